Background: an optimization exercise with open tools, aiming at small area. Do not read the settings as production practice.
Only simulation tests tie the RTL to the original design; equivalence was not proved.
The runs stand in the order in which they began. Some may have run side by side, so a run need not build on the results above it, and the first need not be the original design.
Not every run is shown, and edits may drop behaviour that the tests do not exercise.
Power is estimated from default activity; no workload was simulated.

[config.mk]
export PLATFORM = sky130hd
export DESIGN_NAME = fury
export DESIGN_NICKNAME = fury
export VERILOG_FILES = /design/flow/design.v
export SDC_FILE = /design/flow/constraint.sdc
export NUM_CORES = 4
export LEC_CHECK = 0
export CAP_MARGIN = 20
export CORE_MARGIN = 2
export CORE_UTILIZATION = 30
export PLACE_DENSITY = 0.5
export SLEW_MARGIN = 20
[monster_left_1.hex]
fc
fc
fc
fc
fc
fc
fc
fc
fc
fc
fc
fc
fc
fc
00
00
fc
fc
fc
fc
fc
fc
fc
fc
fc
00
00
00
00
00
00
00
fc
00
ff
ff
00
fc
fc
fc
fc
fc
fc
00
00
ff
ff
ff
ff
ff
ff
ff
00
00
ff
ff
00
fc
fc
fc
fc
fc
00
db
ff
ff
ff
ff
ff
ff
ff
ff
ff
ff
ff
92
00
fc
fc
fc
fc
00
db
db
db
ff
ff
ff
ff
ff
ff
ff
ff
ff
ff
00
00
00
fc
fc
00
00
db
db
db
ff
ff
ff
ff
ff
ff
ff
ff
ff
00
ff
00
ff
00
fc
24
00
00
db
ff
ff
ff
ff
ff
ff
ff
ff
ff
ff
ff
ff
ff
b6
00
fc
49
00
00
db
ff
ff
ff
ff
ff
ff
ff
ff
ff
ff
ff
ff
ff
ff
b6
00
00
00
00
00
49
49
49
49
ff
ff
ff
ff
ff
ff
ff
ff
ff
ff
b6
00
00
00
00
00
17
17
49
ff
ff
ff
ff
ff
ff
ff
ff
ff
ff
ff
b6
00
fc
00
00
b6
1f
ff
ff
ff
ff
ff
ff
ff
ff
ff
ff
ff
ff
ff
b6
00
fc
fc
00
b6
b6
ff
ff
ff
ff
ff
ff
ff
ff
ff
ff
ff
ff
ff
b6
00
fc
fc
fc
ff
80
b6
b6
ff
ff
ff
ff
ff
ff
ff
ff
ff
ff
ff
b6
00
fc
fc
fc
fc
fc
80
b6
b6
ff
ff
ff
ff
ff
ff
ff
ff
ff
b6
00
fc
fc
fc
fc
fc
e0
e0
e0
b6
b6
db
00
00
00
00
00
00
00
b6
00
fc
fc
fc
fc
00
b6
b6
b6
b6
92
b6
fa
db
db
ff
ff
ff
00
00
fc
fc
fc
fc
fc
fc
fc
00
00
ff
ff
ff
fa
00
00
00
00
00
fc
fc
fc
fc
fc
fc
fc
fc
fc
fc
00
ff
ff
00
ff
ff
ff
ff
ff
fc
fc
fc
fc
fc
fc
fc
fc
fc
fc
fc
00
b6
b6
00
ff
ff
ff
ff
00
fc
fc
fc
fc
fc
fc
fc
fc
fc
fc
fc
00
00
00
00
b6
b6
b6
b6
00
fc
fc
fc
fc
fc
fc
fc
fc
fc
fc
fc
fc
fc
fc
00
00
00
00
00
00
fc
fc
fc
fc
fc
00
00
00
00
00
00
00
00
00
00
00
00
00
00
00
00
00
00
00
00
00
00
00
00
00
00
00
00
00
00
00
00
00
00
00
00
00
00
00
00
00
00
00
00
00
00
00
00
00
00
00
00
00
00
00
00
00
00
00
00
00
00
00
00
00
00
00
00
00
00
00
00
00
00
00
00
00
00
00
00
00
00
00
00
00
00
00
00
00
00
00
00
[monster_right_1.hex]
fc
fc
fc
fc
00
00
fc
fc
fc
fc
fc
fc
fc
fc
fc
fc
fc
fc
fc
fc
fc
fc
fc
00
ff
ff
00
fc
00
00
00
00
00
00
00
fc
fc
fc
fc
fc
fc
fc
fc
00
ff
ff
00
00
ff
ff
ff
ff
ff
ff
ff
00
00
fc
fc
fc
fc
fc
fc
00
92
ff
ff
ff
ff
ff
ff
ff
ff
ff
ff
ff
db
00
fc
fc
fc
fc
00
00
00
ff
ff
ff
ff
ff
ff
ff
ff
ff
ff
db
db
db
00
fc
fc
00
ff
00
ff
00
ff
ff
ff
ff
ff
ff
ff
ff
ff
db
db
db
00
00
fc
00
96
ff
ff
ff
ff
ff
ff
ff
ff
ff
ff
ff
ff
ff
db
00
00
24
00
b6
ff
ff
ff
ff
ff
ff
ff
ff
ff
ff
ff
ff
ff
ff
db
00
00
49
00
b6
ff
ff
ff
ff
ff
ff
ff
ff
ff
ff
49
49
49
49
00
00
00
00
00
b6
ff
ff
ff
ff
ff
ff
ff
ff
ff
ff
ff
49
17
17
00
00
00
00
00
b6
ff
ff
ff
ff
ff
ff
ff
ff
ff
ff
ff
ff
ff
1f
b6
00
00
fc
00
b6
ff
ff
ff
ff
ff
ff
ff
ff
ff
ff
ff
ff
ff
b6
b6
00
fc
fc
00
b6
ff
ff
ff
ff
ff
ff
ff
ff
ff
ff
ff
b6
b6
80
ff
fc
fc
fc
fc
00
b6
ff
ff
ff
ff
ff
ff
ff
ff
ff
b6
b6
80
fc
fc
fc
fc
fc
fc
00
96
b6
db
db
db
db
db
db
db
b6
b6
e0
e0
e0
fc
fc
fc
fc
fc
fc
00
00
00
00
00
00
00
00
00
92
b6
b6
b6
b6
00
fc
fc
fc
fc
fc
fc
fc
00
ff
ff
ff
db
db
00
ff
ff
00
db
00
fc
fc
fc
fc
fc
fc
fc
fc
fc
00
00
00
00
00
fa
ff
ff
00
00
fa
fc
fc
fc
fc
fc
fc
fc
fc
fc
00
ff
ff
ff
ff
00
b6
b6
00
fc
fc
fc
fc
fc
fc
fc
fc
fc
fc
fc
00
b6
b6
b6
b6
00
00
00
00
fc
fc
fc
fc
fc
fc
fc
fc
fc
fc
fc
00
00
00
00
00
00
fc
fc
fc
fc
fc
fc
fc
fc
fc
00
00
00
00
00
00
00
00
00
00
00
00
00
00
00
00
00
00
00
00
00
00
00
00
00
00
00
00
00
00
00
00
00
00
00
00
00
00
00
00
00
00
00
00
00
00
00
00
00
00
00
00
00
00
00
00
00
00
00
00
00
00
00
00
00
00
00
00
00
00
00
00
00
00
00
00
00
00
00
00
00
00
00
00
00
00
00
00
00
00
00
00
[monster_left_0.hex]
fc
fc
fc
fc
fc
fc
fc
fc
fc
fc
fc
fc
fc
fc
00
00
fc
fc
fc
fc
fc
fc
fc
fc
fc
00
00
00
00
00
00
00
fc
00
ff
ff
00
fc
fc
fc
fc
fc
fc
00
00
ff
ff
ff
ff
ff
ff
ff
00
00
ff
ff
00
fc
fc
fc
fc
fc
00
db
ff
ff
ff
ff
ff
ff
ff
ff
ff
ff
ff
92
00
fc
fc
fc
fc
00
db
db
db
ff
ff
ff
ff
ff
ff
ff
ff
ff
ff
00
00
00
fc
fc
fc
00
db
db
db
ff
ff
ff
ff
ff
ff
ff
ff
ff
ff
ff
ff
ff
00
fc
24
00
00
db
ff
ff
ff
ff
ff
ff
ff
ff
ff
ff
ff
ff
ff
b6
00
fc
49
00
00
db
ff
ff
ff
ff
ff
ff
ff
ff
ff
ff
ff
ff
ff
ff
b6
00
00
00
00
00
49
49
49
49
ff
ff
ff
ff
ff
ff
ff
ff
ff
ff
b6
00
00
00
00
00
17
17
49
ff
ff
ff
ff
ff
ff
ff
ff
ff
ff
ff
b6
00
fc
00
00
b6
1f
ff
ff
ff
ff
ff
ff
ff
ff
ff
ff
ff
ff
ff
b6
00
fc
fc
00
b6
b6
ff
ff
ff
ff
ff
ff
ff
ff
ff
ff
ff
ff
ff
b6
00
fc
fc
fc
ff
80
b6
b6
ff
ff
ff
ff
ff
ff
ff
ff
ff
ff
ff
b6
00
fc
fc
fc
fc
fc
80
b6
b6
ff
ff
ff
ff
ff
ff
ff
ff
ff
b6
00
fc
fc
fc
fc
fc
e0
e0
e0
b6
b6
db
db
db
db
db
db
db
b6
b6
00
fc
fc
fc
fc
00
b6
b6
b6
b6
92
00
00
00
00
00
00
00
00
00
fc
fc
fc
fc
fc
00
00
00
00
00
00
fa
db
db
ff
ff
ff
00
00
fc
fc
fc
fc
fc
fc
fc
00
db
00
ff
ff
00
db
db
ff
ff
ff
00
fc
fc
fc
fc
fc
fc
fc
fc
fc
fc
00
b6
b6
00
ff
ff
ff
ff
00
fc
fc
fc
fc
fc
fc
fc
fc
fc
fc
fc
00
00
00
00
b6
b6
b6
b6
00
fc
fc
fc
fc
fc
fc
fc
fc
fc
fc
fc
fc
fc
fc
00
00
00
00
00
00
fc
fc
fc
fc
fc
00
00
00
00
00
00
00
00
00
00
00
00
00
00
00
00
00
00
00
00
00
00
00
00
00
00
00
00
00
00
00
00
00
00
00
00
00
00
00
00
00
00
00
00
00
00
00
00
00
00
00
00
00
00
00
00
00
00
00
00
00
00
00
00
00
00
00
00
00
00
00
00
00
00
00
00
00
00
00
00
00
00
00
00
00
00
00
00
00
00
00
00
[hero_main_0.hex]
fc
fc
fc
00
fc
fc
00
00
00
00
00
00
00
00
00
fc
fc
fc
fc
fc
fc
fc
00
b6
91
69
00
b2
d6
d6
b6
b6
d6
d6
da
b6
8c
00
fc
fc
fc
fc
fc
00
91
00
6d
00
92
00
00
00
00
00
00
00
00
69
00
fc
fc
fc
fc
fc
fc
00
fc
91
6d
00
b6
d6
d6
d6
d6
d6
d6
d6
89
00
fc
fc
fc
fc
fc
fc
00
fc
00
8c
b6
d6
92
8e
91
92
8d
91
91
00
91
00
fc
fc
fc
fc
fc
fc
fc
00
6d
b6
8d
91
91
b1
91
91
91
49
00
91
00
fc
fc
fc
fc
fc
fc
fc
00
00
00
00
00
00
00
00
00
00
00
00
00
91
91
8d
fc
fc
fc
fc
fc
fc
00
f6
88
88
a5
a6
89
88
88
88
ff
00
fc
00
00
00
fc
00
00
fc
00
00
f5
f6
f2
f6
00
69
f5
f5
f6
ff
00
fc
fc
fc
00
00
8d
8c
00
00
6d
00
ff
ff
ff
00
00
ff
ff
ff
00
6d
fc
fc
fc
fc
00
64
8c
8d
00
6d
00
00
ff
ff
ff
ff
ff
ff
00
45
8d
fc
fc
fc
fc
fc
fc
00
44
8d
00
00
6d
6d
49
44
45
6e
8d
44
f6
d6
fc
fc
fc
fc
fc
fc
fc
fc
00
6c
00
6c
6c
4c
6c
4c
4c
6c
6c
fc
fc
fc
fc
fc
fc
fc
fc
fc
fc
fc
00
00
6c
24
48
00
28
28
6d
6c
fc
fc
fc
fc
fc
fc
fc
fc
fc
fc
fc
fc
00
00
fc
fc
fc
fc
fc
00
20
fc
fc
fc
fc
fc
fc
00
00
00
00
00
00
00
00
00
00
00
00
00
00
00
00
00
00
00
00
00
00
00
00
00
00
00
00
00
00
00
00
00
00
00
00
00
00
00
00
00
00
00
00
00
00
00
00
00
00
00
00
00
00
00
00
00
00
00
00
00
00
00
00
00
00
00
00
00
00
00
00
00
00
00
00
00
00
00
00
00
00
00
00
00
00
00
00
00
00
00
00
00
00
00
00
00
00
00
00
00
00
00
00
00
00
00
00
00
00
00
00
00
00
00
00
00
00
00
00
00
00
00
00
00
00
00
00
00
00
00
00
00
00
00
00
00
00
00
00
00
00
00
00
00
00
00
00
00
00
00
00
00
00
00
00
00
00
00
00
00
00
00
00
00
00
00
00
00
00
00
00
00
00
00
00
00
00
00
00
00
00
00
00
00
00
00
00
00
00
00
00
00
00
00
00
00
[monster_up_0.hex]
fc
fc
fc
fc
fc
00
00
00
00
00
00
00
00
00
00
fc
fc
fc
fc
fc
fc
fc
fc
00
00
db
db
db
db
db
db
db
db
db
db
00
00
fc
fc
fc
fc
00
db
ff
ff
ff
ff
ff
db
db
db
db
ff
ff
ff
ff
ff
b6
00
fc
fc
00
ff
ff
ff
ff
ff
ff
ff
db
ff
ff
ff
ff
ff
ff
ff
b6
00
fc
fc
00
ff
ff
ff
ff
ff
ff
ff
db
ff
ff
ff
ff
ff
ff
ff
b6
00
fc
fc
00
ff
ff
ff
ff
ff
ff
ff
db
ff
ff
ff
ff
ff
ff
ff
b2
00
fc
fc
00
00
ff
ff
ff
ff
ff
ff
db
ff
ff
ff
ff
ff
ff
ff
00
00
fc
00
ff
ff
00
b6
ff
ff
ff
ff
db
ff
ff
ff
ff
ff
b6
00
ff
ff
00
00
b6
ff
ff
ff
ff
ff
ff
ff
db
ff
ff
ff
ff
ff
ff
ff
b6
b6
00
fc
00
ff
ff
ff
ff
ff
ff
ff
ff
ff
ff
ff
ff
ff
ff
ff
b6
00
fc
fc
00
ff
ff
ff
ff
ff
ff
ff
ff
ff
ff
ff
ff
ff
ff
ff
b6
00
fc
fc
00
ff
ff
ff
ff
ff
ff
ff
ff
ff
ff
ff
ff
ff
ff
ff
b6
00
fc
fc
00
ff
ff
ff
ff
ff
ff
ff
ff
ff
ff
ff
ff
ff
ff
ff
96
00
fc
fc
fc
b2
b6
ff
ff
ff
ff
ff
ff
ff
ff
ff
ff
ff
ff
b6
00
fc
fc
fc
fc
00
00
b6
ff
ff
ff
ff
ff
ff
ff
ff
ff
ff
b6
00
00
fc
fc
fc
fc
ff
ff
00
00
00
00
00
00
00
00
00
00
00
00
ff
00
fc
fc
fc
fc
db
db
00
db
db
db
db
92
b6
db
db
db
db
00
db
00
fc
fc
fc
fc
00
00
00
b6
ff
ff
ff
b6
db
ff
ff
ff
b6
00
00
fc
fc
fc
fc
fc
00
00
00
b6
ff
ff
ff
b2
db
ff
ff
ff
b6
00
00
fc
fc
fc
fc
fc
fc
fc
00
db
db
00
00
00
00
00
00
db
db
00
fc
fc
fc
fc
fc
fc
fc
fc
00
00
00
fc
fc
fc
fc
fc
fc
00
00
00
fc
fc
fc
fc
00
00
00
00
00
00
00
00
00
00
00
00
00
00
00
00
00
00
00
00
00
00
00
00
00
00
00
00
00
00
00
00
00
00
00
00
00
00
00
00
00
00
00
00
00
00
00
00
00
00
00
00
00
00
00
00
00
00
00
00
00
00
00
00
00
00
00
00
00
00
00
00
00
00
00
00
00
00
00
00
00
00
00
00
00
00
00
00
00
00
00
00
[monster_up_1.hex]
fc
fc
fc
fc
fc
00
00
00
00
00
00
00
00
00
00
fc
fc
fc
fc
fc
fc
fc
fc
24
24
b6
b6
b6
b6
b6
b6
b6
b6
b6
b6
24
24
fc
fc
fc
fc
48
fe
92
92
ff
ff
ff
ff
ff
ff
ff
ff
ff
ff
92
92
d9
48
fc
fc
00
ff
ff
ff
ff
ff
ff
ff
db
ff
ff
ff
ff
ff
ff
ff
92
00
fc
fc
00
ff
ff
ff
ff
ff
ff
ff
db
ff
ff
ff
ff
ff
ff
ff
b6
00
fc
fc
00
b6
ff
ff
ff
ff
ff
ff
db
ff
ff
ff
ff
ff
ff
ff
6d
00
fc
fc
24
24
db
ff
ff
ff
ff
ff
db
ff
ff
ff
ff
ff
ff
db
24
00
fc
00
ff
db
24
b6
ff
ff
ff
ff
db
ff
ff
ff
ff
ff
b6
24
db
db
00
00
db
ff
b6
ff
ff
ff
ff
ff
db
ff
ff
ff
ff
ff
ff
b6
db
db
00
b4
24
ff
ff
ff
ff
ff
ff
ff
ff
ff
ff
ff
ff
ff
ff
ff
92
24
b4
fc
00
ff
ff
ff
ff
ff
ff
ff
ff
ff
ff
ff
ff
ff
ff
ff
b6
00
fc
fc
00
ff
ff
ff
ff
ff
ff
ff
ff
ff
ff
ff
ff
ff
ff
ff
b6
00
fc
fc
24
ff
ff
ff
ff
ff
ff
ff
ff
ff
ff
ff
ff
ff
ff
ff
6d
24
fc
fc
fc
92
92
ff
ff
ff
ff
ff
ff
ff
ff
ff
ff
ff
ff
92
00
fc
fc
fc
fc
00
00
b6
ff
ff
ff
ff
ff
ff
ff
ff
ff
ff
b6
00
00
fc
fc
fc
fc
92
92
24
24
24
24
24
24
24
24
24
24
24
24
92
00
fc
fc
fc
fc
49
49
00
6d
6d
6d
6d
49
6d
6d
6d
6d
6d
00
49
b4
fc
fc
fc
fc
6c
6c
00
db
ff
ff
ff
b6
ff
ff
ff
ff
db
00
6c
fc
fc
fc
fc
fc
fc
fc
00
b6
ff
92
92
49
6e
92
92
ff
b7
00
fc
fc
fc
fc
fc
fc
fc
fc
00
b6
92
24
24
24
24
24
24
96
b2
00
fc
fc
fc
fc
fc
fc
fc
fc
00
00
00
fc
fc
fc
fc
fc
fc
00
00
00
fc
fc
fc
fc
00
00
00
00
00
00
00
00
00
00
00
00
00
00
00
00
00
00
00
00
00
00
00
00
00
00
00
00
00
00
00
00
00
00
00
00
00
00
00
00
00
00
00
00
00
00
00
00
00
00
00
00
00
00
00
00
00
00
00
00
00
00
00
00
00
00
00
00
00
00
00
00
00
00
00
00
00
00
00
00
00
00
00
00
00
00
00
00
00
00
00
00
[monster_down_1.hex]
fc
00
00
fc
fc
fc
fc
fc
fc
fc
fc
fc
fc
fc
fc
fc
fc
00
00
fc
24
db
db
24
fc
24
24
24
24
24
24
24
24
24
24
fc
24
db
db
24
00
db
db
b6
fe
b7
b7
b7
b6
92
b6
b7
b7
b7
b7
fe
b6
ff
db
00
b4
24
db
ff
ff
ff
ff
ff
ff
ff
ff
ff
ff
ff
ff
ff
ff
b6
24
b4
fc
00
ff
ff
ff
ff
ff
ff
ff
db
ff
ff
ff
ff
ff
ff
ff
92
00
fc
fc
00
ff
ff
ff
ff
ff
ff
ff
db
ff
ff
ff
ff
ff
ff
ff
b2
00
fc
fc
00
ff
ff
ff
ff
ff
ff
ff
db
ff
ff
ff
ff
ff
ff
ff
b6
00
fc
fc
00
ff
b6
ff
ff
ff
ff
ff
db
ff
ff
ff
ff
ff
ff
b6
b6
00
fc
fc
00
ff
6d
db
db
fb
db
db
db
ff
db
db
db
db
db
6d
b6
00
fc
fc
00
ff
ff
69
29
44
db
db
db
db
db
29
44
29
49
ff
b6
00
fc
fc
00
ff
ff
db
17
00
49
24
44
24
24
13
00
17
db
ff
b6
00
fc
fc
00
ff
ff
ff
df
1b
24
00
00
00
00
1b
1b
df
ff
ff
b6
00
fc
fc
00
ff
ff
ff
ff
bf
92
00
00
00
00
9b
bf
ff
ff
ff
b6
00
fc
fc
b4
ba
d6
ff
db
db
ff
60
60
60
60
a4
db
db
ff
d6
24
b4
fc
fc
fc
24
24
db
d6
a5
e9
e0
e0
e0
e0
d2
a5
da
db
24
00
fc
fc
fc
fc
49
00
49
49
ad
e9
ed
ed
ed
ed
ff
ad
49
49
00
00
fc
fc
fc
fc
ff
49
00
49
4d
4d
4d
4d
4d
4d
49
4d
49
00
49
00
fc
fc
fc
fc
6e
fb
00
ff
49
49
49
49
49
49
49
49
ff
00
fb
48
fc
fc
fc
fc
24
f9
00
ff
ff
b6
b6
92
92
b6
b6
ff
ff
00
f9
fd
fc
fc
fc
fc
fc
fc
00
b6
b6
24
24
24
24
24
24
b6
b6
00
fc
fc
fc
fc
fc
fc
fc
fc
00
00
00
fc
fc
fc
fc
fc
fc
00
00
00
fc
fc
fc
fc
00
00
00
00
00
00
00
00
00
00
00
00
00
00
00
00
00
00
00
00
00
00
00
00
00
00
00
00
00
00
00
00
00
00
00
00
00
00
00
00
00
00
00
00
00
00
00
00
00
00
00
00
00
00
00
00
00
00
00
00
00
00
00
00
00
00
00
00
00
00
00
00
00
00
00
00
00
00
00
00
00
00
00
00
00
00
00
00
00
00
00
00
[monster_right_0.hex]
fc
fc
fc
fc
00
00
fc
fc
fc
fc
fc
fc
fc
fc
fc
fc
fc
fc
fc
fc
fc
fc
fc
00
ff
ff
00
fc
00
00
00
00
00
00
00
fc
fc
fc
fc
fc
fc
fc
fc
00
ff
ff
00
00
ff
ff
ff
ff
ff
ff
ff
00
00
fc
fc
fc
fc
fc
fc
00
92
ff
ff
ff
ff
ff
ff
ff
ff
ff
ff
ff
db
00
fc
fc
fc
fc
00
00
00
ff
ff
ff
ff
ff
ff
ff
ff
ff
ff
db
db
db
00
fc
fc
00
ff
00
ff
00
ff
ff
ff
ff
ff
ff
ff
ff
ff
db
db
db
00
00
fc
00
96
ff
ff
ff
ff
ff
ff
ff
ff
ff
ff
ff
ff
ff
db
00
00
24
00
b6
ff
ff
ff
ff
ff
ff
ff
ff
ff
ff
ff
ff
ff
ff
db
00
00
49
00
b2
ff
ff
ff
ff
ff
ff
ff
ff
ff
ff
49
49
49
49
00
00
00
00
00
b6
ff
ff
ff
ff
ff
ff
ff
ff
ff
ff
ff
49
17
17
00
00
00
00
00
b6
ff
ff
ff
ff
ff
ff
ff
ff
ff
ff
ff
ff
ff
1f
b6
00
00
fc
00
b6
ff
ff
ff
ff
ff
ff
ff
ff
ff
ff
ff
ff
ff
b6
b6
00
fc
fc
00
b6
ff
ff
ff
ff
ff
ff
ff
ff
ff
ff
ff
b6
b6
80
ff
fc
fc
fc
fc
00
b6
ff
ff
ff
ff
ff
ff
ff
ff
ff
b6
b6
80
fc
fc
fc
fc
fc
fc
00
b6
00
00
00
00
00
00
00
db
b6
b6
e0
e0
e0
fc
fc
fc
fc
fc
fc
00
00
ff
ff
ff
db
db
fa
b6
92
b6
b6
b6
b6
00
fc
fc
fc
fc
fc
fc
fc
00
00
00
00
00
fa
ff
ff
ff
00
00
fc
fc
fc
fc
fc
fc
fc
fc
fc
fc
ff
ff
ff
ff
ff
00
ff
ff
00
fc
fc
fc
fc
fc
fc
fc
fc
fc
fc
fc
00
ff
ff
ff
ff
00
b6
b6
00
fc
fc
fc
fc
fc
fc
fc
fc
fc
fc
fc
00
b6
b6
b6
b6
00
00
00
00
fc
fc
fc
fc
fc
fc
fc
fc
fc
fc
fc
00
00
00
00
00
00
fc
fc
fc
fc
fc
fc
fc
fc
fc
00
00
00
00
00
00
00
00
00
00
00
00
00
00
00
00
00
00
00
00
00
00
00
00
00
00
00
00
00
00
00
00
00
00
00
00
00
00
00
00
00
00
00
00
00
00
00
00
00
00
00
00
00
00
00
00
00
00
00
00
00
00
00
00
00
00
00
00
00
00
00
00
00
00
00
00
00
00
00
00
00
00
00
00
00
00
00
00
00
00
00
00
[hero_left.hex]
fc
fc
fc
fc
fc
fc
fc
fc
fc
00
00
00
00
00
00
00
00
00
00
fc
fc
fc
fc
fc
fc
fc
fc
fc
fc
00
d6
d6
d6
d6
d6
d6
d6
d6
d6
d6
fc
fc
fc
fc
fc
fc
fc
fc
fc
00
00
91
91
91
91
91
91
91
91
00
00
00
fc
fc
fc
fc
fc
fc
fc
00
d6
d6
91
91
91
91
91
91
91
6d
00
91
6d
00
fc
fc
fc
fc
fc
00
d6
d6
6d
d6
91
91
91
91
91
91
6d
00
91
6d
00
fc
fc
fc
fc
fc
00
d6
91
6d
d6
91
91
91
91
91
91
6d
00
91
6d
00
fc
fc
fc
fc
fc
00
91
6d
6d
91
91
d6
d6
d6
d6
d6
6d
00
6d
48
00
fc
00
00
fc
fc
00
00
00
00
00
91
91
d6
d6
d6
91
00
00
00
00
00
00
8c
ad
00
fc
fc
fc
00
88
ff
00
91
91
91
91
6d
00
00
db
00
fc
00
44
8c
8c
8c
fc
00
00
00
88
f5
f5
00
00
00
00
f5
00
ff
00
fc
fc
00
64
64
8c
00
00
00
ff
ff
ff
fb
f5
ff
ff
00
00
ff
ff
fc
fc
fc
fc
00
00
44
00
f6
00
00
ff
ff
ff
ff
00
00
00
ff
ff
ff
fc
fc
fc
fc
fc
fc
00
00
88
00
ff
ff
ff
ff
00
6d
49
00
00
00
00
fc
fc
fc
fc
fc
fc
fc
fc
fc
00
00
00
6d
49
00
f6
f6
6d
6d
00
fc
fc
fc
fc
fc
fc
fc
fc
fc
fc
fc
fc
00
6d
49
00
f6
88
49
49
00
fc
fc
fc
fc
fc
fc
fc
fc
fc
fc
fc
fc
00
00
00
00
00
00
00
00
00
fc
fc
fc
fc
fc
fc
fc
fc
fc
fc
fc
fc
fc
00
48
6c
6c
6c
6c
fc
fc
fc
fc
fc
fc
fc
fc
fc
fc
fc
fc
fc
fc
6c
48
00
00
00
00
00
48
00
fc
fc
fc
fc
fc
fc
fc
fc
fc
fc
fc
fc
00
00
fc
fc
fc
fc
fc
00
00
fc
fc
fc
00
00
00
00
00
00
00
00
00
00
00
00
00
00
00
00
00
00
00
00
00
00
00
00
00
00
00
00
00
00
00
00
00
00
00
00
00
00
00
00
00
00
00
00
00
00
00
00
00
00
00
00
00
00
00
00
00
00
00
00
00
00
00
00
00
00
00
00
00
00
00
00
00
00
00
00
00
00
00
00
00
00
00
00
00
00
00
00
00
00
00
00
00
00
00
00
00
00
00
00
00
00
00
00
00
00
00
00
00
00
00
00
00
[hero_main_1.hex]
fc
fc
fc
00
fc
fc
00
00
00
00
00
00
00
00
00
fc
fc
fc
fc
fc
fc
fc
00
b5
91
69
00
d6
b6
b6
d6
b6
b6
d6
b6
d6
6c
00
fc
fc
fc
fc
fc
00
b6
91
6c
00
92
91
b1
8d
8d
91
8d
b1
91
69
00
fc
fc
fc
fc
fc
fc
00
fc
92
6d
00
d6
d6
d6
d6
d6
d6
d6
b6
6d
00
fc
fc
fc
fc
fc
fc
00
fc
00
8c
b6
d6
d6
b6
d6
d6
d6
b6
92
00
91
fc
fc
fc
fc
fc
fc
fc
fc
00
69
b6
91
91
91
92
b1
91
91
69
00
92
00
fc
fc
fc
fc
fc
fc
fc
00
6d
b2
69
6c
6d
69
69
69
6d
69
00
91
91
00
00
fc
fc
fc
fc
fc
fc
00
68
88
ff
00
6c
88
00
ff
8c
db
00
00
6d
6d
fc
fc
00
00
fc
00
00
f5
f2
f5
f6
00
8c
f1
f5
f5
ff
00
fc
fc
fc
00
00
88
b1
fc
00
00
ff
f5
fb
ff
ff
ff
ff
fa
d5
ff
00
fc
fc
fc
00
00
64
8c
6d
20
6d
00
00
ff
ff
ff
ff
ff
ff
00
48
6d
fc
fc
fc
fc
fc
00
44
6d
00
f5
00
6e
00
00
00
00
00
00
44
88
f6
fc
fc
fc
fc
fc
fc
fc
00
44
00
00
6c
8c
6d
6c
4d
4c
6c
4c
00
00
fc
fc
fc
fc
fc
fc
fc
fc
00
88
00
6d
28
29
00
24
48
4c
6c
fc
fc
fc
fc
fc
fc
fc
fc
fc
fc
fc
fc
00
00
fc
fc
fc
fc
dc
00
00
fc
fc
fc
fc
fc
fc
00
00
00
00
00
00
00
00
00
00
00
00
00
00
00
00
00
00
00
00
00
00
00
00
00
00
00
00
00
00
00
00
00
00
00
00
00
00
00
00
00
00
00
00
00
00
00
00
00
00
00
00
00
00
00
00
00
00
00
00
00
00
00
00
00
00
00
00
00
00
00
00
00
00
00
00
00
00
00
00
00
00
00
00
00
00
00
00
00
00
00
00
00
00
00
00
00
00
00
00
00
00
00
00
00
00
00
00
00
00
00
00
00
00
00
00
00
00
00
00
00
00
00
00
00
00
00
00
00
00
00
00
00
00
00
00
00
00
00
00
00
00
00
00
00
00
00
00
00
00
00
00
00
00
00
00
00
00
00
00
00
00
00
00
00
00
00
00
00
00
00
00
00
00
00
00
00
00
00
00
00
00
00
00
00
00
00
00
00
00
00
00
00
00
00
00
00
[hero_down.hex]
fc
00
00
fc
fc
00
00
00
00
00
00
00
00
00
00
fc
fc
fc
fc
fc
fc
00
d6
91
6d
00
d6
d6
d6
d6
d6
d6
d6
d6
d6
91
6d
fc
fc
fc
fc
fc
00
91
91
6d
00
91
91
91
91
91
91
91
91
91
91
6d
fc
fc
fc
fc
fc
fc
fc
fc
91
6d
00
d6
d6
d6
d6
d6
d6
d6
d6
00
6d
00
fc
fc
fc
fc
fc
fc
fc
00
6d
d6
d6
d6
d6
d6
d6
d6
d6
d6
6d
00
00
fc
fc
fc
fc
fc
fc
fc
00
6d
d6
91
91
91
91
91
91
91
91
6d
00
6d
00
fc
fc
fc
fc
fc
fc
00
6d
91
6d
6d
6d
6d
6d
6d
6d
6d
48
00
91
91
00
00
fc
fc
fc
fc
fc
00
88
88
ff
00
88
88
88
00
ff
88
db
fc
00
6d
6d
fc
fc
fc
fc
fc
00
f5
88
88
00
e2
e2
88
00
88
f5
ff
fc
fc
00
00
00
fc
fc
fc
00
00
ff
f5
fb
ff
ff
ff
ff
fb
fb
ff
ff
00
fc
fc
fc
00
fc
00
00
00
6d
00
ff
ff
ff
00
00
00
ff
ff
00
00
00
fc
fc
fc
fc
fc
ad
ad
8c
00
00
6d
00
ff
ff
ff
ff
00
00
00
88
00
fc
fc
fc
fc
fc
8c
ad
8c
00
00
6d
6d
00
00
00
00
49
6d
00
f6
00
fc
fc
fc
fc
fc
00
00
64
8c
f5
00
6c
6c
6c
00
6c
6c
6c
00
fc
fc
fc
fc
fc
fc
fc
fc
fc
00
00
f6
00
48
48
00
48
48
48
6c
00
fc
fc
fc
fc
fc
fc
fc
fc
fc
00
00
00
00
fc
fc
fc
fc
fc
fc
00
00
fc
fc
fc
fc
fc
fc
00
00
00
00
00
00
00
00
00
00
00
00
00
00
00
00
00
00
00
00
00
00
00
00
00
00
00
00
00
00
00
00
00
00
00
00
00
00
00
00
00
00
00
00
00
00
00
00
00
00
00
00
00
00
00
00
00
00
00
00
00
00
00
00
00
00
00
00
00
00
00
00
00
00
00
00
00
00
00
00
00
00
00
00
00
00
00
00
00
00
00
00
00
00
00
00
00
00
00
00
00
00
00
00
00
00
00
00
00
00
00
00
00
00
00
00
00
00
00
00
00
00
00
00
00
00
00
00
00
00
00
00
00
00
00
00
00
00
00
00
00
00
00
00
00
00
00
00
00
00
00
00
00
00
00
00
00
00
00
00
00
00
00
00
00
00
00
00
00
00
00
00
00
00
00
00
[run.sh]
#!/bin/bash
# synth_recipe.tcl (not shown) runs the flow's synth.tcl, then flattens the netlist and writes it again
# the make line also repeats each setting of config.mk as NAME=value (left out here)
make -C /OpenROAD-flow-scripts/flow DESIGN_CONFIG=/design/flow/config.mk WORK_HOME=/design/flow/orfs CLKGATE_MAP_FILE= SYNTH_SCRIPT=/design/flow/synth_recipe.tcl finish
[design.v]
module Monster_state_calculator(m0, m1, m2, m3, m4, m5, m6, m7, m8, m9, m10, m11, x_bg, y_bg, addr_monster, monster_up_on, monster_down_on, monster_left_on, monster_right_on);
    input wire [18: 0] m0, m1, m2, m3, m4, m5, m6, m7, m8, m9, m10, m11;
    input wire [7: 0] x_bg, y_bg;
    output wire [8: 0] addr_monster;
    output wire monster_up_on, monster_down_on, monster_left_on, monster_right_on;
    parameter
        MONS_W = 20,
        MONS_H = 21,
        MONSTERS = 12;
    wire [11: 0] monster;
    wire [7: 0] x_monster, y_monster;
    wire [11: 0] addr;
    assign monster[0] = m0[0] && (x_bg >= m0[10: 3]) && (x_bg < m0[10: 3] + MONS_W) && (y_bg >= m0[18: 11]) && (y_bg < m0[18: 11] + MONS_H);
    assign monster[1] = m1[0] && (x_bg >= m1[10: 3]) && (x_bg < m1[10: 3] + MONS_W) && (y_bg >= m1[18: 11]) && (y_bg < m1[18: 11] + MONS_H);
    assign monster[2] = m2[0] && (x_bg >= m2[10: 3]) && (x_bg < m2[10: 3] + MONS_W) && (y_bg >= m2[18: 11]) && (y_bg < m2[18: 11] + MONS_H);
    assign monster[3] = m3[0] && (x_bg >= m3[10: 3]) && (x_bg < m3[10: 3] + MONS_W) && (y_bg >= m3[18: 11]) && (y_bg < m3[18: 11] + MONS_H);
    assign monster[4] = m4[0] && (x_bg >= m4[10: 3]) && (x_bg < m4[10: 3] + MONS_W) && (y_bg >= m4[18: 11]) && (y_bg < m4[18: 11] + MONS_H);
    assign monster[5] = m5[0] && (x_bg >= m5[10: 3]) && (x_bg < m5[10: 3] + MONS_W) && (y_bg >= m5[18: 11]) && (y_bg < m5[18: 11] + MONS_H);
    assign monster[6] = m6[0] && (x_bg >= m6[10: 3]) && (x_bg < m6[10: 3] + MONS_W) && (y_bg >= m6[18: 11]) && (y_bg < m6[18: 11] + MONS_H);
    assign monster[7] = m7[0] && (x_bg >= m7[10: 3]) && (x_bg < m7[10: 3] + MONS_W) && (y_bg >= m7[18: 11]) && (y_bg < m7[18: 11] + MONS_H);
    assign monster[8] = m8[0] && (x_bg >= m8[10: 3]) && (x_bg < m8[10: 3] + MONS_W) && (y_bg >= m8[18: 11]) && (y_bg < m8[18: 11] + MONS_H);
    assign monster[9] = m9[0] && (x_bg >= m9[10: 3]) && (x_bg < m9[10: 3] + MONS_W) && (y_bg >= m9[18: 11]) && (y_bg < m9[18: 11] + MONS_H);
    assign monster[10] = m10[0] && (x_bg >= m10[10: 3]) && (x_bg < m10[10: 3] + MONS_W) && (y_bg >= m10[18: 11]) && (y_bg < m10[18: 11] + MONS_H);
    assign monster[11] = m11[0] && (x_bg >= m11[10: 3]) && (x_bg < m11[10: 3] + MONS_W) && (y_bg >= m11[18: 11]) && (y_bg < m11[18: 11] + MONS_H);
    assign monster_up_on = (m0[2: 1] == 2'b00 && monster[0]) || (m1[2: 1] == 2'b00 && monster[1]) || (m2[2: 1] == 2'b00 && monster[2]) || (m3[2: 1] == 2'b00 && monster[3]) || (m4[2: 1] == 2'b00 && monster[4]) || (m5[2: 1] == 2'b00 && monster[5]) || (m6[2: 1] == 2'b00 && monster[6]) || (m7[2: 1] == 2'b00 && monster[7]) || (m8[2: 1] == 2'b00 && monster[8]) || (m9[2: 1] == 2'b00 && monster[9]) || (m10[2: 1] == 2'b00 && monster[10]) || (m11[2: 1] == 2'b00 && monster[11]);
    assign monster_down_on = (m0[2: 1] == 2'b01 && monster[0]) || (m1[2: 1] == 2'b01 && monster[1]) || (m2[2: 1] == 2'b01 && monster[2]) || (m3[2: 1] == 2'b01 && monster[3]) || (m4[2: 1] == 2'b01 && monster[4]) || (m5[2: 1] == 2'b01 && monster[5]) || (m6[2: 1] == 2'b01 && monster[6]) || (m7[2: 1] == 2'b01 && monster[7]) || (m8[2: 1] == 2'b01 && monster[8]) || (m9[2: 1] == 2'b01 && monster[9]) || (m10[2: 1] == 2'b01 && monster[10]) || (m11[2: 1] == 2'b01 && monster[11]);
    assign monster_left_on = (m0[2: 1] == 2'b10 && monster[0]) || (m1[2: 1] == 2'b10 && monster[1]) || (m2[2: 1] == 2'b10 && monster[2]) || (m3[2: 1] == 2'b10 && monster[3]) || (m4[2: 1] == 2'b10 && monster[4]) || (m5[2: 1] == 2'b10 && monster[5]) || (m6[2: 1] == 2'b10 && monster[6]) || (m7[2: 1] == 2'b10 && monster[7]) || (m8[2: 1] == 2'b10 && monster[8]) || (m9[2: 1] == 2'b10 && monster[9]) || (m10[2: 1] == 2'b10 && monster[10]) || (m11[2: 1] == 2'b10 && monster[11]);
    assign monster_right_on = (m0[2: 1] == 2'b11 && monster[0]) || (m1[2: 1] == 2'b11 && monster[1]) || (m2[2: 1] == 2'b11 && monster[2]) || (m3[2: 1] == 2'b11 && monster[3]) || (m4[2: 1] == 2'b11 && monster[4]) || (m5[2: 1] == 2'b11 && monster[5]) || (m6[2: 1] == 2'b11 && monster[6]) || (m7[2: 1] == 2'b11 && monster[7]) || (m8[2: 1] == 2'b11 && monster[8]) || (m9[2: 1] == 2'b11 && monster[9]) || (m10[2: 1] == 2'b11 && monster[10]) || (m11[2: 1] == 2'b11 && monster[11]);
    assign x_monster = ({8{monster[0]}} & (x_bg - m0[10: 3])) |
        ({8{monster[1]}} & (x_bg - m1[10: 3])) |
        ({8{monster[2]}} & (x_bg - m2[10: 3])) |
        ({8{monster[3]}} & (x_bg - m3[10: 3])) |
        ({8{monster[4]}} & (x_bg - m4[10: 3])) |
        ({8{monster[5]}} & (x_bg - m5[10: 3])) |
        ({8{monster[6]}} & (x_bg - m6[10: 3])) |
        ({8{monster[7]}} & (x_bg - m7[10: 3])) |
        ({8{monster[8]}} & (x_bg - m8[10: 3])) |
        ({8{monster[9]}} & (x_bg - m9[10: 3])) |
        ({8{monster[10]}} & (x_bg - m10[10: 3])) |
        ({8{monster[11]}} & (x_bg - m11[10: 3]));
    assign y_monster = ({8{monster[0]}} & (y_bg - m0[18: 11])) |
        ({8{monster[1]}} & (y_bg - m1[18: 11])) |
        ({8{monster[2]}} & (y_bg - m2[18: 11])) |
        ({8{monster[3]}} & (y_bg - m3[18: 11])) |
        ({8{monster[4]}} & (y_bg - m4[18: 11])) |
        ({8{monster[5]}} & (y_bg - m5[18: 11])) |
        ({8{monster[6]}} & (y_bg - m6[18: 11])) |
        ({8{monster[7]}} & (y_bg - m7[18: 11])) |
        ({8{monster[8]}} & (y_bg - m8[18: 11])) |
        ({8{monster[9]}} & (y_bg - m9[18: 11])) |
        ({8{monster[10]}} & (y_bg - m10[18: 11])) |
        ({8{monster[11]}} & (y_bg - m11[18: 11]));
    assign addr = {y_monster, 4'b0000} + {2'b00, y_monster, 2'b00} + {4'b0000, x_monster};
    assign addr_monster = addr[8: 0];
endmodule
module VGA_selector(rst, alive, clk_vga, clk_hero, clk_pace, data_bg, data_hero_main_0, data_hero_main_1, data_hero_up, data_hero_down, data_hero_left, data_hero_right, data_monster_up_0, data_monster_up_1, data_monster_down_0, data_monster_down_1, data_monster_left_0, data_monster_left_1, data_monster_right_0, data_monster_right_1, addr_bg, addr_hero, addr_monster, state_monsters, state_hero, x_ptr, y_ptr, pressing, RGB);
    input wire rst, clk_vga, clk_hero, clk_pace, alive;
    input wire pressing;
    input wire [7: 0] data_bg, data_hero_main_0, data_hero_main_1, data_hero_up, data_hero_down, data_hero_left, data_hero_right, data_monster_up_0, data_monster_up_1, data_monster_down_0, data_monster_down_1, data_monster_left_0, data_monster_left_1, data_monster_right_0, data_monster_right_1;
    input wire [227: 0] state_monsters;
    input wire [1: 0] state_hero;
    input wire [9: 0] x_ptr, y_ptr;
    output wire [15: 0] addr_bg;
    output wire [8: 0] addr_hero, addr_monster;
    output reg [7: 0] RGB;
    wire [7: 0] x_bg, y_bg;
    wire [4: 0] x_hero, y_hero;
    wire bg_on, hero_main_on, hero_up_on, hero_down_on, hero_left_on, hero_right_on;
    wire monster_up_on, monster_down_on, monster_left_on, monster_right_on, monster_on;
    parameter
        TRANSPARENT = 8'b11111100,
        LEFT = 155,
        BG_W = 330,
        BG_H = 480,
        HERO_LEFT = 72,
        HERO_UP = 112,
        HERO_W = 21,
        HERO_MAIN_H = 15,
        HERO_HORI_H = 19,
        HERO_VERT_H = 16,
        MONS_W = 20,
        MONS_H = 21,
        MONSTERS = 12;
    assign x_bg = (x_ptr - LEFT) / 2;
    assign y_bg = y_ptr / 2;
    assign x_hero = x_bg - HERO_LEFT;
    assign y_hero = y_bg - HERO_UP;
    assign addr_bg = {1'b0, y_bg, 7'b0000000} + {3'b000, y_bg, 5'b00000} + {6'b000000, y_bg, 2'b00} + {8'b00000000, y_bg} + {8'b00000000, x_bg};
    assign addr_hero = {y_hero, 4'b0000} + {2'b00, y_hero, 2'b00} + {4'b0000, y_hero} + {4'b0000, x_hero};
    assign bg_on = (x_ptr >= LEFT) && (x_ptr < LEFT + BG_W) && (y_ptr >= 0) && (y_ptr < BG_H);
    assign hero_main_on = (x_bg >= HERO_LEFT) && (x_bg < HERO_LEFT + HERO_W) && (y_bg >= HERO_UP) && (y_bg < HERO_UP + HERO_MAIN_H);
    assign hero_up_on = (x_bg >= HERO_LEFT) && (x_bg < HERO_LEFT + HERO_W) && (y_bg >= HERO_UP) && (y_bg < HERO_UP + HERO_VERT_H);
    assign hero_down_on = (x_bg >= HERO_LEFT) && (x_bg < HERO_LEFT + HERO_W) && (y_bg >= HERO_UP) && (y_bg < HERO_UP + HERO_VERT_H);
    assign hero_left_on = (x_bg >= HERO_LEFT) && (x_bg < HERO_LEFT + HERO_W) && (y_bg >= HERO_UP) && (y_bg < HERO_UP + HERO_HORI_H);
    assign hero_right_on = (x_bg >= HERO_LEFT) && (x_bg < HERO_LEFT + HERO_W) && (y_bg >= HERO_UP) && (y_bg < HERO_UP + HERO_HORI_H);
    assign monster_on = monster_up_on | monster_down_on | monster_left_on | monster_right_on;
    Monster_state_calculator monster_state_calculator(state_monsters[18: 0], state_monsters[37: 19], state_monsters[56: 38], state_monsters[75: 57], state_monsters[94: 76], state_monsters[113: 95], state_monsters[132: 114], state_monsters[151: 133], state_monsters[170: 152], state_monsters[189: 171], state_monsters[208: 190], state_monsters[227: 209], x_bg, y_bg, addr_monster, monster_up_on, monster_down_on, monster_left_on, monster_right_on);
    always @(posedge clk_vga) begin
        if (rst)
            RGB <= 8'b0;
        else if (bg_on) begin
            if (alive && monster_on) begin
                if (monster_up_on && clk_hero && data_monster_up_0 != TRANSPARENT) begin
                    RGB <= data_monster_up_0;
                end
                else if (monster_up_on && !clk_hero && data_monster_up_1 != TRANSPARENT) begin
                    RGB <= data_monster_up_1;
                end
                else if (monster_down_on && clk_hero && data_monster_down_0 != TRANSPARENT) begin
                    RGB <= data_monster_down_0;
                end
                else if (monster_down_on && !clk_hero && data_monster_down_1 != TRANSPARENT) begin
                    RGB <= data_monster_down_1;
                end
                else if (monster_left_on && clk_hero && data_monster_left_0 != TRANSPARENT) begin
                    RGB <= data_monster_left_0;
                end
                else if (monster_left_on && !clk_hero && data_monster_left_1 != TRANSPARENT) begin
                    RGB <= data_monster_left_1;
                end
                else if (monster_right_on && clk_hero && data_monster_right_0 != TRANSPARENT) begin
                    RGB <= data_monster_right_0;
                end
                else if (monster_right_on && !clk_hero && data_monster_right_1 != TRANSPARENT) begin
                    RGB <= data_monster_right_1;
                end
                else
                    RGB <= data_bg;
            end
            else if (pressing) begin
                case (state_hero)
                    2'b00: begin
                        if (hero_up_on && data_hero_up != TRANSPARENT)
                            RGB <= data_hero_up;
                        else
                            RGB <= data_bg;
                    end
                    2'b01: begin
                        if (hero_down_on && data_hero_down != TRANSPARENT)
                            RGB <= data_hero_down;
                        else
                            RGB <= data_bg;
                    end
                    2'b10: begin
                        if (hero_left_on && data_hero_left != TRANSPARENT)
                            RGB <= data_hero_left;
                        else
                            RGB <= data_bg;
                    end
                    2'b11: begin
                        if (hero_right_on && data_hero_right != TRANSPARENT)
                            RGB <= data_hero_right;
                        else
                            RGB <= data_bg;
                    end
                endcase
            end
            else if (hero_main_on && clk_hero && data_hero_main_0 != TRANSPARENT)
                RGB <= data_hero_main_0;
            else if (hero_main_on && !clk_hero && data_hero_main_1 != TRANSPARENT)
                RGB <= data_hero_main_1;
            else
                RGB <= data_bg;
        end
        else
            RGB <= 8'b0;
    end
endmodule
module VGA_generator(clk, rst, hsync, vsync, x_ptr, y_ptr, valid);
    input wire clk, rst;
    output wire vsync, hsync, valid;
    output wire [9: 0] x_ptr, y_ptr;
    reg [9: 0] x_cnt, y_cnt;
    parameter
        HPIXELS = 10'd800,
        VLINES = 10'd521,
        HBP = 10'd144,
        HFP = 10'd784,
        VBP = 10'd31,
        VFP = 10'd511;
    always @(posedge clk) begin
        if (rst)
            x_cnt <= 0;
        else if (x_cnt == HPIXELS - 1)
            x_cnt <= 0;
        else
            x_cnt <= x_cnt + 1;
    end
    always @(posedge clk) begin
        if (rst)
            y_cnt <= 0;
        else if (y_cnt == VLINES - 1)
            y_cnt <= 0;
        else if (x_cnt == HPIXELS - 1)
            y_cnt <= y_cnt + 1;
    end
    assign valid = (x_cnt > HBP) && (x_cnt < HFP) && (y_cnt > VBP) && (y_cnt < VFP);
    assign hsync = (x_cnt >= 10'd96) ? 1'b1 : 1'b0;
    assign vsync = (y_cnt >= 10'd2) ? 1'b1 : 1'b0;
    assign x_ptr = x_cnt - HBP;
    assign y_ptr = y_cnt - VBP;
endmodule
module VGA_render(valid, RGB, vga_R, vga_G, vga_B);
    input wire valid;
    input wire [7: 0] RGB;
    output wire [2: 0] vga_R, vga_G;
    output wire [1: 0] vga_B;
    assign vga_R = valid ? RGB[7: 5] : 3'b000;
    assign vga_G = valid ? RGB[4: 2] : 3'b000;
    assign vga_B = valid ? RGB[1: 0] : 2'b00;
endmodule
module Seven_seg(scanning, score, segment, an);
    input wire [1: 0] scanning;
    input wire [15: 0] score;
    output wire [7: 0] segment;
    output wire [3: 0] an;
    reg [3: 0] digit, anode;
    reg [7: 0] digit_seg;
    assign segment[7: 0] = digit_seg;
    assign an = anode;
    always @* begin
        anode <= 4'b1111;
        case (scanning)
            0: anode <= 4'b1110;
            1: anode <= 4'b1101;
            2: anode <= 4'b1011;
            3: anode <= 4'b0111;
        endcase
    end
    always @* begin
        case (scanning)
            0: digit <= score[3: 0];
            1: digit <= score[7: 4];
            2: digit <= score[11: 8];
            3: digit <= score[15: 12];
        endcase
    end
   always @* begin
        case (digit)
            4'b0000: digit_seg <= 8'b11000000;
            4'b0001: digit_seg <= 8'b11111001;
            4'b0010: digit_seg <= 8'b10100100;
            4'b0011: digit_seg <= 8'b10110000;
            4'b0100: digit_seg <= 8'b10011001;
            4'b0101: digit_seg <= 8'b10010010;
            4'b0110: digit_seg <= 8'b10000010;
            4'b0111: digit_seg <= 8'b11111000;
            4'b1000: digit_seg <= 8'b10000000;
            4'b1001: digit_seg <= 8'b10010000;
            default: digit_seg <= 8'b11111111;
        endcase
    end
endmodule
module Score_counter(clk, rst, alive, score_pulse, score);
    input wire clk, rst;
    input wire alive;
    input wire [11: 0] score_pulse;
    output reg [15: 0] score;
    wire pulse;
    reg pulse_d;
    assign pulse = |score_pulse;
    always @(posedge clk) begin
        if (rst)
            pulse_d <= 1'b0;
        else
            pulse_d <= pulse;
    end
    always @(posedge clk) begin
        if (rst || !alive) begin
            score <= 0;
        end else if (pulse && !pulse_d) begin
            if (score[3: 0] == 9) begin
                score[3: 0] <= 0;
                if (score[7: 4] == 9) begin
                    score[7: 4] <= 0;
                    if (score[11: 8] == 9) begin
                        score[11: 8] <= 0;
                        if (score[15: 12] == 9)
                            score[15: 12] <= 0;
                        else
                            score[15: 12] <= score[15: 12] + 1;
                    end else
                        score[11: 8] <= score[11: 8] + 1;
                end else
                    score[7: 4] <= score[7: 4] + 1;
            end else
                score[3: 0] <= score[3: 0] + 1;
        end
    end
endmodule
module Hero_state(clk, rst, en, btn, old_state, state);
    input wire clk, rst, en;
    input wire [3: 0] btn;
    output reg [1: 0] old_state, state;
    always @(posedge clk) begin
      if (rst) begin
        old_state <= 2'b00;
        state <= 2'b00;
      end else if (en) begin
        old_state <= state;
        case (btn)
            4'b0001: begin
                state <= 2'b00;
            end
            4'b0010: begin
                state <= 2'b01;
            end
            4'b0100: begin
                state <= 2'b10;
            end
            4'b1000: begin
                state <= 2'b11;
            end
        endcase
      end
    end
endmodule
module State_machine(clk, rst, game_tick, clk_move, state_hero, power, pressing, alive, state_monsters, toggle, score_pulse);
    input wire clk, rst, game_tick, clk_move, power, pressing;
    input wire [1: 0] state_hero;
    output reg alive, toggle;
    output reg [227: 0] state_monsters;
    output reg [MONSTERS - 1: 0] score_pulse;
    reg monsters_alive [MONSTERS - 1: 0];
    reg [1: 0] monsters_direct [MONSTERS - 1: 0];
    reg [7: 0] monsters_x [MONSTERS - 1: 0], monsters_y [MONSTERS -1: 0];
    parameter
        MONSTERS = 12,
        Y_DOWN_0 = 47,
        Y_DOWN_1 = 67,
        Y_DOWN_2 = 87,
        Y_UP_0 = 167,
        Y_UP_1 = 147,
        Y_UP_2 = 127,
        Y_HORI = 105,
        X_VERT = 73,
        X_LEFT_0 = 131,
        X_LEFT_1 = 111,
        X_LEFT_2 = 91,
        X_RIGHT_0 = 14,
        X_RIGHT_1 = 34,
        X_RIGHT_2 = 54;
    wire [1: 0] random;
    wire [11: 0] resurrect;
    reg [31: 0] cnt;
    reg [31: 0] cnt_attack;
    reg [2: 0] attack;
    reg [11: 0] die;
    reg pressed;
    reg toggled;
    reg moved;
    reg attacking;
    reg power_d;
    always @(posedge clk) begin
        if (rst) begin
            power_d <= 1'b0;
            toggle <= 1'b0;
        end else begin
            power_d <= power;
            if (power && !power_d)
                toggle <= ~toggle;
        end
    end
    always @(posedge clk) begin
      if (rst) begin
        cnt <= 0;
        attack <= 3'b100;
        alive <= 0;
        toggled <= 0;
        pressed <= 0;
        attacking <= 0;
        cnt_attack <= 0;
        moved <= 0;
      end else if (game_tick) begin
        moved <= clk_move;
        if (pressing)
            cnt <= cnt + 233;
        else
            cnt <= cnt + 1;
        toggled <= toggle;
        if (toggled != toggle) begin
            alive <= ~alive;
        end
        else
            alive <= ~(|die) & alive;
        pressed <= pressing;
        if (alive) begin
            if (pressing && !pressed) begin
                attack <= state_hero;
                attacking <= 1;
                cnt_attack <= 0;
            end else begin
                if (attacking) begin
                    if (cnt_attack == 500)
                        attacking <= 0;
                    else
                        cnt_attack <= cnt_attack + 1;
                end
            end
        end
      end
    end
    assign random = {cnt[10], cnt[9]};
    assign resurrect = {cnt[20], cnt[23], cnt[10], cnt[2], cnt[9], cnt[15], cnt[3], cnt[12], cnt[5], cnt[31], cnt[29], cnt[0]};
    genvar i;
    generate
        for (i = 0; i < MONSTERS; i = i + 1) begin
            always @(posedge clk) begin
              if (rst) begin
                state_monsters[i * 19 + 18: i * 19] <= 0;
                die[i] <= 0;
                score_pulse[i] <= 0;
              end else if (game_tick) begin
                if (!alive) begin
                    state_monsters[i * 19 + 18: i * 19] <= 0;
                    die[i] <= 0;
                end
                if (state_monsters[i * 19] == 1) begin
                    case (state_monsters[i * 19 + 2: i * 19 + 1])
                        2'b00: begin
                            if (state_monsters[i * 19 + 18: i * 19 + 11] == Y_UP_2) begin
                                if (attacking == 1'b1 && attack == 2'b01) begin
                                    state_monsters[i * 19] <= 0;
                                    score_pulse[i] <= 1;
                                end
                            end
                        end
                        2'b01: begin
                            if (state_monsters[i * 19 + 18: i * 19 + 11] == Y_DOWN_2) begin
                                if (attacking == 1'b1 && attack == 2'b00) begin
                                    state_monsters[i * 19] <= 0;
                                    score_pulse[i] <= 1;
                                end
                            end
                        end
                        2'b10: begin
                            if (state_monsters[i * 19 + 10: i * 19 + 3] == X_LEFT_2) begin
                                if (attacking == 1'b1 && attack == 2'b11) begin
                                    state_monsters[i * 19] <= 0;
                                    score_pulse[i] <= 1;
                                end
                            end
                        end
                        2'b11: begin
                            if (state_monsters[i * 19 + 10: i * 19 + 3] == X_RIGHT_2) begin
                                if (attacking == 1'b1 && attack == 2'b10) begin
                                    state_monsters[i * 19] <= 0;
                                    score_pulse[i] <= 1;
                                end
                            end
                        end
                    endcase
                end else begin
                    score_pulse[i] <= 0;
                end
                if (clk_move && !moved) begin
                    if (!state_monsters[i * 19] && resurrect[i]) begin
                        state_monsters[i * 19] <= 1'b1;
                        state_monsters[i * 19 + 2: i * 19 + 1] <= random;
                        case (random)
                            2'b00: begin
                                state_monsters[i * 19 + 10: i * 19 + 3] <= X_VERT;
                                state_monsters[i * 19 + 18: i * 19 + 11] <= Y_UP_0;
                            end
                            2'b01: begin
                                state_monsters[i * 19 + 10: i * 19 + 3] <= X_VERT;
                                state_monsters[i * 19 + 18: i * 19 + 11] <= Y_DOWN_0;
                            end
                            2'b10: begin
                                state_monsters[i * 19 + 10: i * 19 + 3] <= X_LEFT_0;
                                state_monsters[i * 19 + 18: i * 19 + 11] <= Y_HORI;
                            end
                            2'b11: begin
                                state_monsters[i * 19 + 10: i * 19 + 3] <= X_RIGHT_0;
                                state_monsters[i * 19 + 18: i * 19 + 11] <= Y_HORI;
                            end
                        endcase
                    end
                    if (state_monsters[i * 19] == 1) begin
                        case (state_monsters[i * 19 + 2: i * 19 + 1])
                            2'b00: begin
                                case (state_monsters[i * 19 + 18: i * 19 + 11])
                                    Y_UP_0: begin
                                        state_monsters[i * 19 + 18: i * 19 + 11] <= Y_UP_1;
                                    end
                                    Y_UP_1: begin
                                        state_monsters[i * 19 + 18: i * 19 + 11] <= Y_UP_2;
                                    end
                                    Y_UP_2: begin
                                        die[i] <= 1;
                                    end
                                endcase
                            end
                            2'b01: begin
                                case (state_monsters[i * 19 + 18: i * 19 + 11])
                                    Y_DOWN_0: begin
                                        state_monsters[i * 19 + 18: i * 19 + 11] <= Y_DOWN_1;
                                    end
                                    Y_DOWN_1: begin
                                        state_monsters[i * 19 + 18: i * 19 + 11] <= Y_DOWN_2;
                                    end
                                    Y_DOWN_2: begin
                                        die[i] <= 1;
                                    end
                                endcase
                            end
                            2'b10: begin
                                case (state_monsters[i * 19 + 10: i * 19 + 3])
                                    X_LEFT_0: begin
                                        state_monsters[i * 19 + 10: i * 19 + 3] <= X_LEFT_1;
                                    end
                                    X_LEFT_1: begin
                                        state_monsters[i * 19 + 10: i * 19 + 3] <= X_LEFT_2;
                                    end
                                    X_LEFT_2: begin
                                        die[i] <= 1;
                                    end
                                endcase
                            end
                            2'b11: begin
                                case (state_monsters[i * 19 + 10: i * 19 + 3])
                                    X_RIGHT_0: begin
                                        state_monsters[i * 19 + 10: i * 19 + 3] <= X_RIGHT_1;
                                    end
                                    X_RIGHT_1: begin
                                        state_monsters[i * 19 + 10: i * 19 + 3] <= X_RIGHT_2;
                                    end
                                    X_RIGHT_2: begin
                                        die[i] <= 1;
                                    end
                                endcase
                            end
                        endcase
                    end
                end
              end
            end
        end
    endgenerate
endmodule
module Sprite_roms(clk, addr_hero, addr_monster, data_hero_main_0, data_hero_main_1, data_hero_up, data_hero_down, data_hero_left, data_hero_right, data_monster_up_0, data_monster_up_1, data_monster_down_0, data_monster_down_1, data_monster_left_0, data_monster_left_1, data_monster_right_0, data_monster_right_1);
    input wire clk;
    input wire [8: 0] addr_hero, addr_monster;
    output reg [7: 0] data_hero_main_0, data_hero_main_1, data_hero_up, data_hero_down, data_hero_left, data_hero_right, data_monster_up_0, data_monster_up_1, data_monster_down_0, data_monster_down_1, data_monster_left_0, data_monster_left_1, data_monster_right_0, data_monster_right_1;
    reg [7: 0] rom_hero_main_0 [0: 511];
    reg [7: 0] rom_hero_main_1 [0: 511];
    reg [7: 0] rom_hero_up [0: 511];
    reg [7: 0] rom_hero_down [0: 511];
    reg [7: 0] rom_hero_left [0: 511];
    reg [7: 0] rom_hero_right [0: 511];
    reg [7: 0] rom_monster_up_0 [0: 511];
    reg [7: 0] rom_monster_up_1 [0: 511];
    reg [7: 0] rom_monster_down_0 [0: 511];
    reg [7: 0] rom_monster_down_1 [0: 511];
    reg [7: 0] rom_monster_left_0 [0: 511];
    reg [7: 0] rom_monster_left_1 [0: 511];
    reg [7: 0] rom_monster_right_0 [0: 511];
    reg [7: 0] rom_monster_right_1 [0: 511];
    initial begin
        $readmemh("hero_main_0.hex", rom_hero_main_0);
        $readmemh("hero_main_1.hex", rom_hero_main_1);
        $readmemh("hero_up.hex", rom_hero_up);
        $readmemh("hero_down.hex", rom_hero_down);
        $readmemh("hero_left.hex", rom_hero_left);
        $readmemh("hero_right.hex", rom_hero_right);
        $readmemh("monster_up_0.hex", rom_monster_up_0);
        $readmemh("monster_up_1.hex", rom_monster_up_1);
        $readmemh("monster_down_0.hex", rom_monster_down_0);
        $readmemh("monster_down_1.hex", rom_monster_down_1);
        $readmemh("monster_left_0.hex", rom_monster_left_0);
        $readmemh("monster_left_1.hex", rom_monster_left_1);
        $readmemh("monster_right_0.hex", rom_monster_right_0);
        $readmemh("monster_right_1.hex", rom_monster_right_1);
    end
    always @(posedge clk) begin
        data_hero_main_0 <= rom_hero_main_0[addr_hero];
        data_hero_main_1 <= rom_hero_main_1[addr_hero];
        data_hero_up <= rom_hero_up[addr_hero];
        data_hero_down <= rom_hero_down[addr_hero];
        data_hero_left <= rom_hero_left[addr_hero];
        data_hero_right <= rom_hero_right[addr_hero];
        data_monster_up_0 <= rom_monster_up_0[addr_monster];
        data_monster_up_1 <= rom_monster_up_1[addr_monster];
        data_monster_down_0 <= rom_monster_down_0[addr_monster];
        data_monster_down_1 <= rom_monster_down_1[addr_monster];
        data_monster_left_0 <= rom_monster_left_0[addr_monster];
        data_monster_left_1 <= rom_monster_left_1[addr_monster];
        data_monster_right_0 <= rom_monster_right_0[addr_monster];
        data_monster_right_1 <= rom_monster_right_1[addr_monster];
    end
endmodule
module fury(clk, rst, power, btn, game_tick, move, pace, scan, bg_data,
            segment, an, vsync, hsync, vga_R, vga_G, vga_B, Led, bg_addr);
    input wire clk, rst, power, game_tick, move, pace;
    input wire [3: 0] btn;
    input wire [1: 0] scan;
    input wire [7: 0] bg_data;
    output wire [7: 0] segment;
    output wire [3: 0] an;
    output wire vsync, hsync;
    output wire [2: 0] vga_R, vga_G;
    output wire [1: 0] vga_B;
    output wire [7: 0] Led;
    output wire [15: 0] bg_addr;
    parameter
        MONSTERS = 12;
    wire valid, pressing, alive, toggle;
    wire [MONSTERS - 1: 0] score_pulse;
    wire [15: 0] score;
    wire [9: 0] x_ptr, y_ptr;
    wire [7: 0] RGB, data_hero_main_0, data_hero_main_1, data_hero_up, data_hero_down, data_hero_left, data_hero_right, data_monster_up_0, data_monster_up_1, data_monster_down_0, data_monster_down_1, data_monster_left_0, data_monster_left_1, data_monster_right_0, data_monster_right_1;
    wire [8: 0] addr_hero, addr_monster;
    wire [1: 0] state_hero, state_hero_old;
    wire [227: 0] state_monsters;
    assign pressing = ^btn;
    assign Led = {7'b0000000, alive};
    Score_counter score_counter(
        .clk(clk),
        .rst(rst),
        .alive(alive),
        .score_pulse(score_pulse),
        .score(score)
    );
    Seven_seg seven_seg(
        .scanning(scan),
        .score(score),
        .segment(segment),
        .an(an)
    );
    State_machine state_machine(
        .clk(clk),
        .rst(rst),
        .game_tick(game_tick),
        .clk_move(move),
        .state_hero(state_hero),
        .power(power),
        .pressing(pressing),
        .alive(alive),
        .toggle(toggle),
        .state_monsters(state_monsters),
        .score_pulse(score_pulse)
    );
    Hero_state hero_state(
        .clk(clk),
        .rst(rst),
        .en(game_tick),
        .btn(btn),
        .old_state(state_hero_old),
        .state(state_hero)
    );
    VGA_generator generator(
        .clk(clk),
        .rst(rst),
        .hsync(hsync),
        .vsync(vsync),
        .x_ptr(x_ptr),
        .y_ptr(y_ptr),
        .valid(valid)
    );
    VGA_selector selector(
        rst,
        alive,
        clk,
        pace,
        game_tick,
        bg_data,
        data_hero_main_0,
        data_hero_main_1,
        data_hero_up,
        data_hero_down,
        data_hero_left,
        data_hero_right,
        data_monster_up_0,
        data_monster_up_1,
        data_monster_down_0,
        data_monster_down_1,
        data_monster_left_0,
        data_monster_left_1,
        data_monster_right_0,
        data_monster_right_1,
        bg_addr,
        addr_hero,
        addr_monster,
        state_monsters,
        state_hero,
        x_ptr,
        y_ptr,
        pressing,
        RGB
    );
    VGA_render render(valid, RGB, vga_R, vga_G, vga_B);
    Sprite_roms sprite_roms(
        .clk(clk),
        .addr_hero(addr_hero),
        .addr_monster(addr_monster),
        .data_hero_main_0(data_hero_main_0),
        .data_hero_main_1(data_hero_main_1),
        .data_hero_up(data_hero_up),
        .data_hero_down(data_hero_down),
        .data_hero_left(data_hero_left),
        .data_hero_right(data_hero_right),
        .data_monster_up_0(data_monster_up_0),
        .data_monster_up_1(data_monster_up_1),
        .data_monster_down_0(data_monster_down_0),
        .data_monster_down_1(data_monster_down_1),
        .data_monster_left_0(data_monster_left_0),
        .data_monster_left_1(data_monster_left_1),
        .data_monster_right_0(data_monster_right_0),
        .data_monster_right_1(data_monster_right_1)
    );
endmodule
[hero_up.hex]
fc
fc
fc
fc
fc
fc
00
00
00
00
00
00
00
00
00
fc
fc
00
00
fc
fc
fc
fc
fc
fc
fc
d6
d6
d6
d6
d6
d6
d6
d6
d6
91
6d
d6
91
91
91
fc
fc
fc
fc
fc
fc
d6
91
91
91
91
91
91
91
91
91
6d
d6
91
6d
6d
fc
fc
fc
fc
fc
00
00
d6
d6
d6
d6
d6
d6
d6
d6
91
00
91
00
fc
00
fc
fc
fc
fc
fc
00
00
d6
d6
d6
d6
d6
d6
d6
d6
6d
00
00
fc
fc
00
fc
fc
fc
fc
00
d6
00
d6
91
91
91
91
91
91
91
6d
00
00
fc
fc
fc
fc
fc
00
00
91
91
00
91
6d
6d
6d
6d
6d
6d
6d
6d
00
00
fc
fc
fc
fc
fc
91
6d
00
fc
00
db
db
db
db
db
db
db
db
db
00
fc
fc
ad
8c
00
00
00
00
fc
fc
00
ff
ff
ff
ff
ff
ff
ff
ff
db
00
fc
00
8c
8c
00
00
fc
fc
fc
00
49
00
00
00
00
00
00
00
00
00
49
00
8c
64
00
fc
fc
fc
fc
fc
00
49
00
24
49
49
49
24
24
49
00
49
00
44
00
fc
fc
fc
fc
fc
fc
00
88
00
49
6d
6d
6d
49
49
6d
00
00
00
fc
fc
fc
fc
fc
fc
fc
fc
00
f6
00
49
6d
6d
6d
49
49
6d
00
fc
fc
fc
fc
fc
fc
fc
fc
fc
fc
fc
fc
00
6c
6c
6c
48
6c
6c
6c
00
fc
fc
fc
fc
fc
fc
fc
fc
fc
fc
fc
fc
00
6c
48
48
48
48
48
6c
00
fc
fc
fc
fc
fc
fc
fc
fc
fc
fc
fc
fc
00
00
fc
fc
fc
fc
fc
00
00
fc
fc
fc
fc
fc
fc
00
00
00
00
00
00
00
00
00
00
00
00
00
00
00
00
00
00
00
00
00
00
00
00
00
00
00
00
00
00
00
00
00
00
00
00
00
00
00
00
00
00
00
00
00
00
00
00
00
00
00
00
00
00
00
00
00
00
00
00
00
00
00
00
00
00
00
00
00
00
00
00
00
00
00
00
00
00
00
00
00
00
00
00
00
00
00
00
00
00
00
00
00
00
00
00
00
00
00
00
00
00
00
00
00
00
00
00
00
00
00
00
00
00
00
00
00
00
00
00
00
00
00
00
00
00
00
00
00
00
00
00
00
00
00
00
00
00
00
00
00
00
00
00
00
00
00
00
00
00
00
00
00
00
00
00
00
00
00
00
00
00
00
00
00
00
00
00
00
00
00
00
00
00
00
00
[monster_down_0.hex]
fc
00
00
fc
fc
fc
fc
fc
fc
fc
fc
fc
fc
fc
fc
fc
fc
00
00
fc
00
ff
db
24
fc
24
24
24
24
24
24
24
24
24
24
fc
24
ff
ff
00
00
b6
b6
b7
da
db
db
db
db
b6
b7
db
db
db
db
ff
b7
ff
b6
00
d8
00
db
ff
ff
ff
ff
ff
ff
ff
ff
ff
ff
ff
ff
ff
ff
b6
00
d8
fc
00
ff
ff
ff
ff
ff
ff
ff
db
ff
ff
ff
ff
ff
ff
ff
92
00
fc
fc
00
ff
ff
ff
ff
ff
ff
ff
db
ff
ff
ff
ff
ff
ff
ff
b6
00
fc
fc
00
ff
ff
ff
ff
ff
ff
ff
db
ff
ff
ff
ff
ff
ff
ff
b6
00
fc
fc
00
ff
71
ff
ff
ff
ff
ff
db
db
ff
ff
ff
ff
ff
6d
b6
00
fc
fc
00
ff
92
92
92
92
db
ff
ff
ff
ff
92
92
92
92
92
b6
00
fc
fc
00
ff
ff
92
0e
00
92
92
92
92
92
0e
00
0e
92
ff
b6
00
fc
fc
00
ff
ff
ff
7b
0d
24
00
00
00
00
1b
0d
7b
ff
ff
b6
00
fc
fc
00
ff
ff
ff
ff
7f
6d
00
00
00
00
5f
7f
ff
ff
ff
b6
00
fc
fc
6c
db
db
ff
db
ff
df
20
20
20
20
a9
ff
db
ff
db
69
6c
fc
fc
fc
49
6d
db
db
ad
f2
c0
c0
c0
c0
c9
ad
db
db
6d
00
fc
fc
fc
fc
49
00
6d
6d
a9
e4
e9
e9
e9
e9
ff
a9
6d
6d
00
00
fc
fc
fc
fc
ff
24
00
24
6d
6e
72
6d
71
6e
6d
6d
24
00
24
00
fc
fc
fc
fc
db
db
00
ff
24
24
24
24
24
24
24
24
ff
00
db
00
fc
fc
fc
fc
da
da
00
ff
db
ff
db
db
db
db
ff
db
ff
00
da
24
fc
fc
fc
fc
fc
fc
00
ff
b6
72
72
92
72
72
8e
b6
ff
00
fc
fc
fc
fc
fc
fc
fc
fc
00
b6
b6
24
24
24
20
20
24
b6
b6
00
fc
fc
fc
fc
fc
fc
fc
fc
00
00
00
fc
fc
fc
fc
fc
fc
00
00
00
fc
fc
fc
fc
00
00
00
00
00
00
00
00
00
00
00
00
00
00
00
00
00
00
00
00
00
00
00
00
00
00
00
00
00
00
00
00
00
00
00
00
00
00
00
00
00
00
00
00
00
00
00
00
00
00
00
00
00
00
00
00
00
00
00
00
00
00
00
00
00
00
00
00
00
00
00
00
00
00
00
00
00
00
00
00
00
00
00
00
00
00
00
00
00
00
00
00
[hero_right.hex]
fc
fc
00
00
00
00
00
00
00
00
00
00
fc
fc
fc
fc
fc
fc
fc
fc
fc
fc
fc
d6
d6
00
d6
d6
d6
d6
d6
91
00
00
fc
fc
fc
fc
fc
fc
fc
fc
fc
00
00
00
d6
d6
d6
d6
d6
91
00
49
00
00
fc
fc
fc
fc
fc
fc
fc
00
d6
d6
00
d6
00
91
91
91
00
49
6d
d6
d6
00
fc
fc
fc
fc
fc
fc
00
d6
91
00
d6
6d
00
00
00
49
6d
6d
d6
91
6d
00
fc
fc
fc
fc
fc
00
d6
91
00
d6
91
6d
00
6d
91
91
6d
d6
91
6d
00
fc
fc
fc
fc
fc
00
91
6d
00
91
91
91
91
91
91
91
6d
91
6d
6d
00
fc
fc
fc
fc
fc
00
00
00
00
00
00
00
00
00
00
00
00
00
00
00
00
fc
fc
fc
fc
fc
fc
00
db
00
88
00
db
88
88
ff
00
00
88
00
fc
fc
fc
fc
fc
fc
fc
fc
00
ff
00
f5
00
ff
88
f5
f5
f5
88
00
00
00
fc
fc
fc
00
00
fc
fc
fc
ff
ff
00
00
ff
ff
f5
fb
ff
ff
ff
00
fc
fc
fc
00
ad
8c
00
fc
fc
ff
ff
ff
00
00
00
ff
ff
ff
ff
00
00
fc
fc
00
ad
8c
44
00
fc
fc
00
00
00
00
49
6d
00
ff
ff
ff
ff
00
fc
fc
8c
8c
8c
44
00
fc
fc
fc
00
88
6d
49
6d
49
00
6d
6d
f6
f5
00
8c
64
00
00
fc
fc
fc
fc
fc
00
88
6d
49
6d
49
00
49
49
88
f6
00
44
00
fc
fc
fc
fc
fc
fc
fc
fc
00
00
00
00
00
00
00
00
00
00
00
00
fc
fc
fc
fc
fc
fc
fc
fc
fc
fc
6c
6c
6c
6c
48
00
fc
00
00
fc
fc
fc
fc
fc
fc
fc
fc
fc
fc
00
48
00
00
00
00
00
48
6c
fc
fc
fc
fc
fc
fc
fc
fc
fc
fc
fc
fc
00
00
fc
fc
fc
fc
fc
00
00
fc
fc
fc
fc
fc
fc
fc
fc
fc
00
00
00
00
00
00
00
00
00
00
00
00
00
00
00
00
00
00
00
00
00
00
00
00
00
00
00
00
00
00
00
00
00
00
00
00
00
00
00
00
00
00
00
00
00
00
00
00
00
00
00
00
00
00
00
00
00
00
00
00
00
00
00
00
00
00
00
00
00
00
00
00
00
00
00
00
00
00
00
00
00
00
00
00
00
00
00
00
00
00
00
00
00
00
00
00
00
00
00
00
00
00
00
00
00
00
00
00
00
00
00
00
00
[constraint.sdc]
create_clock -name core_clock -period 20.0 [get_ports {clk}]
set_input_delay 4.0000 -clock core_clock [delete_from_list [all_inputs] [get_ports {clk}]]
set_output_delay 4.0000 -clock core_clock [all_outputs]
set_load 0.01 [all_outputs]
==> run notes, run 1 <==
- Sw Share: 0.392
- Worst Reg2Reg Path Length in Cells: 28
- Final slew viol count: 0
- Full die area: 0.224 mm²
- Synth warn: 7
- Finished Layout Cells: approximately 13,000
- Final RePlAce weighted congestion: 1.06
- R2R setup slack: roughly 9 ns
- CTS H-tree lvls: 3
- Max Cap Violations: 0
- RR Endpoint: sprite_roms.data_monster_down_1[4]$_DFF_P_
- DP Cell Count: ~12,000
- Clock Sinks: between 400 and 500
- WL/cell: 35.8 µm
- Place WS: slightly above 9 ns
- Die Span Y: approximately 470 µm
- Filler cell count: 24,000
- Yosys cell types: 115
- Initial antenna violation count: 28
- Area added between synthesis and finish: 10.1%
- Flop pwr share: 0.302
- Startpoint types: register
- Largest net degree at the start of global routing: about 150
- Post-synth top area share: 0.146
- Avg Cell Area, Syn: 6.64 µm²
- CP Data Required Time: around 16 ns
- Clk slew on worst S/H paths: about 0.05 ns
- Die X: around 470 µm
- Hold Path Sink: generator.x_cnt[0]$_SDFF_PP0_
- PortBufs: 57
- Actual slew at the worst max-slew pin: 1.29 ns
- Hold path cells: 1
- Synth cell count leaders: nor2_1 (1,164), a21oi_1 (1,108), nand2_1 (983)
- Hold Path Class: reg -> reg
- Clock Tree Root: clkbuf_16
- CTS Hold Buffers Added: 0
- Main area contributors after synthesis: dfxtp_1 (15%), ha_1 (12%), a21oi_1 (8.4%)
- Sequential area share after synthesis: 0.146
- Final setup margin: between 8 and 9 ns
- Max-Slew Margin vs Limit: 0.134
- Final net count: roughly 10,000
- Setup_tns: 0 ns
- #FFs+latches synth: about 480
- Worst skew pair latency: approximately 0.73 ns
- DRC: 0
- FMAX: between 80 and 90 MHz
- Final hold vios: 0
- Crit path time final: ~11 ns
- Routed Antenna Nets: 0
- Synth area leader: dfxtp_1
- Part of the power in the clock network: 0.408
- Sw Pwr: ~1.3 mW
- Critical path type: reg -> out
- Min-delay src: generator.x_cnt[0]$_SDFF_PP0_
- EDFF count, synth: 0
- Pre-antenna DRT Iters: 7
- RSZ-0062 raised after global routing: false
- Slowest stage delay, CP: 0.60 ns
- Crit path max fanout: 25
- CTS tree: done
- All-Layer GR Usage: 0.383
- Io pins: 66
- Num rows: 172
- CTS buffer count: 71
- Total Wirelength: roughly 450 mm
- Post-CTS Setup Repair Bufs: 0
- Pwr dens: roughly 47 mW/mm²
- Max VDD drop: about 0.051 mV
- CP Capture Type: output pin
- DP HPWL: roughly 330 mm
- Layout cells sized above 1: 0.0618
- Gate Count Post-Synth: a little under 10,000
- Vias per cell: 6.67
- Comb pwr share: 0.291
- Leak pwr: roughly 26 nW
- Most used cell, CP: inv_1
- RR Startpoint: generator.y_cnt[1]$_SDFFE_PP0P_
- Worst Path Arrival: 7.39 ns
- # setup viols final: 0
- Initial Util: 0.301
- Longest Clk Path Bufs: 3
- Critical path's slowest cell: ha_1
- Core Region: between 0.2 and 0.25 mm²
- Post-cts sizing count: 0
- Library cell with the highest instance count after synthesis: nor2_1
- Global-route wire length before repair: between 600 and 700 mm
- Fraction of registers with async set/reset: 0
- Max Clock Skew: just over 0.05 ns
- Drt initial violations: approximately 13,000
- Internal power: approximately 2.1 mW
- Synth Cell Area: between 0.06 and 0.07 mm²
- GRT overflow: 0
- Crit share post-route: 0.570
- Vias in the first global route: between 70,000 and 80,000
- Run status: complete, no violations
- Ys flop type: dfxtp_1
- Vias: about 84,000
registers in the layout (all words and copies together), names as in the netlist, 10 cells and up:
signal,cells
generator.x_cnt,10
generator.y_cnt,10
score_counter.score,16
state_machine.cnt,32
state_machine.cnt_attack,32
state_machine.die,12
state_machine.score_pulse,12
state_machine.state_monsters,228
critical path: cells and delay by family, from the launching register on:
family	cells	cell delay, ns
and+or+nand+nor	2	0.23
AOI/OAI and AO/OA	8	1.41
xor gates and xnor gates	2	0.27
DFF	1	0.51
buffers and inverters	8	1.73
adders and majority gates	5	2.51
stage by stage:
step | utilization | total power, mW | instance area, µm² | hold slack (ns)
detailed placement | 0.320 | 1.99 | 70100 | 0.485
CTS | 0.331 | 3.39 | 72500 | 0.498
floorplan | - | 1.54 | 66000 | 0.432
global placement | 0.320 | 2.00 | 70000 | 0.466
finish | 0.331 | 3.41 | 72600 | 0.494
global route | 0.331 | 3.51 | 72600 | 0.512
logic make-up (layout without fill, tap and decap cells):
family	Yosys count	after routing	synth area share
AOI/OAI and AO/OA	3692	3692	0.352
xor gates and xnor gates	344	344	0.0461
adders and majority gates	654	654	0.129
buffers and inverters	1223	941	0.0711
DFF	481	481	0.146
muxes	89	89	0.0156
other	2	27	0.000114
and+or+nand+nor	3450	3450	0.240
worst max path at each step:
stage                                                       endpoint                             from  cells past startpoint  slack, ns
final                                                    bg_addr[15]    generator.x_cnt[4]$_SDFF_PP0_                     25       8.61
after global routing                                     bg_addr[15]    generator.x_cnt[4]$_SDFF_PP0_                     25       8.13
after CTS                                                bg_addr[15]    generator.x_cnt[4]$_SDFF_PP0_                     25       8.49
after detailed placement  sprite_roms.data_monster_down_1[4]$_DFF_P_  generator.y_cnt[1]$_SDFFE_PP0P_                     28       9.09
after global placement                                   bg_addr[15]    generator.x_cnt[4]$_SDFF_PP0_                     25       9.09
after floorplan                                          bg_addr[15]  generator.y_cnt[1]$_SDFFE_PP0P_                     20       9.57
metal layers:
metal	GRT usage	part of all wire	wire (µm)
met1	0.487	0.40	180000
met4	0.271	0.084	37800
met2	0.564	0.41	186000
met3	0.0934	0.10	44800
met5	0	0.00034	152
power by group through the flow:
stage          clock network [mW]  registers [mW]  logic, mW
5_1_grt                      1.46            1.03       1.02
2_1_floorplan                   0            1.02      0.518
4_1_cts                      1.42            1.03      0.945
3_3_place_gp                    0            1.05      0.947
3_5_place_dp                    0            1.05      0.940
6_report                     1.39            1.03      0.994
area by class of cell:
cell class                 count  area [µm²]  share of cell area
timing repair buffer         338        2860              0.0393
sequential                   481        9640               0.133
multi-input combinational   8237       52200               0.719
clock inverter                39         601             0.00827
tap                         2871        3590              0.0495
antenna                       19        47.5            0.000655
inverter                     479        1800              0.0248
clock buffer                  85        1880              0.0259
cells in the final DEF (no fill, tap or decap), types with 67 or more instances in the layout:
cell       netlist  routed
a21oi_1       1108    1107
o211ai_1       162     162
nand4_1        147     147
xor2_1         122     113
ha_1           607     600
nand2b_1        88      87
a31oi_1        172     171
dfxtp_1        481     478
a211oi_1       137     135
xnor2_1        220     205
inv_1          462     453
nor2_1        1164    1143
nor2b_1         89      88
mux2i_1         67      67
a221oi_1        69      69
buf_4           13     267
nor3_1         290     286
o22ai_1         98      98
a22oi_1        115     115
nand2_1        983     978
nor4_1          83      81
o21ai_0        960     957
nand3_1        277     277
clkbuf_16        0      72
a21o_1          86      86
--- run 2: outline of the changes from run 1 ---
design.v: 711 -> 3078 lines; modules unchanged: 1
  Monster_state_calculator: edited, 55 -> 77 lines
  VGA_selector: edited, 113 -> 57 lines
  VGA_generator: edited, 34 -> 23 lines
  VGA_render: edited, 9 -> 8 lines
  Score_counter: edited, 37 -> 35 lines
  Hero_state: edited, 27 -> 17 lines
  State_machine: edited, 223 -> 110 lines
  Sprite_roms: edited, 51 -> 2572 lines, shown in part
  fury: edited, 120 -> 137 lines
==> module Monster_state_calculator as of run 2 <==
module Monster_state_calculator(x_bg, y_bg, oc0, oc1, oc2, dir0, dir1, offset, monster_up_on, monster_down_on, monster_left_on, monster_right_on);
    input wire [7: 0] x_bg, y_bg;
    input wire oc0, oc1;
    input wire [3: 0] oc2;
    input wire [1: 0] dir0, dir1;
    output wire [9: 0] offset;
    output wire monster_up_on, monster_down_on, monster_left_on, monster_right_on;
    parameter
        Y_DOWN_0 = 47,
        Y_DOWN_1 = 67,
        Y_DOWN_2 = 87,
        Y_UP_0 = 167,
        Y_UP_1 = 147,
        Y_UP_2 = 127,
        Y_HORI = 105,
        X_VERT = 73,
        X_LEFT_0 = 131,
        X_LEFT_1 = 111,
        X_LEFT_2 = 91,
        X_RIGHT_0 = 14,
        X_RIGHT_1 = 34,
        X_RIGHT_2 = 54,
        MONS_W = 20,
        MONS_H = 21;
    wire [3: 0] d0, d1;
    assign d0 = {dir0 == 2'd3, dir0 == 2'd2, dir0 == 2'd1, dir0 == 2'd0};
    assign d1 = {dir1 == 2'd3, dir1 == 2'd2, dir1 == 2'd1, dir1 == 2'd0};
    wire in_v = (x_bg >= X_VERT) && (x_bg < X_VERT + MONS_W);
    wire in_h = (y_bg >= Y_HORI) && (y_bg < Y_HORI + MONS_H);
    wire up0 = oc0 && d0[0] && in_v && (y_bg >= Y_UP_0) && (y_bg < Y_UP_0 + MONS_H);
    wire up1 = oc1 && d1[0] && in_v && (y_bg >= Y_UP_1) && (y_bg < Y_UP_1 + MONS_H);
    wire up2 = oc2[0] && in_v && (y_bg >= Y_UP_2) && (y_bg < Y_UP_2 + MONS_H);
    wire dn0 = oc0 && d0[1] && in_v && (y_bg >= Y_DOWN_0) && (y_bg < Y_DOWN_0 + MONS_H);
    wire dn1 = oc1 && d1[1] && in_v && (y_bg >= Y_DOWN_1) && (y_bg < Y_DOWN_1 + MONS_H);
    wire dn2 = oc2[1] && in_v && (y_bg >= Y_DOWN_2) && (y_bg < Y_DOWN_2 + MONS_H);
    wire lf0 = oc0 && d0[2] && in_h && (x_bg >= X_LEFT_0) && (x_bg < X_LEFT_0 + MONS_W);
    wire lf1 = oc1 && d1[2] && in_h && (x_bg >= X_LEFT_1) && (x_bg < X_LEFT_1 + MONS_W);
    wire lf2 = oc2[2] && in_h && (x_bg >= X_LEFT_2) && (x_bg < X_LEFT_2 + MONS_W);
    wire rt0 = oc0 && d0[3] && in_h && (x_bg >= X_RIGHT_0) && (x_bg < X_RIGHT_0 + MONS_W);
    wire rt1 = oc1 && d1[3] && in_h && (x_bg >= X_RIGHT_1) && (x_bg < X_RIGHT_1 + MONS_W);
    wire rt2 = oc2[3] && in_h && (x_bg >= X_RIGHT_2) && (x_bg < X_RIGHT_2 + MONS_W);
    assign monster_up_on = up0 | up1 | up2;
    assign monster_down_on = dn0 | dn1 | dn2;
    assign monster_left_on = lf0 | lf1 | lf2;
    assign monster_right_on = rt0 | rt1 | rt2;
    wire vert = monster_up_on | monster_down_on;
    wire hori = monster_left_on | monster_right_on;
    wire [7: 0] xo_x_vert = x_bg - X_VERT;
    wire [7: 0] xo_x_left_0 = x_bg - X_LEFT_0;
    wire [7: 0] xo_x_left_1 = x_bg - X_LEFT_1;
    wire [7: 0] xo_x_left_2 = x_bg - X_LEFT_2;
    wire [7: 0] xo_x_right_0 = x_bg - X_RIGHT_0;
    wire [7: 0] xo_x_right_1 = x_bg - X_RIGHT_1;
    wire [7: 0] xo_x_right_2 = x_bg - X_RIGHT_2;
    wire [7: 0] yo_y_hori = y_bg - Y_HORI;
    wire [7: 0] yo_y_up_0 = y_bg - Y_UP_0;
    wire [7: 0] yo_y_up_1 = y_bg - Y_UP_1;
    wire [7: 0] yo_y_up_2 = y_bg - Y_UP_2;
    wire [7: 0] yo_y_down_0 = y_bg - Y_DOWN_0;
    wire [7: 0] yo_y_down_1 = y_bg - Y_DOWN_1;
    wire [7: 0] yo_y_down_2 = y_bg - Y_DOWN_2;
    wire [4: 0] x_monster = ({5{vert}} & xo_x_vert[4: 0]) |
        ({5{lf0}} & xo_x_left_0[4: 0]) |
        ({5{lf1}} & xo_x_left_1[4: 0]) |
        ({5{lf2}} & xo_x_left_2[4: 0]) |
        ({5{rt0}} & xo_x_right_0[4: 0]) |
        ({5{rt1}} & xo_x_right_1[4: 0]) |
        ({5{rt2}} & xo_x_right_2[4: 0]);
    wire [4: 0] y_monster = ({5{hori}} & yo_y_hori[4: 0]) |
        ({5{up0}} & yo_y_up_0[4: 0]) |
        ({5{up1}} & yo_y_up_1[4: 0]) |
        ({5{up2}} & yo_y_up_2[4: 0]) |
        ({5{dn0}} & yo_y_down_0[4: 0]) |
        ({5{dn1}} & yo_y_down_1[4: 0]) |
        ({5{dn2}} & yo_y_down_2[4: 0]);
    assign offset = {y_monster, x_monster};
endmodule
==> module VGA_selector as of run 2 <==
module VGA_selector(clk, rst, alive, pace, pressing, state_hero, x_cnt, y_cnt, data_bg, addr_bg, x_bg, y_bg, offset, mon_addr, monster_up_on, monster_down_on, monster_left_on, monster_right_on, m_up, m_down, m_left, m_right, t_up, t_down, t_left, t_right, hero_img, hero_y, hero_x, hero_pix, t_hero, RGB);
    input wire clk, rst, alive, pace, pressing;
    input wire [1: 0] state_hero;
    input wire [9: 0] x_cnt, y_cnt;
    input wire [7: 0] data_bg;
    output wire [15: 0] addr_bg;
    output wire [7: 0] x_bg, y_bg;
    input wire [9: 0] offset;
    output reg [9: 0] mon_addr;
    input wire monster_up_on, monster_down_on, monster_left_on, monster_right_on;
    input wire [7: 0] m_up, m_down, m_left, m_right, hero_pix;
    input wire t_up, t_down, t_left, t_right, t_hero;
    output wire [2: 0] hero_img;
    output wire [4: 0] hero_y, hero_x;
    output reg [7: 0] RGB;
    wire [9: 0] xb = x_cnt - 10'd299;
    wire [9: 0] yb = y_cnt - 10'd31;
    assign x_bg = xb[8: 1];
    assign y_bg = yb[8: 1];
    assign addr_bg = {1'b0, y_bg, 7'b0000000} + {3'b000, y_bg, 5'b00000} + {6'b000000, y_bg, 2'b00} + {8'b00000000, y_bg} + {8'b00000000, x_bg};
    wire bg_x = (x_cnt >= 10'd299) && (x_cnt < 10'd629);
    wire draw = bg_x && (y_cnt >= 10'd32) && (y_cnt < 10'd511);
    wire hero_in = (x_cnt >= 10'd443) && (x_cnt < 10'd485) && (y_cnt >= 10'd255) && (y_cnt < 10'd293);
    wire [9: 0] hxp = x_cnt - 10'd444;
    wire [9: 0] hyp = y_cnt - 10'd255;
    assign hero_x = hxp[5: 1];
    assign hero_y = hyp[5: 1];
    assign hero_img = pressing ? {1'b1, state_hero} : {2'b00, ~pace};
    wire monster_on = monster_up_on | monster_down_on | monster_left_on | monster_right_on;
    reg [7: 0] pix;
    always @* begin
        if (alive && monster_on) begin
            if (monster_up_on && !t_up)
                pix = m_up;
            else if (monster_down_on && !t_down)
                pix = m_down;
            else if (monster_left_on && !t_left)
                pix = m_left;
            else if (monster_right_on && !t_right)
                pix = m_right;
            else
                pix = data_bg;
        end
        else if (hero_in && !t_hero)
            pix = hero_pix;
        else
            pix = data_bg;
    end
    always @(posedge clk) begin
        if (rst || !draw)
            RGB <= 8'b0;
        else
            RGB <= pix;
    end
    always @(posedge clk)
        mon_addr <= offset;
endmodule
==> module VGA_generator as of run 2 <==
module VGA_generator(clk, rst, hsync, vsync, x_cnt, y_cnt);
    input wire clk, rst;
    output wire vsync, hsync;
    output reg [9: 0] x_cnt, y_cnt;
    always @(posedge clk) begin
        if (rst)
            x_cnt <= 0;
        else if (x_cnt == 10'd799)
            x_cnt <= 0;
        else
            x_cnt <= x_cnt + 1;
    end
    always @(posedge clk) begin
        if (rst)
            y_cnt <= 0;
        else if (y_cnt == 10'd520)
            y_cnt <= 0;
        else if (x_cnt == 10'd799)
            y_cnt <= y_cnt + 1;
    end
    assign hsync = (x_cnt >= 10'd96);
    assign vsync = (y_cnt >= 10'd2);
endmodule
==> module VGA_render as of run 2 <==
module VGA_render(RGB, vga_R, vga_G, vga_B);
    input wire [7: 0] RGB;
    output wire [2: 0] vga_R, vga_G;
    output wire [1: 0] vga_B;
    assign vga_R = RGB[7: 5];
    assign vga_G = RGB[4: 2];
    assign vga_B = RGB[1: 0];
endmodule
==> module Score_counter, changes in run 2 <==
@@ -1,11 +1,9 @@
-module Score_counter(clk, rst, alive, score_pulse, score);
+module Score_counter(clk, rst, alive, pulse, score);
     input wire clk, rst;
     input wire alive;
-    input wire [11: 0] score_pulse;
+    input wire pulse;
     output reg [15: 0] score;
-    wire pulse;
     reg pulse_d;
-    assign pulse = |score_pulse;
     always @(posedge clk) begin
         if (rst)
             pulse_d <= 1'b0;
==> module Hero_state as of run 2 <==
module Hero_state(clk, rst, en, btn, state);
    input wire clk, rst, en;
    input wire [3: 0] btn;
    output reg [1: 0] state;
    always @(posedge clk) begin
      if (rst)
        state <= 2'b00;
      else if (en) begin
        case (btn)
            4'b0001: state <= 2'b00;
            4'b0010: state <= 2'b01;
            4'b0100: state <= 2'b10;
            4'b1000: state <= 2'b11;
        endcase
      end
    end
endmodule
==> module State_machine as of run 2 <==
module State_machine(clk, rst, game_tick, clk_move, state_hero, power, pressing, alive, oc0, oc1, oc2, dir0, dir1, kill_pulse);
    input wire clk, rst, game_tick, clk_move, power, pressing;
    input wire [1: 0] state_hero;
    output reg alive;
    output wire oc0, oc1;           
    output wire [3: 0] oc2;         
    output reg [1: 0] dir0, dir1;
    output reg kill_pulse;          
    parameter
        MONSTERS = 12;
    reg [2: 0] mc [MONSTERS - 1: 0];
    reg [31: 0] cnt;
    reg [8: 0] cnt_attack;
    reg [1: 0] attack;
    reg toggle, toggled, pressed, moved, attacking, power_d, die;
    wire [1: 0] random = {cnt[10], cnt[9]};
    wire [11: 0] resurrect = {cnt[20], cnt[23], cnt[10], cnt[2], cnt[9], cnt[15], cnt[3], cnt[12], cnt[5], cnt[31], cnt[29], cnt[0]};
    wire mv = clk_move && !moved;
    wire [1: 0] kdir = attack ^ 2'b01;
    wire [MONSTERS - 1: 0] is0, is1;
    wire [MONSTERS - 1: 0] is2 [3: 0];
    genvar i;
    generate
        for (i = 0; i < MONSTERS; i = i + 1) begin : g
            assign is0[i] = (mc[i] == 3'b001);
            assign is1[i] = (mc[i] == 3'b010);
            assign is2[0][i] = (mc[i] == 3'b100);
            assign is2[1][i] = (mc[i] == 3'b101);
            assign is2[2][i] = (mc[i] == 3'b110);
            assign is2[3][i] = (mc[i] == 3'b111);
            wire st = |mc[i];
            wire kill = attacking && mc[i][2] && (mc[i][1: 0] == kdir);
            always @(posedge clk) begin
                if (rst)
                    mc[i] <= 3'b000;
                else if (game_tick) begin
                    if (mv && !st && resurrect[i])
                        mc[i] <= 3'b001;
                    else if (st && (!alive || kill))
                        mc[i] <= 3'b000;
                    else if (mv) begin
                        if (mc[i] == 3'b001)
                            mc[i] <= 3'b010;
                        else if (mc[i] == 3'b010)
                            mc[i] <= {1'b1, dir1};
                    end
                end
            end
        end
    endgenerate
    assign oc0 = |is0;
    assign oc1 = |is1;
    assign oc2 = {|is2[3], |is2[2], |is2[1], |is2[0]};
    always @(posedge clk) begin
        if (rst) begin
            power_d <= 1'b0;
            toggle <= 1'b0;
        end else begin
            power_d <= power;
            if (power && !power_d)
                toggle <= ~toggle;
        end
    end
    always @(posedge clk) begin
      if (rst) begin
        cnt <= 0;
        attack <= 2'b00;
        alive <= 0;
        toggled <= 0;
        pressed <= 0;
        attacking <= 0;
        cnt_attack <= 0;
        moved <= 0;
        die <= 0;
        kill_pulse <= 0;
        dir0 <= 0;
        dir1 <= 0;
      end else if (game_tick) begin
        moved <= clk_move;
        if (pressing)
            cnt <= cnt + 233;
        else
            cnt <= cnt + 1;
        toggled <= toggle;
        if (toggled != toggle)
            alive <= ~alive;
        else
            alive <= ~die & alive;
        die <= (alive & die) | (mv & (|oc2));
        kill_pulse <= attacking & oc2[kdir];
        if (mv) begin
            dir0 <= random;
            dir1 <= dir0;
        end
        pressed <= pressing;
        if (alive) begin
            if (pressing && !pressed) begin
                attack <= state_hero;
                attacking <= 1;
                cnt_attack <= 0;
            end else if (attacking) begin
                if (cnt_attack == 500)
                    attacking <= 0;
                else
                    cnt_attack <= cnt_attack + 1;
            end
        end
      end
    end
endmodule
==> module Sprite_roms as of run 2, first 39 of 2572 lines <==
module Sprite_roms(mon_addr, pace, hero_img, hero_y, hero_x, m_up, m_down, m_left, m_right, t_up, t_down, t_left, t_right, hero_pix, t_hero);
    input wire [9: 0] mon_addr;
    input wire pace;
    input wire [2: 0] hero_img;
    input wire [4: 0] hero_y, hero_x;
    output wire [7: 0] m_up, m_down, m_left, m_right, hero_pix;
    output wire t_up, t_down, t_left, t_right, t_hero;
    wire up_0 = mon_addr[1] ? 1'b0 : 1'b1;
    wire up_1 = mon_addr[2] ? up_0 : 1'b1;
    wire up_2 = mon_addr[2] ? 1'b0 : 1'b1;
    wire up_3 = mon_addr[0] ? up_2 : up_1;
    wire up_4 = mon_addr[1] ? 1'b1 : 1'b0;
    wire up_5 = mon_addr[2] ? up_4 : 1'b0;
    wire up_6 = mon_addr[0] ? up_5 : 1'b0;
    wire up_7 = mon_addr[3] ? up_6 : up_3;
    wire up_8 = mon_addr[8] ? 1'b0 : up_7;
    wire up_9 = mon_addr[2] ? 1'b0 : up_0;
    wire up_10 = mon_addr[0] ? up_9 : up_2;
    wire up_11 = mon_addr[3] ? 1'b0 : up_10;
    wire up_12 = mon_addr[0] ? 1'b1 : up_4;
    wire up_13 = mon_addr[4] ? up_12 : up_11;
    wire up_14 = mon_addr[0] ? 1'b0 : up_9;
    wire up_15 = mon_addr[3] ? 1'b0 : up_14;
    wire up_16 = mon_addr[0] ? up_4 : 1'b0;
    wire up_17 = mon_addr[4] ? up_16 : up_15;
    wire up_18 = pace ? up_17 : 1'b0;
    wire up_19 = mon_addr[8] ? up_18 : up_13;
    wire up_20 = mon_addr[5] ? up_19 : up_8;
    wire up_21 = mon_addr[6] ? up_17 : up_20;
    wire up_22 = mon_addr[3] ? 1'b0 : up_9;
    wire up_23 = mon_addr[4] ? up_4 : up_22;
    wire up_24 = mon_addr[4] ? up_12 : up_22;
    wire up_25 = mon_addr[5] ? up_24 : up_23;
    wire up_26 = mon_addr[3] ? 1'b0 : up_2;
    wire up_27 = pace ? up_24 : up_26;
    wire up_28 = mon_addr[5] ? up_26 : up_27;
    wire up_29 = mon_addr[6] ? up_28 : up_25;
    wire up_30 = mon_addr[9] ? up_29 : up_21;
    wire up_31 = mon_addr[8] ? up_23 : up_17;
==> module fury as of run 2 <==
module fury(clk, rst, power, btn, game_tick, move, pace, scan, bg_data,
            segment, an, vsync, hsync, vga_R, vga_G, vga_B, Led, bg_addr);
    input wire clk, rst, power, game_tick, move, pace;
    input wire [3: 0] btn;
    input wire [1: 0] scan;
    input wire [7: 0] bg_data;
    output wire [7: 0] segment;
    output wire [3: 0] an;
    output wire vsync, hsync;
    output wire [2: 0] vga_R, vga_G;
    output wire [1: 0] vga_B;
    output wire [7: 0] Led;
    output wire [15: 0] bg_addr;
    wire pressing, alive, kill_pulse;
    wire oc0, oc1;
    wire [3: 0] oc2;
    wire [1: 0] dir0, dir1, state_hero;
    wire [15: 0] score;
    wire [9: 0] x_cnt, y_cnt, offset, mon_addr;
    wire [7: 0] x_bg, y_bg, RGB, m_up, m_down, m_left, m_right, hero_pix;
    wire [2: 0] hero_img;
    wire [4: 0] hero_y, hero_x;
    wire t_up, t_down, t_left, t_right, t_hero;
    wire monster_up_on, monster_down_on, monster_left_on, monster_right_on;
    assign pressing = ^btn;
    assign Led = {7'b0000000, alive};
    Score_counter score_counter(
        .clk(clk),
        .rst(rst),
        .alive(alive),
        .pulse(kill_pulse),
        .score(score)
    );
    Seven_seg seven_seg(
        .scanning(scan),
        .score(score),
        .segment(segment),
        .an(an)
    );
    State_machine state_machine(
        .clk(clk),
        .rst(rst),
        .game_tick(game_tick),
        .clk_move(move),
        .state_hero(state_hero),
        .power(power),
        .pressing(pressing),
        .alive(alive),
        .oc0(oc0),
        .oc1(oc1),
        .oc2(oc2),
        .dir0(dir0),
        .dir1(dir1),
        .kill_pulse(kill_pulse)
    );
    Hero_state hero_state(
        .clk(clk),
        .rst(rst),
        .en(game_tick),
        .btn(btn),
        .state(state_hero)
    );
    VGA_generator generator(
        .clk(clk),
        .rst(rst),
        .hsync(hsync),
        .vsync(vsync),
        .x_cnt(x_cnt),
        .y_cnt(y_cnt)
    );
    Monster_state_calculator monster_state_calculator(
        .x_bg(x_bg),
        .y_bg(y_bg),
        .oc0(oc0),
        .oc1(oc1),
        .oc2(oc2),
        .dir0(dir0),
        .dir1(dir1),
        .offset(offset),
        .monster_up_on(monster_up_on),
        .monster_down_on(monster_down_on),
        .monster_left_on(monster_left_on),
        .monster_right_on(monster_right_on)
    );
    VGA_selector selector(
        .clk(clk),
        .rst(rst),
        .alive(alive),
        .pace(pace),
        .pressing(pressing),
        .state_hero(state_hero),
        .x_cnt(x_cnt),
        .y_cnt(y_cnt),
        .data_bg(bg_data),
        .addr_bg(bg_addr),
        .x_bg(x_bg),
        .y_bg(y_bg),
        .offset(offset),
        .mon_addr(mon_addr),
        .monster_up_on(monster_up_on),
        .monster_down_on(monster_down_on),
        .monster_left_on(monster_left_on),
        .monster_right_on(monster_right_on),
        .m_up(m_up),
        .m_down(m_down),
        .m_left(m_left),
        .m_right(m_right),
        .hero_img(hero_img),
        .hero_y(hero_y),
        .hero_x(hero_x),
        .t_up(t_up),
        .t_down(t_down),
        .t_left(t_left),
        .t_right(t_right),
        .t_hero(t_hero),
        .hero_pix(hero_pix),
        .RGB(RGB)
    );
    VGA_render render(RGB, vga_R, vga_G, vga_B);
    Sprite_roms sprite_roms(
        .mon_addr(mon_addr),
        .pace(pace),
        .hero_img(hero_img),
        .hero_y(hero_y),
        .hero_x(hero_x),
        .m_up(m_up),
        .m_down(m_down),
        .m_left(m_left),
        .m_right(m_right),
        .t_up(t_up),
        .t_down(t_down),
        .t_left(t_left),
        .t_right(t_right),
        .t_hero(t_hero),
        .hero_pix(hero_pix)
    );
endmodule
removed: hero_down.hex
removed: hero_left.hex
removed: hero_main_0.hex
removed: hero_main_1.hex
removed: hero_right.hex
removed: hero_up.hex
removed: monster_down_0.hex
removed: monster_down_1.hex
removed: monster_left_0.hex
removed: monster_left_1.hex
removed: monster_right_0.hex
removed: monster_right_1.hex
removed: monster_up_0.hex
removed: monster_up_1.hex
removed: run.sh
==> flow/run.sh (new file) <==
#!/bin/bash
# The standard layout (standard.sh), except that synthesis maps the logic with
# an area-oriented ABC script (flow/area.abc) in place of ORFS's speed script.
# Everything else, including the registers, is the standard synthesis.
set -euo pipefail
W=$(pwd)
export FLOW_SYNTH_TCL=$W/synth_recipe.tcl
export AREA_ABC_SCRIPT=$W/flow/area.abc
bash standard.sh SYNTH_SCRIPT=$W/flow/area_synth.tcl finish > standard.log 2>&1
==> flow/area.abc (new file) <==
strash
&get -n
&deepsyn -T 180
&put
dch -f
map -a
topo
stime -c
==> flow/area_synth.tcl (new file) <==
# The standard flow's synthesis script (synth_recipe.tcl), with yosys's abc pass given
# the ABC script flow/area.abc instead of ORFS's mapping script.
proc abc {args} {
  set i [lsearch $args -script]
  if {$i >= 0} {
    set args [lreplace $args $i [expr {$i + 1}] -script $::env(AREA_ABC_SCRIPT)]
  }
  yosys abc {*}$args
}
source $::env(FLOW_SYNTH_TCL)
==> standard.sh (new file) <==
#!/bin/bash
# synth_recipe.tcl (not shown) runs the flow's synth.tcl, then flattens the netlist and writes it again
# the make line also repeats each setting of config.mk as NAME=value (left out here)
make -C /OpenROAD-flow-scripts/flow DESIGN_CONFIG=/design/flow/config.mk WORK_HOME=/design/flow/orfs CLKGATE_MAP_FILE= SYNTH_SCRIPT=/design/flow/synth_recipe.tcl "${@:-finish}"
==> run notes, run 2 <==
- Run status: complete, no violations
- DRC: 0 (unchanged)
- FMAX: 84.7 MHz (-3.5%)
- Final RePlAce weighted congestion: 1.18 (+11%)
- Total Wirelength: 204 mm (-54%)
- Layout cells sized above 1: 0.0632 (+0.00140)
- Startpoint types: register
- Gate Count Post-Synth: 3,978 (-60%)
- Largest net degree at the start of global routing: 46 (-68%)
- Crit share post-route: 0.590 (+0.0205)
- Final net count: 4,363 (-58%)
- Area of the multi-input gates: 0.0177 mm² (-66%)
- Synth warn: 7 (unchanged)
- Initial Util: 0.304 (+0.00335)
- CTS H-tree lvls: 4 (+1)
- RSZ-0062 raised after global routing: false
- Setup_tns: 0 ns (unchanged)
- CTS tree: done
- Global-route wire length before repair: 281 mm (-55%)
- # setup viols final: 0 (unchanged)
- CP Capture Type: output pin
- Clock Tree Root: clkbuf_16
- WL/cell: 39.1 µm (+9.4%)
- Max Clock Skew: 0.0160 ns (-0.0353 ns)
- Synth Cell Area: 0.0227 mm² (-66%)
- Die Span Y: 279 µm (-41%)
- Commonest non-fill, non-tap cell in the layout: nor2_1
- Vias in the first global route: 33,800 (-56%)
- CP Data Required Time: 16.00 ns (about the same)
- Worst skew pair latency: 0.49 ns (-0.24 ns)
- Crit path max fanout: 21 (-16%)
- Largest registers: state_machine.mc x36, state_machine.cnt x32, score_counter.score x16
- Largest Register: state_machine.mc
- Actual slew at the worst max-slew pin: 1.34 ns (+0.0520 ns)
- Vias per cell: 7.04 (+5.5%)
- Max FFs per register: 36 (-84%)
- Full die area: 0.0780 mm² (-65%)
- Num rows: 100 (-42%)
- Die X: 279 µm (-41%)
- Io pins: 66 (unchanged)
- RR Startpoint: generator.x_cnt[2]$_SDFF_PP0_
- Initial antenna violation count: 29 (+3.6%)
- Final Core Density: 0.354 (+0.0230)
- Critical path type: reg -> out
- Max Cap Violations: 0 (unchanged)
- Final instance area: 0.0265 mm² (-64%)
- Post-CTS Setup Repair Bufs: 0 (unchanged)
- Most used cell, CP: nor2_1
- All-Layer GR Usage: 0.516 (+0.133)
- Synth cell count leaders: nor2_1 (828), clkinv_1 (581), nand2_1 (474)
- Routed met1 length: 71.1 mm (-61%)
- Core Region: 0.0747 mm² (-66%)
- Area added between synthesis and finish: 16.4%
- Clock Sinks: 149 (-69%)
- Post-cts sizing count: 0 (unchanged)
- #FFs+latches synth: 149 (-69%)
- DP Area: 0.0257 mm² (-63%)
- Fraction of registers with async set/reset: 0 (unchanged)
- Max-Slew Margin vs Limit: 0.105 (-0.0289)
- CTS Hold Buffers Added: 0 (unchanged)
- Main area contributors after synthesis: nor2_1 (14%), dfxtp_1 (13%), clkinv_1 (9.6%)
- Critical path's slowest cell: dfxtp_1
- Filler cell count: 8,586 (-64%)
- Vias: 36,700 (-56%)
- Final hold vios: 0 (unchanged)
- Crit path time final: 11.80 ns (+0.409 ns)
- PortBufs: 57 (unchanged)
- Clk slew on worst S/H paths: 0.07 ns (+0.02 ns)
- Place WS: 8.93 ns (-0.155 ns)
- Pwr dens: 54.8 mW/mm² (+17%)
- Max Used Layer: met5
- Post-synth top area share: 0.137 (-0.00931)
- Ys flop type: dfxtp_1
- CTS buffer count: 17 (-76%)
- Final slew viol count: 0 (unchanged)
- Worst Path Arrival: 7.80 ns (+0.41 ns)
- Max VDD drop: 0.0686 mV (+35%)
- Routed Antenna Nets: 0 (unchanged)
- Avg Cell Area, Syn: 5.72 µm² (-14%)
- Slowest stage delay, CP: 0.89 ns (+0.29 ns)
- Pre-antenna DRT Iters: 8 (+1)
- GRT overflow: 0 (unchanged)
- Sequential cell area: 0.00298 mm² (-69%)
- DP HPWL: 151 mm (-54%)
- Min-delay src: state_machine.moved$_SDFFE_PP0P_
- Drt initial violations: 7,008 (-44%)
- WL met2: 78.8 mm (-58%)
- Longest Clk Path Bufs: 2 (-1)
- Final setup margin: 8.20 ns (-0.409 ns)
- Most frequent cells in the layout: nor2_1 (799), clkinv_1 (580), nand2_1 (474)
- Critical Path Start: generator.x_cnt[2]$_SDFF_PP0_
- Synth area leader: nor2_1
- EDFF count, synth: 0 (unchanged)
- Hold Path Class: reg -> reg
- WL met3: 30.5 mm (-32%)
- Sequential area share after synthesis: 0.131 (-0.0148)
- Library cell with the highest instance count after synthesis: nor2_1
- Leak pwr: 9.16 nW (-65%)
- Yosys cell types: 52 (-55%)
run 2: cell types whose count changed in the layout (fill, tap and decap cells not counted), moves of 453 or more:
cell and delta:
a21oi_1 -739, o21ai_0 -578, clkinv_1 +567, nand2_1 -504, ha_1 -483, inv_1 -453
run 2: stage by stage:
stage               power, mW  hold WS (ns)  cells
floorplan               0.688         0.424   3984
global placement         1.05         0.443   5155
detailed placement       1.03         0.452   5156
CTS                      1.36         0.467   5188
global route             1.46         0.500   5196
finish                   1.45         0.463   5218
run 2: final timing paths:
path | to | slack, ns | cells past startpoint
max | bg_addr[15] | 8.20 | 33
min reg2reg | state_machine.moved$_SDFFE_PP0P_ | 0.46 | 2
min | state_machine.moved$_SDFFE_PP0P_ | 0.46 | 2
max reg2reg | selector.RGB[5]$_SDFF_PP0_ | 11.86 | 17
run 2: where the power goes:
group          switching [mW]  internal, mW
Combinational           0.634         0.166
Clock                   0.160         0.177
Sequential             0.0111         0.303
Total                   0.805         0.647
run 2: metal layers:
layer | vias up | GRT usage
li1 | 14800 | -
met3 | 1348 | 0.266
met2 | 3673 | 0.712
met5 | - | 0.00500
met4 | 30 | 0.451
met1 | 16900 | 0.578
run 2: layout make-up:
type	instances	share of cell area
Clock buffer	18	0.0162
Clock inverter	14	0.00624
Antenna cell	25	0.00236
Multi-Input combinational cell	3245	0.667
Timing Repair Buffer	217	0.0672
Inverter	581	0.0824
Tap cell	969	0.0458
Sequential cell	149	0.113
run 2: cells by family (layout without fill, tap and decap cells):
| kind of cell | after synthesis | in the layout | share of synthesized area |
|---|---|---|---|
| buffers and inverters | 590 | 830 | 0.0989 |
| adders and majority gates | 132 | 132 | 0.0772 |
| AOI/OAI and AO/OA | 1350 | 1350 | 0.368 |
| other | 2 | 33 | 0.000330 |
| and+or+nand+nor | 1731 | 1731 | 0.315 |
| muxes | 1 | 1 | 0.000440 |
| xor gates and xnor gates | 23 | 23 | 0.00886 |
| DFF | 149 | 149 | 0.131 |
run 2: worst max-delay path, delay by kind of cell (launching register included):
kind	cells	cell delay [ns]
simple gates	13	1.29
buf+inv	8	1.88
xor+xnor	1	0.13
flops	1	0.89
fa+ha+maj	5	2.05
compound gates	6	1.06
==> inputs of run 3 (changes only) <==
--- a/design.v
+++ b/design.v
@@ -1,5 +1,5 @@
-module Monster_state_calculator(x_bg, y_bg, oc0, oc1, oc2, dir0, dir1, offset, monster_up_on, monster_down_on, monster_left_on, monster_right_on);
-    input wire [7: 0] x_bg, y_bg;
+module Monster_state_calculator(x_cnt, y_cnt, oc0, oc1, oc2, dir0, dir1, offset, monster_up_on, monster_down_on, monster_left_on, monster_right_on);
+    input wire [9: 0] x_cnt, y_cnt;
     input wire oc0, oc1;
     input wire [3: 0] oc2;
     input wire [1: 0] dir0, dir1;
@@ -22,79 +22,92 @@
         X_RIGHT_2 = 54,
         MONS_W = 20,
         MONS_H = 21;
+    function in_x(input [9: 0] xc, input integer x);
+        in_x = (xc >= 299 + 2 * x) && (xc < 299 + 2 * (x + MONS_W));
+    endfunction
+    function in_y(input [9: 0] yc, input integer y);
+        in_y = (yc >= 31 + 2 * y) && (yc < 31 + 2 * (y + MONS_H));
+    endfunction
     wire [3: 0] d0, d1;
     assign d0 = {dir0 == 2'd3, dir0 == 2'd2, dir0 == 2'd1, dir0 == 2'd0};
     assign d1 = {dir1 == 2'd3, dir1 == 2'd2, dir1 == 2'd1, dir1 == 2'd0};
-    wire in_v = (x_bg >= X_VERT) && (x_bg < X_VERT + MONS_W);
-    wire in_h = (y_bg >= Y_HORI) && (y_bg < Y_HORI + MONS_H);
-    wire up0 = oc0 && d0[0] && in_v && (y_bg >= Y_UP_0) && (y_bg < Y_UP_0 + MONS_H);
-    wire up1 = oc1 && d1[0] && in_v && (y_bg >= Y_UP_1) && (y_bg < Y_UP_1 + MONS_H);
-    wire up2 = oc2[0] && in_v && (y_bg >= Y_UP_2) && (y_bg < Y_UP_2 + MONS_H);
-    wire dn0 = oc0 && d0[1] && in_v && (y_bg >= Y_DOWN_0) && (y_bg < Y_DOWN_0 + MONS_H);
-    wire dn1 = oc1 && d1[1] && in_v && (y_bg >= Y_DOWN_1) && (y_bg < Y_DOWN_1 + MONS_H);
-    wire dn2 = oc2[1] && in_v && (y_bg >= Y_DOWN_2) && (y_bg < Y_DOWN_2 + MONS_H);
-    wire lf0 = oc0 && d0[2] && in_h && (x_bg >= X_LEFT_0) && (x_bg < X_LEFT_0 + MONS_W);
-    wire lf1 = oc1 && d1[2] && in_h && (x_bg >= X_LEFT_1) && (x_bg < X_LEFT_1 + MONS_W);
-    wire lf2 = oc2[2] && in_h && (x_bg >= X_LEFT_2) && (x_bg < X_LEFT_2 + MONS_W);
-    wire rt0 = oc0 && d0[3] && in_h && (x_bg >= X_RIGHT_0) && (x_bg < X_RIGHT_0 + MONS_W);
-    wire rt1 = oc1 && d1[3] && in_h && (x_bg >= X_RIGHT_1) && (x_bg < X_RIGHT_1 + MONS_W);
-    wire rt2 = oc2[3] && in_h && (x_bg >= X_RIGHT_2) && (x_bg < X_RIGHT_2 + MONS_W);
+    wire in_v = in_x(x_cnt, X_VERT);
+    wire in_h = in_y(y_cnt, Y_HORI);
+    wire up0 = oc0 && d0[0] && in_v && in_y(y_cnt, Y_UP_0);
+    wire up1 = oc1 && d1[0] && in_v && in_y(y_cnt, Y_UP_1);
+    wire up2 = oc2[0] && in_v && in_y(y_cnt, Y_UP_2);
+    wire dn0 = oc0 && d0[1] && in_v && in_y(y_cnt, Y_DOWN_0);
+    wire dn1 = oc1 && d1[1] && in_v && in_y(y_cnt, Y_DOWN_1);
+    wire dn2 = oc2[1] && in_v && in_y(y_cnt, Y_DOWN_2);
+    wire lf0 = oc0 && d0[2] && in_h && in_x(x_cnt, X_LEFT_0);
+    wire lf1 = oc1 && d1[2] && in_h && in_x(x_cnt, X_LEFT_1);
+    wire lf2 = oc2[2] && in_h && in_x(x_cnt, X_LEFT_2);
+    wire rt0 = oc0 && d0[3] && in_h && in_x(x_cnt, X_RIGHT_0);
+    wire rt1 = oc1 && d1[3] && in_h && in_x(x_cnt, X_RIGHT_1);
+    wire rt2 = oc2[3] && in_h && in_x(x_cnt, X_RIGHT_2);
     assign monster_up_on = up0 | up1 | up2;
     assign monster_down_on = dn0 | dn1 | dn2;
     assign monster_left_on = lf0 | lf1 | lf2;
     assign monster_right_on = rt0 | rt1 | rt2;
     wire vert = monster_up_on | monster_down_on;
     wire hori = monster_left_on | monster_right_on;
-    wire [7: 0] xo_x_vert = x_bg - X_VERT;
-    wire [7: 0] xo_x_left_0 = x_bg - X_LEFT_0;
-    wire [7: 0] xo_x_left_1 = x_bg - X_LEFT_1;
-    wire [7: 0] xo_x_left_2 = x_bg - X_LEFT_2;
-    wire [7: 0] xo_x_right_0 = x_bg - X_RIGHT_0;
-    wire [7: 0] xo_x_right_1 = x_bg - X_RIGHT_1;
-    wire [7: 0] xo_x_right_2 = x_bg - X_RIGHT_2;
-    wire [7: 0] yo_y_hori = y_bg - Y_HORI;
-    wire [7: 0] yo_y_up_0 = y_bg - Y_UP_0;
-    wire [7: 0] yo_y_up_1 = y_bg - Y_UP_1;
-    wire [7: 0] yo_y_up_2 = y_bg - Y_UP_2;
-    wire [7: 0] yo_y_down_0 = y_bg - Y_DOWN_0;
-    wire [7: 0] yo_y_down_1 = y_bg - Y_DOWN_1;
-    wire [7: 0] yo_y_down_2 = y_bg - Y_DOWN_2;
-    wire [4: 0] x_monster = ({5{vert}} & xo_x_vert[4: 0]) |
-        ({5{lf0}} & xo_x_left_0[4: 0]) |
-        ({5{lf1}} & xo_x_left_1[4: 0]) |
-        ({5{lf2}} & xo_x_left_2[4: 0]) |
-        ({5{rt0}} & xo_x_right_0[4: 0]) |
-        ({5{rt1}} & xo_x_right_1[4: 0]) |
-        ({5{rt2}} & xo_x_right_2[4: 0]);
-    wire [4: 0] y_monster = ({5{hori}} & yo_y_hori[4: 0]) |
-        ({5{up0}} & yo_y_up_0[4: 0]) |
-        ({5{up1}} & yo_y_up_1[4: 0]) |
-        ({5{up2}} & yo_y_up_2[4: 0]) |
-        ({5{dn0}} & yo_y_down_0[4: 0]) |
-        ({5{dn1}} & yo_y_down_1[4: 0]) |
-        ({5{dn2}} & yo_y_down_2[4: 0]);
+    function [4: 0] off_x(input [9: 0] xc, input integer x);
+        reg [9: 0] t;
+        begin
+            t = xc - (299 + 2 * x);
+            off_x = t[5: 1];
+        end
+    endfunction
+    function [4: 0] off_y(input [9: 0] yc, input integer y);
+        reg [9: 0] t;
+        begin
+            t = yc - (31 + 2 * y);
+            off_y = t[5: 1];
+        end
+    endfunction
+    wire [4: 0] x_monster = ({5{vert}} & off_x(x_cnt, X_VERT)) |
+        ({5{lf0}} & off_x(x_cnt, X_LEFT_0)) |
+        ({5{lf1}} & off_x(x_cnt, X_LEFT_1)) |
+        ({5{lf2}} & off_x(x_cnt, X_LEFT_2)) |
+        ({5{rt0}} & off_x(x_cnt, X_RIGHT_0)) |
+        ({5{rt1}} & off_x(x_cnt, X_RIGHT_1)) |
+        ({5{rt2}} & off_x(x_cnt, X_RIGHT_2));
+    wire [4: 0] y_monster = ({5{hori}} & off_y(y_cnt, Y_HORI)) |
+        ({5{up0}} & off_y(y_cnt, Y_UP_0)) |
+        ({5{up1}} & off_y(y_cnt, Y_UP_1)) |
+        ({5{up2}} & off_y(y_cnt, Y_UP_2)) |
+        ({5{dn0}} & off_y(y_cnt, Y_DOWN_0)) |
+        ({5{dn1}} & off_y(y_cnt, Y_DOWN_1)) |
+        ({5{dn2}} & off_y(y_cnt, Y_DOWN_2));
     assign offset = {y_monster, x_monster};
 endmodule
-module VGA_selector(clk, rst, alive, pace, pressing, state_hero, x_cnt, y_cnt, data_bg, addr_bg, x_bg, y_bg, offset, mon_addr, monster_up_on, monster_down_on, monster_left_on, monster_right_on, m_up, m_down, m_left, m_right, t_up, t_down, t_left, t_right, hero_img, hero_y, hero_x, hero_pix, t_hero, RGB);
+module VGA_selector(clk, rst, alive, pace, pressing, state_hero, x_cnt, y_cnt, data_bg, addr_bg, offset, mon_addr, monster_up_on, monster_down_on, monster_left_on, monster_right_on, m_up, m_down, m_hor, t_up, t_down, t_hor, hero_img, hero_y, hero_x, hero_pix, t_hero, RGB);
     input wire clk, rst, alive, pace, pressing;
     input wire [1: 0] state_hero;
     input wire [9: 0] x_cnt, y_cnt;
     input wire [7: 0] data_bg;
     output wire [15: 0] addr_bg;
-    output wire [7: 0] x_bg, y_bg;
     input wire [9: 0] offset;
     output reg [9: 0] mon_addr;
     input wire monster_up_on, monster_down_on, monster_left_on, monster_right_on;
-    input wire [7: 0] m_up, m_down, m_left, m_right, hero_pix;
-    input wire t_up, t_down, t_left, t_right, t_hero;
+    input wire [7: 0] m_up, m_down, m_hor, hero_pix;
+    input wire t_up, t_down, t_hor, t_hero;
     output wire [2: 0] hero_img;
     output wire [4: 0] hero_y, hero_x;
     output reg [7: 0] RGB;
-    wire [9: 0] xb = x_cnt - 10'd299;
-    wire [9: 0] yb = y_cnt - 10'd31;
-    assign x_bg = xb[8: 1];
-    assign y_bg = yb[8: 1];
-    assign addr_bg = {1'b0, y_bg, 7'b0000000} + {3'b000, y_bg, 5'b00000} + {6'b000000, y_bg, 2'b00} + {8'b00000000, y_bg} + {8'b00000000, x_bg};
+    reg [15: 0] addr_r;
+    wire x297 = (x_cnt == 10'd297);
+    wire x298 = (x_cnt == 10'd298);
+    wire step = !x_cnt[0] && (x_cnt >= 10'd300) && (x_cnt <= 10'd626);
+    wire [15: 0] addr_inc = x297 ? (y_cnt[0] ? 16'd256 : 16'd91) :
+                            x298 ? 16'hff01 : {15'b0, step};
+    always @(posedge clk) begin
+        if (x298 && y_cnt == 10'd31)
+            addr_r <= 16'd0;
+        else
+            addr_r <= addr_r + addr_inc;
+    end
+    assign addr_bg = addr_r;
     wire bg_x = (x_cnt >= 10'd299) && (x_cnt < 10'd629);
     wire draw = bg_x && (y_cnt >= 10'd32) && (y_cnt < 10'd511);
     wire hero_in = (x_cnt >= 10'd443) && (x_cnt < 10'd485) && (y_cnt >= 10'd255) && (y_cnt < 10'd293);
@@ -111,10 +124,8 @@
                 pix = m_up;
             else if (monster_down_on && !t_down)
                 pix = m_down;
-            else if (monster_left_on && !t_left)
-                pix = m_left;
-            else if (monster_right_on && !t_right)
-                pix = m_right;
+            else if ((monster_left_on || monster_right_on) && !t_hor)
+                pix = m_hor;     
             else
                 pix = data_bg;
         end
@@ -211,12 +222,8 @@
     input wire pulse;
     output reg [15: 0] score;
     reg pulse_d;
-    always @(posedge clk) begin
-        if (rst)
-            pulse_d <= 1'b0;
-        else
-            pulse_d <= pulse;
-    end
+    always @(posedge clk)
+        pulse_d <= pulse;
     always @(posedge clk) begin
         if (rst || !alive) begin
             score <= 0;
@@ -320,20 +327,14 @@
                 toggle <= ~toggle;
         end
     end
+    wire start_attack = alive && pressing && !pressed;
     always @(posedge clk) begin
       if (rst) begin
         cnt <= 0;
-        attack <= 2'b00;
         alive <= 0;
         toggled <= 0;
-        pressed <= 0;
         attacking <= 0;
-        cnt_attack <= 0;
         moved <= 0;
-        die <= 0;
-        kill_pulse <= 0;
-        dir0 <= 0;
-        dir1 <= 0;
       end else if (game_tick) begin
         moved <= clk_move;
         if (pressing)
@@ -345,6 +346,14 @@
             alive <= ~alive;
         else
             alive <= ~die & alive;
+        if (start_attack)
+            attacking <= 1;
+        else if (alive && attacking && cnt_attack == 500)
+            attacking <= 0;
+      end
+    end
+    always @(posedge clk) begin
+      if (game_tick) begin
         die <= (alive & die) | (mv & (|oc2));
         kill_pulse <= attacking & oc2[kdir];
         if (mv) begin
@@ -352,28 +361,22 @@
             dir1 <= dir0;
         end
         pressed <= pressing;
-        if (alive) begin
-            if (pressing && !pressed) begin
-                attack <= state_hero;
-                attacking <= 1;
-                cnt_attack <= 0;
-            end else if (attacking) begin
-                if (cnt_attack == 500)
-                    attacking <= 0;
-                else
-                    cnt_attack <= cnt_attack + 1;
-            end
-        end
+        if (start_attack) begin
+            attack <= state_hero;
+            cnt_attack <= 0;
+        end else if (alive && attacking && cnt_attack != 500)
+            cnt_attack <= cnt_attack + 1;
       end
     end
 endmodule
-module Sprite_roms(mon_addr, pace, hero_img, hero_y, hero_x, m_up, m_down, m_left, m_right, t_up, t_down, t_left, t_right, hero_pix, t_hero);
+module Sprite_roms(mon_addr, pace, mirror, hero_img, hero_y, hero_x, m_up, m_down, m_hor, t_up, t_down, t_hor, hero_pix, t_hero);
     input wire [9: 0] mon_addr;
-    input wire pace;
+    input wire pace, mirror;
     input wire [2: 0] hero_img;
     input wire [4: 0] hero_y, hero_x;
-    output wire [7: 0] m_up, m_down, m_left, m_right, hero_pix;
-    output wire t_up, t_down, t_left, t_right, t_hero;
+    output wire [7: 0] m_up, m_down, m_hor, hero_pix;
+    output wire t_up, t_down, t_hor, t_hero;
+    wire [4: 0] hor_x = mirror ? 5'd19 - mon_addr[4: 0] : mon_addr[4: 0];
     wire up_0 = mon_addr[1] ? 1'b0 : 1'b1;
     wire up_1 = mon_addr[2] ? up_0 : 1'b1;
     wire up_2 = mon_addr[2] ? 1'b0 : 1'b1;
@@ -1076,503 +1079,292 @@
     assign m_down[5] = down_394;
     assign m_down[6] = down_426;
     assign m_down[7] = down_446;
-    wire left_0 = mon_addr[1] ? 1'b0 : 1'b1;
-    wire left_1 = mon_addr[2] ? left_0 : 1'b1;
-    wire left_2 = mon_addr[2] ? 1'b0 : 1'b1;
-    wire left_3 = mon_addr[0] ? left_2 : left_1;
-    wire left_4 = mon_addr[5] ? left_3 : 1'b1;
-    wire left_5 = mon_addr[1] ? 1'b1 : 1'b0;
-    wire left_6 = mon_addr[0] ? 1'b1 : left_5;
-    wire left_7 = mon_addr[5] ? left_6 : 1'b1;
-    wire left_8 = mon_addr[4] ? left_7 : left_4;
-    wire left_9 = mon_addr[2] ? 1'b0 : left_0;
-    wire left_10 = mon_addr[0] ? 1'b0 : left_9;
-    wire left_11 = pace ? left_10 : 1'b0;
-    wire left_12 = mon_addr[5] ? left_11 : left_10;
-    wire left_13 = mon_addr[0] ? left_5 : 1'b0;
-    wire left_14 = mon_addr[5] ? left_13 : left_5;
-    wire left_15 = mon_addr[4] ? left_14 : left_12;
-    wire left_16 = mon_addr[7] ? left_15 : left_8;
-    wire left_17 = mon_addr[2] ? left_0 : 1'b0;
-    wire left_18 = mon_addr[0] ? 1'b0 : left_17;
-    wire left_19 = mon_addr[5] ? left_18 : left_1;
-    wire left_20 = mon_addr[7] ? 1'b0 : left_19;
-    wire left_21 = mon_addr[3] ? left_20 : left_16;
-    wire left_22 = mon_addr[0] ? left_9 : left_2;
-    wire left_23 = pace ? left_22 : left_3;
-    wire left_24 = pace ? left_2 : left_1;
-    wire left_25 = mon_addr[5] ? left_24 : left_23;
-    wire left_26 = pace ? left_6 : 1'b1;
-    wire left_27 = mon_addr[5] ? 1'b1 : left_26;
-    wire left_28 = mon_addr[4] ? left_27 : left_25;
-    wire left_29 = mon_addr[5] ? 1'b0 : 1'b1;
-    wire left_30 = mon_addr[7] ? left_29 : left_28;
-    wire left_31 = mon_addr[2] ? left_5 : 1'b0;
-    wire left_32 = mon_addr[0] ? left_31 : 1'b0;
-    wire left_33 = pace ? 1'b0 : left_32;
-    wire left_34 = mon_addr[5] ? left_33 : 1'b0;
-    wire left_35 = mon_addr[0] ? left_31 : left_9;
-    wire left_36 = mon_addr[5] ? 1'b0 : left_35;
-    wire left_37 = mon_addr[7] ? left_36 : left_34;
-    wire left_38 = mon_addr[3] ? left_37 : left_30;
-    wire left_39 = mon_addr[9] ? left_38 : left_21;
-    wire left_40 = mon_addr[5] ? left_9 : left_22;
-    wire left_41 = mon_addr[4] ? left_6 : left_40;
-    wire left_42 = mon_addr[5] ? 1'b0 : left_13;
-    wire left_43 = mon_addr[4] ? left_42 : 1'b0;
-    wire left_44 = mon_addr[7] ? left_43 : left_41;
-    wire left_45 = mon_addr[3] ? 1'b0 : left_44;
-    wire left_46 = mon_addr[7] ? 1'b0 : left_1;
-    wire left_47 = mon_addr[7] ? 1'b0 : left_32;
-    wire left_48 = mon_addr[3] ? left_47 : left_46;
-    wire left_49 = mon_addr[9] ? left_48 : left_45;
-    wire left_50 = mon_addr[6] ? left_49 : left_39;
-    wire left_51 = mon_addr[5] ? left_3 : left_22;
-    wire left_52 = mon_addr[5] ? left_13 : 1'b0;
-    wire left_53 = mon_addr[4] ? left_52 : left_51;
-    wire left_54 = mon_addr[7] ? left_53 : 1'b0;
-    wire left_55 = mon_addr[3] ? 1'b0 : left_54;
-    wire left_56 = mon_addr[5] ? left_9 : left_10;
-    wire left_57 = mon_addr[4] ? 1'b0 : left_56;
-    wire left_58 = mon_addr[5] ? left_22 : left_2;
-    wire left_59 = mon_addr[5] ? left_5 : left_13;
-    wire left_60 = mon_addr[4] ? left_59 : left_58;
-    wire left_61 = mon_addr[7] ? left_60 : left_57;
-    wire left_62 = mon_addr[3] ? 1'b0 : left_61;
-    wire left_63 = mon_addr[6] ? left_62 : left_55;
-    wire left_64 = mon_addr[8] ? left_63 : left_50;
-    wire left_65 = mon_addr[2] ? 1'b1 : left_5;
-    wire left_66 = mon_addr[0] ? 1'b1 : 1'b0;
-    wire left_67 = pace ? left_0 : left_66;
-    wire left_68 = mon_addr[5] ? left_67 : 1'b0;
-    wire left_69 = mon_addr[4] ? left_68 : left_65;
-    wire left_70 = mon_addr[7] ? left_69 : 1'b0;
-    wire left_71 = mon_addr[5] ? left_31 : 1'b0;
-    wire left_72 = mon_addr[0] ? left_1 : 1'b1;
-    wire left_73 = mon_addr[0] ? 1'b1 : left_1;
-    wire left_74 = pace ? 1'b1 : left_73;
-    wire left_75 = mon_addr[5] ? left_74 : left_72;
-    wire left_76 = mon_addr[7] ? left_75 : left_71;
-    wire left_77 = mon_addr[3] ? left_76 : left_70;
-    wire left_78 = mon_addr[5] ? left_66 : left_33;
-    wire left_79 = mon_addr[7] ? 1'b0 : left_78;
-    wire left_80 = mon_addr[2] ? left_0 : left_5;
-    wire left_81 = mon_addr[0] ? left_80 : left_65;
-    wire left_82 = pace ? left_81 : left_9;
-    wire left_83 = mon_addr[0] ? left_80 : 1'b1;
-    wire left_84 = mon_addr[5] ? left_83 : left_82;
-    wire left_85 = mon_addr[7] ? 1'b0 : left_84;
-    wire left_86 = mon_addr[3] ? left_85 : left_79;
-    wire left_87 = mon_addr[9] ? left_86 : left_77;
-    wire left_88 = mon_addr[2] ? 1'b1 : 1'b0;
-    wire left_89 = mon_addr[0] ? left_88 : left_5;
-    wire left_90 = mon_addr[0] ? 1'b1 : left_88;
-    wire left_91 = mon_addr[5] ? left_90 : left_89;
-    wire left_92 = mon_addr[0] ? left_65 : left_88;
-    wire left_93 = mon_addr[2] ? 1'b1 : left_0;
-    wire left_94 = mon_addr[0] ? left_65 : left_93;
-    wire left_95 = mon_addr[5] ? left_94 : left_92;
-    wire left_96 = mon_addr[4] ? left_56 : left_95;
-    wire left_97 = mon_addr[7] ? left_96 : left_91;
-    wire left_98 = mon_addr[2] ? left_5 : 1'b1;
-    wire left_99 = mon_addr[5] ? left_72 : left_98;
-    wire left_100 = mon_addr[7] ? 1'b1 : left_99;
-    wire left_101 = mon_addr[3] ? left_100 : left_97;
-    wire left_102 = mon_addr[5] ? 1'b0 : left_80;
-    wire left_103 = mon_addr[7] ? 1'b0 : left_102;
-    wire left_104 = mon_addr[9] ? left_103 : left_101;
-    wire left_105 = mon_addr[6] ? left_104 : left_87;
-    wire left_106 = mon_addr[4] ? left_0 : left_88;
-    wire left_107 = mon_addr[5] ? left_10 : left_0;
-    wire left_108 = mon_addr[4] ? left_107 : left_42;
-    wire left_109 = mon_addr[7] ? left_108 : left_106;
-    wire left_110 = mon_addr[3] ? 1'b1 : left_109;
-    wire left_111 = mon_addr[0] ? left_88 : left_31;
-    wire left_112 = mon_addr[5] ? left_111 : left_88;
-    wire left_113 = mon_addr[4] ? left_0 : left_112;
-    wire left_114 = mon_addr[7] ? 1'b0 : left_113;
-    wire left_115 = mon_addr[0] ? left_9 : 1'b0;
-    wire left_116 = mon_addr[0] ? 1'b1 : left_65;
-    wire left_117 = pace ? left_116 : left_115;
-    wire left_118 = pace ? 1'b0 : left_92;
-    wire left_119 = mon_addr[5] ? left_118 : left_117;
-    wire left_120 = mon_addr[7] ? left_119 : 1'b1;
-    wire left_121 = mon_addr[3] ? left_120 : left_114;
-    wire left_122 = mon_addr[6] ? left_121 : left_110;
-    wire left_123 = mon_addr[8] ? left_122 : left_105;
-    wire left_124 = mon_addr[0] ? left_1 : left_65;
-    wire left_125 = pace ? left_124 : left_22;
-    wire left_126 = mon_addr[5] ? left_83 : left_125;
-    wire left_127 = mon_addr[7] ? 1'b0 : left_126;
-    wire left_128 = mon_addr[3] ? left_127 : left_79;
-    wire left_129 = mon_addr[9] ? left_128 : left_77;
-    wire left_130 = mon_addr[5] ? left_22 : left_0;
-    wire left_131 = mon_addr[4] ? left_130 : left_92;
-    wire left_132 = mon_addr[7] ? left_131 : left_91;
-    wire left_133 = mon_addr[5] ? 1'b1 : left_98;
-    wire left_134 = mon_addr[7] ? 1'b1 : left_133;
-    wire left_135 = mon_addr[3] ? left_134 : left_132;
-    wire left_136 = mon_addr[0] ? left_65 : left_1;
-    wire left_137 = mon_addr[5] ? left_80 : left_136;
-    wire left_138 = mon_addr[7] ? 1'b0 : left_137;
-    wire left_139 = mon_addr[9] ? left_138 : left_135;
-    wire left_140 = mon_addr[6] ? left_139 : left_129;
-    wire left_141 = mon_addr[0] ? left_88 : left_17;
-    wire left_142 = mon_addr[5] ? left_141 : 1'b0;
-    wire left_143 = mon_addr[4] ? left_22 : left_142;
-    wire left_144 = mon_addr[5] ? left_5 : left_6;
-    wire left_145 = mon_addr[4] ? left_40 : left_144;
-    wire left_146 = mon_addr[7] ? left_145 : left_143;
-    wire left_147 = mon_addr[3] ? 1'b1 : left_146;
-    wire left_148 = mon_addr[4] ? left_22 : left_92;
-    wire left_149 = mon_addr[0] ? left_98 : 1'b0;
-    wire left_150 = mon_addr[0] ? left_98 : left_9;
-    wire left_151 = pace ? left_150 : left_149;
-    wire left_152 = mon_addr[5] ? left_88 : left_151;
-    wire left_153 = mon_addr[7] ? left_152 : left_148;
-    wire left_154 = pace ? 1'b1 : left_9;
-    wire left_155 = pace ? left_10 : 1'b1;
-    wire left_156 = mon_addr[5] ? left_155 : left_154;
-    wire left_157 = mon_addr[7] ? left_156 : 1'b1;
-    wire left_158 = mon_addr[3] ? left_157 : left_153;
-    wire left_159 = mon_addr[6] ? left_158 : left_147;
-    wire left_160 = mon_addr[8] ? left_159 : left_140;
-    wire left_161 = mon_addr[4] ? left_68 : left_111;
-    wire left_162 = mon_addr[7] ? left_161 : 1'b0;
-    wire left_163 = mon_addr[3] ? left_76 : left_162;
-    wire left_164 = mon_addr[5] ? left_13 : left_33;
-    wire left_165 = mon_addr[7] ? 1'b0 : left_164;
-    wire left_166 = mon_addr[0] ? left_17 : left_88;
-    wire left_167 = pace ? left_166 : left_9;
-    wire left_168 = mon_addr[0] ? left_17 : left_93;
-    wire left_169 = pace ? left_168 : left_83;
-    wire left_170 = mon_addr[5] ? left_169 : left_167;
-    wire left_171 = mon_addr[7] ? 1'b0 : left_170;
-    wire left_172 = mon_addr[3] ? left_171 : left_165;
-    wire left_173 = mon_addr[9] ? left_172 : left_163;
-    wire left_174 = mon_addr[5] ? left_88 : left_89;
-    wire left_175 = mon_addr[0] ? left_88 : left_93;
-    wire left_176 = mon_addr[5] ? left_88 : left_175;
-    wire left_177 = mon_addr[4] ? left_130 : left_176;
-    wire left_178 = mon_addr[7] ? left_177 : left_174;
-    wire left_179 = mon_addr[3] ? left_100 : left_178;
-    wire left_180 = mon_addr[9] ? left_138 : left_179;
-    wire left_181 = mon_addr[6] ? left_180 : left_173;
-    wire left_182 = mon_addr[0] ? left_93 : left_31;
-    wire left_183 = pace ? 1'b0 : left_182;
-    wire left_184 = mon_addr[5] ? left_183 : left_10;
-    wire left_185 = mon_addr[7] ? left_184 : 1'b1;
-    wire left_186 = mon_addr[3] ? left_185 : left_153;
-    wire left_187 = mon_addr[6] ? left_186 : left_147;
-    wire left_188 = mon_addr[8] ? left_187 : left_181;
-    wire left_189 = mon_addr[6] ? left_104 : left_129;
-    wire left_190 = mon_addr[5] ? left_31 : left_88;
-    wire left_191 = mon_addr[4] ? left_0 : left_190;
-    wire left_192 = mon_addr[7] ? left_108 : left_191;
-    wire left_193 = mon_addr[3] ? 1'b1 : left_192;
-    wire left_194 = pace ? 1'b0 : left_65;
-    wire left_195 = mon_addr[5] ? left_194 : left_117;
-    wire left_196 = mon_addr[7] ? left_195 : 1'b1;
-    wire left_197 = mon_addr[3] ? left_196 : left_114;
-    wire left_198 = mon_addr[6] ? left_197 : left_193;
-    wire left_199 = mon_addr[8] ? left_198 : left_189;
-    wire left_200 = mon_addr[0] ? left_0 : left_88;
-    wire left_201 = pace ? left_200 : left_22;
-    wire left_202 = mon_addr[5] ? left_169 : left_201;
-    wire left_203 = mon_addr[7] ? 1'b0 : left_202;
-    wire left_204 = mon_addr[3] ? left_203 : left_165;
-    wire left_205 = mon_addr[9] ? left_204 : left_163;
-    wire left_206 = mon_addr[6] ? left_180 : left_205;
-    wire left_207 = mon_addr[5] ? left_32 : 1'b0;
-    wire left_208 = mon_addr[4] ? left_22 : left_207;
-    wire left_209 = mon_addr[7] ? left_145 : left_208;
-    wire left_210 = mon_addr[3] ? 1'b1 : left_209;
-    wire left_211 = mon_addr[0] ? left_65 : left_31;
-    wire left_212 = mon_addr[5] ? left_90 : left_211;
-    wire left_213 = mon_addr[4] ? left_22 : left_212;
-    wire left_214 = pace ? left_93 : left_90;
-    wire left_215 = mon_addr[5] ? left_88 : left_214;
-    wire left_216 = mon_addr[7] ? left_215 : left_213;
-    wire left_217 = mon_addr[0] ? left_93 : left_5;
-    wire left_218 = pace ? 1'b0 : left_217;
-    wire left_219 = mon_addr[5] ? left_218 : left_10;
-    wire left_220 = mon_addr[7] ? left_219 : 1'b1;
-    wire left_221 = mon_addr[3] ? left_220 : left_216;
-    wire left_222 = mon_addr[6] ? left_221 : left_210;
-    wire left_223 = mon_addr[8] ? left_222 : left_206;
-    wire left_224 = mon_addr[4] ? left_0 : left_111;
-    wire left_225 = mon_addr[5] ? 1'b0 : left_166;
-    wire left_226 = mon_addr[7] ? left_225 : left_224;
-    wire left_227 = mon_addr[3] ? left_196 : left_226;
-    wire left_228 = mon_addr[6] ? left_227 : left_193;
-    wire left_229 = mon_addr[8] ? left_228 : left_189;
-    wire left_230 = mon_addr[4] ? left_40 : 1'b1;
-    wire left_231 = mon_addr[7] ? left_230 : left_208;
-    wire left_232 = mon_addr[3] ? 1'b1 : left_231;
-    wire left_233 = mon_addr[3] ? left_157 : left_216;
-    wire left_234 = mon_addr[6] ? left_233 : left_232;
-    wire left_235 = mon_addr[8] ? left_234 : left_140;
-    assign t_left = left_64;
-    assign m_left[0] = left_123;
-    assign m_left[1] = left_160;
-    assign m_left[2] = left_188;
-    assign m_left[3] = left_199;
-    assign m_left[4] = left_160;
-    assign m_left[5] = left_223;
-    assign m_left[6] = left_229;
-    assign m_left[7] = left_235;
-    wire right_0 = mon_addr[1] ? 1'b1 : 1'b0;
-    wire right_1 = mon_addr[2] ? right_0 : 1'b1;
-    wire right_2 = mon_addr[2] ? 1'b0 : 1'b1;
-    wire right_3 = mon_addr[1] ? 1'b0 : 1'b1;
-    wire right_4 = mon_addr[2] ? right_0 : right_3;
-    wire right_5 = mon_addr[0] ? right_4 : right_2;
-    wire right_6 = mon_addr[5] ? right_5 : right_1;
-    wire right_7 = mon_addr[2] ? 1'b0 : right_3;
-    wire right_8 = mon_addr[0] ? right_7 : right_2;
-    wire right_9 = mon_addr[6] ? right_8 : right_6;
-    wire right_10 = mon_addr[0] ? 1'b0 : right_7;
-    wire right_11 = mon_addr[5] ? right_10 : right_7;
-    wire right_12 = mon_addr[5] ? 1'b0 : right_10;
-    wire right_13 = mon_addr[6] ? right_12 : right_11;
-    wire right_14 = mon_addr[7] ? right_13 : right_9;
-    wire right_15 = mon_addr[0] ? 1'b1 : right_0;
-    wire right_16 = mon_addr[5] ? right_0 : right_15;
-    wire right_17 = mon_addr[6] ? right_16 : 1'b1;
-    wire right_18 = mon_addr[0] ? right_0 : 1'b0;
-    wire right_19 = mon_addr[5] ? 1'b0 : right_18;
-    wire right_20 = mon_addr[6] ? 1'b0 : right_19;
-    wire right_21 = mon_addr[7] ? right_20 : right_17;
-    wire right_22 = mon_addr[4] ? right_21 : right_14;
-    wire right_23 = mon_addr[2] ? right_3 : 1'b1;
-    wire right_24 = mon_addr[0] ? right_2 : right_23;
-    wire right_25 = mon_addr[5] ? right_24 : right_2;
-    wire right_26 = mon_addr[6] ? right_24 : right_25;
-    wire right_27 = mon_addr[5] ? 1'b0 : right_24;
-    wire right_28 = mon_addr[6] ? 1'b0 : right_27;
-    wire right_29 = mon_addr[7] ? right_28 : right_26;
-    wire right_30 = mon_addr[9] ? right_29 : right_22;
-    wire right_31 = mon_addr[5] ? right_10 : 1'b0;
-    wire right_32 = mon_addr[5] ? right_7 : right_10;
-    wire right_33 = mon_addr[6] ? right_32 : right_31;
-    wire right_34 = mon_addr[7] ? right_33 : 1'b0;
-    wire right_35 = mon_addr[5] ? right_0 : right_18;
-    wire right_36 = mon_addr[6] ? right_35 : 1'b0;
-    wire right_37 = mon_addr[5] ? 1'b1 : right_15;
-    wire right_38 = mon_addr[5] ? right_15 : 1'b1;
-    wire right_39 = mon_addr[6] ? right_38 : right_37;
-    wire right_40 = mon_addr[7] ? right_39 : right_36;
-    wire right_41 = mon_addr[4] ? right_40 : right_34;
-    wire right_42 = mon_addr[8] ? right_41 : right_30;
-    wire right_43 = mon_addr[2] ? right_0 : 1'b0;
-    wire right_44 = mon_addr[0] ? right_43 : 1'b0;
-    wire right_45 = mon_addr[5] ? right_44 : 1'b1;
-    wire right_46 = mon_addr[6] ? 1'b0 : right_45;
-    wire right_47 = mon_addr[7] ? 1'b0 : right_46;
-    wire right_48 = pace ? right_44 : 1'b0;
-    wire right_49 = pace ? right_43 : 1'b0;
-    wire right_50 = mon_addr[5] ? right_49 : right_48;
-    wire right_51 = mon_addr[6] ? right_43 : right_50;
-    wire right_52 = mon_addr[2] ? 1'b1 : 1'b0;
-    wire right_53 = mon_addr[2] ? 1'b1 : right_0;
-    wire right_54 = mon_addr[0] ? right_53 : right_52;
-    wire right_55 = mon_addr[5] ? 1'b0 : right_54;
-    wire right_56 = mon_addr[6] ? 1'b0 : right_55;
-    wire right_57 = mon_addr[7] ? right_56 : right_51;
-    wire right_58 = mon_addr[9] ? right_57 : right_47;
-    wire right_59 = mon_addr[5] ? right_44 : 1'b0;
-    wire right_60 = mon_addr[6] ? 1'b0 : right_59;
-    wire right_61 = mon_addr[7] ? right_60 : 1'b0;
-    wire right_62 = mon_addr[8] ? right_61 : right_58;
-    wire right_63 = mon_addr[3] ? right_62 : right_42;
-    wire right_64 = mon_addr[5] ? right_3 : 1'b0;
-    wire right_65 = mon_addr[0] ? right_52 : right_0;
-    wire right_66 = mon_addr[5] ? right_65 : right_3;
-    wire right_67 = mon_addr[6] ? right_66 : right_64;
-    wire right_68 = mon_addr[0] ? right_52 : right_4;
-    wire right_69 = mon_addr[0] ? right_43 : 1'b1;
-    wire right_70 = mon_addr[5] ? right_69 : right_68;
-    wire right_71 = mon_addr[5] ? right_53 : right_54;
-    wire right_72 = mon_addr[6] ? right_71 : right_70;
-    wire right_73 = mon_addr[7] ? right_72 : right_67;
-    wire right_74 = mon_addr[0] ? right_0 : right_3;
-    wire right_75 = mon_addr[5] ? right_74 : right_10;
-    wire right_76 = mon_addr[6] ? right_75 : right_3;
-    wire right_77 = mon_addr[7] ? right_76 : right_31;
-    wire right_78 = mon_addr[4] ? right_77 : right_73;
-    wire right_79 = pace ? 1'b0 : right_15;
-    wire right_80 = pace ? 1'b1 : 1'b0;
-    wire right_81 = mon_addr[5] ? right_80 : right_79;
-    wire right_82 = mon_addr[5] ? 1'b0 : right_0;
-    wire right_83 = mon_addr[6] ? right_82 : right_81;
-    wire right_84 = mon_addr[7] ? 1'b0 : right_83;
-    wire right_85 = mon_addr[9] ? right_84 : right_78;
-    wire right_86 = mon_addr[5] ? right_54 : right_53;
-    wire right_87 = pace ? 1'b0 : right_52;
-    wire right_88 = pace ? right_52 : 1'b0;
-    wire right_89 = mon_addr[5] ? right_88 : right_87;
-    wire right_90 = mon_addr[6] ? right_89 : right_86;
-    wire right_91 = mon_addr[7] ? right_90 : right_53;
-    wire right_92 = mon_addr[7] ? right_12 : 1'b0;
-    wire right_93 = mon_addr[4] ? right_92 : right_91;
-    wire right_94 = mon_addr[8] ? right_93 : right_85;
-    wire right_95 = mon_addr[0] ? right_23 : 1'b1;
-    wire right_96 = mon_addr[5] ? 1'b1 : right_95;
-    wire right_97 = mon_addr[6] ? right_96 : 1'b0;
-    wire right_98 = mon_addr[7] ? 1'b1 : right_97;
-    wire right_99 = mon_addr[2] ? 1'b1 : right_3;
-    wire right_100 = mon_addr[0] ? right_2 : right_99;
-    wire right_101 = mon_addr[2] ? right_3 : right_0;
-    wire right_102 = mon_addr[0] ? right_0 : right_101;
-    wire right_103 = pace ? right_102 : right_100;
-    wire right_104 = mon_addr[2] ? right_3 : 1'b0;
-    wire right_105 = mon_addr[2] ? 1'b0 : right_0;
-    wire right_106 = mon_addr[0] ? right_105 : right_104;
-    wire right_107 = pace ? right_100 : right_106;
-    wire right_108 = mon_addr[5] ? right_107 : right_103;
-    wire right_109 = mon_addr[5] ? 1'b0 : right_4;
-    wire right_110 = mon_addr[6] ? right_109 : right_108;
-    wire right_111 = mon_addr[7] ? 1'b0 : right_110;
-    wire right_112 = mon_addr[9] ? right_111 : right_98;
-    wire right_113 = mon_addr[5] ? right_95 : 1'b1;
-    wire right_114 = mon_addr[6] ? right_113 : 1'b1;
-    wire right_115 = mon_addr[5] ? right_2 : right_24;
-    wire right_116 = mon_addr[0] ? 1'b0 : right_105;
-    wire right_117 = pace ? right_116 : right_8;
-    wire right_118 = pace ? right_10 : 1'b0;
-    wire right_119 = mon_addr[5] ? right_118 : right_117;
-    wire right_120 = mon_addr[6] ? right_119 : right_115;
-    wire right_121 = mon_addr[7] ? right_120 : right_114;
-    wire right_122 = mon_addr[8] ? right_121 : right_112;
-    wire right_123 = mon_addr[3] ? right_122 : right_94;
-    wire right_124 = mon_addr[5] ? right_52 : right_3;
-    wire right_125 = mon_addr[6] ? right_124 : right_64;
-    wire right_126 = mon_addr[0] ? 1'b1 : right_53;
-    wire right_127 = mon_addr[5] ? right_126 : right_53;
-    wire right_128 = mon_addr[6] ? right_127 : right_70;
-    wire right_129 = mon_addr[7] ? right_128 : right_125;
-    wire right_130 = mon_addr[6] ? right_10 : right_3;
-    wire right_131 = mon_addr[7] ? right_130 : right_31;
-    wire right_132 = mon_addr[4] ? right_131 : right_129;
-    wire right_133 = mon_addr[6] ? right_0 : right_81;
-    wire right_134 = mon_addr[7] ? 1'b0 : right_133;
-    wire right_135 = mon_addr[9] ? right_134 : right_132;
-    wire right_136 = mon_addr[5] ? right_53 : right_126;
-    wire right_137 = pace ? right_116 : right_53;
-    wire right_138 = mon_addr[5] ? right_88 : right_137;
-    wire right_139 = mon_addr[6] ? right_138 : right_136;
-    wire right_140 = mon_addr[7] ? right_139 : right_126;
-    wire right_141 = mon_addr[6] ? right_10 : 1'b0;
-    wire right_142 = mon_addr[7] ? right_12 : right_141;
-    wire right_143 = mon_addr[4] ? right_142 : right_140;
-    wire right_144 = mon_addr[8] ? right_143 : right_135;
-    wire right_145 = mon_addr[0] ? right_1 : right_101;
-    wire right_146 = pace ? right_145 : right_100;
-    wire right_147 = pace ? right_100 : right_102;
-    wire right_148 = mon_addr[5] ? right_147 : right_146;
-    wire right_149 = mon_addr[5] ? right_4 : right_100;
-    wire right_150 = mon_addr[6] ? right_149 : right_148;
-    wire right_151 = mon_addr[7] ? 1'b0 : right_150;
-    wire right_152 = mon_addr[9] ? right_151 : right_98;
-    wire right_153 = mon_addr[0] ? right_1 : 1'b1;
-    wire right_154 = mon_addr[5] ? right_153 : right_2;
-    wire right_155 = mon_addr[6] ? 1'b1 : right_154;
-    wire right_156 = mon_addr[5] ? right_23 : right_95;
-    wire right_157 = mon_addr[0] ? right_105 : right_101;
-    wire right_158 = pace ? right_157 : right_24;
-    wire right_159 = pace ? 1'b1 : right_54;
-    wire right_160 = mon_addr[5] ? right_159 : right_158;
-    wire right_161 = mon_addr[6] ? right_160 : right_156;
-    wire right_162 = mon_addr[7] ? right_161 : right_155;
-    wire right_163 = mon_addr[8] ? right_162 : right_152;
-    wire right_164 = mon_addr[3] ? right_163 : right_144;
-    wire right_165 = mon_addr[7] ? right_128 : right_67;
-    wire right_166 = mon_addr[4] ? right_19 : right_165;
-    wire right_167 = mon_addr[9] ? right_134 : right_166;
-    wire right_168 = pace ? right_53 : right_126;
-    wire right_169 = mon_addr[5] ? right_126 : right_168;
-    wire right_170 = mon_addr[6] ? right_126 : right_169;
-    wire right_171 = pace ? right_116 : right_105;
-    wire right_172 = mon_addr[0] ? right_3 : right_52;
-    wire right_173 = pace ? right_172 : 1'b0;
-    wire right_174 = mon_addr[5] ? right_173 : right_171;
-    wire right_175 = mon_addr[6] ? right_174 : right_136;
-    wire right_176 = mon_addr[7] ? right_175 : right_170;
-    wire right_177 = mon_addr[4] ? right_142 : right_176;
-    wire right_178 = mon_addr[8] ? right_177 : right_167;
-    wire right_179 = mon_addr[6] ? 1'b1 : right_95;
-    wire right_180 = mon_addr[7] ? right_179 : right_97;
-    wire right_181 = pace ? right_102 : right_106;
-    wire right_182 = mon_addr[5] ? right_107 : right_181;
-    wire right_183 = mon_addr[6] ? right_149 : right_182;
-    wire right_184 = mon_addr[7] ? 1'b0 : right_183;
-    wire right_185 = mon_addr[9] ? right_184 : right_180;
-    wire right_186 = mon_addr[0] ? right_52 : right_53;
-    wire right_187 = pace ? right_186 : right_52;
-    wire right_188 = mon_addr[5] ? right_187 : right_106;
-    wire right_189 = mon_addr[6] ? right_188 : right_156;
-    wire right_190 = mon_addr[7] ? right_189 : right_155;
-    wire right_191 = mon_addr[8] ? right_190 : right_185;
-    wire right_192 = mon_addr[3] ? right_191 : right_178;
-    wire right_193 = mon_addr[6] ? right_109 : right_148;
-    wire right_194 = mon_addr[7] ? 1'b0 : right_193;
-    wire right_195 = mon_addr[9] ? right_194 : right_98;
-    wire right_196 = mon_addr[5] ? right_23 : 1'b1;
-    wire right_197 = mon_addr[6] ? right_113 : right_196;
-    wire right_198 = pace ? right_7 : 1'b0;
-    wire right_199 = mon_addr[5] ? right_198 : right_117;
-    wire right_200 = mon_addr[6] ? right_199 : right_115;
-    wire right_201 = mon_addr[7] ? right_200 : right_197;
-    wire right_202 = mon_addr[8] ? right_201 : right_195;
-    wire right_203 = mon_addr[3] ? right_202 : right_94;
-    wire right_204 = mon_addr[5] ? right_126 : right_54;
-    wire right_205 = mon_addr[6] ? right_204 : right_70;
-    wire right_206 = mon_addr[7] ? right_205 : right_67;
-    wire right_207 = mon_addr[4] ? right_19 : right_206;
-    wire right_208 = mon_addr[9] ? right_134 : right_207;
-    wire right_209 = mon_addr[0] ? right_105 : 1'b0;
-    wire right_210 = pace ? right_116 : right_209;
-    wire right_211 = mon_addr[5] ? right_173 : right_210;
-    wire right_212 = mon_addr[6] ? right_211 : right_136;
-    wire right_213 = mon_addr[7] ? right_212 : right_126;
-    wire right_214 = mon_addr[4] ? right_142 : right_213;
-    wire right_215 = mon_addr[8] ? right_214 : right_208;
-    wire right_216 = pace ? right_145 : right_106;
-    wire right_217 = mon_addr[5] ? right_147 : right_216;
-    wire right_218 = mon_addr[6] ? right_149 : right_217;
-    wire right_219 = mon_addr[7] ? 1'b0 : right_218;
-    wire right_220 = mon_addr[9] ? right_219 : right_180;
-    wire right_221 = mon_addr[6] ? right_96 : right_25;
-    wire right_222 = mon_addr[0] ? right_99 : right_53;
-    wire right_223 = pace ? right_222 : right_52;
-    wire right_224 = mon_addr[5] ? right_223 : right_54;
-    wire right_225 = mon_addr[6] ? right_224 : right_156;
-    wire right_226 = mon_addr[7] ? right_225 : right_221;
-    wire right_227 = mon_addr[8] ? right_226 : right_220;
-    wire right_228 = mon_addr[3] ? right_227 : right_215;
-    wire right_229 = mon_addr[6] ? right_95 : right_196;
-    wire right_230 = mon_addr[0] ? right_99 : right_1;
-    wire right_231 = pace ? right_65 : right_230;
-    wire right_232 = mon_addr[5] ? right_198 : right_231;
-    wire right_233 = mon_addr[6] ? right_232 : right_115;
-    wire right_234 = mon_addr[7] ? right_233 : right_229;
-    wire right_235 = mon_addr[8] ? right_234 : right_195;
-    wire right_236 = mon_addr[3] ? right_235 : right_94;
-    wire right_237 = pace ? right_53 : 1'b1;
-    wire right_238 = mon_addr[5] ? right_159 : right_237;
-    wire right_239 = mon_addr[6] ? right_238 : 1'b1;
-    wire right_240 = mon_addr[7] ? right_239 : right_221;
-    wire right_241 = mon_addr[8] ? right_240 : right_152;
-    wire right_242 = mon_addr[3] ? right_241 : right_144;
-    assign t_right = right_63;
-    assign m_right[0] = right_123;
-    assign m_right[1] = right_164;
-    assign m_right[2] = right_192;
-    assign m_right[3] = right_203;
-    assign m_right[4] = right_164;
-    assign m_right[5] = right_228;
-    assign m_right[6] = right_236;
-    assign m_right[7] = right_242;
+    wire hor_0 = mon_addr[7] ? 1'b0 : 1'b1;
+    wire hor_1 = mon_addr[6] ? hor_0 : 1'b1;
+    wire hor_2 = mirror ? hor_0 : hor_1;
+    wire hor_3 = pace ? hor_2 : hor_0;
+    wire hor_4 = mon_addr[5] ? hor_3 : hor_1;
+    wire hor_5 = hor_x[0] ? hor_0 : hor_4;
+    wire hor_6 = mon_addr[6] ? 1'b0 : hor_0;
+    wire hor_7 = mon_addr[5] ? hor_6 : hor_0;
+    wire hor_8 = hor_x[0] ? hor_6 : hor_7;
+    wire hor_9 = hor_x[1] ? hor_8 : hor_5;
+    wire hor_10 = mon_addr[5] ? 1'b0 : hor_6;
+    wire hor_11 = hor_x[0] ? hor_10 : hor_6;
+    wire hor_12 = hor_x[1] ? hor_10 : hor_11;
+    wire hor_13 = hor_x[2] ? hor_12 : hor_9;
+    wire hor_14 = hor_x[1] ? 1'b0 : hor_11;
+    wire hor_15 = hor_x[2] ? hor_14 : hor_10;
+    wire hor_16 = hor_x[3] ? hor_15 : hor_13;
+    wire hor_17 = hor_x[0] ? hor_0 : hor_10;
+    wire hor_18 = mon_addr[5] ? hor_0 : hor_1;
+    wire hor_19 = mon_addr[5] ? hor_1 : 1'b1;
+    wire hor_20 = hor_x[0] ? hor_19 : hor_18;
+    wire hor_21 = hor_x[1] ? hor_20 : hor_17;
+    wire hor_22 = hor_x[4] ? hor_21 : hor_16;
+    wire hor_23 = mon_addr[7] ? 1'b1 : 1'b0;
+    wire hor_24 = mon_addr[6] ? hor_0 : hor_23;
+    wire hor_25 = mirror ? hor_1 : hor_24;
+    wire hor_26 = pace ? hor_25 : hor_1;
+    wire hor_27 = mon_addr[5] ? hor_0 : hor_26;
+    wire hor_28 = hor_x[0] ? hor_27 : hor_18;
+    wire hor_29 = hor_x[1] ? hor_28 : hor_18;
+    wire hor_30 = mirror ? hor_24 : hor_1;
+    wire hor_31 = pace ? hor_25 : hor_30;
+    wire hor_32 = mon_addr[6] ? 1'b1 : 1'b0;
+    wire hor_33 = mirror ? hor_32 : hor_0;
+    wire hor_34 = mirror ? hor_0 : hor_32;
+    wire hor_35 = pace ? hor_34 : hor_33;
+    wire hor_36 = mon_addr[5] ? hor_35 : hor_31;
+    wire hor_37 = mon_addr[5] ? hor_35 : hor_24;
+    wire hor_38 = hor_x[0] ? hor_37 : hor_36;
+    wire hor_39 = mon_addr[6] ? 1'b0 : hor_23;
+    wire hor_40 = mon_addr[5] ? 1'b0 : hor_39;
+    wire hor_41 = hor_x[1] ? hor_40 : hor_38;
+    wire hor_42 = hor_x[2] ? hor_41 : hor_29;
+    wire hor_43 = hor_x[0] ? 1'b0 : hor_40;
+    wire hor_44 = hor_x[1] ? 1'b0 : hor_43;
+    wire hor_45 = pace ? hor_34 : hor_0;
+    wire hor_46 = mon_addr[5] ? hor_45 : hor_24;
+    wire hor_47 = hor_x[0] ? hor_46 : 1'b0;
+    wire hor_48 = hor_x[1] ? hor_47 : 1'b0;
+    wire hor_49 = hor_x[2] ? hor_48 : hor_44;
+    wire hor_50 = hor_x[3] ? hor_49 : hor_42;
+    wire hor_51 = hor_x[0] ? hor_18 : hor_27;
+    wire hor_52 = hor_x[1] ? hor_18 : hor_51;
+    wire hor_53 = hor_x[4] ? hor_52 : hor_50;
+    wire hor_54 = mon_addr[9] ? hor_53 : hor_22;
+    wire hor_55 = mon_addr[6] ? 1'b1 : hor_23;
+    wire hor_56 = mon_addr[5] ? hor_55 : hor_23;
+    wire hor_57 = hor_x[0] ? hor_56 : hor_55;
+    wire hor_58 = mon_addr[6] ? hor_23 : 1'b0;
+    wire hor_59 = mon_addr[5] ? hor_39 : hor_58;
+    wire hor_60 = hor_x[0] ? hor_59 : hor_23;
+    wire hor_61 = hor_x[1] ? hor_60 : hor_57;
+    wire hor_62 = mon_addr[5] ? hor_39 : 1'b0;
+    wire hor_63 = hor_x[0] ? 1'b0 : hor_62;
+    wire hor_64 = hor_x[1] ? 1'b0 : hor_63;
+    wire hor_65 = hor_x[2] ? hor_64 : hor_61;
+    wire hor_66 = hor_x[3] ? 1'b0 : hor_65;
+    wire hor_67 = mon_addr[5] ? hor_58 : 1'b0;
+    wire hor_68 = mon_addr[5] ? hor_23 : hor_58;
+    wire hor_69 = hor_x[0] ? hor_68 : hor_67;
+    wire hor_70 = hor_x[1] ? hor_69 : 1'b0;
+    wire hor_71 = hor_x[4] ? hor_70 : hor_66;
+    wire hor_72 = mon_addr[8] ? hor_71 : hor_54;
+    wire hor_73 = hor_x[0] ? 1'b0 : hor_67;
+    wire hor_74 = hor_x[0] ? hor_56 : hor_39;
+    wire hor_75 = hor_x[1] ? hor_74 : hor_73;
+    wire hor_76 = hor_x[0] ? hor_55 : hor_56;
+    wire hor_77 = hor_x[1] ? hor_55 : hor_76;
+    wire hor_78 = hor_x[2] ? hor_77 : hor_75;
+    wire hor_79 = mon_addr[6] ? 1'b1 : hor_0;
+    wire hor_80 = mirror ? hor_79 : 1'b1;
+    wire hor_81 = pace ? hor_80 : hor_79;
+    wire hor_82 = mon_addr[5] ? hor_81 : hor_55;
+    wire hor_83 = mon_addr[6] ? hor_23 : 1'b1;
+    wire hor_84 = mon_addr[5] ? hor_83 : hor_32;
+    wire hor_85 = hor_x[0] ? hor_84 : hor_82;
+    wire hor_86 = hor_x[1] ? hor_85 : hor_56;
+    wire hor_87 = hor_x[2] ? hor_86 : hor_55;
+    wire hor_88 = hor_x[3] ? hor_87 : hor_78;
+    wire hor_89 = mirror ? hor_58 : hor_23;
+    wire hor_90 = pace ? hor_89 : hor_58;
+    wire hor_91 = mon_addr[5] ? hor_90 : hor_58;
+    wire hor_92 = mon_addr[5] ? 1'b1 : 1'b0;
+    wire hor_93 = hor_x[0] ? hor_92 : hor_91;
+    wire hor_94 = hor_x[1] ? 1'b0 : hor_93;
+    wire hor_95 = hor_x[4] ? hor_94 : hor_88;
+    wire hor_96 = pace ? 1'b0 : hor_25;
+    wire hor_97 = mon_addr[5] ? hor_33 : hor_96;
+    wire hor_98 = hor_x[0] ? hor_97 : 1'b0;
+    wire hor_99 = mirror ? hor_6 : 1'b0;
+    wire hor_100 = pace ? hor_99 : hor_6;
+    wire hor_101 = mon_addr[5] ? hor_6 : hor_100;
+    wire hor_102 = hor_x[0] ? hor_101 : 1'b0;
+    wire hor_103 = hor_x[1] ? hor_102 : hor_98;
+    wire hor_104 = mirror ? 1'b0 : hor_6;
+    wire hor_105 = pace ? hor_99 : hor_104;
+    wire hor_106 = mon_addr[5] ? 1'b0 : hor_105;
+    wire hor_107 = hor_x[0] ? hor_106 : hor_101;
+    wire hor_108 = mon_addr[6] ? hor_0 : 1'b0;
+    wire hor_109 = mirror ? hor_0 : hor_108;
+    wire hor_110 = mirror ? hor_108 : hor_0;
+    wire hor_111 = pace ? hor_110 : hor_109;
+    wire hor_112 = pace ? hor_6 : hor_104;
+    wire hor_113 = mon_addr[5] ? hor_112 : hor_111;
+    wire hor_114 = hor_x[1] ? hor_113 : hor_107;
+    wire hor_115 = pace ? hor_104 : hor_99;
+    wire hor_116 = mon_addr[5] ? hor_112 : hor_115;
+    wire hor_117 = hor_x[0] ? 1'b0 : hor_116;
+    wire hor_118 = hor_x[1] ? hor_117 : hor_113;
+    wire hor_119 = hor_x[2] ? hor_118 : hor_114;
+    wire hor_120 = hor_x[3] ? hor_119 : hor_103;
+    wire hor_121 = mon_addr[9] ? hor_120 : hor_95;
+    wire hor_122 = hor_x[0] ? hor_0 : hor_7;
+    wire hor_123 = hor_x[0] ? hor_18 : hor_0;
+    wire hor_124 = hor_x[1] ? hor_123 : hor_122;
+    wire hor_125 = hor_x[2] ? hor_124 : hor_39;
+    wire hor_126 = hor_x[0] ? hor_19 : hor_1;
+    wire hor_127 = mirror ? 1'b1 : hor_1;
+    wire hor_128 = mirror ? hor_1 : 1'b1;
+    wire hor_129 = pace ? hor_128 : hor_127;
+    wire hor_130 = mon_addr[5] ? hor_1 : hor_129;
+    wire hor_131 = pace ? hor_127 : hor_128;
+    wire hor_132 = mon_addr[5] ? hor_131 : hor_129;
+    wire hor_133 = hor_x[0] ? hor_132 : hor_130;
+    wire hor_134 = hor_x[1] ? hor_133 : hor_126;
+    wire hor_135 = hor_x[2] ? hor_132 : hor_134;
+    wire hor_136 = hor_x[3] ? hor_135 : hor_125;
+    wire hor_137 = hor_x[0] ? hor_18 : hor_1;
+    wire hor_138 = hor_x[1] ? 1'b0 : hor_137;
+    wire hor_139 = hor_x[4] ? hor_138 : hor_136;
+    wire hor_140 = mon_addr[8] ? hor_139 : hor_121;
+    wire hor_141 = hor_x[1] ? hor_74 : 1'b0;
+    wire hor_142 = hor_x[2] ? hor_77 : hor_141;
+    wire hor_143 = mon_addr[5] ? 1'b1 : hor_32;
+    wire hor_144 = hor_x[0] ? hor_143 : hor_82;
+    wire hor_145 = hor_x[1] ? hor_144 : hor_56;
+    wire hor_146 = hor_x[2] ? hor_145 : hor_55;
+    wire hor_147 = hor_x[3] ? hor_146 : hor_142;
+    wire hor_148 = hor_x[0] ? hor_68 : hor_91;
+    wire hor_149 = hor_x[1] ? hor_73 : hor_148;
+    wire hor_150 = hor_x[4] ? hor_149 : hor_147;
+    wire hor_151 = hor_x[0] ? hor_97 : hor_46;
+    wire hor_152 = mon_addr[5] ? hor_6 : hor_26;
+    wire hor_153 = hor_x[0] ? hor_152 : 1'b0;
+    wire hor_154 = hor_x[1] ? hor_153 : hor_151;
+    wire hor_155 = pace ? 1'b0 : hor_99;
+    wire hor_156 = mon_addr[5] ? hor_155 : hor_112;
+    wire hor_157 = hor_x[0] ? hor_156 : hor_152;
+    wire hor_158 = pace ? hor_0 : hor_33;
+    wire hor_159 = mon_addr[5] ? hor_158 : hor_0;
+    wire hor_160 = mon_addr[5] ? hor_158 : hor_111;
+    wire hor_161 = hor_x[0] ? hor_160 : hor_159;
+    wire hor_162 = hor_x[1] ? hor_161 : hor_157;
+    wire hor_163 = hor_x[1] ? hor_117 : hor_160;
+    wire hor_164 = hor_x[2] ? hor_163 : hor_162;
+    wire hor_165 = hor_x[3] ? hor_164 : hor_154;
+    wire hor_166 = mon_addr[9] ? hor_165 : hor_150;
+    wire hor_167 = hor_x[0] ? hor_24 : 1'b0;
+    wire hor_168 = hor_x[1] ? hor_167 : 1'b0;
+    wire hor_169 = mon_addr[5] ? 1'b1 : hor_108;
+    wire hor_170 = mon_addr[5] ? hor_79 : hor_24;
+    wire hor_171 = hor_x[0] ? hor_170 : hor_169;
+    wire hor_172 = mon_addr[5] ? hor_55 : hor_24;
+    wire hor_173 = mon_addr[5] ? 1'b1 : hor_55;
+    wire hor_174 = hor_x[0] ? hor_173 : hor_172;
+    wire hor_175 = hor_x[1] ? hor_174 : hor_171;
+    wire hor_176 = hor_x[2] ? hor_175 : hor_168;
+    wire hor_177 = mon_addr[5] ? hor_131 : 1'b1;
+    wire hor_178 = hor_x[0] ? hor_177 : 1'b1;
+    wire hor_179 = hor_x[1] ? hor_132 : hor_178;
+    wire hor_180 = hor_x[2] ? hor_132 : hor_179;
+    wire hor_181 = hor_x[3] ? hor_180 : hor_176;
+    wire hor_182 = hor_x[0] ? hor_19 : hor_130;
+    wire hor_183 = hor_x[0] ? 1'b0 : hor_18;
+    wire hor_184 = hor_x[1] ? hor_183 : hor_182;
+    wire hor_185 = hor_x[4] ? hor_184 : hor_181;
+    wire hor_186 = mon_addr[8] ? hor_185 : hor_166;
+    wire hor_187 = mon_addr[5] ? 1'b0 : 1'b1;
+    wire hor_188 = hor_x[0] ? 1'b0 : hor_187;
+    wire hor_189 = hor_x[1] ? 1'b0 : hor_188;
+    wire hor_190 = mon_addr[5] ? hor_32 : hor_58;
+    wire hor_191 = hor_x[0] ? hor_55 : hor_190;
+    wire hor_192 = hor_x[1] ? hor_55 : hor_191;
+    wire hor_193 = hor_x[2] ? hor_192 : hor_189;
+    wire hor_194 = hor_x[3] ? hor_87 : hor_193;
+    wire hor_195 = hor_x[4] ? hor_149 : hor_194;
+    wire hor_196 = hor_x[1] ? hor_153 : 1'b0;
+    wire hor_197 = hor_x[0] ? hor_106 : hor_152;
+    wire hor_198 = mon_addr[5] ? hor_35 : hor_108;
+    wire hor_199 = hor_x[1] ? hor_198 : hor_197;
+    wire hor_200 = hor_x[2] ? hor_163 : hor_199;
+    wire hor_201 = hor_x[3] ? hor_200 : hor_196;
+    wire hor_202 = mon_addr[9] ? hor_201 : hor_195;
+    wire hor_203 = mon_addr[5] ? hor_131 : hor_1;
+    wire hor_204 = hor_x[0] ? hor_203 : hor_19;
+    wire hor_205 = hor_x[1] ? hor_1 : hor_204;
+    wire hor_206 = hor_x[0] ? hor_203 : hor_1;
+    wire hor_207 = hor_x[1] ? hor_203 : hor_206;
+    wire hor_208 = hor_x[2] ? hor_207 : hor_205;
+    wire hor_209 = hor_x[3] ? hor_208 : hor_176;
+    wire hor_210 = pace ? hor_30 : hor_1;
+    wire hor_211 = mon_addr[5] ? hor_0 : hor_210;
+    wire hor_212 = hor_x[0] ? 1'b0 : hor_211;
+    wire hor_213 = hor_x[1] ? hor_212 : hor_182;
+    wire hor_214 = hor_x[4] ? hor_213 : hor_209;
+    wire hor_215 = mon_addr[8] ? hor_214 : hor_202;
+    wire hor_216 = hor_x[1] ? hor_102 : hor_151;
+    wire hor_217 = hor_x[0] ? hor_156 : hor_101;
+    wire hor_218 = mon_addr[5] ? hor_112 : hor_0;
+    wire hor_219 = hor_x[0] ? hor_113 : hor_218;
+    wire hor_220 = hor_x[1] ? hor_219 : hor_217;
+    wire hor_221 = hor_x[2] ? hor_118 : hor_220;
+    wire hor_222 = hor_x[3] ? hor_221 : hor_216;
+    wire hor_223 = mon_addr[9] ? hor_222 : hor_95;
+    wire hor_224 = mon_addr[5] ? 1'b0 : hor_0;
+    wire hor_225 = mon_addr[5] ? hor_108 : hor_0;
+    wire hor_226 = hor_x[0] ? hor_225 : hor_224;
+    wire hor_227 = hor_x[1] ? hor_123 : hor_226;
+    wire hor_228 = hor_x[2] ? hor_227 : hor_39;
+    wire hor_229 = hor_x[1] ? hor_132 : hor_126;
+    wire hor_230 = hor_x[2] ? hor_132 : hor_229;
+    wire hor_231 = hor_x[3] ? hor_230 : hor_228;
+    wire hor_232 = hor_x[4] ? hor_138 : hor_231;
+    wire hor_233 = mon_addr[8] ? hor_232 : hor_223;
+    wire hor_234 = mon_addr[5] ? 1'b1 : hor_34;
+    wire hor_235 = hor_x[0] ? hor_234 : hor_91;
+    wire hor_236 = hor_x[1] ? hor_73 : hor_235;
+    wire hor_237 = hor_x[4] ? hor_236 : hor_194;
+    wire hor_238 = hor_x[0] ? 1'b0 : hor_46;
+    wire hor_239 = hor_x[1] ? hor_153 : hor_238;
+    wire hor_240 = pace ? hor_109 : hor_110;
+    wire hor_241 = hor_x[0] ? hor_198 : hor_240;
+    wire hor_242 = hor_x[1] ? hor_241 : hor_157;
+    wire hor_243 = hor_x[2] ? hor_163 : hor_242;
+    wire hor_244 = hor_x[3] ? hor_243 : hor_239;
+    wire hor_245 = mon_addr[9] ? hor_244 : hor_237;
+    wire hor_246 = mon_addr[5] ? hor_32 : hor_55;
+    wire hor_247 = hor_x[0] ? hor_246 : hor_190;
+    wire hor_248 = hor_x[0] ? hor_173 : hor_55;
+    wire hor_249 = hor_x[1] ? hor_248 : hor_247;
+    wire hor_250 = hor_x[2] ? hor_249 : hor_168;
+    wire hor_251 = hor_x[0] ? hor_1 : hor_203;
+    wire hor_252 = hor_x[1] ? hor_251 : hor_204;
+    wire hor_253 = hor_x[2] ? hor_207 : hor_252;
+    wire hor_254 = hor_x[3] ? hor_253 : hor_250;
+    wire hor_255 = pace ? 1'b1 : hor_128;
+    wire hor_256 = mon_addr[5] ? hor_1 : hor_255;
+    wire hor_257 = hor_x[0] ? hor_256 : hor_130;
+    wire hor_258 = hor_x[1] ? hor_183 : hor_257;
+    wire hor_259 = hor_x[4] ? hor_258 : hor_254;
+    wire hor_260 = mon_addr[8] ? hor_259 : hor_245;
+    wire hor_261 = mon_addr[6] ? hor_23 : hor_0;
+    wire hor_262 = mon_addr[5] ? 1'b0 : hor_261;
+    wire hor_263 = mon_addr[5] ? hor_108 : hor_79;
+    wire hor_264 = hor_x[0] ? hor_263 : hor_262;
+    wire hor_265 = mon_addr[5] ? hor_0 : hor_79;
+    wire hor_266 = hor_x[0] ? hor_18 : hor_265;
+    wire hor_267 = hor_x[1] ? hor_266 : hor_264;
+    wire hor_268 = hor_x[2] ? hor_267 : hor_39;
+    wire hor_269 = hor_x[3] ? hor_230 : hor_268;
+    wire hor_270 = hor_x[4] ? hor_138 : hor_269;
+    wire hor_271 = mon_addr[8] ? hor_270 : hor_223;
+    wire hor_272 = hor_x[1] ? hor_248 : hor_76;
+    wire hor_273 = hor_x[2] ? hor_272 : hor_168;
+    wire hor_274 = hor_x[3] ? hor_180 : hor_273;
+    wire hor_275 = hor_x[4] ? hor_184 : hor_274;
+    wire hor_276 = mon_addr[8] ? hor_275 : hor_166;
+    assign t_hor = hor_72;
+    assign m_hor[0] = hor_140;
+    assign m_hor[1] = hor_186;
+    assign m_hor[2] = hor_215;
+    assign m_hor[3] = hor_233;
+    assign m_hor[4] = hor_186;
+    assign m_hor[5] = hor_260;
+    assign m_hor[6] = hor_271;
+    assign m_hor[7] = hor_276;
     wire hero_0 = hero_x[2] ? 1'b0 : 1'b1;
     wire hero_1 = hero_x[1] ? hero_0 : 1'b1;
     wire hero_2 = hero_x[1] ? 1'b0 : 1'b1;
@@ -2958,10 +2750,10 @@
     wire [1: 0] dir0, dir1, state_hero;
     wire [15: 0] score;
     wire [9: 0] x_cnt, y_cnt, offset, mon_addr;
-    wire [7: 0] x_bg, y_bg, RGB, m_up, m_down, m_left, m_right, hero_pix;
+    wire [7: 0] RGB, m_up, m_down, m_hor, hero_pix;
     wire [2: 0] hero_img;
     wire [4: 0] hero_y, hero_x;
-    wire t_up, t_down, t_left, t_right, t_hero;
+    wire t_up, t_down, t_hor, t_hero;
     wire monster_up_on, monster_down_on, monster_left_on, monster_right_on;
     assign pressing = ^btn;
     assign Led = {7'b0000000, alive};
@@ -3010,8 +2802,8 @@
         .y_cnt(y_cnt)
     );
     Monster_state_calculator monster_state_calculator(
-        .x_bg(x_bg),
-        .y_bg(y_bg),
+        .x_cnt(x_cnt),
+        .y_cnt(y_cnt),
         .oc0(oc0),
         .oc1(oc1),
         .oc2(oc2),
@@ -3034,8 +2826,6 @@
         .y_cnt(y_cnt),
         .data_bg(bg_data),
         .addr_bg(bg_addr),
-        .x_bg(x_bg),
-        .y_bg(y_bg),
         .offset(offset),
         .mon_addr(mon_addr),
         .monster_up_on(monster_up_on),
@@ -3044,15 +2834,13 @@
         .monster_right_on(monster_right_on),
         .m_up(m_up),
         .m_down(m_down),
-        .m_left(m_left),
-        .m_right(m_right),
+        .m_hor(m_hor),
         .hero_img(hero_img),
         .hero_y(hero_y),
         .hero_x(hero_x),
         .t_up(t_up),
         .t_down(t_down),
-        .t_left(t_left),
-        .t_right(t_right),
+        .t_hor(t_hor),
         .t_hero(t_hero),
         .hero_pix(hero_pix),
         .RGB(RGB)
@@ -3061,17 +2849,16 @@
     Sprite_roms sprite_roms(
         .mon_addr(mon_addr),
         .pace(pace),
+        .mirror(monster_right_on),
         .hero_img(hero_img),
         .hero_y(hero_y),
         .hero_x(hero_x),
         .m_up(m_up),
         .m_down(m_down),
-        .m_left(m_left),
-        .m_right(m_right),
+        .m_hor(m_hor),
         .t_up(t_up),
         .t_down(t_down),
-        .t_left(t_left),
-        .t_right(t_right),
+        .t_hor(t_hor),
         .t_hero(t_hero),
         .hero_pix(hero_pix)
     );
--- a/config.mk
+++ b/config.mk
@@ -7,6 +7,6 @@
 export LEC_CHECK = 0
 export CAP_MARGIN = 20
 export CORE_MARGIN = 2
-export CORE_UTILIZATION = 30
-export PLACE_DENSITY = 0.5
+export CORE_UTILIZATION = 20
+export PLACE_DENSITY = 0.3
 export SLEW_MARGIN = 20
==> run notes, run 3 <==
- Max-Slew Margin vs Limit: 0.129 (+0.0241)
- Min-delay src: state_machine.kill_pulse$_DFFE_PP_
- Worst Path Arrival: 11.27 ns (+3.47 ns)
- Commonest non-fill, non-tap cell in the layout: nor2_1
- Slowest stage delay, CP: 0.88 ns (about the same)
- All-Layer GR Usage: 0.372 (-0.144)
- GRT overflow: 0 (unchanged)
- Total Wirelength: 214 mm (+4.7%)
- Longest Clk Path Bufs: 2 (unchanged)
- Clock Tree Root: clkbuf_16
- Clock Sinks: 165 (+11%)
- Fraction of registers with async set/reset: 0 (unchanged)
- Final hold vios: 0 (unchanged)
- CTS tree: done
- Ys flop type: dfxtp_1
- Max Clock Skew: 0.0150 ns (-0.000975 ns)
- Crit path time final: 10.88 ns (-0.923 ns)
- Buf/Inv on CP: 9 (+1)
- Vias: 33,300 (-9.3%)
- # setup viols final: 0 (unchanged)
- Largest Register: state_machine.mc
- Pwr dens: 46.0 mW/mm² (-16%)
- Critical-path cell list: clkdlybuf4s50_1 -> clkinv_1 -> ha_1 -> nand2_1 -> clkinv_1 -> or2_2 -> o21ai_4 -> inv_2 -> buf_4 -> nor2_1 -> clkinv_1 -> nor2_1 -> clkinv_1 -> nand3_1 -> a21oi_1 -> o21ai_0 -> o2111ai_1 -> o22ai_1 -> a221oi_1 -> nor2_1 -> clkinv_1 -> a21oi_1 -> clkinv_1 -> o221a_2
- Io pins: 66 (unchanged)
- Layout cells sized above 1: 0.0649 (+0.00171)
- Top delay family on crit path: compound AO/OA/AOI/OAI gates
- Vias per cell: 6.10 (-13%)
- Avg Cell Area, Syn: 5.75 µm² (+0.61%)
- Largest registers: state_machine.mc x36, state_machine.cnt x32
- Pre-antenna DRT Iters: 7 (-1)
- RR Startpoint: generator.x_cnt[3]$_SDFF_PP0_
- Most used cell, CP: clkinv_1
- Num rows: 121 (+21%)
- FMAX: 91.9 MHz (+8.5%)
- Run status: complete, no violations
- Initial Util: 0.201 (-0.104)
- Initial antenna violation count: 24 (-17%)
- Post-synth top area share: 0.135 (-0.00145)
- Critical Path Start: btn[0]
- Actual slew at the worst max-slew pin: 1.30 ns (-0.0353 ns)
- Library cell with the highest instance count after synthesis: nor2_1
- Max Cap Violations: 0 (unchanged)
- Post-cts sizing count: 0 (unchanged)
- Setup_tns: 0 ns (unchanged)
- Most frequent cells in the layout: nor2_1 (744), clkinv_1 (570), nand2_1 (459)
- Synth area leader: dfxtp_1
- CTS Hold Buffers Added: 0 (unchanged)
- Drt initial violations: 4,447 (-37%)
- Synth Cell Area: 0.0218 mm² (-4.3%)
- Synth warn: 8 (+1)
- Gate Count Post-Synth: 3,784 (-4.9%)
- Leak pwr: 8.91 nW (-2.8%)
- Crit path max fanout: 30 (+43%)
- Die Span Y: 334 µm (+20%)
- Yosys cell types: 53 (+1.9%)
- Critical path's slowest cell: o22ai_1
- Final net count: 4,136 (-5.2%)
- DP HPWL: 166 mm (+10%)
- RSZ-0062 raised after global routing: false
- CTS buffer count: 17 (unchanged)
- Routed Antenna Nets: 0 (unchanged)
- Critical path type: in -> reg
- Startpoint types: input pin
- Final slew viol count: 0 (unchanged)
- Finished Layout Cells: 5,468 (+4.8%)
- Area added between synthesis and finish: 19.8%
- Die X: 334 µm (+20%)
- Crit share post-route: 0.544 (-0.0462)
- Global-route wire length before repair: 284 mm (+1.3%)
- Post-CTS Setup Repair Bufs: 0 (unchanged)
- WL/cell: 39.1 µm (about the same)
- Main area contributors after synthesis: dfxtp_1 (14%), nor2_1 (13%), clkinv_1 (9.9%)
- EDFF count, synth: 18 (+18)
- Final RePlAce weighted congestion: 1.12 (-5.1%)
- Clk slew on worst S/H paths: 0.08 ns (about the same)
- DP Cell Count: 5,418 (+5.1%)
- Hold Path Class: reg -> reg
- Full die area: 0.111 mm² (+43%)
- Max VDD drop: 0.0708 mV (+3.2%)
- Core Region: 0.108 mm² (+45%)
- CP Data Required Time: 20.39 ns (+4.39 ns)
- Largest net degree at the start of global routing: 40 (-13%)
- Max FFs per register: 36 (unchanged)
- CP Capture Type: register
- Worst skew pair latency: 0.51 ns (+0.02 ns)
- CTS H-tree lvls: 4 (unchanged)
- Sequential area share after synthesis: 0.160 (+0.0289)
- Synth cell count leaders: nor2_1 (760), clkinv_1 (572), nand2_1 (459)
- Vias in the first global route: 31,500 (-6.9%)
- PortBufs: 57 (unchanged)
- Filler cell count: 12,700 (+48%)
- #FFs+latches synth: 165 (+11%)
- DRC: 0 (unchanged)
run 3: area by class of cell:
| type | instances | area (µm²) | share of cell area |
|---|---|---|---|
| Multi-Input combinational cell | 3044 | 16200 | 0.621 |
| Sequential cell | 165 | 3490 | 0.134 |
| Inverter | 572 | 2150 | 0.0824 |
| Timing Repair Buffer | 223 | 1820 | 0.0700 |
| Tap cell | 1414 | 1770 | 0.0679 |
| Clock buffer | 17 | 425 | 0.0163 |
| Clock inverter | 15 | 184 | 0.00706 |
| Antenna cell | 18 | 45.0 | 0.00173 |
run 3: cell families (layout without fill, tap and decap cells):
logic type	count (synthesis)	after routing	synth area share
other	2	26	0.000345
xor gates and xnor gates	23	23	0.00926
DFF	165	165	0.160
AOI/OAI and AO/OA	1256	1256	0.354
buffers and inverters	581	827	0.102
adders and majority gates	93	93	0.0542
and+or+nand+nor	1662	1662	0.319
muxes	2	2	0.00103
run 3: through the flow:
step                      hold slack, ns  setup WS, ns  instance area [µm²]  power (mW)   util
after floorplan                    0.371          5.83                21800       0.562      -
after global placement             0.412          9.25                25400       0.835  0.234
after detailed placement           0.422          9.28                25400       0.817  0.234
after CTS                          0.444          9.26                26000        1.18  0.240
after global routing               0.458          9.01                26000        1.22  0.240
final                              0.432          9.12                26100        1.20  0.240
run 3: where the power goes:
group	total (mW)	leakage (nW)	switching, mW	internal, mW
logic	0.492	7.26	0.390	0.101
registers	0.355	1.36	0.0128	0.342
clock network	0.352	0.294	0.183	0.169
run 3: metal layers:
metal	global-route usage	part of all wire
met1	0.476	0.42
met2	0.533	0.40
met3	0.125	0.11
met4	0.233	0.073
met5	0	0.00041
run 3: path summary, 6_finish.rpt:
kind	to	slack [ns]	cells after the start
worst max-delay path	selector.RGB[6]$_SDFF_PP0_	9.12	24
worst min-delay path	score_counter.pulse_d$_DFF_P_	0.43	0
worst max register to register	selector.RGB[6]$_SDFF_PP0_	11.57	24
worst min register to register	score_counter.pulse_d$_DFF_P_	0.43	0
==> run 4: too many edits to list; what changed since run 3 <==
design.v: 2865 -> 2552 lines; modules unchanged: 9
  Sprite_roms: edited, 2362 -> 2049 lines, shown in part
==> module Sprite_roms, changes in run 4, first 39 of 2424 lines <==
@@ -6,6 +6,7 @@
     output wire [7: 0] m_up, m_down, m_hor, hero_pix;
     output wire t_up, t_down, t_hor, t_hero;
     wire [4: 0] hor_x = mirror ? 5'd19 - mon_addr[4: 0] : mon_addr[4: 0];
+    wire [5: 0] hero_code;
     wire up_0 = mon_addr[1] ? 1'b0 : 1'b1;
     wire up_1 = mon_addr[2] ? up_0 : 1'b1;
     wire up_2 = mon_addr[2] ? 1'b0 : 1'b1;
@@ -994,1369 +995,1055 @@
     assign m_hor[5] = hor_260;
     assign m_hor[6] = hor_271;
     assign m_hor[7] = hor_276;
-    wire hero_0 = hero_x[2] ? 1'b0 : 1'b1;
-    wire hero_1 = hero_x[1] ? hero_0 : 1'b1;
-    wire hero_2 = hero_x[1] ? 1'b0 : 1'b1;
+    wire hero_0 = hero_x[1] ? 1'b0 : 1'b1;
+    wire hero_1 = hero_x[0] ? hero_0 : 1'b1;
+    wire hero_2 = hero_x[2] ? hero_0 : hero_1;
     wire hero_3 = hero_x[4] ? 1'b1 : hero_2;
-    wire hero_4 = hero_x[0] ? hero_3 : hero_1;
-    wire hero_5 = hero_x[1] ? 1'b0 : hero_0;
-    wire hero_6 = hero_x[2] ? 1'b1 : 1'b0;
-    wire hero_7 = hero_x[1] ? 1'b1 : hero_6;
-    wire hero_8 = hero_x[4] ? hero_7 : hero_5;
-    wire hero_9 = hero_x[4] ? 1'b1 : 1'b0;
-    wire hero_10 = hero_x[0] ? hero_9 : hero_8;
-    wire hero_11 = hero_y[0] ? hero_10 : hero_4;
-    wire hero_12 = hero_x[1] ? hero_6 : 1'b0;
-    wire hero_13 = hero_x[4] ? 1'b0 : hero_12;
-    wire hero_14 = hero_x[0] ? hero_13 : 1'b0;
-    wire hero_15 = hero_y[0] ? 1'b0 : hero_14;
-    wire hero_16 = hero_x[3] ? hero_15 : hero_11;
-    wire hero_17 = hero_x[0] ? hero_0 : hero_8;
-    wire hero_18 = hero_y[0] ? hero_17 : hero_10;
-    wire hero_19 = hero_x[3] ? 1'b0 : hero_18;
-    wire hero_20 = hero_y[1] ? hero_19 : hero_16;
-    wire hero_21 = hero_x[4] ? hero_7 : hero_0;
-    wire hero_22 = hero_x[0] ? hero_21 : hero_8;
-    wire hero_23 = hero_img[0] ? hero_17 : hero_22;
==> run notes, run 4 <==
- Final net count: 3,794 (-8.3%)
- Most frequent cells in the layout: nor2_1 (709), clkinv_1 (508), nand2_1 (421)
- DP HPWL: 114 mm (-32%)
- PortBufs: 57 (unchanged)
- Layout cells sized above 1: 0.0493 (-0.0156)
- Max Cap Violations: 0 (unchanged)
- Hold path cells: 0 (unchanged)
- DRC: 0 (unchanged)
- Sequential area share after synthesis: 0.171 (+0.0110)
- Actual slew at the worst max-slew pin: 1.24 ns (-0.0597 ns)
- Area added between synthesis and finish: 18.0%
- Post-synth top area share: 0.145 (+0.00933)
- Drt initial violations: 3,541 (-20%)
- Max Clock Skew: 0.0258 ns (+0.0107 ns)
- Ys flop type: dfxtp_1
- WL/cell: 29.4 µm (-25%)
- # setup viols final: 0 (unchanged)
- Max VDD drop: 0.0644 mV (-9.1%)
- DP Cell Count: 5,028 (-7.2%)
- EDFF count, synth: 18 (unchanged)
- Final setup margin: 8.64 ns (-0.483 ns)
- FMAX: 88.0 MHz (-4.3%)
- CP Data Required Time: 20.32 ns (-0.07 ns)
- Final RePlAce weighted congestion: 1.04 (-7.1%)
- Final Core Density: 0.237 (-0.00331)
- Clock Sinks: 165 (unchanged)
- Largest Register: state_machine.mc
- Gate Count Post-Synth: 3,503 (-7.4%)
- Global-route wire length before repair: 211 mm (-26%)
- Max FFs per register: 36 (unchanged)
- Post-CTS Setup Repair Bufs: 0 (unchanged)
- Critical path type: in -> reg
- CTS buffer count: 17 (unchanged)
- Synth area leader: dfxtp_1
- Initial Util: 0.201 (about the same)
- Pre-antenna DRT Iters: 6 (-1)
- Avg Cell Area, Syn: 5.81 µm² (+1.0%)
- R2R setup slack: 10.87 ns (-0.70 ns)
- Clk slew on worst S/H paths: 0.08 ns (about the same)
- Core Region: 0.101 mm² (-6.5%)
- Worst Reg2Reg Path Length in Cells: 22 (-8.3%)
- Max-Slew Margin vs Limit: 0.168 (+0.0394)
- Synth cell count leaders: nor2_1 (713), clkinv_1 (508), nand2_1 (421)
- Crit path max fanout: 19 (-37%)
- Die X: 323 µm (-3.2%)
- Vias in the first global route: 27,400 (-13%)
- Area of the multi-input gates: 0.0150 mm² (-7.6%)
- Library cell with the highest instance count after synthesis: nor2_1
- RSZ-0062 raised after global routing: false
- CP Capture Type: register
- Synth warn: 8 (unchanged)
- GRT overflow: 0 (unchanged)
- Hold Path Class: reg -> reg
- Largest registers: state_machine.mc x36, state_machine.cnt x32
- Worst skew pair latency: 0.49 ns (-0.02 ns)
- CTS H-tree lvls: 4 (unchanged)
- #FFs+latches synth: 165 (unchanged)
- Vias: 28,800 (-14%)
- CTS Hold Buffers Added: 0 (unchanged)
- Vias per cell: 5.69 (-6.7%)
- Synth Cell Area: 0.0204 mm² (-6.5%)
- Final slew viol count: 0 (unchanged)
- Startpoint types: input pin
- Run status: complete, no violations
- Initial antenna violation count: 7 (-71%)
- Largest net degree at the start of global routing: 50 (+25%)
- Clock Tree Root: clkbuf_16
- RR Startpoint: generator.x_cnt[3]$_SDFF_PP0_
- Pwr dens: 51.2 mW/mm² (+11%)
- Crit path time final: 11.36 ns (+0.483 ns)
- Crit share post-route: 0.568 (+0.0241)
- Die Span Y: 323 µm (-3.2%)
- Setup_tns: 0 ns (unchanged)
- CTS tree: done
- Setup crit end: selector.RGB[3]$_SDFF_PP0_
- RR Endpoint: selector.RGB[3]$_SDFF_PP0_
- All-Layer GR Usage: 0.281 (-0.0913)
- Post-cts sizing count: 0 (unchanged)
- Sequential cell area: 0.00348 mm² (about the same)
- Commonest non-fill, non-tap cell in the layout: nor2_1
- Main area contributors after synthesis: dfxtp_1 (14%), nor2_1 (13%), clkinv_1 (9.4%)
- Final hold vios: 0 (unchanged)
- Io pins: 66 (unchanged)
- Worst Path Arrival: 11.68 ns (+0.41 ns)
- Finished Layout Cells: 5,061 (-7.4%)
- Yosys cell types: 57 (+7.5%)
- Place WS: 8.45 ns (-0.830 ns)
- Design Power: 1.23 mW (+2.6%)
- Routed Antenna Nets: 0 (unchanged)
- Total Wirelength: 149 mm (-30%)
- Num rows: 117 (-3.3%)
- Longest Clk Path Bufs: 2 (unchanged)
- Filler cell count: 12,000 (-5.8%)
- Fraction of registers with async set/reset: 0 (unchanged)
- Leak pwr: 8.08 nW (-9.3%)
- Full die area: 0.104 mm² (-6.4%)
- Critical Path Start: btn[2]
[run 4: report_power, final]
part	internal, mW	switching, mW	total [mW]
Clock	0.184	0.174	0.357
Sequential	0.345	0.0171	0.362
Combinational	0.125	0.386	0.511
Total	0.654	0.577	1.23
[run 4: critical path: stages]
cell and delay, ns:
clkdlybuf4s50_1 0.48, clkinv_1 0.09, ha_1 0.32, nand2_1 0.07, clkinv_1 0.04, or2_2 0.42, o21ai_4 0.51, clkinv_1 0.17
buf_4 0.26, nor2_1 0.43, clkinv_1 0.83, a31oi_1 0.35, o21ai_0 0.14, nand3_1 0.13, nand2_1 0.06, a221oi_1 0.36
a2111oi_0 0.12, a31oi_1 0.73, clkinv_1 0.45, ha_1 0.42, clkinv_1 0.06, nor2_1 0.05, a21oi_1 0.35, o21a_1 0.18
o21ai_0 0.06, a2111oi_0 0.53
[run 4: how the worst min path moves through the flow]
stage                                                  start                           endpoint  slack, ns
after detailed placement   state_machine.cnt[6]$_SDFFE_PP0P_  state_machine.cnt[6]$_SDFFE_PP0P_       0.45
after CTS                 state_machine.kill_pulse$_DFFE_PP_      score_counter.pulse_d$_DFF_P_       0.47
after floorplan           state_machine.kill_pulse$_DFFE_PP_      score_counter.pulse_d$_DFF_P_       0.35
after global placement    state_machine.kill_pulse$_DFFE_PP_      score_counter.pulse_d$_DFF_P_       0.46
after global routing      state_machine.kill_pulse$_DFFE_PP_      score_counter.pulse_d$_DFF_P_       0.47
final                     state_machine.kill_pulse$_DFFE_PP_      score_counter.pulse_d$_DFF_P_       0.44
[run 4: cell type report]
cell class              count  share of cell area
well taps                1368              0.0712
inverters                 508              0.0794
repair buffers            160              0.0557
multi-input cells        2827               0.623
clock inverters            12             0.00531
clock buffers              20              0.0204
diodes                      1            0.000104
flip-flops and latches    165               0.145
[run 4: layer usage]
metal / vias to the layer above / wire, µm / GRT usage
met2: 1775 / 63200 / 0.427
met1: 13700 / 62600 / 0.367
li1: 12900 / - / -
met3: 442 / 13700 / 0.0662
met5: - / 20 / 0
met4: 4 / 9140 / 0.146
[run 4: logic make-up (layout without fill, tap and decap cells)]
logic type / count (synthesis) / after routing / synth area share
AO/OA/AOI/OAI: 1159 / 1159 / 0.347
flip-flops: 165 / 165 / 0.171
adder cells (fa/ha/maj): 95 / 95 / 0.0588
buffers and inverters: 517 / 700 / 0.0970
multiplexers: 2 / 2 / 0.00104
other: 2 / 9 / 0.000369
AND/OR/NAND/NOR: 1545 / 1545 / 0.317
XOR/XNOR: 18 / 18 / 0.00774
[run 4: metrics by stage]
step / hold WS, ns / instance area [µm²]
after global placement: 0.457 / 23400
after floorplan: 0.348 / 20400
after global routing: 0.470 / 24000
after CTS: 0.469 / 24000
final: 0.444 / 24000
after detailed placement: 0.454 / 23400
==> run 5: too many edits to list; what changed since run 4 <==
design.v: 2552 -> 2502 lines; modules unchanged: 9
  Sprite_roms: edited, 2049 -> 1999 lines, shown in part
==> module Sprite_roms, changes in run 5, first 37 of 1976 lines <==
@@ -1011,34 +1011,34 @@
     wire hero_13 = hero_x[4] ? hero_8 : hero_12;
     wire hero_14 = hero_y[0] ? hero_13 : hero_9;
     wire hero_15 = hero_y[1] ? hero_14 : hero_10;
-    wire hero_16 = hero_x[2] ? 1'b1 : hero_6;
-    wire hero_17 = hero_x[4] ? hero_16 : hero_12;
-    wire hero_18 = hero_img[0] ? hero_13 : hero_17;
-    wire hero_19 = hero_x[2] ? 1'b0 : 1'b1;
-    wire hero_20 = hero_x[4] ? hero_16 : hero_19;
-    wire hero_21 = hero_y[0] ? hero_20 : hero_18;
-    wire hero_22 = hero_x[2] ? 1'b1 : 1'b0;
-    wire hero_23 = hero_x[4] ? hero_22 : hero_19;
-    wire hero_24 = hero_x[2] ? hero_4 : 1'b1;
-    wire hero_25 = hero_x[0] ? hero_0 : 1'b0;
-    wire hero_26 = hero_x[4] ? hero_25 : hero_24;
-    wire hero_27 = hero_x[4] ? hero_22 : hero_24;
-    wire hero_28 = hero_img[0] ? hero_27 : hero_26;
-    wire hero_29 = hero_y[0] ? hero_28 : hero_23;
-    wire hero_30 = hero_y[1] ? hero_29 : hero_21;
-    wire hero_31 = hero_y[2] ? hero_30 : hero_15;
-    wire hero_32 = hero_x[0] ? hero_6 : 1'b0;
-    wire hero_33 = hero_x[2] ? hero_32 : 1'b0;
-    wire hero_34 = hero_x[4] ? 1'b0 : hero_33;
-    wire hero_35 = hero_y[0] ? 1'b0 : hero_34;
-    wire hero_36 = hero_y[1] ? 1'b0 : hero_35;
-    wire hero_37 = hero_y[2] ? 1'b0 : hero_36;
-    wire hero_38 = hero_x[3] ? hero_37 : hero_31;
+    wire hero_16 = hero_x[0] ? hero_6 : 1'b0;
+    wire hero_17 = hero_x[2] ? hero_16 : 1'b0;
+    wire hero_18 = hero_x[4] ? 1'b0 : hero_17;
+    wire hero_19 = hero_y[0] ? 1'b0 : hero_18;
+    wire hero_20 = hero_y[1] ? 1'b0 : hero_19;
+    wire hero_21 = hero_x[3] ? hero_20 : hero_15;
+    wire hero_22 = hero_x[2] ? 1'b1 : hero_6;
+    wire hero_23 = hero_x[4] ? hero_22 : hero_12;
+    wire hero_24 = hero_img[0] ? hero_13 : hero_23;
+    wire hero_25 = hero_x[2] ? 1'b0 : 1'b1;
==> flow/area.abc (replaced) <==
strash
&get -n
&deepsyn -T 600
&put
dch -f
map -a
topo
stime -c
==> run notes, run 5 <==
- Routed Antenna Nets: 0 (unchanged)
- Post-CTS Setup Repair Bufs: 0 (unchanged)
- #FFs+latches synth: 165 (unchanged)
- FMAX: 93.3 MHz (+6.0%)
- Final slew viol count: 0 (unchanged)
- Min-delay src: state_machine.kill_pulse$_DFFE_PP_
- Flop pwr share: 0.321 (+0.027)
- Largest registers: state_machine.mc x36, state_machine.cnt x32
- Final RePlAce weighted congestion: 1.08 (+4.4%)
- Finished Layout Cells: 4,813 (-4.9%)
- Die X: 318 µm (-1.6%)
- Worst Path Arrival: 6.71 ns (-4.97 ns)
- Post-synth top area share: 0.149 (+0.00490)
- CP Data Required Time: 16.00 ns (-4.32 ns)
- Initial Util: 0.201 (about the same)
- Final hold vios: 0 (unchanged)
- Commonest non-fill, non-tap cell in the layout: nor2_1
- Drt initial violations: 3,318 (-6.3%)
- Max-Slew Margin vs Limit: 0.231 (+0.0624)
- Gate Count Post-Synth: 3,341 (-4.6%)
- Leak pwr: 7.64 nW (-5.4%)
- DP HPWL: 106 mm (-6.8%)
- # setup viols final: 0 (unchanged)
- DP Cell Count: 4,781 (-4.9%)
- Full die area: 0.101 mm² (-3.2%)
- Synth cell count leaders: nor2_1 (634), clkinv_1 (515), nand2_1 (407)
- Clk slew on worst S/H paths: 0.08 ns (about the same)
- Global-route wire length before repair: 199 mm (-5.8%)
- Pre-antenna DRT Iters: 6 (unchanged)
- Buf/Inv on CP: 4 (-4)
- Largest net degree at the start of global routing: 37 (-26%)
- Max FFs per register: 36 (unchanged)
- RR Startpoint: generator.x_cnt[2]$_SDFF_PP0_
- Sequential area share after synthesis: 0.177 (+0.00581)
- Hold path cells: 0 (unchanged)
- Max Clock Skew: 0.0241 ns (-0.00164 ns)
- Avg Cell Area, Syn: 5.89 µm² (+1.4%)
- Sw Share: 0.453 (-0.0161)
- DRC: 0 (unchanged)
- CP Capture Type: output pin
- Max VDD drop: 0.0658 mV (+2.2%)
- Crit path time final: 10.71 ns (-0.647 ns)
- Total Wirelength: 139 mm (-6.6%)
- Clock Sinks: 165 (unchanged)
- Sw Pwr: 0.503 mW (-13%)
- Largest Register: state_machine.mc
- Post-cts sizing count: 0 (unchanged)
- Actual slew at the worst max-slew pin: 1.15 ns (-0.0928 ns)
- R2R setup slack: 11.91 ns (+1.04 ns)
- Fraction of registers with async set/reset: 0 (unchanged)
- Final instance area: 0.0232 mm² (-3.5%)
- Synth area leader: dfxtp_1
- Run status: complete, no violations
- Worst hold margin: 0.419 ns (-0.0242 ns)
- RR Endpoint: selector.RGB[7]$_SDFF_PP0_
- Longest Clk Path Bufs: 2 (unchanged)
- CTS tree: done
- Antenna Diode Count: 0 (-1)
- Core Region: 0.0980 mm² (-3.3%)
- Critical path type: in -> out
- Synth warn: 8 (unchanged)
- Io pins: 66 (unchanged)
- Num rows: 115 (-1.7%)
- GRT overflow: 0 (unchanged)
- Initial antenna violation count: 6 (-1)
- Die Span Y: 318 µm (-1.6%)
- Vias per cell: 5.75 (+1.0%)
- Area added between synthesis and finish: 17.7%
- EDFF count, synth: 18 (unchanged)
- WL/cell: 28.9 µm (-1.8%)
- Yosys cell types: 54 (-5.3%)
- Critical path's slowest cell: clkdlybuf4s50_1
- RSZ-0062 raised after global routing: false
- Slowest stage delay, CP: 0.58 ns (-0.25 ns)
- Filler cell count: 11,300 (-5.6%)
- Most frequent cells in the layout: nor2_1 (632), clkinv_1 (515), nand2_1 (407)
- Crit path max fanout: 7 (-12)
- Setup_tns: 0 ns (unchanged)
- Internal power: 0.609 mW (-6.9%)
- Vias in the first global route: 27,000 (-1.7%)
- Hold Path Sink: score_counter.pulse_d$_DFF_P_
- CTS H-tree lvls: 4 (unchanged)
- Critical Path Start: scan[1]
- Worst skew pair latency: 0.49 ns (about the same)
- All-Layer GR Usage: 0.268 (-0.0131)
- Layout cells sized above 1: 0.0468 (-0.00250)
- Main area contributors after synthesis: dfxtp_1 (15%), nor2_1 (12%), clkinv_1 (9.8%)
- Vias: 27,700 (-3.9%)
- Final net count: 3,627 (-4.4%)
- Comb pwr share: 0.371 (-0.044)
- Critical-path cell list: clkdlybuf4s50_1 -> nor2_1 -> clkinv_1 -> nor2_1 -> nor3_1 -> clkinv_1 -> ha_1 -> o21ai_0 -> clkdlybuf4s50_1
- Pwr dens: 48.0 mW/mm² (-6.3%)
- Crit share post-route: 0.536 (-0.0324)
- Ys flop type: dfxtp_1
- CTS buffer count: 17 (unchanged)
- Synth Cell Area: 0.0197 mm² (-3.3%)
- Library cell with the highest instance count after synthesis: nor2_1
- Top delay family on crit path: buffers and inverters
- DP Area: 0.0226 mm² (-3.4%)
- Startpoint types: input pin
- CTS Hold Buffers Added: 0 (unchanged)
- Clock Tree Root: clkbuf_16
- Part of the power in the clock network: 0.307 (+0.017)
- Worst Reg2Reg Path Length in Cells: 28 (+27%)
- Max Cap Violations: 0 (unchanged)
- Hold Path Class: reg -> reg
- PortBufs: 57 (unchanged)
## run 5: cell count changes after synthesis, moves of 9 or more
| cell | delta |
|---|---|
| nand3_1 | +17 |
| nor3_1 | -30 |
| o32ai_1 | -9 |
| nor2_1 | -79 |
| nand2_1 | -14 |
| a211oi_1 | +10 |
| a21oi_1 | -30 |
| a22oi_1 | +13 |
| o21ai_0 | -56 |
| o211ai_1 | +9 |
## run 5: layout make-up
cell class	instances	area (µm²)	area share
clock buffer	17	425	0.0184
inverter	515	1930	0.0834
sequential	165	3480	0.150
timing repair buffer	157	1320	0.0568
tap	1287	1610	0.0695
multi-input combinational	2658	14300	0.615
clock inverter	14	153	0.00659
## run 5: how the worst max path moves through the flow
stage                                 end  slack [ns]  cells after the start
2_1_floorplan  selector.RGB[7]$_SDFF_PP0_        7.90                     25
3_3_place_gp   selector.RGB[7]$_SDFF_PP0_        9.23                     29
3_5_place_dp                   segment[1]        9.26                      9
4_1_cts                        segment[1]        9.26                      9
5_1_grt                        segment[5]        9.02                     10
6_report                       segment[1]        9.29                      9
## run 5: cell families after synthesis
logic type                 share of synthesized area
xor gates and xnor gates                     0.00712
and+or+nand+nor                                0.309
other                                       0.000381
buffers and inverters                          0.102
DFF                                            0.177
AOI/OAI and AO/OA                              0.345
adders and majority gates                     0.0595
muxes                                       0.000508
## run 5: through the flow
step	utilization	setup WS [ns]	total power, mW
floorplan	-	7.90	0.578
global placement	0.230	9.23	0.772
detailed placement	0.230	9.26	0.753
CTS	0.236	9.26	1.11
global route	0.237	9.02	1.16
finish	0.237	9.29	1.11
## run 5: per-layer routing
layer	part of all wire	global-route usage	vias to the layer above
met5	0.00027	0	-
met2	0.43	0.408	1688
met1	0.41	0.345	13100
li1	-	-	12300
met3	0.093	0.0618	498
met4	0.067	0.154	6
## run 5: power groups by stage
stage          sequential [mW]  combinational, mW  clock [mW]
6_report                 0.357              0.413       0.342
3_5_place_dp             0.365              0.388           0
4_1_cts                  0.357              0.390       0.363
2_1_floorplan            0.364              0.213           0
5_1_grt                  0.360              0.431       0.373
3_3_place_gp             0.365              0.406           0
## run 5: worst reg2reg max path, delay by kind of cell (launching register included)
family / cells / cell delay, ns
flops: 1 / 0.31
compound gates: 9 / 1.54
fa+ha+maj: 1 / 0.53
buf+inv: 8 / 2.75
simple gates: 10 / 2.89
==> inputs of run 6 (changes only) <==
--- a/config.mk
+++ b/config.mk
@@ -8,5 +8,6 @@
 export CAP_MARGIN = 20
 export CORE_MARGIN = 2
 export CORE_UTILIZATION = 20
+export CTS_BUF_LIST = sky130_fd_sc_hd__clkbuf_4 sky130_fd_sc_hd__clkbuf_8
 export PLACE_DENSITY = 0.3
 export SLEW_MARGIN = 20
==> run notes, run 6 <==
- Yosys cell types: 54 (unchanged)
- Area added between synthesis and finish: 16.7%
- RR Endpoint: selector.RGB[7]$_SDFF_PP0_
- Run status: complete, no violations
- Pwr dens: 44.8 mW/mm² (-6.5%)
- #FFs+latches synth: 165 (unchanged)
- Largest registers: state_machine.mc x36, state_machine.cnt x32
- Hold Path Sink: score_counter.pulse_d$_DFF_P_
- Top delay family on crit path: buffers and inverters
- Max-Slew Margin vs Limit: 0.229 (-0.00135)
- Final slew viol count: 0 (unchanged)
- DP Cell Count: 4,781 (unchanged)
- Crit path max fanout: 7 (unchanged)
- RR Startpoint: generator.x_cnt[2]$_SDFF_PP0_
- Longest Clk Path Bufs: 2 (unchanged)
- Largest Register: state_machine.mc
- # setup viols final: 0 (unchanged)
- Max Cap Violations: 0 (unchanged)
- DP Area: 0.0226 mm² (unchanged)
- Die Span Y: 318 µm (unchanged)
- Buf/Inv on CP: 4 (unchanged)
- FMAX: 93.3 MHz (about the same)
- Sequential area share after synthesis: 0.177 (unchanged)
- CP Capture Type: output pin
- Min-delay src: state_machine.kill_pulse$_DFFE_PP_
- Synth cell count leaders: nor2_1 (634), clkinv_1 (515), nand2_1 (407)
- Max FFs per register: 36 (unchanged)
- EDFF count, synth: 18 (unchanged)
- Final RePlAce weighted congestion: 1.08 (unchanged)
- PortBufs: 57 (unchanged)
- Crit path time final: 10.72 ns (+0.00260 ns)
- Place WS: 9.26 ns (unchanged)
- RSZ-0062 raised after global routing: false
- Post-synth top area share: 0.149 (unchanged)
- Vias in the first global route: 27,000 (-0.067%)
- WL/cell: 28.9 µm (about the same)
- CTS Hold Buffers Added: 0 (unchanged)
- Startpoint types: input pin
- Synth warn: 8 (unchanged)
- Crit share post-route: 0.536 (about the same)
- Final setup margin: 9.28 ns (-0.00260 ns)
- All-Layer GR Usage: 0.268 (about the same)
- Hold path cells: 0 (unchanged)
- Worst Reg2Reg Path Length in Cells: 26 (-7.1%)
- DP HPWL: 106 mm (unchanged)
- Library cell with the highest instance count after synthesis: nor2_1
- Max VDD drop: 0.0454 mV (-31%)
- DRC: 0 (unchanged)
- Total Wirelength: 139 mm (about the same)
- Critical-path cell list: clkdlybuf4s50_1 -> nor2_1 -> clkinv_1 -> nor2_1 -> nor3_1 -> clkinv_1 -> ha_1 -> o21ai_0 -> clkdlybuf4s50_1
- Ys flop type: dfxtp_1
- Fraction of registers with async set/reset: 0 (unchanged)
- Core Region: 0.0980 mm² (unchanged)
- Finished Layout Cells: 4,814 (+0.021%)
- Commonest non-fill, non-tap cell in the layout: nor2_1
- GRT overflow: 0 (unchanged)
- Layout cells sized above 1: 0.0468 (unchanged)
- CTS buffer count: 17 (unchanged)
- Num rows: 115 (unchanged)
- Largest net degree at the start of global routing: 37 (unchanged)
- CTS tree: done
- Leak pwr: 7.55 nW (-1.1%)
- Most frequent cells in the layout: nor2_1 (632), clkinv_1 (515), nand2_1 (407)
- R2R setup slack: 11.99 ns (+0.08 ns)
- Worst Path Arrival: 6.72 ns (about the same)
- Gate Count Post-Synth: 3,341 (unchanged)
- Initial Util: 0.201 (unchanged)
- Io pins: 66 (unchanged)
- Clk slew on worst S/H paths: 0.12 ns (+0.04 ns)
- Actual slew at the worst max-slew pin: 1.15 ns (+0.00202 ns)
- Critical path's slowest cell: clkdlybuf4s50_1
- Drt initial violations: 3,337 (+0.57%)
- Vias: 27,600 (-0.13%)
- CTS H-tree lvls: 4 (unchanged)
- Hold Path Class: reg -> reg
- Global-route wire length before repair: 199 mm (about the same)
- Synth area leader: dfxtp_1
- Final net count: 3,627 (unchanged)
- CP Data Required Time: 16.00 ns (about the same)
- Pre-antenna DRT Iters: 6 (unchanged)
- Synth Cell Area: 0.0197 mm² (unchanged)
- Worst skew pair latency: 0.57 ns (+0.08 ns)
- Die X: 318 µm (unchanged)
- Avg Cell Area, Syn: 5.89 µm² (unchanged)
- Clock Sinks: 165 (unchanged)
- Full die area: 0.101 mm² (unchanged)
- Post-CTS Setup Repair Bufs: 0 (unchanged)
- Post-cts sizing count: 0 (unchanged)
- Max Clock Skew: 0.0311 ns (+0.00694 ns)
- Initial antenna violation count: 7 (+1)
- Critical path type: in -> out
- Main area contributors after synthesis: dfxtp_1 (15%), nor2_1 (12%), clkinv_1 (9.8%)
- Setup_tns: 0 ns (unchanged)
- Clock Tree Root: clkbuf_8
- Final hold vios: 0 (unchanged)
- Slowest stage delay, CP: 0.58 ns (about the same)
- Routed Antenna Nets: 0 (unchanged)
- Final instance area: 0.0230 mm² (-0.82%)
- Vias per cell: 5.74 (-0.15%)
- Design Power: 1.03 mW (-7.3%)
run 6: cell count changes in the layout (fill, tap and decap cells not counted), sizes merged:
cell and delta:
diode +1
run 6: worst reg2reg max path, stage by stage (launching register included):
cell and delay (ns):
dfxtp_1 0.32, buf_4 0.32, clkinv_1 0.60, ha_1 0.51
buf_4 0.39, clkinv_1 0.13, buf_4 0.30, nor2_1 0.66
clkinv_1 0.14, buf_4 0.26, nor2_1 0.50, clkinv_1 0.55
nor2_1 0.23, clkinv_1 0.38, nor2_1 0.20, a2111oi_0 0.13
a41oi_1 0.22, o311ai_0 0.28, nand2_1 0.13, nand2_1 0.26
nor2_1 0.42, nand2_1 0.16, o2111ai_1 0.16, o21ai_0 0.12
nand2_1 0.09, a21oi_1 0.06, a2111oi_0 0.38
run 6: worst max path at each step:
stage          slack, ns  startpoint                          to  depth (start not counted)
2_1_floorplan       7.90      btn[0]  selector.RGB[7]$_SDFF_PP0_                         25
3_3_place_gp        9.23      btn[0]  selector.RGB[7]$_SDFF_PP0_                         29
3_5_place_dp        9.26     scan[1]                  segment[1]                          9
4_1_cts             9.26     scan[1]                  segment[1]                          9
5_1_grt             9.02     scan[0]                  segment[5]                         10
6_report            9.28     scan[1]                  segment[1]                          9
run 6: per-stage QoR:
stage               hold slack, ns  utilization
floorplan                    0.371            -
global placement             0.390        0.230
detailed placement           0.402        0.230
CTS                          0.433        0.234
global route                 0.446        0.235
finish                       0.428        0.235
run 6: where the power goes:
group	total (mW)	internal, mW	switching, mW
Sequential	0.358	0.344	0.0140
Clock	0.260	0.0937	0.166
Combinational	0.413	0.0981	0.315
run 6: cell type report:
cell class,instances,area [µm²]
Fill cell,11400,75000
Clock buffer,17,234
Multi-Input combinational cell,2658,14300
Clock inverter,14,153
Tap cell,1287,1610
Timing Repair Buffer,157,1320
Inverter,515,1930
Antenna cell,1,2.50
Sequential cell,165,3480
run 6: layer usage:
| metal | part of all wire | track usage | routed length, µm |
|---|---|---|---|
| met1 | 0.42 | 0.345 | 58200 |
| met2 | 0.42 | 0.407 | 58900 |
| met3 | 0.089 | 0.0616 | 12400 |
| met4 | 0.068 | 0.155 | 9480 |
| met5 | 0 | 0 | 0 |
run 6: kinds of logic (layout without fill, tap and decap cells):
kind of cell / Yosys count / in the layout / share of synthesized area
other cells: 2 / 9 / 0.000381
flops: 165 / 165 / 0.177
xor+xnor: 16 / 16 / 0.00712
compound gates: 1093 / 1093 / 0.345
buf+inv: 524 / 703 / 0.102
simple gates: 1447 / 1447 / 0.309
fa+ha+maj: 93 / 93 / 0.0595
mux: 1 / 1 / 0.000508
--- run 7: outline of the changes from run 6 ---
design.v: 2502 -> 2483 lines; modules unchanged: 9
  Sprite_roms: edited, 1999 -> 1980 lines, shown in part
==> module Sprite_roms, changes in run 7, first 40 of 1815 lines <==
@@ -7,708 +7,706 @@
     output wire t_up, t_down, t_hor, t_hero;
     wire [4: 0] hor_x = mirror ? 5'd19 - mon_addr[4: 0] : mon_addr[4: 0];
     wire [5: 0] hero_code;
-    wire up_0 = mon_addr[1] ? 1'b0 : 1'b1;
-    wire up_1 = mon_addr[2] ? up_0 : 1'b1;
-    wire up_2 = mon_addr[2] ? 1'b0 : 1'b1;
-    wire up_3 = mon_addr[0] ? up_2 : up_1;
-    wire up_4 = mon_addr[1] ? 1'b1 : 1'b0;
-    wire up_5 = mon_addr[2] ? up_4 : 1'b0;
-    wire up_6 = mon_addr[0] ? up_5 : 1'b0;
-    wire up_7 = mon_addr[3] ? up_6 : up_3;
-    wire up_8 = mon_addr[8] ? 1'b0 : up_7;
-    wire up_9 = mon_addr[2] ? 1'b0 : up_0;
-    wire up_10 = mon_addr[0] ? up_9 : up_2;
-    wire up_11 = mon_addr[3] ? 1'b0 : up_10;
-    wire up_12 = mon_addr[0] ? 1'b1 : up_4;
-    wire up_13 = mon_addr[4] ? up_12 : up_11;
-    wire up_14 = mon_addr[0] ? 1'b0 : up_9;
-    wire up_15 = mon_addr[3] ? 1'b0 : up_14;
-    wire up_16 = mon_addr[0] ? up_4 : 1'b0;
-    wire up_17 = mon_addr[4] ? up_16 : up_15;
-    wire up_18 = pace ? up_17 : 1'b0;
-    wire up_19 = mon_addr[8] ? up_18 : up_13;
-    wire up_20 = mon_addr[5] ? up_19 : up_8;
+    wire up_0 = mon_addr[2] ? 1'b0 : 1'b1;
+    wire up_1 = mon_addr[1] ? up_0 : 1'b1;
+    wire up_2 = mon_addr[0] ? up_0 : up_1;
+    wire up_3 = mon_addr[2] ? 1'b1 : 1'b0;
+    wire up_4 = mon_addr[1] ? up_3 : 1'b0;
+    wire up_5 = mon_addr[0] ? up_4 : 1'b0;
+    wire up_6 = mon_addr[3] ? up_5 : up_2;
+    wire up_7 = mon_addr[1] ? 1'b0 : up_0;
+    wire up_8 = mon_addr[0] ? up_7 : up_0;
+    wire up_9 = mon_addr[1] ? 1'b1 : 1'b0;
+    wire up_10 = mon_addr[0] ? 1'b1 : up_9;
+    wire up_11 = mon_addr[4] ? up_10 : up_8;
+    wire up_12 = mon_addr[3] ? 1'b0 : up_11;
+    wire up_13 = mon_addr[5] ? up_12 : up_6;
+    wire up_14 = mon_addr[0] ? 1'b0 : up_7;
==> flow/run.sh (replaced) <==
#!/bin/bash
# The standard layout (standard.sh), except that:
# - synthesis maps the logic with an area-oriented ABC script (flow/area.abc:
#   &deepsyn, then area-oriented &nf mapping)
#   in place of ORFS's speed script; everything else, including the
#   registers, is the standard synthesis;
# - the buffers that placement puts on every input and output port are
#   sky130_fd_sc_hd__buf_1 (BUFFER_PORTS_ARGS of ORFS's buffer_ports call).
set -euo pipefail
W=$(pwd)
export FLOW_SYNTH_TCL=$W/synth_recipe.tcl
export AREA_ABC_SCRIPT=$W/flow/area.abc
export BUFFER_PORTS_ARGS="-buffer_cell sky130_fd_sc_hd__buf_1"
bash standard.sh SYNTH_SCRIPT=$W/flow/area_synth.tcl "BUFFER_PORTS_ARGS=$BUFFER_PORTS_ARGS" finish > standard.log 2>&1
==> flow/area.abc (replaced) <==
strash
&get -n
&deepsyn -T 600
&dch -f
&nf -R 1000 -p -E 100 -F 8 -A 8
&put
topo
stime -c
--- a/config.mk
+++ b/config.mk
@@ -8,6 +8,7 @@
 export CAP_MARGIN = 20
 export CORE_MARGIN = 2
 export CORE_UTILIZATION = 20
-export CTS_BUF_LIST = sky130_fd_sc_hd__clkbuf_4 sky130_fd_sc_hd__clkbuf_8
+export CTS_BUF_LIST = sky130_fd_sc_hd__clkbuf_8
+export CTS_CLUSTER_SIZE = 10
 export PLACE_DENSITY = 0.3
 export SLEW_MARGIN = 20
==> run notes, run 7 <==
- Place WS: 9.45 ns (+0.193 ns)
- Setup_tns: 0 ns (unchanged)
- Critical path type: in -> reg
- WL/cell: 31.2 µm (+8.3%)
- Die Span Y: 314 µm (-1.3%)
- Die X: 314 µm (-1.3%)
- Area added between synthesis and finish: 16.2%
- Longest Clk Path Bufs: 2 (unchanged)
- Final slew viol count: 0 (unchanged)
- CTS Hold Buffers Added: 0 (unchanged)
- Max FFs per register: 36 (unchanged)
- Initial Util: 0.202 (+0.000725)
- EDFF count, synth: 18 (unchanged)
- Hold Path Class: reg -> reg
- Fraction of registers with async set/reset: 0 (unchanged)
- Startpoint types: input pin
- Hold path cells: 0 (unchanged)
- Largest registers: state_machine.mc x36, state_machine.cnt x32
- CTS H-tree lvls: 4 (unchanged)
- RSZ-0062 raised after global routing: false
- Actual slew at the worst max-slew pin: 1.16 ns (+0.0116 ns)
- Drt initial violations: 3,457 (+3.6%)
- PortBufs: 57 (unchanged)
- Post-CTS Setup Repair Bufs: 0 (unchanged)
- DP Cell Count: 4,270 (-11%)
- Clock Tree Root: clkbuf_8
- Final net count: 3,137 (-14%)
- Synth cell count leaders: nand2_1 (382), nor2_1 (357), a21oi_1 (318)
- Layout cells sized above 1: 0.0553 (+0.00852)
- Global-route wire length before repair: 193 mm (-3.0%)
- Total Wirelength: 135 mm (-3.2%)
- Routed Antenna Nets: 0 (unchanged)
- Pwr dens: 42.6 mW/mm² (-5.0%)
- Largest Register: state_machine.mc
- Vias in the first global route: 25,700 (-4.8%)
- GRT overflow: 0 (unchanged)
- Avg Cell Area, Syn: 6.75 µm² (+15%)
- Leak pwr: 7.35 nW (-2.7%)
- CP Data Required Time: 20.43 ns (+4.43 ns)
- Clk slew on worst S/H paths: 0.09 ns (-0.03 ns)
- Core Region: 0.0950 mm² (-3.0%)
- Io pins: 66 (unchanged)
- Post-cts sizing count: 0 (unchanged)
- Synth Cell Area: 0.0192 mm² (-2.7%)
- Gate Count Post-Synth: 2,839 (-15%)
- Most frequent cells in the layout: nand2_1 (382), nor2_1 (351), a21oi_1 (317)
- DRC: 0 (unchanged)
- Main area contributors after synthesis: dfxtp_1 (15%), a21oi_1 (8.3%), nand2_1 (7.5%)
- Worst Path Arrival: 10.71 ns (+3.99 ns)
- # setup viols final: 0 (unchanged)
- CP Capture Type: register
- Final Core Density: 0.234 (about the same)
- Max Cap Violations: 0 (unchanged)
- Max Clock Skew: 0.0226 ns (-0.00849 ns)
- Library cell with the highest instance count after synthesis: nand2_1
- Largest net degree at the start of global routing: 52 (+41%)
- Synth area leader: dfxtp_1
- Run status: complete, no violations
- Final setup margin: 9.72 ns (+0.440 ns)
- Post-synth top area share: 0.154 (+0.00413)
- Finished Layout Cells: 4,305 (-11%)
- Worst Reg2Reg Path Length in Cells: 23 (-12%)
- All-Layer GR Usage: 0.266 (-0.00142)
- Crit share post-route: 0.514 (-0.0220)
- Initial antenna violation count: 8 (+1)
- Pre-antenna DRT Iters: 8 (+2)
- DP HPWL: 97.1 mm (-8.3%)
- Synth warn: 8 (unchanged)
- Vias per cell: 6.22 (+8.4%)
- Yosys cell types: 72 (+33%)
- Full die area: 0.0983 mm² (-2.7%)
- Clock Sinks: 165 (unchanged)
- Num rows: 113 (-1.7%)
- Vias: 26,800 (-3.0%)
- FMAX: 97.3 MHz (+4.3%)
- #FFs+latches synth: 165 (unchanged)
- Worst hold margin: 0.406 ns (-0.0213 ns)
- Ys flop type: dfxtp_1
- Crit path max fanout: 46 (+39)
- CTS buffer count: 17 (unchanged)
- Final hold vios: 0 (unchanged)
- Final RePlAce weighted congestion: 1.06 (-2.3%)
- Crit path time final: 10.28 ns (-0.440 ns)
- Max-Slew Margin vs Limit: 0.217 (-0.0121)
- CTS tree: done
- Worst skew pair latency: 0.56 ns (about the same)
- Max VDD drop: 0.0483 mV (+6.5%)
- Commonest non-fill, non-tap cell in the layout: nand2_1
- Sequential area share after synthesis: 0.182 (+0.00489)
[run 7: changes by cell type in the layout (fill, tap and decap cells not counted), sizes merged, moves of 40 or more]
cell           delta
nand2b           +40
clkinv          -429
nand3            -83
clkdlybuf4s50    -56
nor2b            +55
and3             +48
buf              +66
nor2            -277
o21ai            -55
[run 7: per-stage QoR]
step / power [mW] / area [µm²]
6_report: 0.948 / 22300
5_1_grt: 0.993 / 22300
4_1_cts: 0.953 / 22300
3_5_place_dp: 0.668 / 21800
3_3_place_gp: 0.679 / 21800
2_1_floorplan: 0.522 / 19200
[run 7: critical path: stages]
cell	delay, ns
buf_1	0.10
clkinv_1	0.10
ha_1	0.34
xor2_2	0.15
buf_4	0.34
nand2_1	0.17
o21ai_4	0.08
buf_4	0.57
nand2_1	0.51
o21ai_0	0.39
a2111oi_0	0.14
a31oi_1	0.34
nor2_1	0.08
o41ai_1	0.95
nor2b_1	0.99
nand2_1	0.17
and2_0	0.25
o22ai_1	0.34
o22ai_1	0.17
a22oi_1	0.19
nor2_1	0.06
a21oi_1	0.11
o21ai_0	0.11
[run 7: path summary, 6_finish.rpt]
kind | startpoint | to | slack, ns
max | btn[2] | selector.RGB[5]$_SDFF_PP0_ | 9.72
min | state_machine.kill_pulse$_DFFE_PP_ | score_counter.pulse_d$_DFF_P_ | 0.41
max reg2reg | generator.y_cnt[0]$_SDFFE_PP0P_ | selector.RGB[5]$_SDFF_PP0_ | 12.08
min reg2reg | state_machine.kill_pulse$_DFFE_PP_ | score_counter.pulse_d$_DFF_P_ | 0.41
[run 7: power by group]
| group | total (mW) | internal [mW] | switching [mW] |
|---|---|---|---|
| Sequential | 0.353 | 0.341 | 0.0119 |
| Combinational | 0.323 | 0.0813 | 0.242 |
| Clock | 0.272 | 0.125 | 0.147 |
| Total | 0.948 | 0.547 | 0.401 |
[run 7: final cells by class]
cell class | instances | area [µm²]
diodes | 3 | 7.51
clock buffers | 17 | 234
clock inverters | 15 | 178
fillers | 10800 | 72700
inverters | 85 | 319
multi-input cells | 2586 | 15400
flip-flops and latches | 165 | 3490
well taps | 1265 | 1580
repair buffers | 169 | 1060
[run 7: cells by family after synthesis]
logic type,share of synthesized area
fa+ha+maj,0.0611
xor+xnor,0.0224
mux,0.0106
compound gates,0.405
flops,0.182
simple gates,0.298
other cells,0.000392
buf+inv,0.0202
[run 7: per-layer routing]
layer,GRT usage,part of all wire
met1,0.356,0.42
met4,0.149,0.062
met5,0,0.00030
met2,0.397,0.42
met3,0.0561,0.090
==> inputs of run 8 (changes only) <==
--- a/design.v
+++ b/design.v
@@ -22,11 +22,19 @@
         X_RIGHT_2 = 54,
         MONS_W = 20,
         MONS_H = 21;
+    function ge(input [9: 0] a, input [9: 0] k);
+        integer j;
+        begin
+            ge = 1'b1;
+            for (j = 0; j < 10; j = j + 1)
+                ge = k[j] ? (a[j] & ge) : (a[j] | ge);
+        end
+    endfunction
     function in_x(input [9: 0] xc, input integer x);
-        in_x = (xc >= 299 + 2 * x) && (xc < 299 + 2 * (x + MONS_W));
+        in_x = ge(xc, 299 + 2 * x) && !ge(xc, 299 + 2 * (x + MONS_W));
     endfunction
     function in_y(input [9: 0] yc, input integer y);
-        in_y = (yc >= 31 + 2 * y) && (yc < 31 + 2 * (y + MONS_H));
+        in_y = ge(yc, 31 + 2 * y) && !ge(yc, 31 + 2 * (y + MONS_H));
     endfunction
     wire [3: 0] d0, d1;
     assign d0 = {dir0 == 2'd3, dir0 == 2'd2, dir0 == 2'd1, dir0 == 2'd0};
@@ -51,17 +59,30 @@
     assign monster_right_on = rt0 | rt1 | rt2;
     wire vert = monster_up_on | monster_down_on;
     wire hori = monster_left_on | monster_right_on;
+    function [5: 0] sub6(input [9: 0] a, input [9: 0] k);
+        reg [5: 0] nk;
+        reg c;
+        integer j;
+        begin
+            nk = ~k[5: 0];
+            c = 1'b1;
+            for (j = 0; j < 6; j = j + 1) begin
+                sub6[j] = a[j] ^ nk[j] ^ c;
+                c = (a[j] & nk[j]) | (c & (a[j] ^ nk[j]));
+            end
+        end
+    endfunction
     function [4: 0] off_x(input [9: 0] xc, input integer x);
-        reg [9: 0] t;
+        reg [5: 0] t;
         begin
-            t = xc - (299 + 2 * x);
+            t = sub6(xc, 299 + 2 * x);
             off_x = t[5: 1];
         end
     endfunction
     function [4: 0] off_y(input [9: 0] yc, input integer y);
-        reg [9: 0] t;
+        reg [5: 0] t;
         begin
-            t = yc - (31 + 2 * y);
+            t = sub6(yc, 31 + 2 * y);
             off_y = t[5: 1];
         end
     endfunction
@@ -95,24 +116,56 @@
     output wire [2: 0] hero_img;
     output wire [4: 0] hero_y, hero_x;
     output reg [7: 0] RGB;
+    function ge(input [9: 0] a, input [9: 0] k);
+        integer j;
+        begin
+            ge = 1'b1;
+            for (j = 0; j < 10; j = j + 1)
+                ge = k[j] ? (a[j] & ge) : (a[j] | ge);
+        end
+    endfunction
+    function [5: 0] sub6(input [9: 0] a, input [9: 0] k);
+        reg [5: 0] nk;
+        reg c;
+        integer j;
+        begin
+            nk = ~k[5: 0];
+            c = 1'b1;
+            for (j = 0; j < 6; j = j + 1) begin
+                sub6[j] = a[j] ^ nk[j] ^ c;
+                c = (a[j] & nk[j]) | (c & (a[j] ^ nk[j]));
+            end
+        end
+    endfunction
+    function [15: 0] add16(input [15: 0] a, input [15: 0] b);
+        reg c;
+        integer j;
+        begin
+            c = 1'b0;
+            for (j = 0; j < 16; j = j + 1) begin
+                add16[j] = a[j] ^ b[j] ^ c;
+                c = (a[j] & b[j]) | (c & (a[j] ^ b[j]));
+            end
+        end
+    endfunction
     reg [15: 0] addr_r;
     wire x297 = (x_cnt == 10'd297);
     wire x298 = (x_cnt == 10'd298);
-    wire step = !x_cnt[0] && (x_cnt >= 10'd300) && (x_cnt <= 10'd626);
+    wire step = !x_cnt[0] && ge(x_cnt, 10'd300) && !ge(x_cnt, 10'd627);
     wire [15: 0] addr_inc = x297 ? (y_cnt[0] ? 16'd256 : 16'd91) :
                             x298 ? 16'hff01 : {15'b0, step};
     always @(posedge clk) begin
         if (x298 && y_cnt == 10'd31)
             addr_r <= 16'd0;
         else
-            addr_r <= addr_r + addr_inc;
+            addr_r <= add16(addr_r, addr_inc);
     end
     assign addr_bg = addr_r;
-    wire bg_x = (x_cnt >= 10'd299) && (x_cnt < 10'd629);
-    wire draw = bg_x && (y_cnt >= 10'd32) && (y_cnt < 10'd511);
-    wire hero_in = (x_cnt >= 10'd443) && (x_cnt < 10'd485) && (y_cnt >= 10'd255) && (y_cnt < 10'd293);
-    wire [9: 0] hxp = x_cnt - 10'd444;
-    wire [9: 0] hyp = y_cnt - 10'd255;
+    wire bg_x = ge(x_cnt, 10'd299) && !ge(x_cnt, 10'd629);
+    wire draw = bg_x && ge(y_cnt, 10'd32) && !ge(y_cnt, 10'd511);
+    wire hero_in = ge(x_cnt, 10'd443) && !ge(x_cnt, 10'd485) && ge(y_cnt, 10'd255) && !ge(y_cnt, 10'd293);
+    wire [5: 0] hxp = sub6(x_cnt, 10'd444);
+    wire [5: 0] hyp = sub6(y_cnt, 10'd255);
     assign hero_x = hxp[5: 1];
     assign hero_y = hyp[5: 1];
     assign hero_img = pressing ? {1'b1, state_hero} : {2'b00, ~pace};
@@ -147,13 +200,32 @@
     input wire clk, rst;
     output wire vsync, hsync;
     output reg [9: 0] x_cnt, y_cnt;
+    function [9: 0] inc10(input [9: 0] a);
+        reg c;
+        integer j;
+        begin
+            c = 1'b1;
+            for (j = 0; j < 10; j = j + 1) begin
+                inc10[j] = a[j] ^ c;
+                c = a[j] & c;
+            end
+        end
+    endfunction
+    function ge(input [9: 0] a, input [9: 0] k);
+        integer j;
+        begin
+            ge = 1'b1;
+            for (j = 0; j < 10; j = j + 1)
+                ge = k[j] ? (a[j] & ge) : (a[j] | ge);
+        end
+    endfunction
     always @(posedge clk) begin
         if (rst)
             x_cnt <= 0;
         else if (x_cnt == 10'd799)
             x_cnt <= 0;
         else
-            x_cnt <= x_cnt + 1;
+            x_cnt <= inc10(x_cnt);
     end
     always @(posedge clk) begin
         if (rst)
@@ -161,10 +233,10 @@
         else if (y_cnt == 10'd520)
             y_cnt <= 0;
         else if (x_cnt == 10'd799)
-            y_cnt <= y_cnt + 1;
+            y_cnt <= inc10(y_cnt);
     end
-    assign hsync = (x_cnt >= 10'd96);
-    assign vsync = (y_cnt >= 10'd2);
+    assign hsync = ge(x_cnt, 10'd96);
+    assign vsync = ge(y_cnt, 10'd2);
 endmodule
 module VGA_render(RGB, vga_R, vga_G, vga_B);
     input wire [7: 0] RGB;
@@ -328,6 +400,27 @@
         end
     end
     wire start_attack = alive && pressing && !pressed;
+    wire [31: 0] cnt_k = pressing ? 32'd233 : 32'd1;
+    reg [31: 0] cnt_next;
+    reg [8: 0] cnt_attack_next;
+    reg cy;
+    integer j;
+    always @* begin
+        cy = 1'b0;
+        for (j = 0; j < 32; j = j + 1) begin
+            cnt_next[j] = cnt[j] ^ cnt_k[j] ^ cy;
+            cy = (cnt[j] & cnt_k[j]) | (cy & (cnt[j] ^ cnt_k[j]));
+        end
+    end
+    reg ca;
+    integer m;
+    always @* begin
+        ca = 1'b1;
+        for (m = 0; m < 9; m = m + 1) begin
+            cnt_attack_next[m] = cnt_attack[m] ^ ca;
+            ca = cnt_attack[m] & ca;
+        end
+    end
     always @(posedge clk) begin
       if (rst) begin
         cnt <= 0;
@@ -337,10 +430,7 @@
         moved <= 0;
       end else if (game_tick) begin
         moved <= clk_move;
-        if (pressing)
-            cnt <= cnt + 233;
-        else
-            cnt <= cnt + 1;
+        cnt <= cnt_next;
         toggled <= toggle;
         if (toggled != toggle)
             alive <= ~alive;
@@ -365,7 +455,7 @@
             attack <= state_hero;
             cnt_attack <= 0;
         end else if (alive && attacking && cnt_attack != 500)
-            cnt_attack <= cnt_attack + 1;
+            cnt_attack <= cnt_attack_next;
       end
     end
 endmodule
==> flow/run.sh (replaced) <==
#!/bin/bash
# The standard layout (standard.sh), except that:
# - synthesis maps the logic with an area-oriented ABC script (flow/area.abc:
#   &deepsyn, then area-oriented &nf mapping)
#   in place of ORFS's speed script; everything else, including the
#   registers, is the standard synthesis;
# - synthesis does not extract full and half adders (ADDER_MAP_FILE empty),
#   so ABC maps the adders with the rest of the logic;
# - the buffers that placement puts on every input and output port are
#   sky130_fd_sc_hd__buf_1 (BUFFER_PORTS_ARGS of ORFS's buffer_ports call).
set -euo pipefail
W=$(pwd)
export FLOW_SYNTH_TCL=$W/synth_recipe.tcl
export AREA_ABC_SCRIPT=$W/flow/area.abc
export BUFFER_PORTS_ARGS="-buffer_cell sky130_fd_sc_hd__buf_1"
bash standard.sh SYNTH_SCRIPT=$W/flow/area_synth.tcl ADDER_MAP_FILE= "BUFFER_PORTS_ARGS=$BUFFER_PORTS_ARGS" finish > standard.log 2>&1
==> run notes, run 8 <==
- GRT overflow: 0 (unchanged)
- Clock Sinks: 165 (unchanged)
- Commonest non-fill, non-tap cell in the layout: nor2_1
- Pwr dens: 45.8 mW/mm² (+7.6%)
- Post-cts sizing count: 0 (unchanged)
- Area added between synthesis and finish: 18.3%
- CTS Hold Buffers Added: 0 (unchanged)
- Filler cell count: 9,872 (-8.9%)
- FMAX: 96.0 MHz (-1.3%)
- Top delay family on crit path: simple AND/OR/NAND/NOR gates
- GR peak layer: met2
- Leak pwr: 6.55 nW (-11%)
- Post-synth top area share: 0.168 (+0.0139)
- Die X: 300 µm (-4.2%)
- Library cell with the highest instance count after synthesis: nor2_1
- Synth Cell Area: 0.0176 mm² (-8.3%)
- CTS H-tree lvls: 4 (unchanged)
- Met2 usage: 0.433 (+0.0366)
- Post-CTS Setup Repair Bufs: 0 (unchanged)
- Run status: complete, no violations
- Sequential area share after synthesis: 0.198 (+0.0165)
- Fraction of registers with async set/reset: 0 (unchanged)
- Design Power: 0.952 mW (+0.37%)
- Crit path max fanout: 45 (-2.2%)
- Initial Util: 0.202 (+0.000494)
- Worst skew pair latency: 0.55 ns (about the same)
- Setup_tns: 0 ns (unchanged)
- #FFs+latches synth: 165 (unchanged)
- Crit path time final: 10.42 ns (+0.140 ns)
- Vias: 25,500 (-4.7%)
- Finished Layout Cells: 4,024 (-6.5%)
- Full die area: 0.0902 mm² (-8.2%)
- CTS tree: done
- RSZ-0062 raised after global routing: false
- Final net count: 2,872 (-8.4%)
- Max-Slew Margin vs Limit: 0.197 (-0.0201)
- Avg Cell Area, Syn: 6.65 µm² (-1.5%)
- Longest Clk Path Bufs: 2 (unchanged)
- Global-route wire length before repair: 188 mm (-2.7%)
- # setup viols final: 0 (unchanged)
- Final slew viol count: 0 (unchanged)
- R2R setup slack: 11.92 ns (-0.16 ns)
- Clk slew on worst S/H paths: 0.09 ns (about the same)
- Num rows: 108 (-4.4%)
- DP Area: 0.0203 mm² (-7.1%)
- Buf/Inv on CP: 3 (-1)
- Vias per cell: 6.34 (+1.9%)
- Hold Path Class: reg -> reg
- Ys flop type: dfxtp_1
- Core Region: 0.0869 mm² (-8.5%)
- Clock Tree Root: clkbuf_8
- Final RePlAce weighted congestion: 1.05 (-0.72%)
- DRC: 0 (unchanged)
- Most used cell, CP: nand2_1
- WL/cell: 33.1 µm (+6.0%)
- Sequential cell area: 0.00349 mm² (+0.14%)
- Largest Register: state_machine.mc
- Met3 usage: 0.0554 (-0.000731)
- Final Core Density: 0.239 (+0.00470)
- Drt initial violations: 3,107 (-10%)
- Max Cap Violations: 0 (unchanged)
- DP Cell Count: 3,988 (-6.6%)
- Gate Count Post-Synth: 2,643 (-6.9%)
- Largest net degree at the start of global routing: 56 (+7.7%)
- Crit share post-route: 0.521 (+0.00700)
- EDFF count, synth: 18 (unchanged)
- Main area contributors after synthesis: dfxtp_1 (17%), a21oi_1 (7.9%), nor2_1 (7.5%)
- Layout cells sized above 1: 0.0702 (+0.0148)
- Actual slew at the worst max-slew pin: 1.20 ns (+0.0362 ns)
- Max VDD drop: 0.0470 mV (-2.9%)
- Worst Path Arrival: 10.82 ns (+0.11 ns)
- Max FFs per register: 36 (unchanged)
- All-Layer GR Usage: 0.287 (+0.0205)
- Routed Antenna Nets: 0 (unchanged)
- Final setup margin: 9.58 ns (-0.140 ns)
- PortBufs: 57 (unchanged)
- Critical path type: in -> reg
- CTS buffer count: 17 (unchanged)
- Max Clock Skew: 0.0219 ns (-0.000710 ns)
- GR met1 Demand/Resource: 0.372 (+0.0162)
- Vias in the first global route: 24,400 (-4.8%)
- CP Data Required Time: 20.40 ns (-0.03 ns)
- Synth area leader: dfxtp_1
- Synth warn: 8 (unchanged)
- Worst hold margin: 0.429 ns (+0.0231 ns)
- Place WS: 9.31 ns (-0.138 ns)
- Pre-antenna DRT Iters: 8 (unchanged)
- DP HPWL: 96.7 mm (-0.42%)
- Total Wirelength: 133 mm (-0.94%)
- Slowest stage delay, CP: 0.55 ns (-0.44 ns)
- Area of the multi-input gates: 0.0139 mm² (-9.7%)
- Die Span Y: 300 µm (-4.2%)
- CP Capture Type: register
- Startpoint types: input pin
- Final instance area: 0.0208 mm² (-6.7%)
- Io pins: 66 (unchanged)
- Final hold vios: 0 (unchanged)
- Most frequent cells in the layout: nor2_1 (344), nand2_1 (305), a21oi_1 (275)
- Yosys cell types: 72 (unchanged)
- Largest registers: state_machine.mc x36, state_machine.cnt x32
- Critical path's slowest cell: nor3_1
- Initial antenna violation count: 4 (-4)
- Synth cell count leaders: nor2_1 (351), nand2_1 (306), a21oi_1 (276)
==> run 8: cell types whose count changed after synthesis, moves of 18 or more <==
cell	before	now
ha_1	92	0
and2_0	21	44
a21oi_1	318	276
nand2_1	382	306
nor3_1	136	154
clkinv_1	85	57
==> run 8: where the power goes <==
group | total (mW) | internal (mW) | leakage, nW | switching, mW
Clock | 0.297 | 0.150 | 0.233 | 0.147
Sequential | 0.353 | 0.340 | 1.36 | 0.0128
Combinational | 0.302 | 0.0746 | 4.95 | 0.227
==> run 8: worst register-to-register path, delay by kind of cell, from the launching register on <==
kind	cells	cell delay [ns]
compound gates	14	3.47
simple gates	11	2.48
xor+xnor	1	0.86
buf+inv	2	0.58
flops	1	0.54
==> run 8: area by class of cell <==
cell class                 instances  area share
tap                             1155      0.0696
antenna                            4    0.000482
sequential                       165       0.168
multi-input combinational       2418       0.670
timing repair buffer             193      0.0596
clock inverter                    15      0.0108
inverter                          57      0.0103
clock buffer                      17      0.0113
==> run 8: metal layers <==
metal,routed length (µm),vias to the layer above,share of wire
met5,0,-,0
met4,9720,0,0.073
met3,11700,494,0.088
met2,56500,1643,0.42
met1,55300,12500,0.42
li1,-,10900,-
==> run 8: cell families after synthesis <==
family                     count (synthesis)  share of synthesized area
AOI/OAI and AO/OA                       1111                      0.417
xor gates and xnor gates                  52                     0.0259
adders and majority gates                  1                   0.000570
buffers and inverters                     66                     0.0160
DFF                                      165                      0.198
muxes                                     10                    0.00869
other                                      2                   0.000428
and+or+nand+nor                         1236                      0.333
==> run 8: path summary, 6_finish.rpt <==
check / to / cells past startpoint / start
hold reg to reg: score_counter.pulse_d$_DFF_P_ / 0 / state_machine.kill_pulse$_DFFE_PP_
setup reg to reg: selector.RGB[0]$_SDFF_PP0_ / 28 / generator.y_cnt[1]$_SDFFE_PP0P_
setup / recovery: selector.RGB[7]$_SDFF_PP0_ / 29 / btn[0]
hold / removal: score_counter.pulse_d$_DFF_P_ / 0 / state_machine.kill_pulse$_DFFE_PP_
==> inputs of run 9 (changes only) <==
--- a/config.mk
+++ b/config.mk
@@ -8,7 +8,5 @@
 export CAP_MARGIN = 20
 export CORE_MARGIN = 2
 export CORE_UTILIZATION = 20
-export CTS_BUF_LIST = sky130_fd_sc_hd__clkbuf_8
-export CTS_CLUSTER_SIZE = 10
 export PLACE_DENSITY = 0.3
 export SLEW_MARGIN = 20
==> run notes, run 9 <==
- DP Area: 0.0203 mm² (unchanged)
- Commonest non-fill, non-tap cell in the layout: nor2_1
- Post-cts sizing count: 0 (unchanged)
- Layout cells sized above 1: 0.0702 (unchanged)
- Core Region: 0.0869 mm² (unchanged)
- EDFF count, synth: 18 (unchanged)
- Place WS: 9.31 ns (unchanged)
- Longest Clk Path Bufs: 2 (unchanged)
- Hold Path Class: reg -> reg
- Vias in the first global route: 24,500 (+0.078%)
- Io pins: 66 (unchanged)
- Total Wirelength: 133 mm (about the same)
- Critical path type: in -> reg
- RR Endpoint: selector.RGB[0]$_SDFF_PP0_
- Synth Cell Area: 0.0176 mm² (unchanged)
- Most used cell, CP: nand2_1
- Flop pwr share: 0.348 (-0.023)
- Run status: complete, no violations
- Max-Slew Margin vs Limit: 0.207 (+0.00937)
- DP Cell Count: 3,988 (unchanged)
- Slowest stage delay, CP: 0.55 ns (about the same)
- Post-CTS Setup Repair Bufs: 0 (unchanged)
- Comb pwr share: 0.297 (-0.020)
- Num rows: 108 (unchanged)
- Pwr dens: 48.5 mW/mm² (+5.9%)
- Crit path max fanout: 45 (unchanged)
- Filler cell count: 9,854 (-0.18%)
- Synth area leader: dfxtp_1
- Largest net degree at the start of global routing: 56 (unchanged)
- Global-route wire length before repair: 188 mm (about the same)
- Leak pwr: 6.62 nW (+1.1%)
- Final Core Density: 0.241 (+0.00189)
- Gate Count Post-Synth: 2,643 (unchanged)
- Final setup margin: 9.50 ns (-0.0876 ns)
- Area of the multi-input gates: 0.0139 mm² (unchanged)
- Top delay family on crit path: simple AND/OR/NAND/NOR gates
- Post-synth top area share: 0.168 (unchanged)
- DP HPWL: 96.7 mm (unchanged)
- Critical path's slowest cell: nor3_1
- Vias per cell: 6.36 (+0.30%)
- CTS tree: done
- Largest Register: state_machine.mc
- WL/cell: 33.1 µm (about the same)
- Sequential cell area: 0.00349 mm² (unchanged)
- #FFs+latches synth: 165 (unchanged)
- Die X: 300 µm (unchanged)
- Setup_tns: 0 ns (unchanged)
- Final hold vios: 0 (unchanged)
- CTS buffer count: 17 (unchanged)
- DRC: 0 (unchanged)
- Die Span Y: 300 µm (unchanged)
- Max VDD drop: 0.0656 mV (+40%)
- Pre-antenna DRT Iters: 7 (-1)
- Crit path time final: 10.50 ns (+0.0876 ns)
- Max Cap Violations: 0 (unchanged)
- Final RePlAce weighted congestion: 1.05 (unchanged)
- CTS Hold Buffers Added: 0 (unchanged)
- Part of the power in the clock network: 0.355 (+0.043)
- R2R setup slack: 11.95 ns (+0.03 ns)
- Worst Path Arrival: 10.84 ns (+0.02 ns)
- CP Data Required Time: 20.34 ns (-0.06 ns)
- Internal power: 0.619 mW (+9.6%)
- Main area contributors after synthesis: dfxtp_1 (17%), a21oi_1 (7.9%), nor2_1 (7.5%)
- Buf/Inv on CP: 3 (unchanged)
- Startpoint types: input pin
- Actual slew at the worst max-slew pin: 1.16 ns (-0.0396 ns)
- Worst Reg2Reg Path Length in Cells: 28 (unchanged)
- Most frequent cells in the layout: nor2_1 (344), nand2_1 (305), a21oi_1 (275)
- Synth warn: 8 (unchanged)
- Final instance area: 0.0209 mm² (+0.79%)
- Vias: 25,600 (+0.23%)
- Min-delay src: state_machine.kill_pulse$_DFFE_PP_
- Drt initial violations: 3,230 (+4.0%)
- Max FFs per register: 36 (unchanged)
- Finished Layout Cells: 4,021 (-0.075%)
- Worst skew pair latency: 0.48 ns (-0.07 ns)
- Clock Tree Root: clkbuf_16
- Largest registers: state_machine.mc x36, state_machine.cnt x32
- Max Clock Skew: 0.0138 ns (-0.00805 ns)
- Full die area: 0.0902 mm² (unchanged)
- CP Capture Type: register
- Library cell with the highest instance count after synthesis: nor2_1
- Ys flop type: dfxtp_1
- All-Layer GR Usage: 0.287 (+0.000292)
- Final slew viol count: 0 (unchanged)
- Final net count: 2,872 (unchanged)
- Clk slew on worst S/H paths: 0.06 ns (-0.03 ns)
- Avg Cell Area, Syn: 6.65 µm² (unchanged)
- Crit share post-route: 0.525 (+0.00438)
- Synth cell count leaders: nor2_1 (351), nand2_1 (306), a21oi_1 (276)
- Clock Sinks: 165 (unchanged)
- Sw Share: 0.391 (-0.0158)
- Sw Pwr: 0.397 mW (+2.6%)
- RR Startpoint: generator.y_cnt[1]$_SDFFE_PP0P_
- Sequential area share after synthesis: 0.198 (unchanged)
- # setup viols final: 0 (unchanged)
- CTS H-tree lvls: 4 (unchanged)
- Initial antenna violation count: 2 (-2)
- Routed Antenna Nets: 0 (unchanged)
- Hold path cells: 0 (unchanged)
- Yosys cell types: 72 (unchanged)
- GRT overflow: 0 (unchanged)
- RSZ-0062 raised after global routing: false
- FMAX: 95.2 MHz (-0.83%)
- Hold Path Sink: score_counter.pulse_d$_DFF_P_
- Area added between synthesis and finish: 19.2%
- Initial Util: 0.202 (unchanged)
- Fraction of registers with async set/reset: 0 (unchanged)
- PortBufs: 57 (unchanged)
-- run 9: kinds of logic after synthesis --
| kind of cell | count (synthesis) | share of synthesized area |
|---|---|---|
| AND/OR/NAND/NOR | 1236 | 0.333 |
| AO/OA/AOI/OAI | 1111 | 0.417 |
| flip-flops | 165 | 0.198 |
| buffers and inverters | 66 | 0.0160 |
| XOR/XNOR | 52 | 0.0259 |
| multiplexers | 10 | 0.00869 |
| other | 2 | 0.000428 |
| adder cells (fa/ha/maj) | 1 | 0.000570 |
-- run 9: metal layers --
layer / vias up / wire length, µm / GRT usage
met1: 12500 / 55200 / 0.372
met5: - / 0 / 0
li1: 10900 / - / -
met4: 0 / 9680 / 0.183
met2: 1711 / 56600 / 0.433
met3: 486 / 11700 / 0.0577
-- run 9: final cells by class --
type	count	share of cell area
Timing Repair Buffer	193	0.0591
Antenna cell	1	0.000120
Multi-Input combinational cell	2418	0.665
Clock inverter	9	0.00466
Inverter	57	0.0102
Tap cell	1155	0.0690
Sequential cell	165	0.167
Clock buffer	23	0.0255
-- run 9: power groups by stage --
stage,combinational (mW),clock [mW],sequential (mW)
after detailed placement,0.286,0,0.361
after global routing,0.312,0.391,0.354
final,0.302,0.361,0.353
after floorplan,0.154,0,0.359
after CTS,0.287,0.384,0.353
after global placement,0.297,0,0.360
-- run 9: how the worst max path moves through the flow --
stage / startpoint / to / slack [ns] / depth (start not counted)
finish: btn[0] / selector.RGB[7]$_SDFF_PP0_ / 9.50 / 29
global route: btn[0] / selector.RGB[7]$_SDFF_PP0_ / 9.12 / 29
CTS: btn[0] / selector.RGB[7]$_SDFF_PP0_ / 9.84 / 29
detailed placement: btn[0] / selector.RGB[7]$_SDFF_PP0_ / 9.31 / 29
global placement: btn[0] / selector.RGB[7]$_SDFF_PP0_ / 9.21 / 29
floorplan: btn[3] / selector.RGB[7]$_SDFF_PP0_ / 8.56 / 25
-- run 9: through the flow --
stage,hold slack [ns],total power [mW]
6_report,0.421,1.02
2_1_floorplan,0.363,0.513
3_3_place_gp,0.379,0.657
3_5_place_dp,0.408,0.647
4_1_cts,0.425,1.02
5_1_grt,0.435,1.06
==> inputs of run 10 (changes only) <==
==> flow/area.abc (replaced) <==
strash
&get -n
&deepsyn -T 900
&dch -f
&nf -R 1000 -p -E 100 -F 8 -A 8
&put
topo
stime -c
--- a/config.mk
+++ b/config.mk
@@ -8,5 +8,7 @@
 export CAP_MARGIN = 20
 export CORE_MARGIN = 2
 export CORE_UTILIZATION = 20
+export CTS_BUF_LIST = sky130_fd_sc_hd__clkbuf_8
+export CTS_CLUSTER_SIZE = 10
 export PLACE_DENSITY = 0.3
 export SLEW_MARGIN = 20
==> run notes, run 10 <==
- Run status: complete, no violations
- Slowest stage delay, CP: 0.71 ns (+0.16 ns)
- Max Clock Skew: 0.0208 ns (+0.00692 ns)
- Ys flop type: dfxtp_1
- Initial antenna violation count: 5 (+3)
- Vias: 24,900 (-2.7%)
- Setup_tns: 0 ns (unchanged)
- Max-Slew Margin vs Limit: 0.193 (-0.0137)
- #FFs+latches synth: 165 (unchanged)
- All-Layer GR Usage: 0.270 (-0.0169)
- CP Data Required Time: 20.44 ns (+0.10 ns)
- Fraction of registers with async set/reset: 0 (unchanged)
- Final hold vios: 0 (unchanged)
- GR peak layer: met2
- Buf/Inv on CP: 4 (+1)
- Core Region: 0.0851 mm² (-2.0%)
- Longest Clk Path Bufs: 2 (unchanged)
- Synth warn: 8 (unchanged)
- Filler cell count: 9,822 (-0.32%)
- Routed Antenna Nets: 0 (unchanged)
- Clock Tree Root: clkbuf_8
- GRT overflow: 0 (unchanged)
- Final RePlAce weighted congestion: 1.03 (-2.3%)
- Drt initial violations: 3,735 (+16%)
- RSZ-0062 raised after global routing: false
- Startpoint types: input pin
- WL/cell: 31.5 µm (-5.0%)
- Vias in the first global route: 23,500 (-3.9%)
- Final slew viol count: 0 (unchanged)
- Clock Sinks: 165 (unchanged)
- Largest Register: state_machine.mc
- Sequential area share after synthesis: 0.203 (+0.00421)
- Post-synth top area share: 0.171 (+0.00356)
- Largest net degree at the start of global routing: 53 (-5.4%)
- Post-cts sizing count: 0 (unchanged)
- Post-CTS Setup Repair Bufs: 0 (unchanged)
- CP Capture Type: register
- EDFF count, synth: 18 (unchanged)
- Top delay family on crit path: compound AO/OA/AOI/OAI gates
- Clk slew on worst S/H paths: 0.11 ns (+0.05 ns)
- CTS Hold Buffers Added: 0 (unchanged)
- Crit share post-route: 0.521 (-0.00382)
- CTS H-tree lvls: 4 (unchanged)
- Crit path max fanout: 48 (+6.7%)
- Library cell with the highest instance count after synthesis: nor2_1
- Sequential cell area: 0.00349 mm² (about the same)
- Area of the multi-input gates: 0.0135 mm² (-2.9%)
- Gate Count Post-Synth: 2,611 (-1.2%)
- Die Span Y: 297 µm (-1.0%)
- Design Power: 0.992 mW (-2.3%)
- Pre-antenna DRT Iters: 6 (-1)
- DP HPWL: 90.3 mm (-6.6%)
- Critical path's slowest cell: nor2_1
- Critical path type: in -> reg
- Crit path time final: 10.43 ns (-0.0764 ns)
- Synth cell count leaders: nor2_1 (371), nand2_1 (307), a21oi_1 (279)
- Hold Path Class: reg -> reg
- Met3 usage: 0.0613 (+0.00363)
- Met2 usage: 0.400 (-0.0333)
- Worst skew pair latency: 0.55 ns (+0.07 ns)
- Max VDD drop: 0.0399 mV (-39%)
- Max FFs per register: 36 (unchanged)
- Total Wirelength: 124 mm (-6.6%)
- Layout cells sized above 1: 0.0584 (-0.0118)
- PortBufs: 57 (unchanged)
- Synth Cell Area: 0.0172 mm² (-2.1%)
- Io pins: 66 (unchanged)
- Worst Path Arrival: 10.87 ns (+0.03 ns)
- Synth area leader: dfxtp_1
- Final net count: 2,817 (-1.9%)
- Largest registers: state_machine.mc x36, state_machine.cnt x32
- CTS buffer count: 17 (unchanged)
- Max Cap Violations: 0 (unchanged)
- Global-route wire length before repair: 177 mm (-5.8%)
- Yosys cell types: 71 (-1.4%)
- Actual slew at the worst max-slew pin: 1.21 ns (+0.0460 ns)
- CTS tree: done
- Initial Util: 0.202 (about the same)
- Vias per cell: 6.29 (-1.1%)
- Critical-path cell list: buf_1 -> xor2_1 -> xnor2_2 -> buf_4 -> nor2_1 -> a21o_2 -> buf_4 -> nor2_1 -> a21oi_1 -> o311ai_0 -> nor2_1 -> o41ai_1 -> a21oi_1 -> o21ai_0 -> nand2_1 -> o21ai_0 -> clkinv_1 -> o21ai_0 -> o221ai_1 -> a221oi_1 -> o21ai_0 -> a21oi_1 -> nor2_1
- Avg Cell Area, Syn: 6.59 µm² (-0.88%)
- Most frequent cells in the layout: nor2_1 (368), nand2_1 (307), a21oi_1 (278)
- GR met1 Demand/Resource: 0.357 (-0.0152)
- Num rows: 107 (-0.93%)
- Pwr dens: 49.2 mW/mm² (+1.3%)
- Commonest non-fill, non-tap cell in the layout: nor2_1
- # setup viols final: 0 (unchanged)
- DRC: 0 (unchanged)
- Area added between synthesis and finish: 17.3%
- Die X: 297 µm (-1.0%)
- Main area contributors after synthesis: dfxtp_1 (17%), a21oi_1 (8.1%), nor2_1 (8.1%)
- Full die area: 0.0884 mm² (-2.1%)
- Leak pwr: 6.52 nW (-1.5%)
- FMAX: 95.9 MHz (+0.73%)
-- run 10: cells by family after synthesis --
kind of cell / Yosys count / synth area share
other: 2 / 0.000437
buffers and inverters: 75 / 0.0183
XOR/XNOR: 59 / 0.0300
multiplexers: 6 / 0.00364
adder cells (fa/ha/maj): 2 / 0.00116
AND/OR/NAND/NOR: 1219 / 0.331
flip-flops: 165 / 0.203
AO/OA/AOI/OAI: 1083 / 0.413
-- run 10: worst paths after layout --
| check | startpoint | end | slack (ns) | cells past startpoint |
|---|---|---|---|---|
| min reg2reg | state_machine.kill_pulse$_DFFE_PP_ | score_counter.pulse_d$_DFF_P_ | 0.42 | 0 |
| max reg2reg | generator.y_cnt[2]$_SDFFE_PP0P_ | selector.RGB[1]$_SDFF_PP0_ | 11.19 | 32 |
| max | btn[0] | selector.RGB[7]$_SDFF_PP0_ | 9.57 | 23 |
| min | state_machine.kill_pulse$_DFFE_PP_ | score_counter.pulse_d$_DFF_P_ | 0.42 | 0 |
-- run 10: report_power, final --
group | internal [mW] | switching [mW] | leakage (nW) | total (mW)
Combinational | 0.0915 | 0.268 | 4.94 | 0.359
Sequential | 0.341 | 0.0110 | 1.36 | 0.352
Clock | 0.127 | 0.153 | 0.222 | 0.280
-- run 10: final cells by class --
cell class / instances / area share
Antenna cell: 1 / 0.000124
Multi-Input combinational cell: 2377 / 0.669
Tap cell: 1144 / 0.0709
Inverter: 66 / 0.0123
Timing Repair Buffer: 170 / 0.0529
Clock buffer: 17 / 0.0116
Sequential cell: 165 / 0.173
Clock inverter: 15 / 0.00986
-- run 10: metal layers --
layer	wire, µm	vias up
met5	13	-
met4	8570	2
met3	11500	464
met2	52000	1627
met1	52400	12100
li1	-	10700
-- run 10: worst register-to-register path: cells and delay by family, from the launching register on --
| kind | cells | cell delay [ns] |
|---|---|---|
| simple gates | 16 | 4.31 |
| buf+inv | 4 | 0.98 |
| flops | 1 | 0.45 |
| xor+xnor | 2 | 0.94 |
| mux | 1 | 0.34 |
| compound gates | 9 | 1.74 |
-- run 10: per-stage QoR --
| stage | hold WS, ns | cell area, µm² | util | setup slack, ns | std cells |
|---|---|---|---|---|---|
| after CTS | 0.429 | 20200 | 0.237 | 9.93 | 3954 |
| after detailed placement | 0.430 | 19700 | 0.232 | 9.33 | 3922 |
| after global placement | 0.434 | 19700 | 0.232 | 9.25 | 3921 |
| after floorplan | 0.363 | 17200 | - | 9.48 | 2617 |
| final | 0.418 | 20200 | 0.237 | 9.57 | 3955 |
| after global routing | 0.429 | 20200 | 0.237 | 9.09 | 3955 |

## re-timing with driven ports
The flow's constraints put no driver on any port. The routed layouts listed below were extracted and timed again, unchanged, in two steps.
Step 1: set_driving_cell puts a clkbuf_16 on clk and a buf_2 on each other input, an assumption about the parent block.
Step 2 moves the port delays by t, midway between the first and last clock arrival at a register: inputs arrive t later, outputs are due t later. That takes back most of the time a late clock gives input paths.
Slacks: ideal / step 1 / step 2; pairs: ideal / step 1.
run | t (ns) | setup slack, ns | worst setup path after step 2
run 1 | 0.814 | 8.608 / 8.500 / 8.785 | register to register
run 2 | 0.546 | 8.199 / 8.140 / 8.686 | register to output
run 3 | 0.563 | 9.122 / 9.166 / 8.603 | input to register
run 4 | 0.540 | 8.640 / 8.675 / 8.135 | input to register
run 5 | 0.542 | 9.287 / 9.265 / 9.062 | input to register
run 6 | 0.617 | 9.284 / 9.262 / 9.020 | input to register
run 7 | 0.605 | 9.724 / 9.759 / 9.154 | input to register
run 8 | 0.598 | 9.584 / 9.616 / 9.018 | input to register
run 9 | 0.535 | 9.496 / 9.530 / 8.995 | input to register
run 10 | 0.601 | 9.573 / 9.604 / 9.003 | input to register
After both steps setup and hold are still met in every run listed.
